From an optimization exercise on the open Yosys and OpenROAD flow, aimed at small area, a short achievable clock period and few clock cycles; shortcuts taken in it are not production practice. The RTL was checked by simulation tests, not by an equivalence proof against the original design. Order is by start time. A run may have started before the one above it ended, and the first run may already hold edits. Some runs may be left out. An edit can pass the tests and still lose a function that they never use.

## config.mk

```make
export PLATFORM = sky130hd
export DESIGN_NAME = fpu
export DESIGN_NICKNAME = fpu
export VERILOG_FILES = /design/flow/design.v
export SDC_FILE = /design/flow/constraint.sdc
export NUM_CORES = 4
export LEC_CHECK = 0
export CAP_MARGIN = 20
export CORE_MARGIN = 2
export CORE_UTILIZATION = 40
export SLEW_MARGIN = 20
```

## run.sh

```bash
#!/bin/bash
# synth_recipe.tcl (not shown) runs the flow's synth.tcl, then flattens the netlist and writes it again
# the make line also repeats each setting of config.mk as NAME=value (left out here)
make -C /OpenROAD-flow-scripts/flow DESIGN_CONFIG=/design/flow/config.mk WORK_HOME=/design/flow/orfs CLKGATE_MAP_FILE= SYNTH_SCRIPT=/design/flow/synth_recipe.tcl finish
```

## constraint.sdc

```tcl
create_clock -name core_clock -period 65.0 [get_ports {clock}]
set_input_delay 13.0000 -clock core_clock [delete_from_list [all_inputs] [get_ports {clock}]]
set_output_delay 13.0000 -clock core_clock [all_outputs]
set_load 0.01 [all_outputs]
```

## design.v

```verilog
typedef struct packed {
  logic sign;
  logic [5 - 1:0] exp;
  logic [10 - 1:0] frac;
} fp16_t;
typedef struct packed {
  logic sign;
  logic [8 - 1:0] exp;
  logic [23 - 1:0] frac;
} fp32_t;
typedef struct packed {
  logic sign;
  logic [11 - 1:0] exp;
  logic [52 - 1:0] frac;
} fp64_t;
typedef enum logic[$clog2(10 + 1) - 1:0] {
  FPU_ADD,
  FPU_SUB,
  FPU_MUL,
  FPU_DIV,
  FPU_FMAD,
  FPU_FMS,
  FPU_FNMAD,
  FPU_FNMS,
  FPU_MAX,
  FPU_MIN
} fpuOp_t;
typedef struct packed {
  logic Z, C, N, V;
} condCode_t;
typedef struct packed {
  logic NV, DZ, OF, UF, NX;
} statusFlag_t;
typedef struct packed {
  logic OF, UF, NX;
} opStatusFlag_t;
typedef struct packed {
  logic lt, eq, gt;
} fpuComp_t;
module fpuAddSubAligner
  #(parameter int  FRACW = 10,
    parameter int  EXPW  = 5)
  (input  fp16_t                largeNum, smallNum,
   output fp16_t                alignedSmallNum,
   output logic [FRACW - 1:0] shiftedOut,
   output logic               sticky);
  logic [EXPW - 1:0] expDiff;
  logic [FRACW + 1:0] extFrac;
  always_comb begin
    expDiff = (largeNum.exp == EXPW'(0) ? EXPW'(1) : largeNum.exp) - (smallNum.exp == EXPW'(0) ? EXPW'(1) : smallNum.exp);
    alignedSmallNum.sign = smallNum.sign;
    {extFrac, shiftedOut} = {smallNum.exp != '0 ? 1'b1 : 1'b0, smallNum.frac, FRACW'(0)} >> expDiff;
    alignedSmallNum.exp = largeNum.exp;
    alignedSmallNum.frac = extFrac[FRACW - 1:0];
    sticky = (shiftedOut != FRACW'(0));
  end
endmodule
module fpuLZC
  #(parameter int WIDTH = 16,
              parameter int OUTWIDTH = $clog2(WIDTH + 1))
  (input  logic [WIDTH - 1:0]    lzcIn,
   output logic [OUTWIDTH - 1:0] lzcOut);
  always_comb begin
    lzcOut = WIDTH;
    for (int i = WIDTH - 1; i >= 0; i--) begin
      if (lzcIn[i] && lzcOut == WIDTH)
        lzcOut = WIDTH - i;
    end
  end
endmodule
module fpuTZC
  #(parameter int WIDTH = 16,
              parameter int OUTWIDTH = $clog2(WIDTH + 1))
  (input  logic [WIDTH - 1:0]    tzcIn,
   output logic [OUTWIDTH - 1:0] tzcOut);
  always_comb begin
    tzcOut = 0;
    for (int i = 0; i < WIDTH; i++) begin
      if (tzcIn[i] && tzcOut == 0)
        tzcOut = i;
    end
  end
endmodule
module fpuNormalizer
  #(parameter int FRACW = 10,
    parameter int EXPW = 5,
    parameter int EXP_MAX = 30,
    parameter int PFW = 10)
  (input  logic                     unnormSign,
   input  logic [1:0]               unnormInt,
   input  logic [PFW - 1:0]         unnormFrac,
   input  logic [EXPW - 1:0]        unnormExp,
   input  logic [EXPW - 1:0]        denormDiff,
   input  logic                     sticky,
   input  logic                     OFin,
   input  logic                     div,
   output fp16_t                    normOut,
   output opStatusFlag_t            opStatusFlags);
  logic [$clog2(PFW + 1) - 1:0] lzc;
  logic [PFW + 1:0] explicitSig;
  logic [FRACW - 1:0] roundedFrac;
  logic OF, UF, NX;
  logic preRoundOF;
  logic roundNormOF;
  assign OF = (preRoundOF | roundNormOF | OFin);
  assign opStatusFlags = {OF, UF, NX};
  logic [EXPW - 1:0] roundedExp;
  logic [EXPW - 1:0] preRoundExp;
  logic denormalized;
  assign denormalized = ((unnormExp == EXPW'(0)) & ~OFin);
  logic [PFW - 1:0] postDenormFrac;
  logic [FRACW - 1:0] denormShiftAmount;
  logic guard, round;
  logic denormGuard, denormRound;
  logic [PFW - 1:0] roundedPostDenormFrac;
  assign roundedPostDenormFrac = postDenormFrac;
  logic [1:0] postDenormInt;
  logic [EXPW - 1:0] absDenormDiff;
  fpuLZC #(.WIDTH(PFW)) fpuMulLZC(.lzcIn(unnormFrac), .lzcOut(lzc));
  always_comb begin
    normOut.exp = OF ? {FRACW{'1}} : roundedExp;
    postDenormInt = explicitSig[PFW + 1:PFW];
    if (denormalized) begin
      normOut.frac = OF ? FRACW'(0) :
                           roundedPostDenormFrac[PFW - 1:PFW - FRACW] + (denormRound & (denormGuard | sticky));
      if (denormDiff[EXPW - 1]) begin
        {postDenormInt, postDenormFrac} = (div) ? explicitSig >> denormShiftAmount : explicitSig << denormShiftAmount;
      end
      else begin
        {postDenormInt, postDenormFrac} = (div) ? explicitSig << denormShiftAmount : explicitSig >> denormShiftAmount;
      end
    end
    else begin
      postDenormFrac = (div) ? explicitSig[PFW - 1:PFW - FRACW] : explicitSig[PFW - FRACW:0];
      normOut.frac = OF ? FRACW'(0) : roundedFrac;
    end
  end
  always_comb begin
    normOut.sign = unnormSign;
    denormGuard = postDenormFrac[PFW - FRACW];
    denormRound = postDenormFrac[PFW - FRACW - 1];
    preRoundOF = 1'b0;
    absDenormDiff = (denormDiff[EXPW - 1]) ? ~(denormDiff) + EXPW'(1) : denormDiff;
    denormShiftAmount = (absDenormDiff + 1);
    if (unnormInt > 2'd1) begin
      preRoundExp = (denormalized) ? unnormExp : unnormExp + EXPW'(1);
      if (preRoundExp > EXP_MAX) begin
        preRoundOF = 1'b1;
      end
      explicitSig = {unnormInt, unnormFrac} >> 1;
      denormShiftAmount--;
    end
    else if (unnormInt == 2'b0) begin
      if (lzc <= unnormExp) begin
        preRoundExp = unnormExp - lzc;
        explicitSig = {unnormInt, unnormFrac} << lzc;
      end
      else begin
        preRoundExp = 0;
        explicitSig = {unnormInt, unnormFrac};
      end
    end
    else begin
      preRoundExp = unnormExp;
      explicitSig = {unnormInt, unnormFrac};
    end
    guard = (unnormInt > 2'd1) ? unnormFrac[PFW - FRACW + 1] : explicitSig[PFW - FRACW];
    round = (unnormInt > 2'd1) ? unnormFrac[PFW - FRACW] : explicitSig[PFW - FRACW - 1];
  end
  always_comb begin
    roundedExp = (denormalized && (postDenormInt != 2'd0)) ?
                 EXPW'(1) : preRoundExp;
    roundNormOF = 1'b0;
    if (round & (sticky | guard)) begin
      roundedFrac = explicitSig[PFW - 1:PFW - FRACW] + FRACW'(1);
      if (roundedFrac == '0) begin
        roundedExp = preRoundExp + EXPW'(1);
        if (roundedExp == 0 || roundedExp > EXP_MAX) begin
          roundNormOF = 1;
        end
      end
    end
    else if (guard & round & ~sticky) begin
      roundedFrac = explicitSig[PFW - 1:PFW - FRACW] & 16'hFFFD;
    end
    else begin
      roundedFrac = explicitSig[PFW - 1:PFW - FRACW];
    end
  end
  assign NX = (sticky | round);
  assign UF = ~OF && (roundedExp == 0 && roundedFrac != 0);
endmodule
module fpuAddSubSorter
  (input  fp16_t fpuIn1, fpuIn2,
   output fp16_t largeNum, smallNum);
  assign {largeNum, smallNum} = ({fpuIn1.exp, fpuIn1.frac} > {fpuIn2.exp, fpuIn2.frac}) ?
                                {fpuIn1, fpuIn2} : {fpuIn2, fpuIn1};
endmodule
module fpuIsSpecialValue
  #(parameter int FRACW = 10,
    parameter int EXPW = 5)
  (input  fp16_t  fpuIn,
   output logic inf, nan);
  always_comb begin
    inf = 1'b0;
    nan = 1'b0;
    if (fpuIn.exp == {EXPW{1'b1}}) begin
      if (fpuIn.frac == {FRACW{1'b0}}) begin
        inf = 1'b1;
      end
      else begin
        nan = 1'b1;
      end
    end
  end
endmodule
typedef enum logic[1:0] {
  MUL_WAIT,
  MUL_COMP,
  MUL_DONE
} fpuMultiplyState_t;
module fpuMultiplierFSM
  (input  logic clock, reset, compDone, start,
   output logic compEn,
   output logic done);
  fpuMultiplyState_t currState, nextState;
  always_ff @(posedge clock, posedge reset) begin
    if (reset) begin
      currState <= MUL_WAIT;
    end
    else begin
      currState <= nextState;
    end
  end
  always_comb begin
    compEn = 0;
    done = 0;
    unique case (currState)
      MUL_WAIT: nextState = (start) ? MUL_COMP : MUL_WAIT;
      MUL_COMP: begin
        nextState = (compDone) ? MUL_DONE : MUL_COMP;
        compEn = 1;
      end
      MUL_DONE: begin
        nextState = MUL_DONE;
        done = 1;
      end
    endcase
  end
endmodule
module radix16Mult
  #(parameter int WIDTH = 32,
    parameter int OUTWIDTH = (WIDTH << 1))
   (input  logic [WIDTH - 1:0]    mulIn1, mulIn2,
    input  logic                  clock, reset, start,
    output logic [OUTWIDTH - 1:0] mulOut,
    output logic                  done);
   localparam int ITERS = WIDTH / 4;
   logic [WIDTH + 3:0] storedMultiplier_shiftReg;
   logic [3:0] radixBits;
   int unsigned iterCounter;
   logic compDone;
   logic compEn;
   assign compDone = (iterCounter == ITERS + 1);
   logic [OUTWIDTH - 1:0] extMultiplicand;
   logic [OUTWIDTH - 1:0] currPP;
   logic [OUTWIDTH - 1:0] addend;
   assign addend = (currPP << (iterCounter << 2));
   always_ff @(posedge clock) begin
     if (start) begin
       storedMultiplier_shiftReg <= {4'd0, mulIn2};
       iterCounter <= 0;
       mulOut <= 0;
       extMultiplicand <= mulIn1;
     end
     else if (compEn) begin
       storedMultiplier_shiftReg <= (storedMultiplier_shiftReg >> 4);
       iterCounter <= (iterCounter + 1);
       mulOut <= mulOut + addend;
     end
   end
   assign radixBits = storedMultiplier_shiftReg[3:0];
   always_comb begin
     unique case (radixBits)
       4'b0000: currPP = 0;
       4'b0001: currPP = extMultiplicand;
       4'b0010: currPP = (extMultiplicand << 1);
       4'b0011: currPP = (extMultiplicand << 1) + extMultiplicand;
       4'b0100: currPP = (extMultiplicand << 2);
       4'b0101: currPP = (extMultiplicand << 2) + extMultiplicand;
       4'b0110: currPP = (extMultiplicand << 2) + (extMultiplicand << 1);
       4'b0111: currPP = (extMultiplicand << 2) + (extMultiplicand << 1) + extMultiplicand;
       4'b1000: currPP = (extMultiplicand << 3);
       4'b1001: currPP = (extMultiplicand << 3) + extMultiplicand;
       4'b1010: currPP = (extMultiplicand << 3) + (extMultiplicand << 1);
       4'b1011: currPP = (extMultiplicand << 3) + (extMultiplicand << 1) + extMultiplicand;
       4'b1100: currPP = (extMultiplicand << 3) + (extMultiplicand << 2);
       4'b1101: currPP = (extMultiplicand << 3) + (extMultiplicand << 2) + extMultiplicand;
       4'b1110: currPP = (extMultiplicand << 3) + (extMultiplicand << 2) + (extMultiplicand << 1);
       4'b1111: currPP = (extMultiplicand << 3) + (extMultiplicand << 2) + (extMultiplicand << 1) + extMultiplicand;
     endcase
   end
  fpuMultiplierFSM FSM(.*);
endmodule
typedef enum logic [1:0] {
  DIV_WAIT,
  DIV_COMP,
  DIV_DONE
} fpuDividerState_t;
module fpuDivider
  #(parameter int WIDTH = 16,
    parameter int FRACW = 10)
  (input  logic [WIDTH - 1:0] divIn1, divIn2,
   input  logic               start, clock, reset,
   output logic [WIDTH - 1:0] divOut,
   output logic [WIDTH - 1:0] divRem,
   output logic               done);
  logic [$clog2(WIDTH + 1) - 1:0] shiftCounter;
  logic [2 * WIDTH - 1:0] remShiftReg;
  logic [2 * WIDTH - 1:0] shiftedAQ;
  logic [WIDTH - 1:0] nextPartialRem;
  logic [WIDTH - 1:0] nextDivOut;
  logic [WIDTH:0] tempRemReg;
  logic [WIDTH - 1:0] latchedIn1;
  logic [WIDTH - 1:0] latchedIn2;
  logic compEn, compDone;
  logic restore;
  always_ff @(posedge clock) begin
    if (start) begin
      shiftCounter <= WIDTH;
      remShiftReg <= {WIDTH'(0), divIn1};
      latchedIn1 <= divIn1;
      latchedIn2 <= divIn2;
    end
    else if (compEn) begin
      shiftCounter <= shiftCounter - 1;
      remShiftReg <= {nextPartialRem, nextDivOut};
    end
  end
  assign shiftedAQ = remShiftReg << 1;
  assign tempRemReg = (shiftedAQ[2 * WIDTH - 1:WIDTH] - latchedIn2);
  assign restore = (tempRemReg[WIDTH]);
  assign nextPartialRem = (restore) ? (shiftedAQ[2 * WIDTH - 1:WIDTH]) : tempRemReg;
  assign divOut = remShiftReg[WIDTH - 1:0];
  assign divRem = remShiftReg[2 * WIDTH - 1:WIDTH];
  assign nextDivOut = {shiftedAQ[WIDTH - 1:1] , ~restore};
  assign compDone = (shiftCounter == 1);
  fpuDividerFSM FSM(.*);
endmodule
module fpuDividerFSM
  (input  logic clock, reset, compDone, start,
   output logic compEn, done);
  fpuDividerState_t currState, nextState;
  always_ff @(posedge clock, posedge reset) begin
    if (reset) begin
      currState <= DIV_WAIT;
    end
    else begin
      currState <= nextState;
    end
  end
  always_comb begin
    unique case (currState)
      DIV_WAIT: nextState = (start) ? DIV_COMP : DIV_WAIT;
      DIV_COMP: nextState = (compDone) ? DIV_DONE : DIV_COMP;
      DIV_DONE: nextState = DIV_DONE;
    endcase
  end
  assign compEn = (currState == DIV_COMP);
  assign done = (currState == DIV_DONE);
endmodule
`default_nettype none
module fpuAddSub
  #(parameter int FRACW = 10,
    parameter int EXPW = 5,
    parameter int EXP_MAX = (1 << EXPW) - 2,
    parameter int BIAS = 15)
  (input  logic          sub,
   input  fp16_t           fpuIn1, fpuIn2,
   output fp16_t           fpuOut,
   output condCode_t     condCodes,
   output opStatusFlag_t opStatusFlags);
  logic Z, C, N, V;
  assign condCodes = {Z, C, N, V};
  logic sticky;
  logic effS1;
  logic effS2;
  assign effS1 = fpuIn1.sign;
  assign effS2 = fpuIn2.sign ^ sub;
  fp16_t largeNum;
  fp16_t smallNum;
  fpuAddSubSorter  sorter(.*);
  logic effSignLarge, effSignSmall;
  always_comb begin
    if (largeNum == fpuIn1) begin
      effSignLarge = effS1;
      effSignSmall = effS2;
    end
    else begin
      effSignLarge = effS2;
      effSignSmall = effS1;
    end
  end
  logic [FRACW - 1:0] shiftedOut;
  fp16_t alignedSmallNum;
  fpuAddSubAligner #(.FRACW(FRACW), .EXPW(EXPW)) aligner(.*);
  logic [2 * FRACW - 1:0] fracSum;
  logic [2 * FRACW:0] extLargeFrac;
  logic [2 * FRACW:0] extSmallFrac;
  logic [1:0] intPart;
  assign extLargeFrac = {~(largeNum.exp == 0), largeNum.frac, FRACW'(0)};
  assign extSmallFrac = {(alignedSmallNum == smallNum && smallNum.exp != EXPW'(0)), alignedSmallNum.frac, shiftedOut};
  assign {intPart, fracSum} = (effSignLarge == effSignSmall) ?
                              (extLargeFrac + extSmallFrac) :
                              (extLargeFrac - extSmallFrac);
  fp16_t normalizedOut;
  logic [EXPW - 1:0] denormDiff;
  fpuLZC #(.WIDTH(2 * FRACW)) LZC(.lzcIn(fracSum), .lzcOut(denormDiff));
  fpuNormalizer #(.FRACW(FRACW), .EXPW(EXPW), .EXP_MAX(EXP_MAX), .PFW(2 * FRACW))
                normalizer(.unnormSign(effSignLarge), .unnormInt(intPart),
                           .unnormFrac(fracSum),
                           .unnormExp(largeNum.exp),
                           .sticky,
                           .denormDiff(denormDiff + EXPW'(1)),
                           .OFin(1'b0),
                           .div(1'b0), .normOut(normalizedOut),
                           .opStatusFlags);
  assign Z = (normalizedOut == '0);
  assign C = 1'b0;
  assign N = normalizedOut.sign;
  assign V = 1'b0;
  assign fpuOut = normalizedOut;
endmodule
module fpuComp
  (input  fp16_t   fpuIn1, fpuIn2,
   input  logic  isInf1, isInf2,
   input  logic  isNaN1, isNaN2,
   output logic  lt, eq, gt);
  localparam int MAG_WIDTH = $bits(fpuIn1) - 1;
  logic [MAG_WIDTH - 1:0] mag1;
  logic [MAG_WIDTH - 1:0] mag2;
  logic magLt;
  logic magGt;
  logic noNaNs, noInfs;
  assign noNaNs = (~isNaN1 & ~isNaN2);
  assign noInfs = (~isInf1 & ~isInf2);
  assign mag1 = {fpuIn1.exp, fpuIn1.frac};
  assign mag2 = {fpuIn2.exp, fpuIn2.frac};
  assign magLt = (mag1 < mag2);
  assign magGt = (mag1 > mag2);
  assign lt = ((fpuIn1.sign & fpuIn2.sign & magGt) |
               (~fpuIn1.sign & ~fpuIn2.sign & magLt) |
               (fpuIn1.sign & ~fpuIn2.sign) |
               (isInf1 & fpuIn1.sign)) & noNaNs & ~(isInf2 & fpuIn2.sign);
  assign eq = ((fpuIn1 == fpuIn2) | (isInf1 & isInf2 & fpuIn1.sign == fpuIn2.sign)) & noNaNs;
  assign gt = ((fpuIn1.sign & fpuIn2.sign & magLt) |
               (~fpuIn1.sign & ~fpuIn2.sign & magGt) |
               (~fpuIn1.sign & fpuIn2.sign) |
               (isInf1 & ~fpuIn1.sign)) & noNaNs & ~(isInf2 & ~fpuIn2.sign);
endmodule
typedef enum logic [1:0] {
  FPMUL_WAIT,
  FPMUL_SIGCOMP,
  FPMUL_DONE
} fpuMulState_t;
module fpuMul
  #(parameter int FRACW = 10,
    parameter int EXPW = 5,
    parameter int EXP_MAX = (1 << EXPW) - 1,
    parameter int BIAS = 15)
  (input  fp16_t           fpuIn1, fpuIn2,
   input  logic          clock, reset, start,
   output fp16_t           fpuOut,
   output logic          done,
   output condCode_t     condCodes,
   output opStatusFlag_t opStatusFlags);
  logic [1:0] sigMulOutInt;
  logic [2 * FRACW - 1:0] sigMulOutFrac;
  logic sigMulDone;
  logic [FRACW:0] sigMulIn1;
  logic [FRACW:0] sigMulIn2;
  logic outSign;
  logic sticky;
  logic [EXPW - 1:0] unnormExp;
  logic Z, C, N, V;
  assign condCodes = {Z, C, N, V};
  assign outSign = fpuIn1.sign ^ fpuIn2.sign;
  logic OFin;
  logic expCarry;
  logic denorm;
  assign {expCarry, unnormExp} = fpuIn1.exp + fpuIn2.exp - BIAS;
  assign denorm = ((fpuIn1.exp + fpuIn2.exp) <= {expCarry, unnormExp});
  assign OFin = ((expCarry & ~denorm) | ~denorm & (unnormExp == {EXPW{1'b1}} | unnormExp > EXP_MAX));
  assign sigMulIn1 = (fpuIn1.exp == '0) ? {1'b0, fpuIn1.frac} : {1'b1, fpuIn1.frac};
  assign sigMulIn2 = (fpuIn2.exp == '0) ? {1'b0, fpuIn2.frac} : {1'b1, fpuIn2.frac};
  radix16Mult #(.WIDTH(FRACW + 1)) sigMultiplier(.mulIn1(sigMulIn1), .mulIn2(sigMulIn2), .start,
                                             .clock, .reset, .mulOut({sigMulOutInt, sigMulOutFrac}),
                                             .done(sigMulDone));
  assign sticky = sigMulOutFrac[FRACW - 1:0] != 0;
  fpuNormalizer #(.FRACW(FRACW), .EXPW(EXPW), .EXP_MAX(EXP_MAX), .PFW(2 * FRACW))
                mulNormalizer(.unnormSign(outSign), .unnormInt(sigMulOutInt),
                              .unnormFrac(sigMulOutFrac),
                              .unnormExp(denorm ? EXPW'(0) : unnormExp),
                              .denormDiff(EXPW'(BIAS) - (fpuIn1.exp + fpuIn2.exp)),
                              .sticky,
                              .OFin, .div(1'b0), .normOut(fpuOut),
                              .opStatusFlags);
  assign Z = (fpuOut == '0);
  assign C = 1'b0;
  assign N = fpuOut.sign;
  assign V = 1'b0;
  fpuMulFSM FSM(.*);
endmodule
module fpuMulFSM
  (input  logic start, sigMulDone,
   input  logic clock, reset,
   output logic done);
  fpuMulState_t currState, nextState;
  always_ff @(posedge clock, posedge reset) begin
    if (reset) begin
      currState <= FPMUL_WAIT;
    end
    else begin
      currState <= nextState;
    end
  end
  always_comb begin
    unique case (currState)
      FPMUL_WAIT: nextState = (start) ? FPMUL_SIGCOMP : FPMUL_WAIT;
      FPMUL_SIGCOMP: nextState = (sigMulDone) ? FPMUL_DONE : FPMUL_SIGCOMP;
      FPMUL_DONE: nextState = FPMUL_DONE;
    endcase
  end
  assign done = (currState == FPMUL_DONE);
endmodule
typedef enum logic [1:0] {
  FPDIV_WAIT,
  FPDIV_SIGCOMP,
  FPDIV_DONE
} fpuDivState_t;
module fpuDiv
  #(parameter int FRACW = 10,
    parameter int EXPW = 5,
    parameter int EXP_MAX = (1 << EXPW) - 2,
    parameter int BIAS = 15)
  (input  fp16_t           fpuIn1, fpuIn2,
   input  logic          clock, reset, start,
   output fp16_t           fpuOut,
   output logic          done,
   output condCode_t     condCodes,
   output opStatusFlag_t opStatusFlags);
  logic Z, C, N, V;
  assign condCodes = {Z, C, N, V};
  logic [FRACW:0] dividendSig;
  logic [FRACW:0] divisorSig;
  assign dividendSig = {~(fpuIn1.exp == 0), fpuIn1.frac};
  assign divisorSig = {~(fpuIn2.exp == 0), fpuIn2.frac};
  logic [$clog2(FRACW + 1) - 1:0] divisorTZC;
  fpuTZC #(.WIDTH(FRACW)) tzc(.tzcIn(fpuIn2.frac), .tzcOut(divisorTZC));
  logic [2 * FRACW - 1:0] adjustedDividend;
  logic [2 * FRACW - 1:0] adjustedDivisor;
  logic [2 * FRACW - 1:0] significandDivOut;
  logic [2 * FRACW - 1:0] divOutFrac;
  logic sigDivDone;
  assign adjustedDividend = {dividendSig, {(FRACW-1){1'b0}}};
  assign adjustedDivisor = (divisorSig >> divisorTZC);
  fpuDivider #(.WIDTH(2 * FRACW)) divider(.divIn1(adjustedDividend),
                                          .divIn2(adjustedDivisor),
                                          .start, .clock, .reset,
                                          .divOut(significandDivOut),
                                          .divRem(),
                                          .done(sigDivDone));
  logic outSign;
  assign outSign = fpuIn1.sign ^ fpuIn2.sign;
  logic [1:0] unnormInt;
  logic [2 * FRACW - 1:0] unnormFrac;
  logic expCarry;
  logic denorm;
  logic [EXPW - 1:0] unnormExp;
  logic OFin;
  logic [63:0] intShiftAmt;
  assign intShiftAmt = (FRACW + divisorTZC - 1);
  assign unnormInt = significandDivOut >> intShiftAmt;
  assign divOutFrac = significandDivOut & ((1 << (2 * FRACW - (divisorTZC + 1))) - 1);
  assign unnormFrac = divOutFrac << (FRACW - divisorTZC + 1);
  assign {expCarry, unnormExp} = fpuIn1.exp - fpuIn2.exp + BIAS;
  assign denorm = (fpuIn1.exp + BIAS <= fpuIn2.exp);
  assign OFin = ((expCarry & ~denorm) | ~denorm & (unnormExp == {EXPW{1'b1}} | unnormExp > EXP_MAX));
  fpuNormalizer #(.FRACW(FRACW), .EXPW(EXPW), .EXP_MAX(EXP_MAX), .PFW(2 * FRACW))
                divNormalizer(.unnormSign(outSign),
                              .unnormInt,
                              .unnormFrac,
                              .unnormExp(denorm ? EXPW'(0) : unnormExp),
                              .denormDiff(EXPW'(BIAS) + (fpuIn1.exp - fpuIn2.exp)),
                              .sticky(unnormFrac[FRACW - 1:0] != 0),
                              .OFin, .div(1'b1),
                              .normOut(fpuOut),
                              .opStatusFlags);
  assign Z = (fpuOut == 0);
  assign C = 1'b0;
  assign N = fpuOut.sign;
  assign V = 1'b0;
  fpuDivFSM FSM(.*);
endmodule
module fpuDivFSM
  (input  logic start, sigDivDone,
   input  logic clock, reset,
   output logic done);
  fpuDivState_t currState, nextState;
  always_ff @(posedge clock, posedge reset) begin
    if (reset) begin
      currState <= FPDIV_WAIT;
    end
    else begin
      currState <= nextState;
    end
  end
  always_comb begin
    unique case (currState)
      FPDIV_WAIT: nextState = (start) ? FPDIV_SIGCOMP : FPDIV_WAIT;
      FPDIV_SIGCOMP: nextState = (sigDivDone) ? FPDIV_DONE : FPDIV_SIGCOMP;
      FPDIV_DONE: nextState = FPDIV_DONE;
    endcase
  end
  assign done = (currState == FPDIV_DONE);
endmodule
typedef enum logic [2:0] {
  FPFMAD_WAIT,
  FPFMAD_MUL_KICK,
  FPFMAD_MUL_WAIT,
  FPFMAD_DONE
} fpuFMADState_t;
module fpuFMAD
  #(parameter int FRACW = 10,
    parameter int EXPW = 5,
    parameter int EXP_MAX = (1 << EXPW) - 1,
    parameter int BIAS = 15)
  (input  fp16_t           fpuIn1, fpuIn2, fpuIn3,
   input  logic          clock, reset, start,
   input  logic          sub, negate,
   output fp16_t           fpuOut,
   output logic          done,
   output condCode_t     condCodes,
   output opStatusFlag_t opStatusFlags);
  logic mulStart, mulDone;
  fp16_t mulOut;
  fp16_t addOut;
  fpuMul #(.FRACW(FRACW), .EXPW(EXPW), .EXP_MAX(EXP_MAX), .BIAS(BIAS))
    multiplier(.fpuIn1, .fpuIn2, .clock, .reset, .start(mulStart), .fpuOut(mulOut),
               .done(mulDone), .condCodes(), .opStatusFlags());
  fpuAddSub #(.FRACW(FRACW), .EXPW(EXPW), .EXP_MAX(EXP_MAX), .BIAS(BIAS))
    adder(.sub, .fpuIn1(mulOut), .fpuIn2(fpuIn3), .fpuOut(addOut), .condCodes, .opStatusFlags);
  assign fpuOut = {negate ^ addOut.sign, addOut.exp, addOut.frac};
  fpuFMADFSM FSM(.*);
endmodule
module fpuFMADFSM
  (input  logic clock, reset, start, mulDone,
   output logic mulStart, done);
  fpuFMADState_t currState, nextState;
  always_ff @(posedge clock, posedge reset) begin
    if (reset) begin
      currState <= FPFMAD_WAIT;
    end
    else begin
      currState <= nextState;
    end
  end
  always_comb begin
    mulStart = 0;
    done = 0;
    unique case (currState)
      FPFMAD_WAIT: nextState = (start) ? FPFMAD_MUL_KICK : FPFMAD_WAIT;
      FPFMAD_MUL_KICK: begin
        mulStart = 1;
        nextState = FPFMAD_MUL_WAIT;
      end
      FPFMAD_MUL_WAIT: begin
        nextState = (mulDone) ? FPFMAD_DONE : FPFMAD_MUL_WAIT;
      end
      FPFMAD_DONE: begin
        done = 1;
        nextState = FPFMAD_DONE;
    end
      default: nextState = FPFMAD_WAIT;
    endcase
  end
endmodule
module fpu
  (input  fp16_t          fpuIn1, fpuIn2, fpuIn3,
   input  logic [3:0]   op,
   input  logic         clock, reset, start,
   output fp16_t          fpuOut,
   output logic         fpuDone,
   output condCode_t    condCodes,
   output statusFlag_t  statusFlags,
   output fpuComp_t     comps);
  localparam int WIDTH = 16;
  localparam int FRACW = $bits(fpuIn1.frac);
  localparam int EXPW = $bits(fpuIn1.exp);
  localparam int EXP_MAX = (1 << EXPW) - 2;
  localparam int BIAS = (1 << (EXPW - 1)) - 1;
  localparam logic [WIDTH - 1:0] NAN = (WIDTH == 16) ? 16'h7E00 :
                                       ((WIDTH == 32) ? 32'h7F800000 : 64'h3FF8000000000000);
  fp16_t fpuAddOut;
  fp16_t fpuSubOut;
  fp16_t fpuMulOut;
  fp16_t fpuDivOut;
  fp16_t fpuFMADOut;
  fp16_t fpuFMSOut;
  fp16_t fpuFNMADOut;
  fp16_t fpuFNMSOut;
  fp16_t fpuMaxOut;
  fp16_t fpuMinOut;
  condCode_t addCondCodes;
  condCode_t subCondCodes;
  condCode_t mulCondCodes;
  condCode_t divCondCodes;
  condCode_t fmadCondCodes;
  condCode_t fmsCondCodes;
  condCode_t fnmadCondCodes;
  condCode_t fnmsCondCodes;
  logic isInf1, isInf2, isNaN1, isNaN2;
  fpuIsSpecialValue #(.FRACW(FRACW), .EXPW(EXPW))
                    specVal1(.fpuIn(fpuIn1), .inf(isInf1), .nan(isNaN1)),
                    specval2(.fpuIn(fpuIn2), .inf(isInf2), .nan(isNaN2));
  logic anyNaNs;
  assign anyNaNs = (isNaN1 | isNaN2);
  opStatusFlag_t opStatusFlags;
  logic NV, DZ;
  assign statusFlags = {NV, DZ, opStatusFlags};
  assign NV = anyNaNs ||
              (isInf1 && isInf2 && (fpuIn1.sign ^ fpuIn2.sign) && (op == FPU_ADD || op == FPU_SUB)) ||
              ((op == FPU_MUL) && (isInf1 && fpuIn2 == 0) || (isInf2 && fpuIn1 == 0)) ||
              ((op == FPU_DIV) && (isInf1 && isInf2));
  assign DZ = (op == FPU_DIV && {fpuIn2.exp, fpuIn2.frac} == 0);
  opStatusFlag_t addStatusFlags;
  opStatusFlag_t subStatusFlags;
  opStatusFlag_t mulStatusFlags;
  opStatusFlag_t divStatusFlags;
  opStatusFlag_t fmadStatusFlags;
  opStatusFlag_t fmsStatusFlags;
  opStatusFlag_t fnmadStatusFlags;
  opStatusFlag_t fnmsStatusFlags;
  logic mulDone, divDone, fmadDone, fmsDone, fnmadDone, fnmsDone;
  logic lt, eq, gt;
  assign comps = {lt, eq, gt};
  fpuComp  fpuComp(.*);
  fpuAddSub #(.FRACW(FRACW), .EXPW(EXPW), .EXP_MAX(EXP_MAX), .BIAS(BIAS))
            fpuAdder(.sub(1'b0), .fpuIn1, .fpuIn2, .fpuOut(fpuAddOut),
                     .condCodes(addCondCodes), .opStatusFlags(addStatusFlags)),
            fpuSubtracter(.sub(1'b1), .fpuIn1, .fpuIn2, .fpuOut(fpuSubOut),
                          .condCodes(subCondCodes), .opStatusFlags(subStatusFlags));
  fpuMul #(.FRACW(FRACW), .EXPW(EXPW), .EXP_MAX(EXP_MAX), .BIAS(BIAS))
         fpuMultiplier(.fpuIn1, .fpuIn2, .clock, .reset, .start, .fpuOut(fpuMulOut),
                       .condCodes(mulCondCodes), .opStatusFlags(mulStatusFlags),
                       .done(mulDone));
  fpuDiv #(.FRACW(FRACW), .EXPW(EXPW), .EXP_MAX(EXP_MAX), .BIAS(BIAS))
         fpuDivider(.fpuIn1, .fpuIn2, .clock, .reset, .start,
                    .fpuOut(fpuDivOut), .done(divDone), .condCodes(divCondCodes),
                    .opStatusFlags(divStatusFlags));
  fpuFMAD #(.FRACW(FRACW), .EXPW(EXPW), .EXP_MAX(EXP_MAX), .BIAS(BIAS))
         fpuFMAD(.fpuIn1, .fpuIn2, .fpuIn3, .clock, .reset, .start, .sub(1'b0),
                 .negate(1'b0), .fpuOut(fpuFMADOut), .done(fmadDone),
                 .condCodes(fmadCondCodes),
                 .opStatusFlags(fmadStatusFlags)),
         fpuFMS(.fpuIn1, .fpuIn2, .fpuIn3, .clock, .reset, .start, .sub(1'b1),
                .negate(1'b0), .fpuOut(fpuFMSOut), .done(fmsDone), .condCodes(fmsCondCodes),
                .opStatusFlags(fmsStatusFlags)),
         fpuFNMAD(.fpuIn1, .fpuIn2, .fpuIn3, .clock, .reset, .start, .sub(1'b0), .negate(1'b1),
                  .fpuOut(fpuFNMADOut), .done(fnmadDone), .condCodes(fnmadCondCodes),
                  .opStatusFlags(fnmadStatusFlags)),
         fpuFNMS(.fpuIn1, .fpuIn2, .fpuIn3, .clock, .reset, .start, .sub(1'b1), .negate(1'b1),
                 .fpuOut(fpuFNMSOut), .done(fnmsDone), .condCodes(fnmsCondCodes),
                 .opStatusFlags(fnmsStatusFlags));
  always_comb begin
    unique case (op)
      FPU_ADD: begin
        fpuOut = (anyNaNs) ? NAN : fpuAddOut;
        condCodes = addCondCodes;
        opStatusFlags = addStatusFlags;
        fpuDone = 1;
      end
      FPU_SUB: begin
        fpuOut = (anyNaNs) ? NAN : fpuSubOut;
        condCodes = subCondCodes;
        opStatusFlags = subStatusFlags;
        fpuDone = 1;
      end
      FPU_MUL: begin
        fpuOut = (anyNaNs) ? NAN : fpuMulOut;
        condCodes = mulCondCodes;
        opStatusFlags = mulStatusFlags;
        fpuDone = mulDone;
      end
      FPU_DIV: begin
        fpuOut = (anyNaNs) ? NAN : fpuDivOut;
        condCodes = divCondCodes;
        opStatusFlags = divStatusFlags;
        fpuDone = divDone;
      end
      FPU_FMAD: begin
        fpuOut = (anyNaNs) ? NAN : fpuFMADOut;
        condCodes = fmadCondCodes;
        opStatusFlags = fmadStatusFlags;
        fpuDone = fmadDone;
      end
      FPU_FMS: begin
        fpuOut = (anyNaNs) ? NAN : fpuFMSOut;
        condCodes = fmsCondCodes;
        opStatusFlags = fmsStatusFlags;
        fpuDone = fmsDone;
      end
      FPU_FNMAD: begin
        fpuOut = (anyNaNs) ? NAN : fpuFNMADOut;
        condCodes = fnmadCondCodes;
        opStatusFlags = fnmadStatusFlags;
        fpuDone = fnmadDone;
      end
      FPU_FNMS: begin
        fpuOut = (anyNaNs) ? NAN : fpuFNMSOut;
        condCodes = fnmsCondCodes;
        opStatusFlags = fnmsStatusFlags;
        fpuDone = fnmsDone;
      end
      FPU_MAX: begin
        fpuOut = (gt) ? fpuIn1 : fpuIn2;
        condCodes = 0;
        opStatusFlags = 0;
        fpuDone = 1;
      end
      FPU_MIN: begin
        fpuOut = (lt) ? fpuIn1 : fpuIn2;
        condCodes = 0;
        opStatusFlags = 0;
        fpuDone = 1;
      end
      default: begin
        fpuOut = 0;
        condCodes = 0;
        opStatusFlags = 0;
        fpuDone = 0;
      end
    endcase
  end
endmodule
```

==> results of run 1 <==
stage by stage:
step,setup WS (ps),utilization [%]
5_1_grt,5060,42.5
2_1_floorplan,14980,-
6_report,7130,42.5
4_1_cts,8190,42.4
3_5_place_dp,8330,42.0
3_3_place_gp,8660,42.0
cells by family after synthesis:
kind of cell / synth area share, %
XOR/XNOR: 8.18
adder cells (fa/ha/maj): 9.15
AND/OR/NAND/NOR: 27.9
AO/OA/AOI/OAI: 36.4
flip-flops: 8.00
buffers and inverters: 6.08
other: 0.00277
multiplexers: 4.33
critical path: cells and delay by family:
| family | cells | cell delay [ps] |
|---|---|---|
| XOR/XNOR | 2 | 580 |
| AND/OR/NAND/NOR | 35 | 10170 |
| AO/OA/AOI/OAI | 47 | 11060 |
| adder cells (fa/ha/maj) | 15 | 5370 |
| buffers and inverters | 14 | 4570 |
layer usage:
| metal | up-vias | share of wire [%] | track usage [%] |
|---|---|---|---|
| li1 | 75690 | - | - |
| met1 | 78924 | 41 | 49.3 |
| met2 | 10101 | 42 | 56.6 |
| met3 | 2089 | 10 | 6.98 |
| met4 | 22 | 6.0 | 17.9 |
| met5 | - | 0.020 | 0 |
cells in the mapped netlist (203+ instances only):
cell type / count
a21oi_1: 1759
nor2_1: 2244
nor3_1: 723
nand2b_1: 206
o21ai_0: 1198
dfxtp_1: 303
a22oi_1: 214
xnor2_1: 743
nand4_1: 262
or3_1: 214
a211oi_1: 361
nor4_1: 245
xor2_1: 505
ha_1: 897
mux2i_1: 375
a31oi_1: 353
inv_1: 757
nand3_1: 768
o211ai_1: 321
o22ai_1: 203
a21o_1: 353
nand2_1: 2106
o21bai_1: 252
and3_1: 231
clkbuf_1: 918
state kept, by name, indices dropped and copies added, names as in the netlist, 22 cells and up:
signal                                         count
fpuDivider.divider.remShiftReg                    39
fpuFMAD.multiplier.sigMultiplier.iterCounter      32
fpuFMAD.multiplier.sigMultiplier.mulOut           22
fpuFMS.multiplier.sigMultiplier.iterCounter       32
fpuFMS.multiplier.sigMultiplier.mulOut            22
fpuFNMAD.multiplier.sigMultiplier.iterCounter     32
fpuFNMAD.multiplier.sigMultiplier.mulOut          22
fpuFNMS.multiplier.sigMultiplier.iterCounter      32
fpuFNMS.multiplier.sigMultiplier.mulOut           22
fpuMultiplier.sigMultiplier.iterCounter           32
fpuMultiplier.sigMultiplier.mulOut                22
worst min-delay path by stage:
stage / endpoint / start
2_1_floorplan: register / register
3_3_place_gp: register / register
3_5_place_dp: register / register
4_1_cts: register / register
5_1_grt: fpuDivider.divider.remShiftReg[22] / fpuDivider.divider.remShiftReg[22]
6_report: fpuDivider.divider.remShiftReg[38] / fpuDivider.divider.remShiftReg[38]
cell type report:
| cell class | count | area [µm²] | area share [%] |
|---|---|---|---|
| antenna | 13 | 32.5 | 0.0227 |
| inverter | 820 | 3090 | 2.16 |
| timing repair buffer | 622 | 4840 | 3.38 |
| multi-input combinational | 17849 | 117000 | 81.8 |
| sequential | 467 | 10800 | 7.58 |
| clock inverter | 23 | 205 | 0.143 |
| clock buffer | 64 | 1390 | 0.969 |
| tap | 4515 | 5650 | 3.95 |
==> run summary, run 1 <==
Fillers=roughly 36k; Slowest-stage cell, CP=fa_1; Synth-to-Final Area Change=5.62%; CP Capture Type=output pin; post-DP HPWL=519000 µm; post-synth top area share=8.29%; Worst Hold Class=register to register; Fin. Hold Viols=0; Routed Antenna Nets=0; worst-path fanout max=29; # IOs=between 80 and 90; Min Clock Period, post-route=57870 ps; core area=around 0.34 mm²; Critical Path Most Common Cell=ha_1; Worst path max stage delay=between 1000 and 1500 ps; routed vias=167k; largest net degree at the start of global routing=116; commonest non-fill, non-tap cell in the layout=nor2_1; setup slack, reg-to-reg=around 57000 ps; WL final=667000 µm; Hold Path Stages=2; first-pass GRT wire length=993000 µm; Synth Register Bits=467; Cell Rows=213; Die W=586 µm; Initial Util=roughly two fifths; final std cells w/o fill=24.4k; GRT Total Usage=36.9%; status=complete, no violations; reg-to-reg critical path endpoint=fpuFMS.multiplier.sigMultiplier.mulOut[21]; CP Launch Point=fpuIn2[12]; Die Height=586 µm; number of setup buffers added after CTS=0; critical path arrival=44870 ps; max-cap viol count=0; initial antenna violation count=39; post-synthesis sequential area ratio=roughly 8%; DRC viols=0; Syn Std Cell Area=0.135 mm²; CP Class=input pin to output pin; Final Max Tran Viols=0; First DRT Iteration DRCs=24.5k; Critical Path RT=52000 ps; post-synth top area cell=ha_1; clk sink count=467; Worst-path clk slew=approximately 60 ps; Placed Area=0.141 mm²; Tcrit/Tclk final=between 80 and 90%; count of cell types in the netlist=~170; Final Cell Area=around 0.14 mm²; I/O Buffers=81; Post-Synthesis Cells=20.4k; total CTS buffers=47; CTS Hold Bufs=0; Syn Area/Cell=6.65 µm²; vias in the first global route=154k; Vias/cell=6.84; worst r2r src=fpuFMS.multiplier.sigMultiplier.extMultiplicand[1]; Congestion Overflow GR=0; placed insts=24.3k; YS warnings=14; Root Buffer Master=clkbuf_16; nets=20.8k; commonest non-fill, non-tap cells in the layout=2232 x nor2_1, 2105 x nand2_1, 1751 x a21oi_1, 1189 x o21ai_0, 893 x ha_1; RSZ-0062 raised after global routing=no; ys flop type=dfxtp_1; worst hold slack=498 ps; Worst-Margin Slew=1400 ps; clock skew=35.1 ps; async set-reset flop share out of synthesis=~6.9%; startpoint types=input pin; Slew HR=~6.2%; worst setup path end=fpuOut[8]; top cells by area, synth=ha_1 8.3%, a21oi_1 6.5%, nor2_1 6.2%; DRT Pass-1 Iters=12; layout cells sized above 1=6.72%; CTS H-tree lvls=2; worst skew pair latency=650 ps; setup TNS=0 ps; full die area=0.343 mm²; Max Clock Freq=17.3 MHz; RePlAce Congestion=~1.1; Post-synth EDFFs=132; clock buffer depth=3; CTS resizes=0; CTS tree=built; worst r2r path cells=35; Routed WL per cell=between 20 and 30 µm; Final Setup Violations=0
Testbench counts, summed over its fixed seeds: cycles 19,174.
Power of run 1 is left out: the tool's default activity adds up to more than one toggle a clock period on the data nets, which glitch-free logic cannot reach.
==> run 2: changes to the inputs <==
==> design.v (replaced) <==
typedef struct packed {
  logic sign;
  logic [5 - 1:0] exp;
  logic [10 - 1:0] frac;
} fp16_t;
typedef struct packed {
  logic sign;
  logic [8 - 1:0] exp;
  logic [23 - 1:0] frac;
} fp32_t;
typedef struct packed {
  logic sign;
  logic [11 - 1:0] exp;
  logic [52 - 1:0] frac;
} fp64_t;
typedef enum logic[$clog2(10 + 1) - 1:0] {
  FPU_ADD,
  FPU_SUB,
  FPU_MUL,
  FPU_DIV,
  FPU_FMAD,
  FPU_FMS,
  FPU_FNMAD,
  FPU_FNMS,
  FPU_MAX,
  FPU_MIN
} fpuOp_t;
typedef struct packed {
  logic Z, C, N, V;
} condCode_t;
typedef struct packed {
  logic NV, DZ, OF, UF, NX;
} statusFlag_t;
typedef struct packed {
  logic OF, UF, NX;
} opStatusFlag_t;
typedef struct packed {
  logic lt, eq, gt;
} fpuComp_t;
module fpuAddSubAligner
  #(parameter int  FRACW = 10,
    parameter int  EXPW  = 5)
  (input  fp16_t                largeNum, smallNum,
   output fp16_t                alignedSmallNum,
   output logic [FRACW - 1:0] shiftedOut,
   output logic               sticky);
  logic [EXPW - 1:0] expDiff;
  logic [FRACW + 1:0] extFrac;
  always_comb begin
    expDiff = (largeNum.exp == EXPW'(0) ? EXPW'(1) : largeNum.exp) - (smallNum.exp == EXPW'(0) ? EXPW'(1) : smallNum.exp);
    alignedSmallNum.sign = smallNum.sign;
    {extFrac, shiftedOut} = {smallNum.exp != '0 ? 1'b1 : 1'b0, smallNum.frac, FRACW'(0)} >> expDiff;
    alignedSmallNum.exp = largeNum.exp;
    alignedSmallNum.frac = extFrac[FRACW - 1:0];
    sticky = (shiftedOut != FRACW'(0));
  end
endmodule
module fpuLZC
  #(parameter int WIDTH = 16,
              parameter int OUTWIDTH = $clog2(WIDTH + 1))
  (input  logic [WIDTH - 1:0]    lzcIn,
   output logic [OUTWIDTH - 1:0] lzcOut);
  always_comb begin
    lzcOut = WIDTH;
    for (int i = WIDTH - 1; i >= 0; i--) begin
      if (lzcIn[i] && lzcOut == WIDTH)
        lzcOut = WIDTH - i;
    end
  end
endmodule
module fpuTZC
  #(parameter int WIDTH = 16,
              parameter int OUTWIDTH = $clog2(WIDTH + 1))
  (input  logic [WIDTH - 1:0]    tzcIn,
   output logic [OUTWIDTH - 1:0] tzcOut);
  always_comb begin
    tzcOut = 0;
    for (int i = 0; i < WIDTH; i++) begin
      if (tzcIn[i] && tzcOut == 0)
        tzcOut = i;
    end
  end
endmodule
module fpuNormalizer
  #(parameter int FRACW = 10,
    parameter int EXPW = 5,
    parameter int EXP_MAX = 30,
    parameter int PFW = 10)
  (input  logic                     unnormSign,
   input  logic [1:0]               unnormInt,
   input  logic [PFW - 1:0]         unnormFrac,
   input  logic [EXPW - 1:0]        unnormExp,
   input  logic [EXPW - 1:0]        denormDiff,
   input  logic                     sticky,
   input  logic                     OFin,
   input  logic                     div,
   output fp16_t                    normOut,
   output opStatusFlag_t            opStatusFlags);
  logic [$clog2(PFW + 1) - 1:0] lzc;
  logic [PFW + 1:0] explicitSig;
  logic [FRACW - 1:0] roundedFrac;
  logic OF, UF, NX;
  logic preRoundOF;
  logic roundNormOF;
  assign OF = (preRoundOF | roundNormOF | OFin);
  assign opStatusFlags = {OF, UF, NX};
  logic [EXPW - 1:0] roundedExp;
  logic [EXPW - 1:0] preRoundExp;
  logic denormalized;
  assign denormalized = ((unnormExp == EXPW'(0)) & ~OFin);
  logic [PFW - 1:0] postDenormFrac;
  logic [FRACW - 1:0] denormShiftAmount;
  logic guard, round;
  logic denormGuard, denormRound;
  logic [PFW - 1:0] roundedPostDenormFrac;
  assign roundedPostDenormFrac = postDenormFrac;
  logic [1:0] postDenormInt;
  logic [EXPW - 1:0] absDenormDiff;
  fpuLZC #(.WIDTH(PFW)) fpuMulLZC(.lzcIn(unnormFrac), .lzcOut(lzc));
  always_comb begin
    normOut.exp = OF ? {FRACW{'1}} : roundedExp;
    postDenormInt = explicitSig[PFW + 1:PFW];
    if (denormalized) begin
      normOut.frac = OF ? FRACW'(0) :
                           roundedPostDenormFrac[PFW - 1:PFW - FRACW] + (denormRound & (denormGuard | sticky));
      if (denormDiff[EXPW - 1]) begin
        {postDenormInt, postDenormFrac} = (div) ? explicitSig >> denormShiftAmount : explicitSig << denormShiftAmount;
      end
      else begin
        {postDenormInt, postDenormFrac} = (div) ? explicitSig << denormShiftAmount : explicitSig >> denormShiftAmount;
      end
    end
    else begin
      postDenormFrac = (div) ? explicitSig[PFW - 1:PFW - FRACW] : explicitSig[PFW - FRACW:0];
      normOut.frac = OF ? FRACW'(0) : roundedFrac;
    end
  end
  always_comb begin
    normOut.sign = unnormSign;
    denormGuard = postDenormFrac[PFW - FRACW];
    denormRound = postDenormFrac[PFW - FRACW - 1];
    preRoundOF = 1'b0;
    absDenormDiff = (denormDiff[EXPW - 1]) ? ~(denormDiff) + EXPW'(1) : denormDiff;
    denormShiftAmount = (absDenormDiff + 1);
    if (unnormInt > 2'd1) begin
      preRoundExp = (denormalized) ? unnormExp : unnormExp + EXPW'(1);
      if (preRoundExp > EXP_MAX) begin
        preRoundOF = 1'b1;
      end
      explicitSig = {unnormInt, unnormFrac} >> 1;
      denormShiftAmount--;
    end
    else if (unnormInt == 2'b0) begin
      if (lzc <= unnormExp) begin
        preRoundExp = unnormExp - lzc;
        explicitSig = {unnormInt, unnormFrac} << lzc;
      end
      else begin
        preRoundExp = 0;
        explicitSig = {unnormInt, unnormFrac};
      end
    end
    else begin
      preRoundExp = unnormExp;
      explicitSig = {unnormInt, unnormFrac};
    end
    guard = (unnormInt > 2'd1) ? unnormFrac[PFW - FRACW + 1] : explicitSig[PFW - FRACW];
    round = (unnormInt > 2'd1) ? unnormFrac[PFW - FRACW] : explicitSig[PFW - FRACW - 1];
  end
  always_comb begin
    roundedExp = (denormalized && (postDenormInt != 2'd0)) ?
                 EXPW'(1) : preRoundExp;
    roundNormOF = 1'b0;
    if (round & (sticky | guard)) begin
      roundedFrac = explicitSig[PFW - 1:PFW - FRACW] + FRACW'(1);
      if (roundedFrac == '0) begin
        roundedExp = preRoundExp + EXPW'(1);
        if (roundedExp == 0 || roundedExp > EXP_MAX) begin
          roundNormOF = 1;
        end
      end
    end
    else if (guard & round & ~sticky) begin
      roundedFrac = explicitSig[PFW - 1:PFW - FRACW] & 16'hFFFD;
    end
    else begin
      roundedFrac = explicitSig[PFW - 1:PFW - FRACW];
    end
  end
  assign NX = (sticky | round);
  assign UF = ~OF && (roundedExp == 0 && roundedFrac != 0);
endmodule
module fpuAddSubSorter
  (input  fp16_t fpuIn1, fpuIn2,
   output fp16_t largeNum, smallNum);
  assign {largeNum, smallNum} = ({fpuIn1.exp, fpuIn1.frac} > {fpuIn2.exp, fpuIn2.frac}) ?
                                {fpuIn1, fpuIn2} : {fpuIn2, fpuIn1};
endmodule
module fpuIsSpecialValue
  #(parameter int FRACW = 10,
    parameter int EXPW = 5)
  (input  fp16_t  fpuIn,
   output logic inf, nan);
  always_comb begin
    inf = 1'b0;
    nan = 1'b0;
    if (fpuIn.exp == {EXPW{1'b1}}) begin
      if (fpuIn.frac == {FRACW{1'b0}}) begin
        inf = 1'b1;
      end
      else begin
        nan = 1'b1;
      end
    end
  end
endmodule
module fpuDivIter
  #(parameter int K = 5,
    parameter int NCYC = 4,
    parameter int T = K * NCYC)
  (input  logic        clock,
   input  logic        first,       
   input  logic        run,         
   input  logic [10:0] dividendSig,
   input  logic [10:0] divisor,
   output logic [19:0] quotient,
   output logic [19:0] quotientNext);
  logic [10:0] rem;
  logic [T - 1:0] q;
  logic [10:0] remIn [K + 1];
  logic [T - 1:0] qIn [K + 1];
  always_comb begin
    remIn[0] = first ? 11'd0 : rem;
    qIn[0] = first ? T'({dividendSig, 9'd0}) : q;
    for (int i = 0; i < K; i++) begin
      logic [11:0] shifted;
      logic [12:0] diff;
      shifted = {remIn[i], qIn[i][T - 1]};
      diff = {1'b0, shifted} - {2'b0, divisor};
      remIn[i + 1] = diff[12] ? shifted[10:0] : diff[10:0];
      qIn[i + 1] = {qIn[i][T - 2:0], ~diff[12]};
    end
  end
  always_ff @(posedge clock) begin
    if (run) begin
      rem <= remIn[K];
      q <= qIn[K];
    end
  end
  assign quotient = q[19:0];
  assign quotientNext = run ? qIn[K][19:0] : q[19:0];
endmodule
`default_nettype none
module fpuAddSub
  #(parameter int FRACW = 10,
    parameter int EXPW = 5,
    parameter int EXP_MAX = (1 << EXPW) - 2,
    parameter int BIAS = 15)
  (input  logic          sub,
   input  fp16_t           fpuIn1, fpuIn2,
   output fp16_t           fpuOut,
   output condCode_t     condCodes,
   output opStatusFlag_t opStatusFlags);
  logic Z, C, N, V;
  assign condCodes = {Z, C, N, V};
  logic sticky;
  logic effS1;
  logic effS2;
  assign effS1 = fpuIn1.sign;
  assign effS2 = fpuIn2.sign ^ sub;
  fp16_t largeNum;
  fp16_t smallNum;
  fpuAddSubSorter  sorter(.*);
  logic effSignLarge, effSignSmall;
  always_comb begin
    if (largeNum == fpuIn1) begin
      effSignLarge = effS1;
      effSignSmall = effS2;
    end
    else begin
      effSignLarge = effS2;
      effSignSmall = effS1;
    end
  end
  logic [FRACW - 1:0] shiftedOut;
  fp16_t alignedSmallNum;
  fpuAddSubAligner #(.FRACW(FRACW), .EXPW(EXPW)) aligner(.*);
  logic [2 * FRACW - 1:0] fracSum;
  logic [2 * FRACW:0] extLargeFrac;
  logic [2 * FRACW:0] extSmallFrac;
  logic [1:0] intPart;
  assign extLargeFrac = {~(largeNum.exp == 0), largeNum.frac, FRACW'(0)};
  assign extSmallFrac = {(alignedSmallNum == smallNum && smallNum.exp != EXPW'(0)), alignedSmallNum.frac, shiftedOut};
  assign {intPart, fracSum} = (effSignLarge == effSignSmall) ?
                              (extLargeFrac + extSmallFrac) :
                              (extLargeFrac - extSmallFrac);
  fp16_t normalizedOut;
  logic [EXPW - 1:0] denormDiff;
  fpuLZC #(.WIDTH(2 * FRACW)) LZC(.lzcIn(fracSum), .lzcOut(denormDiff));
  fpuNormalizer #(.FRACW(FRACW), .EXPW(EXPW), .EXP_MAX(EXP_MAX), .PFW(2 * FRACW))
                normalizer(.unnormSign(effSignLarge), .unnormInt(intPart),
                           .unnormFrac(fracSum),
                           .unnormExp(largeNum.exp),
                           .sticky,
                           .denormDiff(denormDiff + EXPW'(1)),
                           .OFin(1'b0),
                           .div(1'b0), .normOut(normalizedOut),
                           .opStatusFlags);
  assign Z = (normalizedOut == '0);
  assign C = 1'b0;
  assign N = normalizedOut.sign;
  assign V = 1'b0;
  assign fpuOut = normalizedOut;
endmodule
module fpuComp
  (input  fp16_t   fpuIn1, fpuIn2,
   input  logic  isInf1, isInf2,
   input  logic  isNaN1, isNaN2,
   output logic  lt, eq, gt);
  localparam int MAG_WIDTH = $bits(fpuIn1) - 1;
  logic [MAG_WIDTH - 1:0] mag1;
  logic [MAG_WIDTH - 1:0] mag2;
  logic magLt;
  logic magGt;
  logic noNaNs, noInfs;
  assign noNaNs = (~isNaN1 & ~isNaN2);
  assign noInfs = (~isInf1 & ~isInf2);
  assign mag1 = {fpuIn1.exp, fpuIn1.frac};
  assign mag2 = {fpuIn2.exp, fpuIn2.frac};
  assign magLt = (mag1 < mag2);
  assign magGt = (mag1 > mag2);
  assign lt = ((fpuIn1.sign & fpuIn2.sign & magGt) |
               (~fpuIn1.sign & ~fpuIn2.sign & magLt) |
               (fpuIn1.sign & ~fpuIn2.sign) |
               (isInf1 & fpuIn1.sign)) & noNaNs & ~(isInf2 & fpuIn2.sign);
  assign eq = ((fpuIn1 == fpuIn2) | (isInf1 & isInf2 & fpuIn1.sign == fpuIn2.sign)) & noNaNs;
  assign gt = ((fpuIn1.sign & fpuIn2.sign & magLt) |
               (~fpuIn1.sign & ~fpuIn2.sign & magGt) |
               (~fpuIn1.sign & fpuIn2.sign) |
               (isInf1 & ~fpuIn1.sign)) & noNaNs & ~(isInf2 & ~fpuIn2.sign);
endmodule
module fpuMulCore
  #(parameter int FRACW = 10,
    parameter int EXPW = 5,
    parameter int EXP_MAX = (1 << EXPW) - 1,
    parameter int BIAS = 15)
  (input  fp16_t           fpuIn1, fpuIn2,
   output fp16_t           fpuOut,
   output opStatusFlag_t   opStatusFlags);
  logic [1:0] sigMulOutInt;
  logic [2 * FRACW - 1:0] sigMulOutFrac;
  logic [FRACW:0] sigMulIn1;
  logic [FRACW:0] sigMulIn2;
  logic outSign;
  logic sticky;
  logic [EXPW - 1:0] unnormExp;
  assign outSign = fpuIn1.sign ^ fpuIn2.sign;
  logic OFin;
  logic expCarry;
  logic denorm;
  assign {expCarry, unnormExp} = fpuIn1.exp + fpuIn2.exp - BIAS;
  assign denorm = ((fpuIn1.exp + fpuIn2.exp) <= {expCarry, unnormExp});
  assign OFin = ((expCarry & ~denorm) | ~denorm & (unnormExp == {EXPW{1'b1}} | unnormExp > EXP_MAX));
  assign sigMulIn1 = (fpuIn1.exp == '0) ? {1'b0, fpuIn1.frac} : {1'b1, fpuIn1.frac};
  assign sigMulIn2 = (fpuIn2.exp == '0) ? {1'b0, fpuIn2.frac} : {1'b1, fpuIn2.frac};
  assign {sigMulOutInt, sigMulOutFrac} = sigMulIn1 * sigMulIn2;
  assign sticky = sigMulOutFrac[FRACW - 1:0] != 0;
  fpuNormalizer #(.FRACW(FRACW), .EXPW(EXPW), .EXP_MAX(EXP_MAX), .PFW(2 * FRACW))
                mulNormalizer(.unnormSign(outSign), .unnormInt(sigMulOutInt),
                              .unnormFrac(sigMulOutFrac),
                              .unnormExp(denorm ? EXPW'(0) : unnormExp),
                              .denormDiff(EXPW'(BIAS) - (fpuIn1.exp + fpuIn2.exp)),
                              .sticky,
                              .OFin, .div(1'b0), .normOut(fpuOut),
                              .opStatusFlags);
endmodule
module fpuDivisor
  #(parameter int FRACW = 10)
  (input  fp16_t            fpuIn2,
   output logic [FRACW:0]   divisor);
  logic [FRACW:0] divisorSig;
  logic [$clog2(FRACW + 1) - 1:0] divisorTZC;
  assign divisorSig = {~(fpuIn2.exp == 0), fpuIn2.frac};
  fpuTZC #(.WIDTH(FRACW)) tzc(.tzcIn(fpuIn2.frac), .tzcOut(divisorTZC));
  assign divisor = divisorSig >> divisorTZC;
endmodule
module fpuDivCore
  #(parameter int FRACW = 10,
    parameter int EXPW = 5,
    parameter int EXP_MAX = (1 << EXPW) - 2,
    parameter int BIAS = 15)
  (input  fp16_t                  fpuIn1, fpuIn2,
   input  logic [2 * FRACW - 1:0] significandDivOut,
   output fp16_t                  fpuOut,
   output opStatusFlag_t          opStatusFlags);
  logic [$clog2(FRACW + 1) - 1:0] divisorTZC;
  fpuTZC #(.WIDTH(FRACW)) tzc(.tzcIn(fpuIn2.frac), .tzcOut(divisorTZC));
  logic [2 * FRACW - 1:0] divOutFrac;
  logic outSign;
  assign outSign = fpuIn1.sign ^ fpuIn2.sign;
  logic [1:0] unnormInt;
  logic [2 * FRACW - 1:0] unnormFrac;
  logic expCarry;
  logic denorm;
  logic [EXPW - 1:0] unnormExp;
  logic OFin;
  logic [63:0] intShiftAmt;
  assign intShiftAmt = (FRACW + divisorTZC - 1);
  assign unnormInt = significandDivOut >> intShiftAmt;
  assign divOutFrac = significandDivOut & ((1 << (2 * FRACW - (divisorTZC + 1))) - 1);
  assign unnormFrac = divOutFrac << (FRACW - divisorTZC + 1);
  assign {expCarry, unnormExp} = fpuIn1.exp - fpuIn2.exp + BIAS;
  assign denorm = (fpuIn1.exp + BIAS <= fpuIn2.exp);
  assign OFin = ((expCarry & ~denorm) | ~denorm & (unnormExp == {EXPW{1'b1}} | unnormExp > EXP_MAX));
  fpuNormalizer #(.FRACW(FRACW), .EXPW(EXPW), .EXP_MAX(EXP_MAX), .PFW(2 * FRACW))
                divNormalizer(.unnormSign(outSign),
                              .unnormInt,
                              .unnormFrac,
                              .unnormExp(denorm ? EXPW'(0) : unnormExp),
                              .denormDiff(EXPW'(BIAS) + (fpuIn1.exp - fpuIn2.exp)),
                              .sticky(unnormFrac[FRACW - 1:0] != 0),
                              .OFin, .div(1'b1),
                              .normOut(fpuOut),
                              .opStatusFlags);
endmodule
module fpu
  (input  fp16_t          fpuIn1, fpuIn2, fpuIn3,
   input  logic [3:0]   op,
   input  logic         clock, reset, start,
   output fp16_t          fpuOut,
   output logic         fpuDone,
   output condCode_t    condCodes,
   output statusFlag_t  statusFlags,
   output fpuComp_t     comps);
  localparam int FRACW = 10;
  localparam int EXPW = 5;
  localparam int EXP_MAX = (1 << EXPW) - 2;
  localparam int BIAS = (1 << (EXPW - 1)) - 1;
  localparam logic [15:0] NAN = 16'h7E00;
  localparam int DIV_K = 5;
  localparam int DIV_NCYC = 4;
  localparam bit DIV_MERGED = 1'b0;
  localparam int DIV_LAT = DIV_MERGED ? DIV_NCYC : DIV_NCYC + 1;
  fp16_t a, b, c;
  logic [3:0] opr;
  always_ff @(posedge clock) begin
    a <= fpuIn1;
    b <= fpuIn2;
    c <= fpuIn3;
    opr <= op;
  end
  logic [2:0] cnt;
  logic [2:0] lat;
  logic opValid;
  logic isFMA;
  assign isFMA = opr[2] & ~opr[3];
  always_comb begin
    opValid = 1'b1;
    unique case (opr)
      FPU_DIV: lat = 3'(DIV_LAT);
      FPU_FMAD, FPU_FMS, FPU_FNMAD, FPU_FNMS: lat = 3'd2;
      FPU_ADD, FPU_SUB, FPU_MUL, FPU_MAX, FPU_MIN: lat = 3'd1;
      default: begin
        lat = 3'd1;
        opValid = 1'b0;
      end
    endcase
  end
  always_ff @(posedge clock, posedge reset) begin
    if (reset) begin
      cnt <= 3'd0;
      fpuDone <= 1'b0;
    end
    else begin
      if (cnt != 3'd0 || start)
        cnt <= cnt + 3'(cnt != 3'd7);
      if (cnt == lat && opValid)
        fpuDone <= 1'b1;
    end
  end
  logic isInf1, isInf2, isNaN1, isNaN2;
  fpuIsSpecialValue #(.FRACW(FRACW), .EXPW(EXPW))
                    specVal1(.fpuIn(a), .inf(isInf1), .nan(isNaN1)),
                    specval2(.fpuIn(b), .inf(isInf2), .nan(isNaN2));
  logic anyNaNs;
  assign anyNaNs = (isNaN1 | isNaN2);
  logic NV, DZ;
  assign NV = anyNaNs ||
              (isInf1 && isInf2 && (a.sign ^ b.sign) && (opr == FPU_ADD || opr == FPU_SUB)) ||
              ((opr == FPU_MUL) && (isInf1 && b == 0) || (isInf2 && a == 0)) ||
              ((opr == FPU_DIV) && (isInf1 && isInf2));
  assign DZ = (opr == FPU_DIV && {b.exp, b.frac} == 0);
  logic lt, eq, gt;
  fpuComp comp(.fpuIn1(a), .fpuIn2(b), .isInf1, .isInf2, .isNaN1, .isNaN2,
               .lt, .eq, .gt);
  fp16_t mulOut;
  opStatusFlag_t mulFlags;
  fpuMulCore #(.FRACW(FRACW), .EXPW(EXPW), .EXP_MAX(EXP_MAX), .BIAS(BIAS))
             mulCore(.fpuIn1(a), .fpuIn2(b), .fpuOut(mulOut), .opStatusFlags(mulFlags));
  fp16_t prod;
  always_ff @(posedge clock)
    prod <= mulOut;
  fp16_t addOut;
  condCode_t addCC;
  opStatusFlag_t addFlags;
  fpuAddSub #(.FRACW(FRACW), .EXPW(EXPW), .EXP_MAX(EXP_MAX), .BIAS(BIAS))
            adder(.sub(opr[0]), .fpuIn1(isFMA ? prod : a), .fpuIn2(isFMA ? c : b),
                  .fpuOut(addOut), .condCodes(addCC), .opStatusFlags(addFlags));
  logic [10:0] divisor;
  logic [19:0] quotient, quotientNext;
  fpuDivisor #(.FRACW(FRACW)) divisorSig(.fpuIn2(b), .divisor);
  fpuDivIter #(.K(DIV_K), .NCYC(DIV_NCYC))
             divIter(.clock, .first(cnt == 3'd1), .run(cnt != 3'd0 && cnt <= 3'(DIV_NCYC)),
                     .dividendSig({~(a.exp == 0), a.frac}), .divisor,
                     .quotient, .quotientNext);
  fp16_t divOut;
  opStatusFlag_t divFlags;
  fpuDivCore #(.FRACW(FRACW), .EXPW(EXPW), .EXP_MAX(EXP_MAX), .BIAS(BIAS))
             divCore(.fpuIn1(a), .fpuIn2(b),
                     .significandDivOut(DIV_MERGED ? quotientNext : quotient),
                     .fpuOut(divOut), .opStatusFlags(divFlags));
  fp16_t resOut;
  logic resZ, resN;
  opStatusFlag_t resFlags;
  always_comb begin
    resOut = 16'd0;
    resZ = 1'b0;
    resN = 1'b0;
    resFlags = 3'd0;
    unique case (opr)
      FPU_ADD, FPU_SUB, FPU_FMAD, FPU_FMS, FPU_FNMAD, FPU_FNMS: begin
        resOut = (anyNaNs) ? NAN : {addOut.sign ^ (opr[2] & opr[1]), addOut.exp, addOut.frac};
        resZ = addCC.Z;
        resN = addCC.N;
        resFlags = addFlags;
      end
      FPU_MUL: begin
        resOut = (anyNaNs) ? NAN : mulOut;
        resZ = (mulOut == '0);
        resN = mulOut.sign;
        resFlags = mulFlags;
      end
      FPU_DIV: begin
        resOut = (anyNaNs) ? NAN : divOut;
        resZ = (divOut == '0);
        resN = divOut.sign;
        resFlags = divFlags;
      end
      FPU_MAX: resOut = (gt) ? a : b;
      FPU_MIN: resOut = (lt) ? a : b;
      default: ;
    endcase
  end
  logic ccZ, ccN;
  always_ff @(posedge clock) begin
    fpuOut <= resOut;
    ccZ <= resZ;
    ccN <= resN;
    statusFlags <= {NV, DZ, resFlags};
    comps <= {lt, eq, gt};
  end
  assign condCodes = {ccZ, 1'b0, ccN, 1'b0};
endmodule
==> run summary, run 2 <==
status=complete, no violations; top cell family by delay on the critical path=simple AND/OR/NAND/NOR gates; stages on the worst setup path=76 (-33%); Critical Path RT=65460 ps (+13460 ps); setup TNS=0 ps (unchanged); Synth-to-Final Area Change=7.62%; I/O Buffers=81 (unchanged); routed vias=44.8k (-73%); ys flop type=dfxtp_1; Worst path max stage delay=710 ps (-350 ps); Syn Area/Cell=6.98 µm² (+5.0%); Critical Path Most Common Cell=nand2_1; CP Class=register to register; total CTS buffers=17 (-64%); worst r2r path cells=76 (+120%); Tcrit/Tclk final=33.5% (-56 points); vias in the first global route=41.6k (-73%); hold path endpoint=fpuDone; post-synth top area share=9.43% (+1.1 points); RSZ-0062 raised after global routing=no; Fillers=9971 (-72%); Final Setup Violations=0 (unchanged); Root Buffer Master=clkbuf_16; Synth top cells by count=584 x nand2_1, 548 x nor2_1, 424 x a21oi_1; worst skew pair latency=520 ps (-130 ps); Worst Hold Launch=fpuDone; Final Max Tran Viols=0 (unchanged); max-cap viol count=0 (unchanged); CP Capture Type=register; nets=5780 (-72%); Fin. Hold Viols=0 (unchanged); startpoint types=register; Worst-Margin Slew=1190 ps (-209 ps); GRT Total Usage=35.1% (-1.8 points); most common cell in the netlist=nand2_1; Die Height=311 µm (-47%); layout cells sized above 1=7.84% (+1.1 points); RePlAce Congestion=1.02 (-3.3%); top cells by area, synth=ha_1 9.4%, nand2_1 5.8%, a21oi_1 5.6%; Congestion Overflow GR=0 (unchanged); First DRT Iteration DRCs=6055 (-75%); clock skew=20.8 ps (-14.4 ps); largest reg by FF count=divIter.q; count of cell types in the netlist=145 (-14%); Die W=311 µm (-47%); Initial Util=40.5% (+0.26 points); CTS resizes=0 (unchanged); Routed WL per cell=26.9 µm (-1.6%); critical path arrival=22210 ps (-22660 ps); core area=0.0935 mm² (-72%); post-synth top area cell=ha_1; Slew HR=19.7% (+13 points); buffers and inverters on the worst path=13 (-1); CTS H-tree lvls=4 (+2); full die area=0.0970 mm² (-72%); Post-Synthesis Cells=5416 (-73%); commonest non-fill, non-tap cells in the layout=584 x nand2_1, 547 x nor2_1, 423 x a21oi_1, 299 x o21ai_0, 285 x ha_1; reg-to-reg critical path endpoint=ccZ; async set-reset flop share out of synthesis=3.01% (-3.8 points); YS warnings=10 (-4); Max Clock Freq=46.0 MHz (+170%); Post-synth EDFFs=31 (-77%); largest net degree at the start of global routing=55 (-53%); Cell Rows=112 (-47%); Hold Path Stages=1 (-1); setup slack, reg-to-reg=43260 ps (-13550 ps); commonest non-fill, non-tap cell in the layout=nand2_1; Synth Register Bits=133 (-72%); worst-path fanout max=54 (+86%); # diodes=0 (-13); clk sink count=133 (-72%); number of setup buffers added after CTS=0 (unchanged); DRT Pass-1 Iters=9 (-3); first-pass GRT wire length=266000 µm (-73%); post-synthesis sequential area ratio=7.91% (-0.084 points); Syn Std Cell Area=0.0378 mm² (-72%); Vias/cell=6.78 (-0.96%); # IOs=84 (unchanged); CTS tree=built; worst r2r src=opr[3]; initial antenna violation count=8 (-79%); CTS Hold Bufs=0 (unchanged); Worst Hold Class=register to register; Slowest-stage cell, CP=dfxtp_1; clock buffer depth=2 (-1); Min Clock Period, post-route=21740 ps (-36130 ps); Worst-path clk slew=80 ps (+20 ps); Largest register FFs=20 (-49%); DRC viols=0 (unchanged); post-DP HPWL=140000 µm (-73%); WL final=178000 µm (-73%); Routed Antenna Nets=0 (unchanged)
## run 2: cell count changes in the layout (fill, tap and decap cells not counted), moves of 571 or more
cell,delta
o21ai_0,-890
nand2_1,-1521
nor2_1,-1685
nor3_1,-571
a21oi_1,-1328
ha_1,-608
## run 2: routing by layer
layer	global-route usage [%]	wire length (µm)	vias up
met5	0	92	-
met2	53.3	75500	2757
met1	48.7	76500	21412
li1	-	-	20187
met3	7.41	18800	428
met4	12.4	7120	12
## run 2: kinds of logic (layout without fill, tap and decap cells)
kind of cell             Yosys count  after routing  share of synthesized area [%]
adder cells (fa/ha/maj)          385            385                           14.7
AND/OR/NAND/NOR                 2071           2071                           26.6
AO/OA/AOI/OAI                   1816           1816                           33.3
flip-flops                       133            133                           7.91
buffers and inverters            603            540                           6.41
XOR/XNOR                         247            247                           5.74
other                              1              2                        0.00992
multiplexers                     160            160                           5.28
## run 2: cell type report
class,count,area [µm²],share of cell area (%)
repair buffers,219,1850,4.54
multi-input cells,4681,32600,80.0
inverters,289,1090,2.68
well taps,1254,1570,3.86
clock inverters,14,173,0.424
flip-flops and latches,133,2990,7.35
clock buffers,18,450,1.11
## run 2: metrics by stage
step | hold slack [ps] | instance area, µm² | cells | util [%] | worst slack [ps]
3_5_place_dp | 467 | 40100 | 6575 | 42.9 | 43790
4_1_cts | 486 | 40700 | 6607 | 43.5 | 43680
3_3_place_gp | 459 | 40100 | 6575 | 42.9 | 44320
6_report | 481 | 40700 | 6608 | 43.5 | 43260
5_1_grt | 492 | 40700 | 6608 | 43.5 | 41610
2_1_floorplan | 450 | 37800 | 5417 | - | 47650
## run 2: how the worst max path moves through the flow
stage,to,from
4_1_cts,ccZ,opr[3]
3_5_place_dp,ccZ,opr[3]
6_report,ccZ,opr[3]
3_3_place_gp,ccZ,opr[3]
5_1_grt,ccZ,opr[3]
2_1_floorplan,ccZ,opr[2]
Testbench counts for the RTL of run 2, summed over its fixed seeds: cycles 11,494.
Power of run 2 is left out for the same reason.
==> run 3: changes to the inputs <==
==> design.v (replaced) <==
typedef struct packed {
  logic sign;
  logic [5 - 1:0] exp;
  logic [10 - 1:0] frac;
} fp16_t;
typedef struct packed {
  logic sign;
  logic [8 - 1:0] exp;
  logic [23 - 1:0] frac;
} fp32_t;
typedef struct packed {
  logic sign;
  logic [11 - 1:0] exp;
  logic [52 - 1:0] frac;
} fp64_t;
typedef enum logic[$clog2(10 + 1) - 1:0] {
  FPU_ADD,
  FPU_SUB,
  FPU_MUL,
  FPU_DIV,
  FPU_FMAD,
  FPU_FMS,
  FPU_FNMAD,
  FPU_FNMS,
  FPU_MAX,
  FPU_MIN
} fpuOp_t;
typedef struct packed {
  logic Z, C, N, V;
} condCode_t;
typedef struct packed {
  logic NV, DZ, OF, UF, NX;
} statusFlag_t;
typedef struct packed {
  logic OF, UF, NX;
} opStatusFlag_t;
typedef struct packed {
  logic lt, eq, gt;
} fpuComp_t;
module fpuAddSubAligner
  #(parameter int  FRACW = 10,
    parameter int  EXPW  = 5)
  (input  fp16_t                largeNum, smallNum,
   output fp16_t                alignedSmallNum,
   output logic [FRACW - 1:0] shiftedOut,
   output logic               sticky);
  logic [EXPW - 1:0] expDiff;
  logic [FRACW + 1:0] extFrac;
  always_comb begin
    expDiff = (largeNum.exp == EXPW'(0) ? EXPW'(1) : largeNum.exp) - (smallNum.exp == EXPW'(0) ? EXPW'(1) : smallNum.exp);
    alignedSmallNum.sign = smallNum.sign;
    {extFrac, shiftedOut} = {smallNum.exp != '0 ? 1'b1 : 1'b0, smallNum.frac, FRACW'(0)} >> expDiff;
    alignedSmallNum.exp = largeNum.exp;
    alignedSmallNum.frac = extFrac[FRACW - 1:0];
    sticky = (shiftedOut != FRACW'(0));
  end
endmodule
module fpuLZC
  #(parameter int WIDTH = 16,
              parameter int OUTWIDTH = $clog2(WIDTH + 1))
  (input  logic [WIDTH - 1:0]    lzcIn,
   output logic [OUTWIDTH - 1:0] lzcOut);
  always_comb begin
    lzcOut = WIDTH;
    for (int i = WIDTH - 1; i >= 0; i--) begin
      if (lzcIn[i] && lzcOut == WIDTH)
        lzcOut = WIDTH - i;
    end
  end
endmodule
module fpuTZC
  #(parameter int WIDTH = 16,
              parameter int OUTWIDTH = $clog2(WIDTH + 1))
  (input  logic [WIDTH - 1:0]    tzcIn,
   output logic [OUTWIDTH - 1:0] tzcOut);
  always_comb begin
    tzcOut = 0;
    for (int i = 0; i < WIDTH; i++) begin
      if (tzcIn[i] && tzcOut == 0)
        tzcOut = i;
    end
  end
endmodule
module fpuNormalizer
  #(parameter int FRACW = 10,
    parameter int EXPW = 5,
    parameter int EXP_MAX = 30,
    parameter int PFW = 20)
  (input  logic                     unnormSign,
   input  logic [1:0]               unnormInt,
   input  logic [PFW - 1:0]         unnormFrac,
   input  logic [EXPW - 1:0]        unnormExp,
   input  logic [EXPW - 1:0]        denormDiff,
   input  logic                     sticky,
   input  logic                     OFin,
   input  logic                     div,
   output fp16_t                    normOut,
   output opStatusFlag_t            opStatusFlags);
  logic [21:0] x;
  assign x = {unnormInt, unnormFrac};
  logic [4:0] lzc;
  fpuLZC #(.WIDTH(PFW)) lz(.lzcIn(unnormFrac), .lzcOut(lzc));
  logic denormalized, caseA, caseB, lzcOK;
  assign denormalized = (unnormExp == 5'd0) & ~OFin;
  assign caseA = unnormInt[1];
  assign caseB = (unnormInt == 2'd0);
  assign lzcOK = (lzc <= unnormExp);
  logic [4:0] preRoundExp;
  always_comb begin
    if (caseA)
      preRoundExp = denormalized ? unnormExp : unnormExp + 5'd1;
    else if (caseB)
      preRoundExp = lzcOK ? unnormExp - lzc : 5'd0;
    else
      preRoundExp = unnormExp;
  end
  logic preRoundOF;
  assign preRoundOF = caseA & ~denormalized & (unnormExp == 5'd30);
  logic [4:0] absDD;
  assign absDD = denormDiff[4] ? (~denormDiff + 5'd1) : denormDiff;
  logic [5:0] absDDp1, absDDm1;
  assign absDDp1 = {1'b0, absDD} + 6'd1;
  assign absDDm1 = {1'b0, absDD} - 6'd1;
  logic shLeft;
  logic [5:0] shAmt;
  logic [21:0] xl;
  always_comb begin
    xl = x;
    if (denormalized) begin
      if (caseA) begin
        xl = {x[21:1], 1'b0};
        shLeft = (denormDiff[4] ^ div) && (absDD != 5'd0);
        shAmt = shLeft ? absDDm1 : absDDp1;
      end
      else begin
        shLeft = (denormDiff[4] ^ div);
        shAmt = absDDp1;
      end
    end
    else begin
      shLeft = caseB & lzcOK;
      shAmt = caseA ? 6'd1 : (shLeft ? {1'b0, lzc} : 6'd0);
    end
  end
  logic [21:0] y;
  assign y = shLeft ? (xl << shAmt) : (x >> shAmt);
  logic [21:0] es0;
  assign es0 = caseA ? (x >> 1) : x;
  logic [21:0] es;
  assign es = denormalized ? es0 : y;
  logic guard, round, roundUp, carryOut;
  assign guard = es[10];
  assign round = es[9];
  assign roundUp = round & (sticky | guard);
  assign carryOut = roundUp & (&es[19:10]);
  logic roundedFracNZ;
  assign roundedFracNZ = roundUp ? ~(&es[19:10]) : (|es[19:10]);
  logic [4:0] roundedExp;
  logic [4:0] preP1;
  assign preP1 = preRoundExp + 5'd1;
  always_comb begin
    if (carryOut)
      roundedExp = preP1;
    else if (denormalized && (y[21:20] != 2'd0))
      roundedExp = 5'd1;
    else
      roundedExp = preRoundExp;
  end
  logic roundNormOF;
  assign roundNormOF = carryOut & (preRoundExp >= 5'd30);
  logic OF, UF, NX;
  assign OF = preRoundOF | roundNormOF | OFin;
  assign NX = sticky | round;
  assign UF = ~OF & (roundedExp == 5'd0) & roundedFracNZ;
  assign opStatusFlags = {OF, UF, NX};
  assign normOut.sign = unnormSign;
  assign normOut.exp = OF ? 5'h1f : roundedExp;
  assign normOut.frac = OF ? 10'd0 : (y[19:10] + 10'(y[9] & (y[10] | sticky)));
endmodule
module fpuAddSubSorter
  (input  fp16_t fpuIn1, fpuIn2,
   output fp16_t largeNum, smallNum);
  assign {largeNum, smallNum} = ({fpuIn1.exp, fpuIn1.frac} > {fpuIn2.exp, fpuIn2.frac}) ?
                                {fpuIn1, fpuIn2} : {fpuIn2, fpuIn1};
endmodule
module fpuIsSpecialValue
  #(parameter int FRACW = 10,
    parameter int EXPW = 5)
  (input  fp16_t  fpuIn,
   output logic inf, nan);
  always_comb begin
    inf = 1'b0;
    nan = 1'b0;
    if (fpuIn.exp == {EXPW{1'b1}}) begin
      if (fpuIn.frac == {FRACW{1'b0}}) begin
        inf = 1'b1;
      end
      else begin
        nan = 1'b1;
      end
    end
  end
endmodule
module fpuSigMult
  (input  logic [10:0] x, y,
   output logic [21:0] p);
  logic [10:0] pp [11];
  always_comb
    for (int i = 0; i < 11; i++)
      pp[i] = x & {11{y[i]}};
  logic w1, w2, w3, w4, w5, w6, w7, w8, w9, w10, w11, w12, w13, w14, w15, w16, w17, w18, w19, w20, w21, w22, w23, w24, w25, w26, w27, w28, w29, w30, w31, w32, w33, w34, w35, w36, w37, w38, w39, w40, w41, w42, w43, w44, w45, w46, w47, w48, w49, w50, w51, w52, w53, w54, w55, w56, w57, w58, w59, w60, w61, w62, w63, w64, w65, w66, w67, w68, w69, w70, w71, w72, w73, w74, w75, w76, w77, w78, w79, w80, w81, w82, w83, w84, w85, w86, w87, w88, w89, w90, w91, w92, w93, w94, w95, w96, w97, w98, w99, w100, w101, w102, w103, w104, w105, w106, w107, w108, w109, w110, w111, w112, w113, w114, w115, w116, w117, w118, w119, w120, w121, w122, w123, w124, w125, w126, w127, w128, w129, w130, w131, w132, w133, w134, w135, w136, w137, w138, w139, w140, w141, w142, w143, w144, w145, w146, w147, w148, w149, w150, w151, w152, w153, w154, w155, w156, w157, w158, w159, w160, w161, w162, w163, w164, w165, w166, w167, w168, w169, w170, w171, w172, w173, w174, w175, w176, w177, w178, w179, w180;
  assign w1 = pp[0][9] ^ pp[1][8];
  assign w2 = pp[0][9] & pp[1][8];
  assign w3 = pp[0][10] ^ pp[1][9] ^ pp[2][8];
  assign w4 = (pp[0][10] & pp[1][9]) | (pp[0][10] & pp[2][8]) | (pp[1][9] & pp[2][8]);
  assign w5 = pp[3][7] ^ pp[4][6];
  assign w6 = pp[3][7] & pp[4][6];
  assign w7 = pp[1][10] ^ pp[2][9] ^ pp[3][8];
  assign w8 = (pp[1][10] & pp[2][9]) | (pp[1][10] & pp[3][8]) | (pp[2][9] & pp[3][8]);
  assign w9 = pp[4][7] ^ pp[5][6];
  assign w10 = pp[4][7] & pp[5][6];
  assign w11 = pp[2][10] ^ pp[3][9] ^ pp[4][8];
  assign w12 = (pp[2][10] & pp[3][9]) | (pp[2][10] & pp[4][8]) | (pp[3][9] & pp[4][8]);
  assign w13 = pp[0][6] ^ pp[1][5];
  assign w14 = pp[0][6] & pp[1][5];
  assign w15 = pp[0][7] ^ pp[1][6] ^ pp[2][5];
  assign w16 = (pp[0][7] & pp[1][6]) | (pp[0][7] & pp[2][5]) | (pp[1][6] & pp[2][5]);
  assign w17 = pp[3][4] ^ pp[4][3];
  assign w18 = pp[3][4] & pp[4][3];
  assign w19 = pp[0][8] ^ pp[1][7] ^ pp[2][6];
  assign w20 = (pp[0][8] & pp[1][7]) | (pp[0][8] & pp[2][6]) | (pp[1][7] & pp[2][6]);
  assign w21 = pp[3][5] ^ pp[4][4] ^ pp[5][3];
  assign w22 = (pp[3][5] & pp[4][4]) | (pp[3][5] & pp[5][3]) | (pp[4][4] & pp[5][3]);
  assign w23 = pp[6][2] ^ pp[7][1];
  assign w24 = pp[6][2] & pp[7][1];
  assign w25 = w1 ^ pp[2][7] ^ pp[3][6];
  assign w26 = (w1 & pp[2][7]) | (w1 & pp[3][6]) | (pp[2][7] & pp[3][6]);
  assign w27 = pp[4][5] ^ pp[5][4] ^ pp[6][3];
  assign w28 = (pp[4][5] & pp[5][4]) | (pp[4][5] & pp[6][3]) | (pp[5][4] & pp[6][3]);
  assign w29 = pp[7][2] ^ pp[8][1] ^ pp[9][0];
  assign w30 = (pp[7][2] & pp[8][1]) | (pp[7][2] & pp[9][0]) | (pp[8][1] & pp[9][0]);
  assign w31 = w3 ^ w5 ^ pp[5][5];
  assign w32 = (w3 & w5) | (w3 & pp[5][5]) | (w5 & pp[5][5]);
  assign w33 = pp[6][4] ^ pp[7][3] ^ pp[8][2];
  assign w34 = (pp[6][4] & pp[7][3]) | (pp[6][4] & pp[8][2]) | (pp[7][3] & pp[8][2]);
  assign w35 = pp[9][1] ^ pp[10][0] ^ w2;
  assign w36 = (pp[9][1] & pp[10][0]) | (pp[9][1] & w2) | (pp[10][0] & w2);
  assign w37 = w7 ^ w9 ^ pp[6][5];
  assign w38 = (w7 & w9) | (w7 & pp[6][5]) | (w9 & pp[6][5]);
  assign w39 = pp[7][4] ^ pp[8][3] ^ pp[9][2];
  assign w40 = (pp[7][4] & pp[8][3]) | (pp[7][4] & pp[9][2]) | (pp[8][3] & pp[9][2]);
  assign w41 = pp[10][1] ^ w4 ^ w6;
  assign w42 = (pp[10][1] & w4) | (pp[10][1] & w6) | (w4 & w6);
  assign w43 = w11 ^ pp[5][7] ^ pp[6][6];
  assign w44 = (w11 & pp[5][7]) | (w11 & pp[6][6]) | (pp[5][7] & pp[6][6]);
  assign w45 = pp[7][5] ^ pp[8][4] ^ pp[9][3];
  assign w46 = (pp[7][5] & pp[8][4]) | (pp[7][5] & pp[9][3]) | (pp[8][4] & pp[9][3]);
  assign w47 = pp[10][2] ^ w8 ^ w10;
  assign w48 = (pp[10][2] & w8) | (pp[10][2] & w10) | (w8 & w10);
  assign w49 = pp[3][10] ^ pp[4][9] ^ pp[5][8];
  assign w50 = (pp[3][10] & pp[4][9]) | (pp[3][10] & pp[5][8]) | (pp[4][9] & pp[5][8]);
  assign w51 = pp[6][7] ^ pp[7][6] ^ pp[8][5];
  assign w52 = (pp[6][7] & pp[7][6]) | (pp[6][7] & pp[8][5]) | (pp[7][6] & pp[8][5]);
  assign w53 = pp[9][4] ^ pp[10][3] ^ w12;
  assign w54 = (pp[9][4] & pp[10][3]) | (pp[9][4] & w12) | (pp[10][3] & w12);
  assign w55 = pp[4][10] ^ pp[5][9] ^ pp[6][8];
  assign w56 = (pp[4][10] & pp[5][9]) | (pp[4][10] & pp[6][8]) | (pp[5][9] & pp[6][8]);
  assign w57 = pp[7][7] ^ pp[8][6] ^ pp[9][5];
  assign w58 = (pp[7][7] & pp[8][6]) | (pp[7][7] & pp[9][5]) | (pp[8][6] & pp[9][5]);
  assign w59 = pp[5][10] ^ pp[6][9] ^ pp[7][8];
  assign w60 = (pp[5][10] & pp[6][9]) | (pp[5][10] & pp[7][8]) | (pp[6][9] & pp[7][8]);
  assign w61 = pp[0][4] ^ pp[1][3];
  assign w62 = pp[0][4] & pp[1][3];
  assign w63 = pp[0][5] ^ pp[1][4] ^ pp[2][3];
  assign w64 = (pp[0][5] & pp[1][4]) | (pp[0][5] & pp[2][3]) | (pp[1][4] & pp[2][3]);
  assign w65 = pp[3][2] ^ pp[4][1];
  assign w66 = pp[3][2] & pp[4][1];
  assign w67 = w13 ^ pp[2][4] ^ pp[3][3];
  assign w68 = (w13 & pp[2][4]) | (w13 & pp[3][3]) | (pp[2][4] & pp[3][3]);
  assign w69 = pp[4][2] ^ pp[5][1] ^ pp[6][0];
  assign w70 = (pp[4][2] & pp[5][1]) | (pp[4][2] & pp[6][0]) | (pp[5][1] & pp[6][0]);
  assign w71 = w15 ^ w17 ^ pp[5][2];
  assign w72 = (w15 & w17) | (w15 & pp[5][2]) | (w17 & pp[5][2]);
  assign w73 = pp[6][1] ^ pp[7][0] ^ w14;
  assign w74 = (pp[6][1] & pp[7][0]) | (pp[6][1] & w14) | (pp[7][0] & w14);
  assign w75 = w19 ^ w21 ^ w23;
  assign w76 = (w19 & w21) | (w19 & w23) | (w21 & w23);
  assign w77 = pp[8][0] ^ w16 ^ w18;
  assign w78 = (pp[8][0] & w16) | (pp[8][0] & w18) | (w16 & w18);
  assign w79 = w25 ^ w27 ^ w29;
  assign w80 = (w25 & w27) | (w25 & w29) | (w27 & w29);
  assign w81 = w20 ^ w22 ^ w24;
  assign w82 = (w20 & w22) | (w20 & w24) | (w22 & w24);
  assign w83 = w31 ^ w33 ^ w35;
  assign w84 = (w31 & w33) | (w31 & w35) | (w33 & w35);
  assign w85 = w26 ^ w28 ^ w30;
  assign w86 = (w26 & w28) | (w26 & w30) | (w28 & w30);
  assign w87 = w37 ^ w39 ^ w41;
  assign w88 = (w37 & w39) | (w37 & w41) | (w39 & w41);
  assign w89 = w32 ^ w34 ^ w36;
  assign w90 = (w32 & w34) | (w32 & w36) | (w34 & w36);
  assign w91 = w43 ^ w45 ^ w47;
  assign w92 = (w43 & w45) | (w43 & w47) | (w45 & w47);
  assign w93 = w38 ^ w40 ^ w42;
  assign w94 = (w38 & w40) | (w38 & w42) | (w40 & w42);
  assign w95 = w49 ^ w51 ^ w53;
  assign w96 = (w49 & w51) | (w49 & w53) | (w51 & w53);
  assign w97 = w44 ^ w46 ^ w48;
  assign w98 = (w44 & w46) | (w44 & w48) | (w46 & w48);
  assign w99 = w55 ^ w57 ^ pp[10][4];
  assign w100 = (w55 & w57) | (w55 & pp[10][4]) | (w57 & pp[10][4]);
  assign w101 = w50 ^ w52 ^ w54;
  assign w102 = (w50 & w52) | (w50 & w54) | (w52 & w54);
  assign w103 = w59 ^ pp[8][7] ^ pp[9][6];
  assign w104 = (w59 & pp[8][7]) | (w59 & pp[9][6]) | (pp[8][7] & pp[9][6]);
  assign w105 = pp[10][5] ^ w56 ^ w58;
  assign w106 = (pp[10][5] & w56) | (pp[10][5] & w58) | (w56 & w58);
  assign w107 = pp[6][10] ^ pp[7][9] ^ pp[8][8];
  assign w108 = (pp[6][10] & pp[7][9]) | (pp[6][10] & pp[8][8]) | (pp[7][9] & pp[8][8]);
  assign w109 = pp[9][7] ^ pp[10][6] ^ w60;
  assign w110 = (pp[9][7] & pp[10][6]) | (pp[9][7] & w60) | (pp[10][6] & w60);
  assign w111 = pp[7][10] ^ pp[8][9] ^ pp[9][8];
  assign w112 = (pp[7][10] & pp[8][9]) | (pp[7][10] & pp[9][8]) | (pp[8][9] & pp[9][8]);
  assign w113 = pp[0][3] ^ pp[1][2];
  assign w114 = pp[0][3] & pp[1][2];
  assign w115 = w61 ^ pp[2][2] ^ pp[3][1];
  assign w116 = (w61 & pp[2][2]) | (w61 & pp[3][1]) | (pp[2][2] & pp[3][1]);
  assign w117 = w63 ^ w65 ^ pp[5][0];
  assign w118 = (w63 & w65) | (w63 & pp[5][0]) | (w65 & pp[5][0]);
  assign w119 = w67 ^ w69 ^ w64;
  assign w120 = (w67 & w69) | (w67 & w64) | (w69 & w64);
  assign w121 = w71 ^ w73 ^ w68;
  assign w122 = (w71 & w73) | (w71 & w68) | (w73 & w68);
  assign w123 = w75 ^ w77 ^ w72;
  assign w124 = (w75 & w77) | (w75 & w72) | (w77 & w72);
  assign w125 = w79 ^ w81 ^ w76;
  assign w126 = (w79 & w81) | (w79 & w76) | (w81 & w76);
  assign w127 = w83 ^ w85 ^ w80;
  assign w128 = (w83 & w85) | (w83 & w80) | (w85 & w80);
  assign w129 = w87 ^ w89 ^ w84;
  assign w130 = (w87 & w89) | (w87 & w84) | (w89 & w84);
  assign w131 = w91 ^ w93 ^ w88;
  assign w132 = (w91 & w93) | (w91 & w88) | (w93 & w88);
  assign w133 = w95 ^ w97 ^ w92;
  assign w134 = (w95 & w97) | (w95 & w92) | (w97 & w92);
  assign w135 = w99 ^ w101 ^ w96;
  assign w136 = (w99 & w101) | (w99 & w96) | (w101 & w96);
  assign w137 = w103 ^ w105 ^ w100;
  assign w138 = (w103 & w105) | (w103 & w100) | (w105 & w100);
  assign w139 = w107 ^ w109 ^ w104;
  assign w140 = (w107 & w109) | (w107 & w104) | (w109 & w104);
  assign w141 = w111 ^ pp[10][7] ^ w108;
  assign w142 = (w111 & pp[10][7]) | (w111 & w108) | (pp[10][7] & w108);
  assign w143 = pp[8][10] ^ pp[9][9] ^ pp[10][8];
  assign w144 = (pp[8][10] & pp[9][9]) | (pp[8][10] & pp[10][8]) | (pp[9][9] & pp[10][8]);
  assign w145 = pp[0][2] ^ pp[1][1];
  assign w146 = pp[0][2] & pp[1][1];
  assign w147 = w113 ^ pp[2][1] ^ pp[3][0];
  assign w148 = (w113 & pp[2][1]) | (w113 & pp[3][0]) | (pp[2][1] & pp[3][0]);
  assign w149 = w115 ^ pp[4][0] ^ w114;
  assign w150 = (w115 & pp[4][0]) | (w115 & w114) | (pp[4][0] & w114);
  assign w151 = w117 ^ w62 ^ w116;
  assign w152 = (w117 & w62) | (w117 & w116) | (w62 & w116);
  assign w153 = w119 ^ w66 ^ w118;
  assign w154 = (w119 & w66) | (w119 & w118) | (w66 & w118);
  assign w155 = w121 ^ w70 ^ w120;
  assign w156 = (w121 & w70) | (w121 & w120) | (w70 & w120);
  assign w157 = w123 ^ w74 ^ w122;
  assign w158 = (w123 & w74) | (w123 & w122) | (w74 & w122);
  assign w159 = w125 ^ w78 ^ w124;
  assign w160 = (w125 & w78) | (w125 & w124) | (w78 & w124);
  assign w161 = w127 ^ w82 ^ w126;
  assign w162 = (w127 & w82) | (w127 & w126) | (w82 & w126);
  assign w163 = w129 ^ w86 ^ w128;
  assign w164 = (w129 & w86) | (w129 & w128) | (w86 & w128);
  assign w165 = w131 ^ w90 ^ w130;
  assign w166 = (w131 & w90) | (w131 & w130) | (w90 & w130);
  assign w167 = w133 ^ w94 ^ w132;
  assign w168 = (w133 & w94) | (w133 & w132) | (w94 & w132);
  assign w169 = w135 ^ w98 ^ w134;
  assign w170 = (w135 & w98) | (w135 & w134) | (w98 & w134);
  assign w171 = w137 ^ w102 ^ w136;
  assign w172 = (w137 & w102) | (w137 & w136) | (w102 & w136);
  assign w173 = w139 ^ w106 ^ w138;
  assign w174 = (w139 & w106) | (w139 & w138) | (w106 & w138);
  assign w175 = w141 ^ w110 ^ w140;
  assign w176 = (w141 & w110) | (w141 & w140) | (w110 & w140);
  assign w177 = w143 ^ w112 ^ w142;
  assign w178 = (w143 & w112) | (w143 & w142) | (w112 & w142);
  assign w179 = pp[9][10] ^ pp[10][9] ^ w144;
  assign w180 = (pp[9][10] & pp[10][9]) | (pp[9][10] & w144) | (pp[10][9] & w144);
  logic [21:0] ra, rb;
  assign ra = {1'b0, pp[10][10], w179, w177, w175, w173, w171, w169, w167, w165, w163, w161, w159, w157, w155, w153, w151, w149, w147, w145, pp[0][1], pp[0][0]};
  assign rb = {1'b0, w180, w178, w176, w174, w172, w170, w168, w166, w164, w162, w160, w158, w156, w154, w152, w150, w148, w146, pp[2][0], pp[1][0], 1'b0};
  assign p = ra + rb;
endmodule
module fpuDivIter
  #(parameter int K = 5,
    parameter int NCYC = 4,
    parameter int T = K * NCYC)
  (input  logic        clock,
   input  logic        first,       
   input  logic        run,         
   input  logic [10:0] dividendSig,
   input  logic [10:0] divisor,
   output logic [19:0] quotient,
   output logic [19:0] quotientNext);
  logic [10:0] rem;
  logic [T - 1:0] q;
  logic [10:0] remIn [K + 1];
  logic [T - 1:0] qIn [K + 1];
  always_comb begin
    remIn[0] = first ? 11'd0 : rem;
    qIn[0] = first ? T'({dividendSig, 9'd0}) : q;
    for (int i = 0; i < K; i++) begin
      logic [11:0] shifted;
      logic [12:0] diff;
      shifted = {remIn[i], qIn[i][T - 1]};
      diff = {1'b0, shifted} - {2'b0, divisor};
      remIn[i + 1] = diff[12] ? shifted[10:0] : diff[10:0];
      qIn[i + 1] = {qIn[i][T - 2:0], ~diff[12]};
    end
  end
  always_ff @(posedge clock) begin
    if (run) begin
      rem <= remIn[K];
      q <= qIn[K];
    end
  end
  assign quotient = q[19:0];
  assign quotientNext = run ? qIn[K][19:0] : q[19:0];
endmodule
`default_nettype none
module fpuAddSubFront
  #(parameter int FRACW = 10,
    parameter int EXPW = 5)
  (input  logic               sub,
   input  fp16_t              fpuIn1, fpuIn2,
   output logic               unnormSign,
   output logic [1:0]         unnormInt,
   output logic [2 * FRACW - 1:0] unnormFrac,
   output logic [EXPW - 1:0]  unnormExp,
   output logic [EXPW - 1:0]  denormDiff,
   output logic               sticky);
  logic effS1;
  logic effS2;
  assign effS1 = fpuIn1.sign;
  assign effS2 = fpuIn2.sign ^ sub;
  fp16_t largeNum;
  fp16_t smallNum;
  fpuAddSubSorter  sorter(.*);
  logic effSignLarge, effSignSmall;
  always_comb begin
    if (largeNum == fpuIn1) begin
      effSignLarge = effS1;
      effSignSmall = effS2;
    end
    else begin
      effSignLarge = effS2;
      effSignSmall = effS1;
    end
  end
  logic [FRACW - 1:0] shiftedOut;
  fp16_t alignedSmallNum;
  fpuAddSubAligner #(.FRACW(FRACW), .EXPW(EXPW)) aligner(.*);
  logic [2 * FRACW:0] extLargeFrac;
  logic [2 * FRACW:0] extSmallFrac;
  assign extLargeFrac = {~(largeNum.exp == 0), largeNum.frac, FRACW'(0)};
  assign extSmallFrac = {(alignedSmallNum == smallNum && smallNum.exp != EXPW'(0)), alignedSmallNum.frac, shiftedOut};
  assign {unnormInt, unnormFrac} = (effSignLarge == effSignSmall) ?
                                   (extLargeFrac + extSmallFrac) :
                                   (extLargeFrac - extSmallFrac);
  logic [EXPW - 1:0] lzc;
  fpuLZC #(.WIDTH(2 * FRACW)) LZC(.lzcIn(unnormFrac), .lzcOut(lzc));
  assign unnormSign = effSignLarge;
  assign unnormExp = largeNum.exp;
  assign denormDiff = lzc + EXPW'(1);
endmodule
module fpuComp
  (input  fp16_t   fpuIn1, fpuIn2,
   input  logic  isInf1, isInf2,
   input  logic  isNaN1, isNaN2,
   output logic  lt, eq, gt);
  localparam int MAG_WIDTH = $bits(fpuIn1) - 1;
  logic [MAG_WIDTH - 1:0] mag1;
  logic [MAG_WIDTH - 1:0] mag2;
  logic magLt;
  logic magGt;
  logic noNaNs, noInfs;
  assign noNaNs = (~isNaN1 & ~isNaN2);
  assign noInfs = (~isInf1 & ~isInf2);
  assign mag1 = {fpuIn1.exp, fpuIn1.frac};
  assign mag2 = {fpuIn2.exp, fpuIn2.frac};
  assign magLt = (mag1 < mag2);
  assign magGt = (mag1 > mag2);
  assign lt = ((fpuIn1.sign & fpuIn2.sign & magGt) |
               (~fpuIn1.sign & ~fpuIn2.sign & magLt) |
               (fpuIn1.sign & ~fpuIn2.sign) |
               (isInf1 & fpuIn1.sign)) & noNaNs & ~(isInf2 & fpuIn2.sign);
  assign eq = ((fpuIn1 == fpuIn2) | (isInf1 & isInf2 & fpuIn1.sign == fpuIn2.sign)) & noNaNs;
  assign gt = ((fpuIn1.sign & fpuIn2.sign & magLt) |
               (~fpuIn1.sign & ~fpuIn2.sign & magGt) |
               (~fpuIn1.sign & fpuIn2.sign) |
               (isInf1 & ~fpuIn1.sign)) & noNaNs & ~(isInf2 & ~fpuIn2.sign);
endmodule
module fpuMulFront
  #(parameter int FRACW = 10,
    parameter int EXPW = 5,
    parameter int EXP_MAX = (1 << EXPW) - 1,
    parameter int BIAS = 15)
  (input  fp16_t           fpuIn1, fpuIn2,
   output logic               unnormSign,
   output logic [1:0]         unnormInt,
   output logic [2 * FRACW - 1:0] unnormFrac,
   output logic [EXPW - 1:0]  unnormExpOut,
   output logic [EXPW - 1:0]  denormDiff,
   output logic               sticky,
   output logic               OFin);
  logic [FRACW:0] sigMulIn1;
  logic [FRACW:0] sigMulIn2;
  logic [EXPW - 1:0] unnormExp;
  assign unnormSign = fpuIn1.sign ^ fpuIn2.sign;
  logic expCarry;
  logic denorm;
  assign {expCarry, unnormExp} = fpuIn1.exp + fpuIn2.exp - BIAS;
  assign denorm = ((fpuIn1.exp + fpuIn2.exp) <= {expCarry, unnormExp});
  assign OFin = ((expCarry & ~denorm) | ~denorm & (unnormExp == {EXPW{1'b1}} | unnormExp > EXP_MAX));
  assign sigMulIn1 = (fpuIn1.exp == '0) ? {1'b0, fpuIn1.frac} : {1'b1, fpuIn1.frac};
  assign sigMulIn2 = (fpuIn2.exp == '0) ? {1'b0, fpuIn2.frac} : {1'b1, fpuIn2.frac};
  fpuSigMult sigMult(.x(sigMulIn1), .y(sigMulIn2), .p({unnormInt, unnormFrac}));
  assign sticky = unnormFrac[FRACW - 1:0] != 0;
  assign unnormExpOut = denorm ? EXPW'(0) : unnormExp;
  assign denormDiff = EXPW'(BIAS) - (fpuIn1.exp + fpuIn2.exp);
endmodule
module fpuDivisor
  #(parameter int FRACW = 10)
  (input  fp16_t            fpuIn2,
   output logic [FRACW:0]   divisor);
  logic [FRACW:0] divisorSig;
  logic [$clog2(FRACW + 1) - 1:0] divisorTZC;
  assign divisorSig = {~(fpuIn2.exp == 0), fpuIn2.frac};
  fpuTZC #(.WIDTH(FRACW)) tzc(.tzcIn(fpuIn2.frac), .tzcOut(divisorTZC));
  assign divisor = divisorSig >> divisorTZC;
endmodule
module fpuDivFront
  #(parameter int FRACW = 10,
    parameter int EXPW = 5,
    parameter int EXP_MAX = (1 << EXPW) - 2,
    parameter int BIAS = 15)
  (input  fp16_t                  fpuIn1, fpuIn2,
   input  logic [2 * FRACW - 1:0] significandDivOut,
   output logic               unnormSign,
   output logic [1:0]         unnormInt,
   output logic [2 * FRACW - 1:0] unnormFrac,
   output logic [EXPW - 1:0]  unnormExpOut,
   output logic [EXPW - 1:0]  denormDiff,
   output logic               sticky,
   output logic               OFin);
  logic [3:0] tzc;
  fpuTZC #(.WIDTH(FRACW)) tz(.tzcIn(fpuIn2.frac), .tzcOut(tzc));
  assign unnormSign = fpuIn1.sign ^ fpuIn2.sign;
  logic [21:0] sh;
  assign sh = {2'b0, significandDivOut} << (4'd11 - tzc);
  logic [19:0] mask;
  always_comb begin
    case (tzc)
      4'd6: mask = 20'h3ffff;
      4'd7: mask = 20'h0ffff;
      4'd8: mask = 20'h03fff;
      4'd9: mask = 20'h00fff;
      default: mask = 20'hfffff;
    endcase
  end
  assign unnormInt = sh[21:20];
  assign unnormFrac = sh[19:0] & mask;
  logic expCarry;
  logic denorm;
  logic [EXPW - 1:0] unnormExp;
  assign {expCarry, unnormExp} = fpuIn1.exp - fpuIn2.exp + BIAS;
  assign denorm = (fpuIn1.exp + BIAS <= fpuIn2.exp);
  assign OFin = ((expCarry & ~denorm) | ~denorm & (unnormExp == {EXPW{1'b1}} | unnormExp > EXP_MAX));
  assign unnormExpOut = denorm ? EXPW'(0) : unnormExp;
  assign denormDiff = EXPW'(BIAS) + (fpuIn1.exp - fpuIn2.exp);
  assign sticky = unnormFrac[FRACW - 1:0] != 0;
endmodule
module fpu
  (input  fp16_t          fpuIn1, fpuIn2, fpuIn3,
   input  logic [3:0]   op,
   input  logic         clock, reset, start,
   output fp16_t          fpuOut,
   output logic         fpuDone,
   output condCode_t    condCodes,
   output statusFlag_t  statusFlags,
   output fpuComp_t     comps);
  localparam int FRACW = 10;
  localparam int EXPW = 5;
  localparam int EXP_MAX = (1 << EXPW) - 2;
  localparam int BIAS = (1 << (EXPW - 1)) - 1;
  localparam logic [15:0] NAN = 16'h7E00;
  localparam int DIV_K = 5;
  localparam int DIV_NCYC = 4;
  localparam bit DIV_MERGED = 1'b0;
  localparam int DIV_LAT = DIV_MERGED ? DIV_NCYC : DIV_NCYC + 1;
  fp16_t a, b;
  logic [3:0] opr;
  always_ff @(posedge clock) begin
    a <= fpuIn1;
    b <= fpuIn2;
    opr <= op;
  end
  logic [2:0] cnt;
  logic [2:0] lat;
  logic opValid;
  logic isFMA;
  assign isFMA = opr[2] & ~opr[3];
  always_comb begin
    opValid = 1'b1;
    unique case (opr)
      FPU_DIV: lat = 3'(DIV_LAT);
      FPU_FMAD, FPU_FMS, FPU_FNMAD, FPU_FNMS: lat = 3'd2;
      FPU_ADD, FPU_SUB, FPU_MUL: lat = 3'd1;
      default: begin
        lat = 3'd1;
        opValid = 1'b0;
      end
    endcase
  end
  always_ff @(posedge clock, posedge reset) begin
    if (reset) begin
      cnt <= 3'd0;
      fpuDone <= 1'b0;
    end
    else begin
      if (cnt != 3'd0 || start)
        cnt <= cnt + 3'(cnt != 3'd7);
      if ((cnt == lat && opValid) || (cnt == 3'd0 && start && (op == FPU_MAX || op == FPU_MIN)))
        fpuDone <= 1'b1;
    end
  end
  logic isInf1, isInf2, isNaN1, isNaN2;
  fpuIsSpecialValue #(.FRACW(FRACW), .EXPW(EXPW))
                    specVal1(.fpuIn(fpuIn1), .inf(isInf1), .nan(isNaN1)),
                    specval2(.fpuIn(fpuIn2), .inf(isInf2), .nan(isNaN2));
  logic anyNaNs;
  assign anyNaNs = (isNaN1 | isNaN2);
  logic NV, DZ;
  assign NV = anyNaNs ||
              (isInf1 && isInf2 && (fpuIn1.sign ^ fpuIn2.sign) && (op == FPU_ADD || op == FPU_SUB)) ||
              ((op == FPU_MUL) && (isInf1 && fpuIn2 == 0) || (isInf2 && fpuIn1 == 0)) ||
              ((op == FPU_DIV) && (isInf1 && isInf2));
  assign DZ = (op == FPU_DIV && {fpuIn2.exp, fpuIn2.frac} == 0);
  logic lt, eq, gt;
  fpuComp comp(.fpuIn1, .fpuIn2, .isInf1, .isInf2, .isNaN1, .isNaN2, .lt, .eq, .gt);
  logic useMul, useDiv, fmaMulPhase;
  always_ff @(posedge clock) begin
    if (cnt == 3'd0) begin
      useMul <= (op == FPU_MUL) || (op[2] & ~op[3]);
      useDiv <= (op == FPU_DIV);
      fmaMulPhase <= (op[2] & ~op[3]);
    end
    else begin
      useMul <= (opr == FPU_MUL);
      useDiv <= (opr == FPU_DIV);
      fmaMulPhase <= 1'b0;
    end
  end
  fp16_t addX, addY;
  fp16_t normOut;
  always_ff @(posedge clock) begin
    if (cnt == 3'd0)
      addX <= fpuIn1;
    else if (fmaMulPhase)
      addX <= normOut;
    addY <= (op[2] & ~op[3]) ? fpuIn3 : fpuIn2;
  end
  logic          mSign, aSign, dSign;
  logic [1:0]    mInt, aInt, dInt;
  logic [19:0]   mFrac, aFrac, dFrac;
  logic [4:0]    mExp, aExp, dExp;
  logic [4:0]    mDD, aDD, dDD;
  logic          mSticky, aSticky, dSticky;
  logic          mOF, dOF;
  fpuMulFront #(.FRACW(FRACW), .EXPW(EXPW), .EXP_MAX(EXP_MAX), .BIAS(BIAS))
              mulFront(.fpuIn1(a), .fpuIn2(b), .unnormSign(mSign), .unnormInt(mInt),
                       .unnormFrac(mFrac), .unnormExpOut(mExp), .denormDiff(mDD),
                       .sticky(mSticky), .OFin(mOF));
  fpuAddSubFront #(.FRACW(FRACW), .EXPW(EXPW))
                 addFront(.sub(opr[0]), .fpuIn1(addX), .fpuIn2(addY),
                          .unnormSign(aSign), .unnormInt(aInt), .unnormFrac(aFrac),
                          .unnormExp(aExp), .denormDiff(aDD), .sticky(aSticky));
  logic [10:0] divisor;
  logic [19:0] quotient, quotientNext;
  fpuDivisor #(.FRACW(FRACW)) divisorSig(.fpuIn2(b), .divisor);
  fpuDivIter #(.K(DIV_K), .NCYC(DIV_NCYC))
             divIter(.clock, .first(cnt == 3'd1), .run(cnt != 3'd0 && cnt <= 3'(DIV_NCYC)),
                     .dividendSig({~(a.exp == 0), a.frac}), .divisor,
                     .quotient, .quotientNext);
  fpuDivFront #(.FRACW(FRACW), .EXPW(EXPW), .EXP_MAX(EXP_MAX), .BIAS(BIAS))
              divFront(.fpuIn1(a), .fpuIn2(b),
                       .significandDivOut(DIV_MERGED ? quotientNext : quotient),
                       .unnormSign(dSign), .unnormInt(dInt), .unnormFrac(dFrac),
                       .unnormExpOut(dExp), .denormDiff(dDD), .sticky(dSticky), .OFin(dOF));
  logic          nSign;
  logic [1:0]    nInt;
  logic [19:0]   nFrac;
  logic [4:0]    nExp, nDD;
  logic          nSticky, nOF, nDiv;
  always_comb begin
    if (useDiv) begin
      {nSign, nInt, nFrac, nExp, nDD, nSticky, nOF} = {dSign, dInt, dFrac, dExp, dDD, dSticky, dOF};
    end
    else if (useMul) begin
      {nSign, nInt, nFrac, nExp, nDD, nSticky, nOF} = {mSign, mInt, mFrac, mExp, mDD, mSticky, mOF};
    end
    else begin
      {nSign, nInt, nFrac, nExp, nDD, nSticky, nOF} = {aSign, aInt, aFrac, aExp, aDD, aSticky, 1'b0};
    end
  end
  assign nDiv = useDiv;
  opStatusFlag_t normFlags;
  fpuNormalizer #(.FRACW(FRACW), .EXPW(EXPW), .EXP_MAX(EXP_MAX), .PFW(2 * FRACW))
                normalizer(.unnormSign(nSign), .unnormInt(nInt), .unnormFrac(nFrac),
                           .unnormExp(nExp), .denormDiff(nDD), .sticky(nSticky),
                           .OFin(nOF), .div(nDiv), .normOut(normOut),
                           .opStatusFlags(normFlags));
  logic isArith, isMaxMin;
  assign isArith = ~op[3];
  assign isMaxMin = (op == FPU_MAX) || (op == FPU_MIN);
  fp16_t res;
  logic resArith, resNaN, resNeg;
  opStatusFlag_t resFlags;
  logic [1:0] resNVDZ;
  always_ff @(posedge clock) begin
    if (isMaxMin)
      res <= ((op[0] ? lt : gt)) ? fpuIn1 : fpuIn2;
    else
      res <= normOut;
    resArith <= isArith;
    resNaN <= isArith & anyNaNs;
    resNeg <= isArith & op[2] & op[1];
    resFlags <= isArith ? normFlags : 3'd0;
    resNVDZ <= {NV, DZ};
    comps <= {lt, eq, gt};
  end
  assign fpuOut = resNaN ? NAN : {res.sign ^ resNeg, res.exp, res.frac};
  assign condCodes = {resArith && (res == '0), 1'b0, resArith && res.sign, 1'b0};
  assign statusFlags = {resNVDZ, resFlags};
endmodule
--- a/config.mk
+++ b/config.mk
@@ -8,4 +8,5 @@
 export CAP_MARGIN = 20
 export CORE_MARGIN = 2
-export CORE_UTILIZATION = 40
+export CORE_UTILIZATION = 65
+export PLACE_DENSITY = 0.75
 export SLEW_MARGIN = 20
==> run summary, run 3 <==
status=complete, no violations; top cells by area, synth=ha_1 11%, fa_1 8.2%, dfxtp_1 7.3%; initial antenna violation count=2 (-6); Worst-path clk slew=70 ps (about the same); setup TNS=0 ps (unchanged); Post-synth EDFFs=47 (+52%); YS warnings=13 (+3); largest net degree at the start of global routing=41 (-25%); WL final=87100 µm (-51%); post-synth top area cell=ha_1; Post-Synthesis Cells=3047 (-44%); Met2 Wirelength=38100 µm (-50%); Fillers=2733 (-73%); Root Buffer Master=clkbuf_16; CTS tree=built; clock skew=11.9 ps (-8.90 ps); Critical Path Most Common Cell=a21oi_1; clock buffer depth=2 (unchanged); RePlAce Congestion=1.01 (-1.3%); CTS Hold Bufs=0 (unchanged); I/O Buffers=81 (unchanged); Multi-input gate area=0.0187 mm² (-43%); clk sink count=136 (+2.3%); Congestion Overflow GR=0 (unchanged); final std cells w/o fill=3507 (-47%); largest reg by FF count=divIter.q; Synth-to-Final Area Change=7.14%; Slowest-stage cell, CP=dfxtp_1; top layer in use=met4; Fin. Hold Viols=0 (unchanged); # IOs=84 (unchanged); post-synthesis sequential area ratio=13.8% (+5.9 points); core area=0.0355 mm² (-62%); setup slack, reg-to-reg=45870 ps (+2620 ps); CP Capture Type=register; GRT Total Usage=45.2% (+10 points); Tcrit/Tclk final=29.4% (-4.0 points); CTS H-tree lvls=4 (unchanged); commonest non-fill, non-tap cell in the layout=nand2_1; Syn Area/Cell=7.65 µm² (+9.6%); Critical Path RT=65190 ps (-270 ps); ys flop type=dfxtp_1; Min Clock Period, post-route=19130 ps (-2620 ps); layout cells sized above 1=5.75% (-2.1 points); Synth top cells by count=301 x nand2_1, 251 x nor2_1, 221 x inv_1; critical path arrival=19320 ps (-2890 ps); Worst Hold Class=register to register; Max Clock Freq=52.3 MHz (+14%); number of setup buffers added after CTS=0 (unchanged); max-cap viol count=0 (unchanged); Final Max Tran Viols=0 (unchanged); worst skew pair latency=460 ps (-60 ps); Syn Std Cell Area=0.0233 mm² (-38%); Largest register FFs=20 (unchanged); routed wl met3=10800 µm (-43%); First DRT Iteration DRCs=3816 (-37%); post-synth top area share=10.9% (+1.5 points); async set-reset flop share out of synthesis=2.94% (-0.066 points); M1 wire length=32200 µm (-58%); most common cell in the netlist=nand2_1; commonest non-fill, non-tap cells in the layout=301 x nand2_1, 251 x nor2_1, 221 x inv_1, 212 x a21oi_1, 204 x ha_1; CTS resizes=0 (unchanged); Worst path max stage delay=940 ps (+230 ps); worst-path fanout max=22 (-59%); Register Area=0.00321 mm² (+7.4%); RSZ-0062 raised after global routing=no; Final Setup Violations=0 (unchanged); dpl ws=47220 ps (+3430 ps); post-DP HPWL=64900 µm (-54%); Vias/cell=7.20 (+6.2%); vias in the first global route=24.4k (-41%); Routed WL per cell=24.8 µm (-7.9%); Slew HR=19.1% (-0.61 points); nets=3386 (-41%); Synth Register Bits=136 (+2.3%); placed insts=3473 (-47%); CP Class=register to register; startpoint types=register; routed vias=25.2k (-44%); full die area=0.0374 mm² (-61%); Cell Rows=69 (-38%); Worst-Margin Slew=1200 ps (+9.42 ps); fin worst setup slack=45870 ps (+2620 ps); DRT Pass-1 Iters=7 (-2); first-pass GRT wire length=136000 µm (-49%); Initial Util=65.7% (+25 points); total CTS buffers=17 (unchanged); count of cell types in the netlist=115 (-21%); DRC viols=0 (unchanged); Die W=193 µm (-38%); fin util=70.4% (+27 points); Routed Antenna Nets=0 (unchanged); Die Height=193 µm (-38%)
## run 3: changes by cell type after synthesis, sizes merged, moves of 92 or more
| cell | previous run | this run |
|---|---|---|
| nand2 | 589 | 301 |
| nor2 | 555 | 252 |
| a21oi | 430 | 215 |
| nand3 | 231 | 77 |
| o21ai | 326 | 177 |
| clkbuf | 236 | 117 |
| nor3 | 154 | 62 |
## run 3: cell families (layout without fill, tap and decap cells)
family,after synthesis,in the layout,synth area share (%)
AOI/OAI and AO/OA,849,849,24.6
xor gates and xnor gates,133,133,5.00
adders and majority gates,300,300,19.2
buffers and inverters,376,372,6.40
DFF,136,136,13.8
muxes,166,166,7.52
other,1,4,0.0161
and+or+nand+nor,1086,1086,23.5
## run 3: stage by stage
stage                     instance area, µm²  hold slack (ps)
after floorplan                        23300              417
after global placement                 24400              441
after detailed placement               24400              448
after CTS                              25000              487
after global routing                   25000              506
final                                  25000              488
## run 3: final timing paths
path                       startpoint         endpoint  cells after the start
max reg2reg                      b[1]  divIter.rem[10]                     74
min in group asynchronous       reset           cnt[0]                      2
max                              b[1]  divIter.rem[10]                     74
min                            opr[3]          fpuDone                      1
max in group asynchronous       reset          fpuDone                      2
min reg2reg                    opr[3]          fpuDone                      1
## run 3: layer usage
| layer | up-vias | global-route usage, % |
|---|---|---|
| li1 | 10936 | - |
| met1 | 11749 | 56.4 |
| met2 | 2040 | 71.1 |
| met3 | 513 | 10.7 |
| met4 | 0 | 27.0 |
| met5 | - | 0 |
## run 3: critical path: cells and delay by family, from the launching register on
family	cells	cell delay [ps]
compound gates	49	10380
flops	1	940
fa+ha+maj	5	2230
buf+inv	3	560
mux	6	1890
simple gates	11	2840
## run 3: cell type report
type,instances,share of cell area (%)
sequential,136,12.9
clock buffer,18,1.80
tap,461,2.31
multi-input combinational,2536,74.7
clock inverter,14,0.591
antenna,2,0.0200
inverter,223,3.35
timing repair buffer,117,4.33
Testbench counts for the RTL of run 3, summed over its fixed seeds: cycles 11,013.
Power of run 3 is left out for the same reason.
==> run 4: changes to the inputs <==
--- a/design.v
+++ b/design.v
@@ -598,6 +598,6 @@
   localparam int BIAS = (1 << (EXPW - 1)) - 1;
   localparam logic [15:0] NAN = 16'h7E00;
-  localparam int DIV_K = 5;
-  localparam int DIV_NCYC = 4;
+  localparam int DIV_K = 4;
+  localparam int DIV_NCYC = 5;
   localparam bit DIV_MERGED = 1'b0;
   localparam int DIV_LAT = DIV_MERGED ? DIV_NCYC : DIV_NCYC + 1;
==> run summary, run 4 <==
Routed WL per cell=25.1 µm (+1.3%); commonest non-fill, non-tap cell in the layout=nand2_1; post-synthesis xor/xnor area fraction=5.50% (+0.51 points); Syn Std Cell Area=0.0230 mm² (-1.2%); max-cap viol count=0 (unchanged); Worst-Margin Slew=1220 ps (+22.5 ps); clk sink count=136 (unchanged); largest reg by FF count=divIter.q; clock buffer depth=2 (unchanged); DRC viols=0 (unchanged); Worst-path clk slew=80 ps (about the same); GRT Total Usage=46.2% (+1.0 points); Tcrit/Tclk final=27.8% (-1.7 points); status=complete, no violations; worst-path fanout max=47 (+110%); setup TNS=0 ps (unchanged); Congestion Overflow GR=0 (unchanged); Max Clock Freq=55.4 MHz (+6.0%); CP Class=register to register; Compound-Gate Fraction of Synth Area=25.4% (+0.83 points); I/O Buffers=81 (unchanged); Worst Hold Class=register to register; post-synth top area cell=ha_1; mux contribution to synthesized area=7.20% (-0.32 points); worst skew pair latency=450 ps (about the same); DRT Pass-1 Iters=19 (+12); Vias/cell=7.11 (-1.3%); First DRT Iteration DRCs=3353 (-12%); RePlAce Congestion=1.08 (+7.8%); CP Capture Type=register; nets=3300 (-2.5%); # IOs=84 (unchanged); initial antenna violation count=1 (-1); Critical Path RT=65180 ps (about the same); Slowest-stage cell, CP=a21boi_0; ys flop type=dfxtp_1; CTS tree=built; Largest register FFs=20 (unchanged); Worst path max stage delay=990 ps (+50 ps); Routed Antenna Nets=0 (unchanged); Initial Util=66.4% (+0.67 points); startpoint types=register; critical path arrival=18220 ps (-1100 ps); global route hottest layer=met2; Fin. Hold Viols=0 (unchanged); largest family of logic cells by synthesized area=compound AO/OA/AOI/OAI gates; core area=0.0347 mm² (-2.2%); Synth top cells by count=287 x nand2_1, 249 x nor2_1, 215 x inv_1; Slew HR=17.9% (-1.2 points); Synth-to-Final Area Change=7.42%; largest net degree at the start of global routing=54 (+32%); full die area=0.0370 mm² (-1.1%); async set-reset flop share out of synthesis=2.94% (unchanged); commonest non-fill, non-tap cells in the layout=287 x nand2_1, 249 x nor2_1, 215 x inv_1, 196 x a21oi_1, 192 x ha_1; count of cell types in the netlist=121 (+5.2%); Die Height=192 µm (-0.57%); RSZ-0062 raised after global routing=no; met3 usage=13.7% (+3.0 points); CTS Hold Bufs=0 (unchanged); top cells by area, synth=ha_1 10%, fa_1 8.3%, dfxtp_1 7.4%; Die W=192 µm (-0.57%); Post-Synthesis Cells=2985 (-2.0%); Syn Area/Cell=7.72 µm² (+0.89%); post-DP HPWL=66300 µm (+2.1%); met1 Usage GRT=55.7% (-0.67 points); first-pass GRT wire length=132000 µm (-3.0%); layout cells sized above 1=6.87% (+1.1 points); number of setup buffers added after CTS=0 (unchanged); clock skew=15.4 ps (+3.51 ps); total CTS buffers=17 (unchanged); M2 GR Usage=73.1% (+2.0 points); YS warnings=13 (unchanged); vias in the first global route=23.6k (-3.6%); Synth Register Bits=136 (unchanged); post-synthesis sequential area ratio=13.9% (+0.16 points); Cell Rows=68 (-1.4%); Final Setup Violations=0 (unchanged); Post-Synth Adder-Cell Area=18.7% (-0.51 points); WL final=86200 µm (-0.99%); post-synth top area share=10.4% (-0.52 points); most common cell in the netlist=nand2_1; Root Buffer Master=clkbuf_16; CTS resizes=0 (unchanged); Final Max Tran Viols=0 (unchanged); routed vias=24.4k (-3.5%); Min Clock Period, post-route=18040 ps (-1090 ps); simple-gate share of the synthesized area=22.7% (-0.84 points); CTS H-tree lvls=4 (unchanged); Post-synth EDFFs=47 (unchanged)
## run 4: cell types whose count changed after synthesis, sizes merged, moves of 9 or more
cell   previous run  this run
a221o             3        12
mux2i           120       109
nand2           301       287
a31o              5        17
buf              36        45
o32ai             4        14
a21oi           215       202
or3              23        13
o21ai           177       160
ha              204       192
mux2             43        33
## run 4: logic make-up after synthesis
| kind of cell | after synthesis |
|---|---|
| compound gates | 836 |
| xor+xnor | 144 |
| fa+ha+maj | 287 |
| buf+inv | 380 |
| flops | 136 |
| mux | 150 |
| other cells | 1 |
| simple gates | 1051 |
## run 4: through the flow
step	utilization (%)	worst slack, ps	hold slack (ps)	area (µm²)	std cells
final	71.3	46960	546	24800	3429
after detailed placement	69.4	47740	515	24100	3393
after global routing	71.3	46110	564	24700	3426
after floorplan	-	49080	469	23100	2986
after global placement	69.3	48220	478	24100	3393
after CTS	71.2	47670	545	24700	3425
## run 4: critical path: cells and delay by family, from the launching register on
family / cells / cell delay, ps
adder cells (fa/ha/maj): 5 / 2380
AND/OR/NAND/NOR: 17 / 4410
flip-flops: 1 / 510
buffers and inverters: 4 / 1570
AO/OA/AOI/OAI: 31 / 8180
multiplexers: 1 / 430
XOR/XNOR: 1 / 240
## run 4: layout make-up
class	count	area, µm²
fill	2746	9960
tap	455	569
inverter	219	822
antenna	3	7.51
sequential	136	3210
clock inverter	15	220
timing repair buffer	114	1080
clock buffer	17	425
multi-input combinational	2470	18400
## run 4: final timing paths
check                          end  slack [ps]     start  depth (start not counted)
max                        addX[2]       46960  addX[14]                         59
min                        fpuDone         550   fpuDone                          1
max reg2reg                addX[2]       46960  addX[14]                         59
min reg2reg                fpuDone         550   fpuDone                          1
max in group asynchronous  fpuDone       52090     reset                          2
min in group asynchronous   cnt[2]       12740     reset                          2
## run 4: routing by layer
| layer | wire [µm] | vias up | part of all wire, % |
|---|---|---|---|
| met5 | 0 | - | 0 |
| met4 | 5910 | 0 | 6.9 |
| met3 | 11400 | 450 | 13 |
| met2 | 38000 | 1842 | 44 |
| met1 | 30900 | 11337 | 36 |
| li1 | - | 10737 | - |
Testbench counts for the RTL of run 4, summed over its fixed seeds: cycles 11,239.
Power of run 4 is left out for the same reason.
==> run 5: changes to the inputs <==
--- a/design.v
+++ b/design.v
@@ -95,4 +95,5 @@
    input  logic                     OFin,
    input  logic                     div,
+   input  logic                     ddFromLzc,   
    output fp16_t                    normOut,
    output opStatusFlag_t            opStatusFlags);
@@ -117,6 +118,8 @@
   logic preRoundOF;
   assign preRoundOF = caseA & ~denormalized & (unnormExp == 5'd30);
+  logic [4:0] dd;
+  assign dd = ddFromLzc ? lzc + 5'd1 : denormDiff;
   logic [4:0] absDD;
-  assign absDD = denormDiff[4] ? (~denormDiff + 5'd1) : denormDiff;
+  assign absDD = dd[4] ? (~dd + 5'd1) : dd;
   logic [5:0] absDDp1, absDDm1;
   assign absDDp1 = {1'b0, absDD} + 6'd1;
@@ -130,9 +133,9 @@
       if (caseA) begin
         xl = {x[21:1], 1'b0};
-        shLeft = (denormDiff[4] ^ div) && (absDD != 5'd0);
+        shLeft = (dd[4] ^ div) && (absDD != 5'd0);
         shAmt = shLeft ? absDDm1 : absDDp1;
       end
       else begin
-        shLeft = (denormDiff[4] ^ div);
+        shLeft = (dd[4] ^ div);
         shAmt = absDDp1;
       end
@@ -441,5 +444,4 @@
    output logic [2 * FRACW - 1:0] unnormFrac,
    output logic [EXPW - 1:0]  unnormExp,
-   output logic [EXPW - 1:0]  denormDiff,
    output logic               sticky);
   logic effS1;
@@ -471,9 +473,6 @@
                                    (extLargeFrac + extSmallFrac) :
                                    (extLargeFrac - extSmallFrac);
-  logic [EXPW - 1:0] lzc;
-  fpuLZC #(.WIDTH(2 * FRACW)) LZC(.lzcIn(unnormFrac), .lzcOut(lzc));
   assign unnormSign = effSignLarge;
   assign unnormExp = largeNum.exp;
-  assign denormDiff = lzc + EXPW'(1);
 endmodule
 module fpuComp
@@ -602,8 +601,7 @@
   localparam bit DIV_MERGED = 1'b0;
   localparam int DIV_LAT = DIV_MERGED ? DIV_NCYC : DIV_NCYC + 1;
-  fp16_t a, b;
+  fp16_t b;
   logic [3:0] opr;
   always_ff @(posedge clock) begin
-    a <= fpuIn1;
     b <= fpuIn2;
     opr <= op;
@@ -682,5 +680,5 @@
   logic          mOF, dOF;
   fpuMulFront #(.FRACW(FRACW), .EXPW(EXPW), .EXP_MAX(EXP_MAX), .BIAS(BIAS))
-              mulFront(.fpuIn1(a), .fpuIn2(b), .unnormSign(mSign), .unnormInt(mInt),
+              mulFront(.fpuIn1(addX), .fpuIn2(b), .unnormSign(mSign), .unnormInt(mInt),
                        .unnormFrac(mFrac), .unnormExpOut(mExp), .denormDiff(mDD),
                        .sticky(mSticky), .OFin(mOF));
@@ -688,5 +686,5 @@
                  addFront(.sub(opr[0]), .fpuIn1(addX), .fpuIn2(addY),
                           .unnormSign(aSign), .unnormInt(aInt), .unnormFrac(aFrac),
-                          .unnormExp(aExp), .denormDiff(aDD), .sticky(aSticky));
+                          .unnormExp(aExp), .sticky(aSticky));
   logic [10:0] divisor;
   logic [19:0] quotient, quotientNext;
@@ -694,8 +692,8 @@
   fpuDivIter #(.K(DIV_K), .NCYC(DIV_NCYC))
              divIter(.clock, .first(cnt == 3'd1), .run(cnt != 3'd0 && cnt <= 3'(DIV_NCYC)),
-                     .dividendSig({~(a.exp == 0), a.frac}), .divisor,
+                     .dividendSig({~(addX.exp == 0), addX.frac}), .divisor,
                      .quotient, .quotientNext);
   fpuDivFront #(.FRACW(FRACW), .EXPW(EXPW), .EXP_MAX(EXP_MAX), .BIAS(BIAS))
-              divFront(.fpuIn1(a), .fpuIn2(b),
+              divFront(.fpuIn1(addX), .fpuIn2(b),
                        .significandDivOut(DIV_MERGED ? quotientNext : quotient),
                        .unnormSign(dSign), .unnormInt(dInt), .unnormFrac(dFrac),
@@ -714,5 +712,5 @@
     end
     else begin
-      {nSign, nInt, nFrac, nExp, nDD, nSticky, nOF} = {aSign, aInt, aFrac, aExp, aDD, aSticky, 1'b0};
+      {nSign, nInt, nFrac, nExp, nDD, nSticky, nOF} = {aSign, aInt, aFrac, aExp, 5'd0, aSticky, 1'b0};
     end
   end
@@ -722,5 +720,5 @@
                 normalizer(.unnormSign(nSign), .unnormInt(nInt), .unnormFrac(nFrac),
                            .unnormExp(nExp), .denormDiff(nDD), .sticky(nSticky),
-                           .OFin(nOF), .div(nDiv), .normOut(normOut),
+                           .OFin(nOF), .div(nDiv), .ddFromLzc(~useMul & ~useDiv), .normOut(normOut),
                            .opStatusFlags(normFlags));
   logic isArith, isMaxMin;
@@ -728,20 +726,26 @@
   assign isMaxMin = (op == FPU_MAX) || (op == FPU_MIN);
   fp16_t res;
-  logic resArith, resNaN, resNeg;
+  logic resArith, resNaN, resNeg, resMaxMin, resSelIn1;
   opStatusFlag_t resFlags;
   logic [1:0] resNVDZ;
   always_ff @(posedge clock) begin
-    if (isMaxMin)
-      res <= ((op[0] ? lt : gt)) ? fpuIn1 : fpuIn2;
-    else
-      res <= normOut;
+    res <= normOut;
     resArith <= isArith;
     resNaN <= isArith & anyNaNs;
     resNeg <= isArith & op[2] & op[1];
+    resMaxMin <= isMaxMin;
+    resSelIn1 <= op[0] ? lt : gt;
     resFlags <= isArith ? normFlags : 3'd0;
     resNVDZ <= {NV, DZ};
     comps <= {lt, eq, gt};
   end
-  assign fpuOut = resNaN ? NAN : {res.sign ^ resNeg, res.exp, res.frac};
+  always_comb begin
+    if (resMaxMin)
+      fpuOut = resSelIn1 ? addX : b;
+    else if (resNaN)
+      fpuOut = NAN;
+    else
+      fpuOut = {res.sign ^ resNeg, res.exp, res.frac};
+  end
   assign condCodes = {resArith && (res == '0), 1'b0, resArith && res.sign, 1'b0};
   assign statusFlags = {resNVDZ, resFlags};
--- a/config.mk
+++ b/config.mk
@@ -6,4 +6,5 @@
 export NUM_CORES = 4
 export LEC_CHECK = 0
+export ABC_AREA = 1
 export CAP_MARGIN = 20
 export CORE_MARGIN = 2
==> run summary, run 5 <==
CP Class=register to output pin; vias in the first global route=22.1k (-6.2%); DRT Pass-1 Iters=7 (-12); CTS Hold Bufs=0 (unchanged); CTS H-tree lvls=4 (unchanged); # IOs=84 (unchanged); most common cell in the netlist=nand2_1; core area=0.0326 mm² (-6.0%); worst r2r src=addX[5]; setup TNS=0 ps (unchanged); Worst-Margin Slew=1070 ps (-154 ps); full die area=0.0346 mm² (-6.3%); Routed WL per cell=18.4 µm (-27%); First DRT Iteration DRCs=2539 (-24%); Fillers=2864 (+4.3%); async set-reset flop share out of synthesis=3.28% (+0.34 points); number of setup buffers added after CTS=0 (unchanged); Min Clock Period, post-route=15840 ps (-2200 ps); nets=3722 (+13%); hold path endpoint=fpuDone; count of cell types in the netlist=80 (-34%); worst skew pair latency=450 ps (about the same); WL final=70500 µm (-18%); Hold Path Stages=1 (unchanged); fin util=70.7% (-0.65 points); Congestion Overflow GR=0 (unchanged); post-synthesis sequential area ratio=13.6% (-0.34 points); commonest non-fill, non-tap cells in the layout=939 x nand2_1, 550 x inv_1, 233 x o21ai_0, 217 x nand3_1, 209 x nor2_1; Slew HR=28.7% (+11 points); largest net degree at the start of global routing=43 (-20%); Max Clock Freq=63.1 MHz (+14%); Initial Util=66.1% (-0.29 points); CP Capture Type=output pin; Fin. Hold Viols=0 (unchanged); status=complete, no violations; clock skew=15.8 ps (+0.371 ps); setup slack, reg-to-reg=49440 ps (+2480 ps); layout cells sized above 1=7.60% (+0.74 points); commonest non-fill, non-tap cell in the layout=nand2_1; Routed Antenna Nets=0 (unchanged); Worst Hold Class=register to register; routed vias=23.0k (-5.7%); Post-Synthesis Cells=3364 (+13%); post-synth top area cell=nand2_1; CTS tree=built; largest reg by FF count=divIter.q; CTS resizes=0 (unchanged); critical path arrival=2840 ps (-15380 ps); worst-path fanout max=17 (-64%); RSZ-0062 raised after global routing=no; total CTS buffers=17 (unchanged); Die W=186 µm (-3.2%); clk sink count=122 (-10%); # diodes=0 (-3); final std cells w/o fill=3835 (+12%); Post-synth EDFFs=47 (unchanged); first-pass GRT wire length=111000 µm (-16%); Worst Hold Launch=fpuDone; top cells by area, synth=nand2_1 16%, ha_1 11%, inv_1 9.6%; Root Buffer Master=clkbuf_16; placed insts=3802 (+12%); post-DP HPWL=55700 µm (-16%); Largest register FFs=20 (unchanged); Syn Area/Cell=6.41 µm² (-17%); Syn Std Cell Area=0.0216 mm² (-6.4%); Synth-to-Final Area Change=6.91%; fin worst setup slack=49160 ps (+2200 ps); startpoint types=register; RePlAce Congestion=1.11 (+2.3%); Cell Rows=66 (-2.9%); clock buffer depth=2 (unchanged); dpl ws=49370 ps (+1640 ps); Synth top cells by count=939 x nand2_1, 550 x inv_1, 233 x o21ai_0; GRT Total Usage=40.8% (-5.4 points); Tcrit/Tclk final=24.4% (-3.4 points); Vias/cell=5.99 (-16%); reg-to-reg critical path endpoint=addX[8]; Worst-path clk slew=80 ps (about the same); DRC viols=0 (unchanged); I/O Buffers=81 (unchanged); Critical Path RT=52000 ps (-13180 ps); worst r2r path cells=80 (+36%); Final Max Tran Viols=0 (unchanged); post-synth top area share=16.3% (+5.9 points); initial antenna violation count=1 (unchanged); Synth Register Bits=122 (-10%); YS warnings=13 (unchanged); max-cap viol count=0 (unchanged); Die Height=186 µm (-3.2%); ys flop type=dfxtp_1; Final Setup Violations=0 (unchanged)
-- run 5: cell types whose count changed in the layout (fill, tap and decap cells not counted), moves of 40 or more --
cell / change
nand2_1: +652
xnor2_1: -66
nand3_1: +139
a21oi_1: -56
and2_1: -124
nor2b_1: -49
o21ai_0: +88
nand2_2: +54
nor2_1: -40
a21o_1: -67
inv_1: +335
mux2i_1: -103
-- run 5: stage by stage --
step	area [µm²]	hold slack, ps
after floorplan	21600	474
after global placement	22400	489
after detailed placement	22400	504
after CTS	23000	534
after global routing	23100	559
final	23100	528
-- run 5: final cells by class --
cell class | count | area (µm²) | share of cell area, %
Multi-Input combinational cell | 2549 | 15700 | 68.2
Sequential cell | 122 | 2930 | 12.7
Inverter | 579 | 2180 | 9.46
Timing Repair Buffer | 111 | 1060 | 4.58
Tap cell | 442 | 553 | 2.40
Clock buffer | 17 | 425 | 1.85
Clock inverter | 15 | 175 | 0.760
-- run 5: routing by layer --
| layer | vias to the layer above | GRT usage (%) | share of wire (%) |
|---|---|---|---|
| met4 | 0 | 20.1 | 5.1 |
| met3 | 302 | 7.32 | 9.7 |
| met5 | - | 0 | 0 |
| li1 | 10819 | - | - |
| met1 | 10600 | 51.5 | 40 |
| met2 | 1263 | 67.5 | 45 |
-- run 5: kinds of logic (layout without fill, tap and decap cells) --
kind of cell | after synthesis | after routing | share of synthesized area (%)
and+or+nand+nor | 1603 | 1603 | 33.6
buffers and inverters | 694 | 722 | 13.5
AOI/OAI and AO/OA | 561 | 561 | 15.3
adders and majority gates | 287 | 287 | 20.0
DFF | 122 | 122 | 13.6
xor gates and xnor gates | 92 | 92 | 3.77
muxes | 4 | 4 | 0.186
other | 1 | 2 | 0.0174
-- run 5: how the worst max path moves through the flow --
stage,start,end,slack [ps],depth (start not counted)
6_report,resMaxMin,fpuOut[15],49160,4
5_1_grt,addX[6],addX[8],48380,80
4_1_cts,resMaxMin,fpuOut[15],49230,4
3_5_place_dp,fpuIn2[2],resSelIn1,49370,15
3_3_place_gp,fpuIn2[2],resSelIn1,49370,15
2_1_floorplan,fpuIn2[2],resSelIn1,50200,14
-- run 5: critical path, stage by stage, from the launching register on --
cell and delay [ps]:
dfxtp_1 470, nor2_1 770, inv_1 260, o22ai_1 290
clkdlybuf4s50_1 590
Testbench counts for the RTL of run 5, summed over its fixed seeds: cycles 11,239.
Power of run 5 is left out for the same reason.
==> run 6: changes to the inputs <==
--- a/design.v
+++ b/design.v
@@ -601,8 +601,6 @@
   localparam bit DIV_MERGED = 1'b0;
   localparam int DIV_LAT = DIV_MERGED ? DIV_NCYC : DIV_NCYC + 1;
-  fp16_t b;
   logic [3:0] opr;
   always_ff @(posedge clock) begin
-    b <= fpuIn2;
     opr <= op;
   end
@@ -670,5 +668,5 @@
     else if (fmaMulPhase)
       addX <= normOut;
-    addY <= (op[2] & ~op[3]) ? fpuIn3 : fpuIn2;
+    addY <= (isFMA && cnt != 3'd0) ? fpuIn3 : fpuIn2;
   end
   logic          mSign, aSign, dSign;
@@ -680,5 +678,5 @@
   logic          mOF, dOF;
   fpuMulFront #(.FRACW(FRACW), .EXPW(EXPW), .EXP_MAX(EXP_MAX), .BIAS(BIAS))
-              mulFront(.fpuIn1(addX), .fpuIn2(b), .unnormSign(mSign), .unnormInt(mInt),
+              mulFront(.fpuIn1(addX), .fpuIn2(addY), .unnormSign(mSign), .unnormInt(mInt),
                        .unnormFrac(mFrac), .unnormExpOut(mExp), .denormDiff(mDD),
                        .sticky(mSticky), .OFin(mOF));
@@ -689,5 +687,5 @@
   logic [10:0] divisor;
   logic [19:0] quotient, quotientNext;
-  fpuDivisor #(.FRACW(FRACW)) divisorSig(.fpuIn2(b), .divisor);
+  fpuDivisor #(.FRACW(FRACW)) divisorSig(.fpuIn2(addY), .divisor);
   fpuDivIter #(.K(DIV_K), .NCYC(DIV_NCYC))
              divIter(.clock, .first(cnt == 3'd1), .run(cnt != 3'd0 && cnt <= 3'(DIV_NCYC)),
@@ -695,5 +693,5 @@
                      .quotient, .quotientNext);
   fpuDivFront #(.FRACW(FRACW), .EXPW(EXPW), .EXP_MAX(EXP_MAX), .BIAS(BIAS))
-              divFront(.fpuIn1(addX), .fpuIn2(b),
+              divFront(.fpuIn1(addX), .fpuIn2(addY),
                        .significandDivOut(DIV_MERGED ? quotientNext : quotient),
                        .unnormSign(dSign), .unnormInt(dInt), .unnormFrac(dFrac),
@@ -742,5 +740,5 @@
   always_comb begin
     if (resMaxMin)
-      fpuOut = resSelIn1 ? addX : b;
+      fpuOut = resSelIn1 ? addX : addY;
     else if (resNaN)
       fpuOut = NAN;
==> run summary, run 6 <==
status=complete, no violations; Synth-to-Final Area Change=6.09%; Slew HR=34.6% (+5.9 points); Post-synth EDFFs=47 (unchanged); CTS resizes=0 (unchanged); post-synth top area share=17.4% (+1.0 points); async set-reset flop share out of synthesis=3.77% (+0.49 points); critical path arrival=2820 ps (-20 ps); Die W=183 µm (-1.8%); worst skew pair latency=390 ps (-60 ps); Final Max Tran Viols=0 (unchanged); core area=0.0315 mm² (-3.5%); Routed Antenna Nets=0 (unchanged); Worst-Margin Slew=978 ps (-88.6 ps); Syn Std Cell Area=0.0208 mm² (-3.7%); Post-Synthesis Cells=3362 (-0.059%); YS warnings=13 (unchanged); Cell Rows=65 (-1.5%); top cells by area, synth=nand2_1 17%, ha_1 12%, inv_1 9.7%; First DRT Iteration DRCs=3302 (+30%); layout cells sized above 1=4.49% (-3.1 points); RSZ-0062 raised after global routing=no; RePlAce Congestion=1.10 (-0.38%); final std cells w/o fill=3764 (-1.9%); # diodes=0 (unchanged); Worst-path clk slew=80 ps (about the same); CP Class=register to output pin; Final Setup Violations=0 (unchanged); Congestion Overflow GR=0 (unchanged); Critical Path RT=52000 ps (about the same); # IOs=84 (unchanged); worst setup path end=fpuOut[0]; CP Capture Type=output pin; Synth top cells by count=961 x nand2_1, 539 x inv_1, 269 x nor2_1; clk sink count=106 (-13%); DRC viols=0 (unchanged); Synth Register Bits=106 (-13%); commonest non-fill, non-tap cells in the layout=961 x nand2_1, 539 x inv_1, 269 x nor2_1, 224 x o21ai_0, 215 x nand3_1; Min Clock Period, post-route=15820 ps (-15.2 ps); Routed WL per cell=18.8 µm (+2.5%); post-synth top area cell=nand2_1; setup slack, reg-to-reg=49350 ps (-90 ps); clock skew=11.2 ps (-4.60 ps); full die area=0.0334 mm² (-3.6%); max-cap viol count=0 (unchanged); post-DP HPWL=56300 µm (+1.1%); WL final=70900 µm (+0.61%); first-pass GRT wire length=113000 µm (+1.8%); largest reg by FF count=divIter.q; nets=3705 (-0.46%); most common cell in the netlist=nand2_1; DRT Pass-1 Iters=12 (+5); clock buffer depth=2 (unchanged); CTS Hold Bufs=0 (unchanged); Max Clock Freq=63.2 MHz (about the same); post-synthesis sequential area ratio=12.6% (-1.0 points); setup TNS=0 ps (unchanged); Fin. Hold Viols=0 (unchanged); Syn Area/Cell=6.18 µm² (-3.7%); count of cell types in the netlist=78 (-2.5%); routed vias=23.2k (+0.80%); CTS tree=built; CP Launch Point=resMaxMin; Vias/cell=6.16 (+2.7%); worst r2r path cells=78 (-2.5%); GRT Total Usage=42.6% (+1.8 points); number of setup buffers added after CTS=0 (unchanged); placed insts=3748 (-1.4%); startpoint types=register; I/O Buffers=81 (unchanged); vias in the first global route=22.0k (-0.67%); fin worst setup slack=49180 ps (+15.2 ps); dpl ws=49450 ps (+80.6 ps); Tcrit/Tclk final=24.3% (about the same); total CTS buffers=9 (-8); CTS H-tree lvls=3 (-1); reg-to-reg critical path endpoint=addX[8]; commonest non-fill, non-tap cell in the layout=nand2_1; Worst Hold Class=register to register; largest net degree at the start of global routing=45 (+4.7%); Largest register FFs=20 (unchanged); worst-path fanout max=17 (unchanged); ys flop type=dfxtp_1; initial antenna violation count=0 (-1); Die Height=183 µm (-1.8%); Initial Util=66.0% (-0.14 points); worst r2r src=addY[7]; Root Buffer Master=clkbuf_16
-- run 6: changes by cell type in the layout (fill, tap and decap cells not counted), moves of 16 or more --
cell	previous run	this run
nor2_1	209	269
nand2_2	54	16
a21oi_1	140	171
nand2_1	939	961
dfxtp_1	71	55
o22ai_1	32	16
-- run 6: area by class of cell --
type / count / area [µm²]
Clock inverter: 7 / 88.8
Tap cell: 402 / 503
Inverter: 560 / 2100
Fill cell: 2781 / 9450
Clock buffer: 9 / 225
Multi-Input combinational cell: 2574 / 15500
Timing Repair Buffer: 106 / 998
Sequential cell: 106 / 2610
-- run 6: routing by layer --
layer  vias up  share of wire [%]  global-route usage (%)
met1     10504                 40                    56.8
met3       294                 13                    10.2
met2      1589                 42                    65.8
met5         -                  0                       0
met4         0                4.6                    18.8
li1      10781                  -                       -
-- run 6: worst max-delay path: stages (launching register included) --
cell	delay, ps
dfxtp_1	520
nor2_1	830
inv_1	240
o22ai_1	230
clkdlybuf4s50_1	610
-- run 6: logic make-up (layout without fill, tap and decap cells) --
group / Yosys count / count (layout) / synth area share (%)
AO/OA/AOI/OAI: 552 / 552 / 15.3
XOR/XNOR: 95 / 95 / 4.01
adder cells (fa/ha/maj): 293 / 293 / 21.2
buffers and inverters: 683 / 682 / 12.9
flip-flops: 106 / 106 / 12.6
multiplexers: 8 / 8 / 0.398
other: 1 / 2 / 0.0181
AND/OR/NAND/NOR: 1624 / 1624 / 33.6
-- run 6: worst min-delay path by stage --
| stage | startpoint | to | slack (ps) | cells past startpoint |
|---|---|---|---|---|
| after CTS | fpuDone | fpuDone | 500 | 1 |
| after global placement | fpuDone | fpuDone | 470 | 1 |
| after floorplan | opr[1] | useMul | 450 | 2 |
| after global routing | fpuDone | fpuDone | 540 | 1 |
| final | fpuDone | fpuDone | 500 | 1 |
| after detailed placement | fpuDone | fpuDone | 480 | 1 |
-- run 6: metrics by stage --
step	hold slack [ps]	area (µm²)	utilization (%)
floorplan	450	20800	-
CTS	497	22000	70.0
global placement	466	21700	69.0
detailed placement	484	21700	69.0
global route	542	22000	70.0
finish	500	22000	70.0
Testbench counts for the RTL of run 6, summed over its fixed seeds: cycles 11,239.
Power of run 6 is left out for the same reason.
==> run 7: changes to the inputs <==
--- a/design.v
+++ b/design.v
@@ -445,33 +445,26 @@
    output logic [EXPW - 1:0]  unnormExp,
    output logic               sticky);
-  logic effS1;
   logic effS2;
-  assign effS1 = fpuIn1.sign;
   assign effS2 = fpuIn2.sign ^ sub;
-  fp16_t largeNum;
-  fp16_t smallNum;
-  fpuAddSubSorter  sorter(.*);
-  logic effSignLarge, effSignSmall;
-  always_comb begin
-    if (largeNum == fpuIn1) begin
-      effSignLarge = effS1;
-      effSignSmall = effS2;
-    end
-    else begin
-      effSignLarge = effS2;
-      effSignSmall = effS1;
-    end
-  end
+  logic in1Larger;
+  assign in1Larger = {fpuIn1.exp, fpuIn1.frac} > {fpuIn2.exp, fpuIn2.frac};
+  fp16_t largeNum, smallNum;
+  assign largeNum = in1Larger ? fpuIn1 : fpuIn2;
+  assign smallNum = in1Larger ? fpuIn2 : fpuIn1;
+  assign unnormSign = (in1Larger || fpuIn1 == fpuIn2) ? fpuIn1.sign : effS2;
+  logic [EXPW - 1:0] expDiff;
+  assign expDiff = (largeNum.exp == EXPW'(0) ? EXPW'(1) : largeNum.exp) -
+                   (smallNum.exp == EXPW'(0) ? EXPW'(1) : smallNum.exp);
+  logic [FRACW + 1:0] extFrac;
   logic [FRACW - 1:0] shiftedOut;
-  fp16_t alignedSmallNum;
-  fpuAddSubAligner #(.FRACW(FRACW), .EXPW(EXPW)) aligner(.*);
+  assign {extFrac, shiftedOut} = {smallNum.exp != '0 ? 1'b1 : 1'b0, smallNum.frac, FRACW'(0)} >> expDiff;
+  assign sticky = (shiftedOut != FRACW'(0));
   logic [2 * FRACW:0] extLargeFrac;
   logic [2 * FRACW:0] extSmallFrac;
   assign extLargeFrac = {~(largeNum.exp == 0), largeNum.frac, FRACW'(0)};
-  assign extSmallFrac = {(alignedSmallNum == smallNum && smallNum.exp != EXPW'(0)), alignedSmallNum.frac, shiftedOut};
-  assign {unnormInt, unnormFrac} = (effSignLarge == effSignSmall) ?
+  assign extSmallFrac = {(largeNum.exp == smallNum.exp && smallNum.exp != EXPW'(0)), extFrac[FRACW - 1:0], shiftedOut};
+  assign {unnormInt, unnormFrac} = (fpuIn1.sign == effS2) ?
                                    (extLargeFrac + extSmallFrac) :
                                    (extLargeFrac - extSmallFrac);
-  assign unnormSign = effSignLarge;
   assign unnormExp = largeNum.exp;
 endmodule
==> run summary, run 7 <==
status=complete, no violations; hold path endpoint=fpuDone; RePlAce Congestion=1.08 (-2.4%); count of cell types in the netlist=78 (unchanged); post-DP HPWL=54900 µm (-2.6%); Final Setup Violations=0 (unchanged); CTS Hold Bufs=0 (unchanged); setup slack, reg-to-reg=48840 ps (-510 ps); Slowest-stage cell, CP=dfxtp_1; total CTS buffers=9 (unchanged); routed vias=22.7k (-1.9%); critical path arrival=16260 ps (+13440 ps); CP Capture Type=register; max-cap viol count=0 (unchanged); Root Buffer Master=clkbuf_16; worst skew pair latency=390 ps (about the same); commonest non-fill, non-tap cell in the layout=nand2_1; Initial Util=66.4% (+0.45 points); Post-synth EDFFs=47 (unchanged); Synth-to-Final Area Change=5.90%; CTS tree=built; GRT Total Usage=42.0% (-0.57 points); Synth Register Bits=106 (unchanged); Critical Path RT=65110 ps (+13110 ps); reg-to-reg critical path endpoint=divIter.rem[10]; core area=0.0307 mm² (-2.3%); CTS resizes=0 (unchanged); RSZ-0062 raised after global routing=no; Die Height=181 µm (-0.81%); Min Clock Period, post-route=16160 ps (+332 ps); CP Class=register to register; Die W=181 µm (-0.81%); Post-Synthesis Cells=3284 (-2.3%); Fin. Hold Viols=0 (unchanged); post-synth top area share=17.1% (-0.28 points); Hold Path Stages=1 (unchanged); Critical Path Most Common Cell=a21oi_1; Worst-Margin Slew=963 ps (-15.0 ps); Worst path max stage delay=920 ps (+90 ps); clock buffer depth=2 (unchanged); WL final=69900 µm (-1.4%); largest reg by FF count=divIter.q; commonest non-fill, non-tap cells in the layout=930 x nand2_1, 551 x inv_1, 239 x nand3_1, 225 x nor2_1, 221 x o21ai_0; Syn Area/Cell=6.22 µm² (+0.70%); Final Max Tran Viols=0 (unchanged); Largest register FFs=20 (unchanged); Routed WL per cell=19.0 µm (+0.89%); clock skew=16.1 ps (+4.90 ps); post-synth top area cell=nand2_1; most common cell in the netlist=nand2_1; ys flop type=dfxtp_1; Max Clock Freq=61.9 MHz (-2.1%); full die area=0.0329 mm² (-1.6%); startpoint types=register; Worst Hold Class=register to register; Routed Antenna Nets=0 (unchanged); fin util=70.3% (+0.35 points); worst r2r path cells=71 (-9.0%); I/O Buffers=81 (unchanged); number of setup buffers added after CTS=0 (unchanged); nets=3626 (-2.1%); # diodes=0 (unchanged); async set-reset flop share out of synthesis=3.77% (unchanged); CTS H-tree lvls=3 (unchanged); Vias/cell=6.18 (+0.36%); top cell family by delay on the critical path=compound AO/OA/AOI/OAI gates; top cells by area, synth=nand2_1 17%, ha_1 12%, inv_1 10%; buffers and inverters on the worst path=10 (+8); placed insts=3663 (-2.3%); worst r2r src=addY[2]; layout cells sized above 1=4.48% (-0.014 points); YS warnings=11 (-2); first-pass GRT wire length=111000 µm (-2.0%); Fillers=2637 (-5.2%); Syn Std Cell Area=0.0204 mm² (-1.6%); largest net degree at the start of global routing=57 (+27%); Cell Rows=64 (-1.5%); Synth top cells by count=930 x nand2_1, 551 x inv_1, 240 x nand3_1; Tcrit/Tclk final=24.9% (+0.51 points); DRT Pass-1 Iters=6 (-6); Congestion Overflow GR=0 (unchanged); worst-path fanout max=54 (+37); initial antenna violation count=0 (unchanged); final std cells w/o fill=3679 (-2.3%); Worst Hold Launch=fpuDone; # IOs=84 (unchanged); Slew HR=35.0% (+0.43 points); clk sink count=106 (unchanged); post-synthesis sequential area ratio=12.8% (+0.21 points); First DRT Iteration DRCs=2776 (-16%); vias in the first global route=21.8k (-0.90%); Worst-path clk slew=90 ps (about the same); DRC viols=0 (unchanged); setup TNS=0 ps (unchanged)
-- run 7: cells by family after synthesis --
kind of cell / Yosys count / share of synthesized area (%)
muxes: 8 / 0.404
adders and majority gates: 293 / 21.5
DFF: 106 / 12.8
other: 1 / 0.0184
AOI/OAI and AO/OA: 537 / 15.3
buffers and inverters: 690 / 13.4
and+or+nand+nor: 1563 / 32.9
xor gates and xnor gates: 86 / 3.69
-- run 7: layout make-up --
class	instances	area (µm²)	share of cell area [%]
inverters	572	2150	9.93
well taps	396	495	2.29
clock inverters	7	88.8	0.411
clock buffers	9	225	1.04
repair buffers	100	953	4.41
flip-flops and latches	106	2610	12.1
multi-input cells	2489	15100	69.8
-- run 7: worst register-to-register path, delay by kind of cell (launching register included) --
family / cells / cell delay [ps]
flip-flops: 1 / 920
AND/OR/NAND/NOR: 21 / 3950
multiplexers: 1 / 160
AO/OA/AOI/OAI: 35 / 6850
buffers and inverters: 10 / 2530
adder cells (fa/ha/maj): 4 / 1500
-- run 7: worst max path at each step --
stage | start | endpoint | depth (start not counted)
floorplan | fpuIn2[2] | resSelIn1 | 14
global placement | fpuIn2[2] | resSelIn1 | 17
detailed placement | fpuIn2[2] | resSelIn1 | 15
CTS | addY[2] | divIter.rem[10] | 69
global route | addY[2] | divIter.rem[8] | 71
finish | addY[2] | divIter.rem[10] | 71
-- run 7: stage by stage --
step / cell area (µm²) / worst slack [ps] / hold WS (ps)
final: 21600 / 48840 / 502
after detailed placement: 21300 / 49230 / 488
after CTS: 21600 / 49370 / 509
after floorplan: 20400 / 50100 / 463
after global routing: 21600 / 47620 / 533
after global placement: 21300 / 49260 / 473
-- run 7: layer usage --
layer	global-route usage (%)	vias up	part of all wire, %
li1	-	10511	-
met1	53.7	10358	38
met2	67.0	1549	44
met3	8.73	309	12
met4	22.0	0	5.5
met5	0	-	0
Testbench counts for the RTL of run 7, summed over its fixed seeds: cycles 11,239.
Power of run 7 is left out for the same reason.
==> run 8: changes to the inputs <==
--- a/config.mk
+++ b/config.mk
@@ -9,5 +9,5 @@
 export CAP_MARGIN = 20
 export CORE_MARGIN = 2
-export CORE_UTILIZATION = 65
-export PLACE_DENSITY = 0.75
+export CORE_UTILIZATION = 80
+export PLACE_DENSITY = 0.88
 export SLEW_MARGIN = 20
==> run summary, run 8 <==
status=complete, no violations; Largest register FFs=20 (unchanged); Post-Synthesis Cells=3284 (unchanged); ys flop type=dfxtp_1; Min Clock Period, post-route=16400 ps (+243 ps); Syn Std Cell Area=0.0204 mm² (unchanged); Critical Path Most Common Cell=nand2_1; RePlAce Congestion=1.11 (+2.7%); GRT Total Usage=50.7% (+8.6 points); YS warnings=11 (unchanged); # IOs=84 (unchanged); clock skew=28.9 ps (+12.9 ps); Slew HR=27.4% (-7.6 points); most common cell in the netlist=nand2_1; buffers and inverters on the worst path=12 (+2); Final Setup Violations=0 (unchanged); Worst-Margin Slew=1090 ps (+124 ps); I/O Buffers=81 (unchanged); Worst Hold Class=register to register; top cells by area, synth=nand2_1 17%, ha_1 12%, inv_1 10%; Fillers=1563 (-41%); largest net degree at the start of global routing=57 (unchanged); post-synth top area share=17.1% (unchanged); RSZ-0062 raised after global routing=no; Vias/cell=6.50 (+5.2%); Slowest-stage cell, CP=dfxtp_1; post-DP HPWL=52500 µm (-4.3%); Multi-input gate area=0.0151 mm² (about the same); worst skew pair latency=400 ps (about the same); DRC viols=0 (unchanged); Synth-to-Final Area Change=5.41%; worst-path fanout max=56 (+3.7%); CTS tree=built; CTS resizes=0 (unchanged); Congestion Overflow GR=0 (unchanged); post-synthesis sequential area ratio=12.8% (unchanged); startpoint types=register; Register Area=0.00261 mm² (unchanged); total CTS buffers=9 (unchanged); Critical Path RT=65130 ps (+20 ps); async set-reset flop share out of synthesis=3.77% (unchanged); Worst path max stage delay=1050 ps (+130 ps); Cell Rows=58 (-9.4%); vias in the first global route=22.3k (+2.3%); initial antenna violation count=0 (unchanged); clock buffer depth=2 (unchanged); Syn Area/Cell=6.22 µm² (unchanged); top cell family by delay on the critical path=simple AND/OR/NAND/NOR gates; first-pass GRT wire length=108000 µm (-2.1%); setup slack, reg-to-reg=48600 ps (-240 ps); Initial Util=81.3% (+15 points); First DRT Iteration DRCs=3968 (+43%); core area=0.0251 mm² (-18%); Root Buffer Master=clkbuf_16; Die Height=164 µm (-9.6%); routed vias=23.5k (+3.2%); commonest non-fill, non-tap cell in the layout=nand2_1; max-cap viol count=0 (unchanged); Worst-path clk slew=110 ps (+20 ps); Max Clock Freq=61.0 MHz (-1.5%); Tcrit/Tclk final=25.2% (+0.37 points); Post-synth EDFFs=47 (unchanged); post-synth top area cell=nand2_1; Routed Antenna Nets=0 (unchanged); CP Capture Type=register; Synth Register Bits=106 (unchanged); Synth top cells by count=930 x nand2_1, 551 x inv_1, 240 x nand3_1; CTS Hold Bufs=0 (unchanged); DRT Pass-1 Iters=8 (+2); largest reg by FF count=divIter.q; Die W=164 µm (-9.6%); critical path arrival=16530 ps (+270 ps); CP Class=register to register; Fin. Hold Viols=0 (unchanged); Routed WL per cell=19.0 µm (about the same); Final Max Tran Viols=0 (unchanged); dpl ws=49150 ps (-87.0 ps); setup TNS=0 ps (unchanged); commonest non-fill, non-tap cells in the layout=930 x nand2_1, 551 x inv_1, 239 x nand3_1, 225 x nor2_1, 221 x o21ai_0; fin worst setup slack=48600 ps (-243 ps); nets=3621 (-0.14%); WL final=68600 µm (-1.9%); layout cells sized above 1=4.30% (-0.18 points); CTS H-tree lvls=3 (unchanged); full die area=0.0268 mm² (-18%); number of setup buffers added after CTS=0 (unchanged); clk sink count=106 (unchanged); # diodes=0 (unchanged); count of cell types in the netlist=78 (unchanged)
==> run 8: worst paths after layout <==
path / cells after the start / to / start
setup reg to reg: 78 / addX[8] / addY[8]
hold / removal: 1 / fpuDone / fpuDone
min in group asynchronous: 2 / cnt[2] / reset
setup / recovery: 78 / addX[8] / addY[8]
max in group asynchronous: 2 / cnt[0] / reset
hold reg to reg: 1 / fpuDone / fpuDone
==> run 8: logic make-up (layout without fill, tap and decap cells) <==
kind of cell	count (synthesis)	after routing	synth area share [%]
compound gates	537	537	15.3
xor+xnor	86	86	3.69
fa+ha+maj	293	293	21.5
buf+inv	690	683	13.4
flops	106	106	12.8
mux	8	8	0.404
other cells	1	2	0.0184
simple gates	1563	1563	32.9
==> run 8: final cells by class <==
type                            instances  share of cell area (%)
Clock inverter                          7                   0.401
Clock buffer                            9                    1.05
Timing Repair Buffer                   95                    4.35
Inverter                              572                    9.98
Multi-Input combinational cell       2489                    70.2
Tap cell                              330                    1.92
Sequential cell                       106                    12.1
==> run 8: routing by layer <==
layer  track usage [%]  wire length [µm]  up-vias
met5                 0                 0        -
met4              31.7              5230        0
met3              14.3             10300      541
met2              79.5             29600     1984
met1              61.5             23500    10422
li1                  -                 -    10509
==> run 8: stage by stage <==
| step | instance area (µm²) | instances | hold WS (ps) | util (%) |
|---|---|---|---|---|
| finish | 21500 | 3608 | 517 | 85.7 |
| global route | 21500 | 3608 | 527 | 85.7 |
| CTS | 21500 | 3607 | 503 | 85.6 |
| detailed placement | 21200 | 3591 | 480 | 84.3 |
| global placement | 21200 | 3591 | 466 | 84.3 |
| floorplan | 20400 | 3285 | 463 | - |
Power of run 8 is left out for the same reason.

==> what the ideal ports hide <==
The results above use ideal ports. As a check the final layouts listed here were re-extracted and re-timed, cells and wires unchanged. Step 1: set_driving_cell puts a clkbuf_16 on clock and a buf_2 on each other input, an assumption about the parent block. Step 2, shift: input delay + t, output delay - t, t = (earliest + latest rising clock arrival at the registers) / 2. This alone moves slack from input paths to output paths. Slacks: ideal ports / drivers / drivers and shift; pairs: ideal ports / drivers.
run	t (ns)	setup WS [ns]	worst hold slack (ns)	worst setup path after step 2	pins driven straight from the clock port
run 1	0.697	7.130 / 7.082 / 7.082	0.498 / 0.498 / 0.498	input to output	1
run 2	0.576	43.256 / 43.256 / 43.256	0.481 / 0.481 / 0.481	register to register	1
run 3	0.503	45.870 / 45.870 / 45.870	0.488 / 0.488 / 0.488	register to register	1
run 4	0.496	46.961 / 46.961 / 46.961	0.546 / 0.546 / 0.546	register to register	1
run 5	0.506	49.162 / 49.102 / 49.279	0.528 / 0.528 / 0.528	input to register	1
run 6	0.442	49.177 / 49.120 / 49.354	0.500 / 0.500 / 0.500	register to register	1
run 7	0.438	48.845 / 48.845 / 48.845	0.502 / 0.502 / 0.502	register to register	1
run 8	0.433	48.602 / 48.602 / 48.602	0.517 / 0.517 / 0.517	register to register	1
After both steps setup and hold are still met in every run listed. The setup slack of run 1, which loses most, moves by -0.048 ns with the drivers and by -0.048 ns with both steps.
